Source: an optimization exercise on an open RTL-to-GDS flow (aim: small area). Production flows keep margins and buffers that such runs may drop. RTL that was checked went through simulation tests only; none was proved equivalent to the original. Order is by start time. A run may have started before the one above it ended, and the first run may already hold edits. Not every run is shown, and edits may drop behaviour that the tests do not exercise. No functional check of the RTL was part of runs 7, 12 and 13. Power and IR drop assume default switching activity.

==> flow/design.v <==
module rst_synch(RST_n, clk, rst_n);
input RST_n, clk;
output reg rst_n;
reg metastab;
always_ff @(negedge clk, negedge RST_n) begin
	if (!RST_n)
		metastab <= 1'b0;
	else
		metastab <= 1'b1;
end
always_ff @(negedge clk, negedge RST_n) begin
	if (!RST_n)
		rst_n <= 1'b0;
	else
		rst_n <= metastab;
end
endmodule
module SPI_mstr16(clk, rst_n, cmd, wrt, done, rd_data, SS_n, SCLK, MOSI, MISO);
    typedef enum reg [1:0] {IDLE, PORCH, ACTIVE, FINAL} state_t;
    state_t state, next_state;
    input clk, rst_n;
    input [15:0] cmd;
    input wrt;
    input MISO;
    output [15:0] rd_data;
    output MOSI, SCLK;
    output reg SS_n;
    output reg done;
    logic rst_cnt, smpl, shft, set_done, clr_done;  
    reg [4:0] rcv_cnt;
    reg [4:0] sclk_div;
    reg [15:0] shft_reg;
    reg MISO_smpl;
    assign SCLK = sclk_div[4];
    always_ff @(posedge clk, negedge rst_n)
        if(!rst_n)
            sclk_div <= 5'b00000;
        else if(rst_cnt)
            sclk_div <= 5'b10111;
        else
            sclk_div <= sclk_div + 1;
    always_ff @(posedge clk, negedge rst_n)
        if(!rst_n)
            MISO_smpl <= 1'b0;
        else if(smpl)
            MISO_smpl <= MISO;
        else
            MISO_smpl <= MISO_smpl;
    assign rd_data = shft_reg;
    assign MOSI = shft_reg[15];
    always_ff @(posedge clk, negedge rst_n)
        if(!rst_n)
            shft_reg <= 16'h0000;
        else if(wrt)
            shft_reg <= cmd;
        else if(shft)
            shft_reg <= {shft_reg[14:0], MISO_smpl};
        else
            shft_reg <= shft_reg;
    always_ff @(posedge clk, negedge rst_n)
        if(!rst_n)
            rcv_cnt <= 5'b00000;
        else if(rst_cnt)
            rcv_cnt <= 5'b00000;
        else if(smpl)
            rcv_cnt <= rcv_cnt + 1;
        else
            rcv_cnt <= rcv_cnt;
    always_ff @(posedge clk, negedge rst_n)
        if(!rst_n)
            SS_n <= 1'b1;
        else if(clr_done)
            SS_n <= 1'b0;
        else if(set_done)
            SS_n <= 1'b1;
    always_ff @(posedge clk, negedge rst_n)
        if(!rst_n)
            done <= 1'b0;
        else if(clr_done)
            done <= 1'b0;
        else if(set_done & SS_n)
            done <= 1'b1;
    always_ff @(posedge clk, negedge rst_n)
        if(!rst_n)
            state <= IDLE;
        else
            state <= next_state;
    always_comb begin
        next_state = ACTIVE;
        rst_cnt = 0;
        smpl = 0;
        shft = 0;
        set_done = 0;
        clr_done = 0;
        case(state)
            IDLE:  
                if(wrt) begin
                    rst_cnt = 1;
                    clr_done = 1;
                    next_state = PORCH;
                end else
                    next_state = IDLE;
            PORCH:  
                if(!(&sclk_div))  
                    next_state = PORCH;
            ACTIVE: 
                if(&sclk_div)  
                    shft = 1;  
                else if(&sclk_div[3:0])  
                    smpl = 1;  
                else if(rcv_cnt[4]) begin  
                    set_done = 1;  
                    next_state = FINAL;
                end
            FINAL:
                if(SS_n) begin  
                    shft = 1;  
                    set_done = 1;  
                    next_state = IDLE;
                end else
                    next_state = FINAL;
        endcase
    end
endmodule
module UART_rcv(clk, rst_n, RX, clr_rdy, rx_data, rdy);
    typedef enum reg [1:0] {IDLE, ACTIVE, SHIFT} state_t;
    state_t state, next_state;
    input clk, rst_n;
    input RX;
    input clr_rdy;
    output [7:0] rx_data;
    output reg rdy;
    reg RX_meta, RX_stab;
    reg [3:0] rx_counter;
    reg [11:0] baud_counter;
    reg [8:0] RX_DATA;
    reg shift, rst_rx_cnt, rst_baud_cnt, set_rdy, unset_rdy;
    always_ff @(posedge clk, negedge rst_n) begin
        if(!rst_n) begin
            RX_meta <= 1'b0;
            RX_stab <= 1'b0;
        end else begin
            RX_meta <= RX;
            RX_stab <= RX_meta;
        end
    end
    always_ff @(posedge clk, negedge rst_n) begin
        if(!rst_n)
            baud_counter <= 12'h000;
        else if(rst_baud_cnt && state == IDLE)
            baud_counter <= 12'd1302;
        else if(rst_baud_cnt && state == ACTIVE)
            baud_counter <= 12'h000;
        else if(state == ACTIVE)
            baud_counter <= baud_counter + 1;
    end
    always_ff @(posedge clk, negedge rst_n) begin
        if(!rst_n)
            rx_counter <= 4'h0;
        else if(rst_rx_cnt)
            rx_counter <= 4'h0;
        else if(shift)
            rx_counter <= rx_counter + 1;
    end
    always_ff @(posedge clk, negedge rst_n)
        if(!rst_n)
            RX_DATA = 9'h000;
        else if(shift)
            RX_DATA = {RX_stab, RX_DATA[8:1]};
    always_ff @(posedge clk, negedge rst_n) begin
        if(!rst_n)
            rdy <= 1'b0;
        else if(clr_rdy || unset_rdy)
            rdy <= 1'b0;
        else if(set_rdy)
            rdy <= 1'b1;
    end
    assign rx_data = RX_DATA[7:0];
    always_ff @(posedge clk, negedge rst_n) begin
        if(!rst_n)
            state <= IDLE;
        else
            state <= next_state;
    end
    always_comb begin
        shift = 0;
        rst_rx_cnt = 0;
        rst_baud_cnt = 0;
        next_state = ACTIVE;
        unset_rdy = 0;
        set_rdy = 0;
        case(state)
            IDLE: if(RX_stab == 1'b0) begin
				unset_rdy = 1;
                rst_rx_cnt = 1;
                rst_baud_cnt = 1;
            end else begin
                next_state = IDLE;
                set_rdy = 1;
            end
            ACTIVE: if(baud_counter == 2604) begin
				rst_baud_cnt = 1;
                shift = 1;
            end else if(rx_counter == 10) begin
				set_rdy = 1;
                next_state = IDLE;
            end
        endcase
    end
endmodule
module Auth_blk(clk, rst_n, RX, rider_off, pwr_up);
    typedef enum reg [1:0] {OFF, PWR1, PWR2} state_t;
    state_t state, next_state;
    input clk, rst_n;
    input RX, rider_off;
    output reg pwr_up;
    reg clr_rdy;
    wire rdy;
    wire [7:0] rx_data;
    UART_rcv rcv(.clk(clk), .rst_n(rst_n), .RX(RX), .clr_rdy(clr_rdy), .rx_data(rx_data), .rdy(rdy));
    always_ff @(posedge clk, negedge rst_n)
        if(!rst_n)
            state <= OFF;
        else
            state <= next_state;
    always_comb begin
        next_state = PWR1;
        pwr_up = 0;
        clr_rdy = 0;
        case(state)
            OFF:  
                if(rx_data == 8'h67 && rdy)
                    pwr_up = 1;
                else
                    next_state = OFF;
            PWR1:  
                if(rx_data == 8'h73 && rdy) begin
                    if(rider_off)  
                        next_state = OFF;
                    else begin  
                        next_state = PWR2;
                        pwr_up = 1;
                    end
                end else
                    pwr_up = 1;
            PWR2:
                if(rider_off)  
                    next_state = OFF;
                else if(rx_data == 8'h67 && rdy)  
                    pwr_up = 1;
                else begin
                    next_state = PWR2;
                    pwr_up = 1;
                end
        endcase
    end
endmodule
module inertial_integrator(clk, rst_n, vld, ptch_rt, AZ, ptch);
	input clk, rst_n;
	input vld;
	input [15:0] ptch_rt, AZ;
	output signed [15:0] ptch;
	reg [26:0] ptch_int;
	wire [15:0] ptch_rt_comp;
	wire signed [15:0] AZ_comp, ptch_acc;
	wire signed [26:0] fusion_ptch_offset;
	wire signed [25:0] ptch_acc_product;
	localparam PTCH_RT_OFFSET 	= 16'h03c2;
	localparam AZ_OFFSET 		= 16'hfe80;
	localparam FUDGE 			= 327;
	assign ptch_rt_comp = ptch_rt - PTCH_RT_OFFSET;
	assign AZ_comp = AZ - AZ_OFFSET;
	assign ptch_acc_product = AZ_comp * $signed(FUDGE);
	assign ptch_acc = {{3{ptch_acc_product[25]}}, ptch_acc_product[25:13]};
	assign fusion_ptch_offset = (ptch_acc > ptch) ? 1024 : -1024;
	always_ff @(posedge clk, negedge rst_n)
		if(!rst_n)
			ptch_int <= 0;
		else if(vld)
			ptch_int <= ptch_int - {{11{ptch_rt_comp[15]}}, ptch_rt_comp} +
						fusion_ptch_offset;
	assign ptch = ptch_int[26:11];
endmodule
module inert_intf(clk, rst_n, vld, ptch, SS_n, SCLK, MOSI, MISO, INT);
    typedef enum reg[3:0]{INIT1, INIT2, INIT3, INIT4, CHECK, READ1, READ2, READ3, READ4, VALID}state_t;
    state_t state, nxt_state;
    input clk, rst_n;
    output reg vld;
    output [15:0] ptch;
    output SS_n, SCLK, MOSI;
    input MISO;
    input INT;  
    reg [15:0] timer;  
    reg C_P_H, C_P_L, C_AZ_H, C_AZ_L;
    reg wrt;
    wire done;  
    wire [15:0] rd_data;
    reg [15:0] cmd;  
    SPI_mstr16 mstr(.clk(clk), .rst_n(rst_n),
                    .cmd(cmd), .wrt(wrt), .done(done), .rd_data(rd_data),
                    .SS_n(SS_n), .SCLK(SCLK), .MOSI(MOSI), .MISO(MISO));
    wire [15:0] ptch_rt, ptch, AZ;
    inertial_integrator integ(.clk(clk), .rst_n(rst_n),
                                .vld(vld), .ptch_rt(ptch_rt), .AZ(AZ), .ptch(ptch));
    reg INT_meta, INT_stab;
    always_ff @(posedge clk, negedge rst_n) begin
        if(!rst_n) begin
            INT_meta <= 1'b0;
            INT_stab <= 1'b0;
        end else begin
            INT_meta <= INT;
            INT_stab <= INT_meta;
        end
    end
    reg [7:0] AZ_h, AZ_l;
    always_ff @(posedge clk, negedge rst_n)
        if(!rst_n)
            AZ_h <= 8'h00;
        else if(C_AZ_H)
            AZ_h <= rd_data[7:0];
    always_ff @(posedge clk, negedge rst_n)
        if(!rst_n)
            AZ_l <= 8'h00;
        else if(C_AZ_L)
            AZ_l <= rd_data[7:0];
    assign AZ = {AZ_h, AZ_l};
    reg [7:0] ptch_h, ptch_l;
    always_ff @(posedge clk, negedge rst_n)
        if(!rst_n)
            ptch_h <= 8'h00;
        else if(C_P_H)
            ptch_h <= rd_data[7:0];
    always_ff @(posedge clk, negedge rst_n)
        if(!rst_n)
            ptch_l <= 8'h00;
        else if(C_P_L)
            ptch_l <= rd_data[7:0];
    assign ptch_rt = {ptch_h, ptch_l};
    always @(posedge clk, negedge rst_n)
        if(!rst_n)
            timer <= 16'h0000;
        else
            timer <= timer + 1'b1;
    always_ff @(posedge clk, negedge rst_n)
        if(!rst_n)
            state <= INIT1;
        else
            state <= nxt_state;
    always_comb begin
        nxt_state = INIT1;
        wrt = 1'b0;
        cmd = 16'h0D02;
        vld = 1'b0;
        C_P_H = 1'b0;
        C_P_L = 1'b0;
        C_AZ_H = 1'b0;
        C_AZ_L = 1'b0;
        case(state)
            INIT1:  
                if(&timer) begin
                    wrt = 1'b1;
                    nxt_state = INIT2;
                end
                else
                    nxt_state = INIT1;
            INIT2:
                begin
                    cmd = 16'h1053;
                    if(done) begin
                        wrt = 1'b1;
                        nxt_state = INIT3;
                    end
                    else begin
                        nxt_state = INIT2;
                    end
                end
            INIT3:
                begin
                    cmd = 16'h1150;
                    if(done) begin
                        wrt = 1'b1;
                        nxt_state = INIT4;
                    end
                    else
                        nxt_state = INIT3;
                end
            INIT4:
                begin
                    cmd = 16'h1460;
                    if(done) begin
                        wrt = 1'b1;
                        nxt_state = CHECK;
                    end
                    else
                        nxt_state = INIT4;
                end
            CHECK:  
                if(INT_stab == 1)
                    nxt_state = READ1;
                else
                    nxt_state = CHECK;
            READ1:  
                begin
                    cmd = 16'hA200;
                    if(done) begin
                        wrt = 1'b1;
                        nxt_state = READ2;
                    end
                    else
                        nxt_state = READ1;
                end
            READ2:  
                begin
                    cmd = 16'hA300;
                    if(done) begin
                        wrt = 1'b1;
                        C_P_L = 1'b1;
                        nxt_state = READ3;
                    end
                    else
                        nxt_state = READ2;
                end
            READ3:  
                begin
                    cmd = 16'hAC00;
                    if(done) begin
                        wrt = 1'b1;
                        C_P_H = 1'b1;
                        nxt_state = READ4;
                    end
                    else
                        nxt_state = READ3;
                end
            READ4:  
                begin
                    cmd = 16'hAD00;
                    if(done) begin
                        wrt = 1'b1;
                        C_AZ_L = 1'b1;
                        nxt_state = VALID;
                    end
                    else
                        nxt_state = READ4;
                end
            VALID:  
                begin
                    if(done) begin
                        C_AZ_H = 1'b1;
                        vld = 1'b1;
                        nxt_state = CHECK;
                    end
                    else
                        nxt_state = VALID;
                end
        endcase
    end
endmodule
module balance_cntrl(clk,rst_n,vld,ptch,ld_cell_diff,lft_spd,lft_rev,
                     rght_spd,rght_rev,rider_off, en_steer, pwr_up, too_fast);
  parameter fast_sim = 0;
  input clk,rst_n;
  input vld;                         
  input signed [15:0] ptch;          
  input signed [11:0] ld_cell_diff;  
  input rider_off;                   
  input en_steer;
  output [10:0] lft_spd;             
  output lft_rev;                    
  output [10:0] rght_spd;            
  output rght_rev;                   
  input pwr_up;						 
  output too_fast;					 
    reg signed [17:0] ptch_I_term;
    reg signed [9:0] ptch_err_tmp, prev_ptch_err;
    wire signed [6:0] ptch_D_sat;
    wire signed [9:0] ptch_err_sat, ptch_D_diff;
    wire signed [12:0] ptch_D_term;
    wire signed [14:0] ptch_P_term;
    wire signed [15:0] PID_cntrl, lft_shaped, rght_shaped;
    reg signed [15:0] lft_torque, rght_torque;
    wire [15:0] lft_torque_abs, rght_torque_abs, lft_shaped_abs, rght_shaped_abs;
    wire signed [17:0] ptch_err_sat_ext;
    wire signed [17:0] integral;
    wire ov;
  localparam P_COEFF = 5'h0E;
  localparam D_COEFF = 6'h14;                
  localparam LOW_TORQUE_BAND = 8'h46;    
  localparam GAIN_MULTIPLIER = 6'h0F;    
  localparam MIN_DUTY = 15'h03D4;        
    assign ptch_err_sat = ptch[15] ? &ptch[14:9] ? ptch[9:0]
                                                 : 10'h200
                                   : |ptch[14:9] ? 10'h1ff
                                                 : {1'b0, ptch[8:0]};
    assign ptch_P_term = ptch_err_sat * $signed(P_COEFF);
    always_ff @(posedge clk, negedge rst_n) begin
        if(!rst_n)
            ptch_I_term <= 18'h00000;
        else if(!pwr_up)  
            ptch_I_term <= 18'h00000;
        else if(rider_off)  
            ptch_I_term <= 18'h00000;
        else if(vld & ~ov)  
            ptch_I_term <= integral;
        else
            ptch_I_term <= ptch_I_term;  
    end
    assign ptch_err_sat_ext = { {8{ptch_err_sat[9]}}, ptch_err_sat };
    assign integral = ptch_err_sat_ext + ptch_I_term;
    assign ov = (ptch_err_sat_ext[17] & ptch_I_term[17] & ~integral[17]) | (~ptch_err_sat_ext[17] & ~ptch_I_term[17] & integral[17]);
    always_ff @(posedge clk, negedge rst_n) begin
        if(!rst_n) begin
            ptch_err_tmp <= 10'h000;
            prev_ptch_err <= 10'h000;
        end else if(vld) begin  
            ptch_err_tmp <= ptch_err_sat;
            prev_ptch_err <= ptch_err_tmp;
        end else begin  
            ptch_err_tmp <= ptch_err_tmp;
            prev_ptch_err <= prev_ptch_err;
        end
    end
    assign ptch_D_diff = ptch_err_sat - prev_ptch_err;
    assign ptch_D_sat = ptch_D_diff[9] ? &ptch_D_diff[8:6] ? ptch_D_diff[6:0]
                                                           : 7'h40
                                       : |ptch_D_diff[8:6] ? 7'h3f
                                                           : {1'b0, ptch_D_diff[5:0]};
    assign ptch_D_term = ptch_D_sat * $signed(D_COEFF);
    reg [15:0] ptch_P_term_16, ptch_I_term_16, ptch_D_term_16;
    always_ff @(posedge clk, negedge rst_n)
        if(!rst_n) begin
            ptch_P_term_16 <= 16'h0000;
            ptch_I_term_16 <= 16'h0000;
            ptch_D_term_16 <= 16'h0000;
        end else begin
            ptch_P_term_16 <= { ptch_P_term[14], ptch_P_term };  
            ptch_I_term_16 <= (fast_sim) ? ptch_I_term[17:2] : { {4{ptch_I_term[17]}}, ptch_I_term[17:6] };  
            ptch_D_term_16 <= { {3{ptch_D_term[12]}}, ptch_D_term };  
        end
    assign PID_cntrl = ptch_P_term_16 + ptch_I_term_16 + ptch_D_term_16;  
    always_ff @(posedge clk, negedge rst_n)
        if(!rst_n)
            lft_torque <= 16'h0000;
        else begin
            lft_torque <= (en_steer) ? PID_cntrl - { {7{ld_cell_diff[11]}}, ld_cell_diff[11:3] }
                                     : PID_cntrl;
        end
    always_ff @(posedge clk, negedge rst_n)
        if(!rst_n)
            rght_torque <= 16'h0000;
        else begin
            rght_torque <= (en_steer) ? PID_cntrl + { {7{ld_cell_diff[11]}}, ld_cell_diff[11:3] }
                                     : PID_cntrl;
        end
    assign lft_torque_abs = lft_torque[15] ? ~lft_torque + 1
                                           : lft_torque;
    assign rght_torque_abs = rght_torque[15] ? ~rght_torque + 1
                                             : rght_torque;
    assign lft_shaped = (lft_torque_abs >= LOW_TORQUE_BAND) ? (lft_torque[15]) ? lft_torque - MIN_DUTY
                                                                               : lft_torque + MIN_DUTY
                                                            : lft_torque * $signed(GAIN_MULTIPLIER);
    assign rght_shaped = (rght_torque_abs >= LOW_TORQUE_BAND) ? (rght_torque[15]) ? rght_torque - MIN_DUTY
                                                                                  : rght_torque + MIN_DUTY
                                                              : rght_torque * $signed(GAIN_MULTIPLIER);
    assign lft_shaped_abs = lft_shaped[15] ? ~lft_shaped + 1
                                           : lft_shaped;
    assign rght_shaped_abs = rght_shaped[15] ? ~rght_shaped + 1
                                             : rght_shaped;
    assign lft_rev = lft_shaped[15];
    assign rght_rev = rght_shaped[15];
    assign lft_spd = (|lft_shaped_abs[15:11] ? 11'h7ff : lft_shaped_abs[10:0]) & {11{pwr_up}};
    assign rght_spd = (|rght_shaped_abs[15:11] ? 11'h7ff : rght_shaped_abs[10:0]) & {11{pwr_up}};
    assign too_fast = (lft_spd > 1536) | (rght_spd > 1536);
endmodule
module steer_en(clk,rst_n, lft_ld, rght_ld, en_steer, rider_off, ld_cell_diff);
  input clk;		     
  input rst_n;		     
  input [11:0] lft_ld, rght_ld;     
  output reg en_steer;		 
  output reg rider_off;      
  output [11:0] ld_cell_diff;	 
  wire diff_gt_eigth;	 
  wire diff_gt_15_16;	 
  wire sum_gt_min;		 
  wire sum_lt_min;		 
  wire [11:0] intr_cell_diff;	 
  wire [12:0] ld_sum;			 
  wire tmr_full;				 
  reg [25:0] timer_cnt;			 
  reg clr_tmr;				 
  localparam MIN_RIDER_WEIGHT = 12'h200;	 
  localparam HYSTERESIS = 6'h20;			 
  parameter fast_sim = 0;					 
  typedef enum reg [1:0] {IDLE, WAIT, STEER_EN} state_t;
  state_t state, nxt_state;
  assign ld_sum = lft_ld + rght_ld;
  assign intr_cell_diff = (lft_ld > rght_ld) ? (lft_ld - rght_ld) : (rght_ld - lft_ld);
  assign ld_cell_diff = lft_ld - rght_ld;
  always_ff @(posedge clk, negedge rst_n)
    if(!rst_n)
	timer_cnt <= 26'h0000000;
    else if(clr_tmr)
	timer_cnt <= 26'h0000000;
    else
	timer_cnt <= timer_cnt + 1'b1;
	assign tmr_full = fast_sim ? &timer_cnt[14:0] : &timer_cnt;
	assign diff_gt_eigth = (intr_cell_diff > ((ld_sum) >> 3));
	assign diff_gt_15_16 = (intr_cell_diff > ((ld_sum)-((ld_sum) >> 4)));
	assign sum_gt_min = ((ld_sum) > (MIN_RIDER_WEIGHT + HYSTERESIS));
	assign sum_lt_min = ((ld_sum) < (MIN_RIDER_WEIGHT - HYSTERESIS));
	always_ff @(posedge clk, negedge rst_n)
	if(!rst_n)
		state <= IDLE;
	else
		state <= nxt_state;
always_comb begin
    en_steer = 1'b0;
    clr_tmr = 1'b0;
    nxt_state = IDLE;
    rider_off = 1'b0;
    case(state)
	IDLE:
	    if(sum_gt_min) begin
		nxt_state = WAIT;
		clr_tmr = 1'b1;
	    end
	    else begin
		nxt_state = IDLE;
		rider_off = 1'b1;
	    end
	WAIT:
	    if(!sum_gt_min) begin
		nxt_state = IDLE;
		rider_off = 1'b1;
	    end
	    else if(diff_gt_eigth) begin
		nxt_state = WAIT;
		clr_tmr = 1'b1;
	    end
	    else if(tmr_full) begin
		nxt_state = STEER_EN;
		en_steer = 1'b1;
	    end
	    else
		nxt_state = WAIT;
	STEER_EN:
	    if(sum_lt_min) begin
		nxt_state = IDLE;
		en_steer = 1'b0;
		rider_off = 1'b1;
	    end
	    else if(diff_gt_15_16) begin
		nxt_state = WAIT;
		clr_tmr = 1'b1;
		en_steer = 1'b0;
	    end
	    else if(!diff_gt_15_16) begin
		en_steer = 1'b1;
		nxt_state = STEER_EN;
	    end
	    else
		nxt_state = STEER_EN;
    endcase
end
endmodule
module PWM11(clk, rst_n, duty, PWM_sig);
input clk, rst_n;
input [10:0] duty;
output reg PWM_sig;
reg [10:0] cnt;
reg S, R;
assign S = cnt == 0;
assign R = cnt >= duty;
always_ff @(posedge clk, negedge rst_n) begin
    if(!rst_n)
        cnt <= 0;
    else
        cnt <= cnt + 1;
end
always_ff @(posedge clk, negedge rst_n) begin
    if(!rst_n)
        PWM_sig <= 0;
    else if(R)
        PWM_sig <= 0;
    else if(S)
        PWM_sig <= 1;
    else
        PWM_sig <= PWM_sig;
end
endmodule
module mtr_drv(clk, rst_n, lft_spd, lft_rev, PWM_rev_lft, PWM_frwrd_lft, rght_spd, rght_rev, PWM_rev_rght, PWM_frwrd_rght);
    input clk, rst_n;
    input [10:0] lft_spd, rght_spd;
    input lft_rev, rght_rev;
    output PWM_rev_lft, PWM_frwrd_lft;
    output PWM_rev_rght, PWM_frwrd_rght;
    reg lft_sig, rght_sig;
    PWM11 lft(.clk(clk), .rst_n(rst_n), .duty(lft_spd), .PWM_sig(lft_sig)),
            rght(.clk(clk), .rst_n(rst_n), .duty(rght_spd), .PWM_sig(rght_sig));
    assign PWM_rev_lft = lft_rev & lft_sig;
    assign PWM_frwrd_lft = ~lft_rev & lft_sig;
    assign PWM_rev_rght = rght_rev & rght_sig;
    assign PWM_frwrd_rght = ~rght_rev & rght_sig;
endmodule
module A2D_intf(clk, rst_n, nxt, lft_ld, rght_ld, batt, SS_n, SCLK, MOSI, MISO);
    localparam LFT_LD = 2'b00;
    localparam RGHT_LD = 2'b01;
    localparam BATT = 2'b10;
    typedef enum reg[1:0]{IDLE, WRITE, UPDATE, READ}state_t;
    state_t state, nxt_state;
    input clk, rst_n;
    input nxt;  
    output reg [11:0] lft_ld, rght_ld, batt;
    wire [2:0] channel; 
    input MISO;
    output MOSI, SCLK;
    output SS_n;
    reg wrt, update;  
    wire done;  
    wire [15:0] cmd, rd_data;
    reg [1:0] count;
    SPI_mstr16 master(.clk(clk), .rst_n(rst_n), .cmd(cmd),
                      .wrt(wrt), .done(done), .rd_data(rd_data),
                      .SS_n(SS_n), .SCLK(SCLK), .MOSI(MOSI), .MISO(MISO));
    always_ff @(posedge clk, negedge rst_n)
        if(!rst_n)
            count <= 2'b00;
        else if(update)
            count <= (count == 2'b10) ? 2'b00 : count + 1;
    assign channel = (count == LFT_LD) ? 3'b000 : (count == RGHT_LD) ? 3'b100 : 3'b101;
    assign cmd = {2'b00,channel,11'h000};
    always_ff @(posedge clk, negedge rst_n)
        if(!rst_n)
            lft_ld <= 12'h000;
        else if(update && count == LFT_LD)
            lft_ld <= rd_data[11:0];
    always_ff @(posedge clk, negedge rst_n)
        if(!rst_n)
            rght_ld <= 12'h000;
        else if(update && count == RGHT_LD)
            rght_ld <= rd_data[11:0];
    always_ff @(posedge clk, negedge rst_n)
        if(!rst_n)
            batt <= 12'h000;
        else if(update && count == BATT)
            batt <= rd_data[11:0];
    always_ff @(posedge clk, negedge rst_n)
        if (!rst_n)
            state <= IDLE;
        else
            state <= nxt_state;
    always_comb begin
        update = 1'b0;
        wrt = 1'b0;
        nxt_state = IDLE;
        case(state)
            IDLE:  
                if(nxt)begin
                    wrt = 1'b1;
                    nxt_state = WRITE;
                end
                else
                    nxt_state = IDLE;
            WRITE:  
                if(done)
                    nxt_state = UPDATE;
                else
                    nxt_state = WRITE;
            UPDATE: begin
                nxt_state = READ;
                wrt = 1'b1;
            end
            READ:  
                if(done) begin
                    nxt_state = IDLE;
                    update = 1'b1;
                end else
                    nxt_state = READ;
        endcase
    end
endmodule
module piezo(clk, rst_n, norm_mode, ovr_spd, batt_low, sound, sound_n);
    input clk, rst_n;  
    input norm_mode, ovr_spd, batt_low;
    output reg sound;
    output sound_n;
    assign sound_n = ~sound;
    wire S, R;
    wire S_norm, S_ovr, S_batt;
    wire R_norm, R_ovr, R_batt;
    reg [26:0] count;
    always_ff @(posedge clk, negedge rst_n)
        if(!rst_n)
            count <= 27'h0000000;
        else if(count == 27'h5f5e100)  
            count <= 27'h0000000;
        else
            count <= count + 1;
    assign S_norm = norm_mode & (count[26:22] == 5'b00001) & !count[16];
    assign R_norm = !norm_mode | (count[26:22] != 5'b00001) | count[16];
    assign S_ovr = ovr_spd & !count[13] & count[19];
    assign R_ovr = !ovr_spd | count[13];
    assign S_batt = batt_low & !count[15] & (count[26:25] == 2'b00) & (count[23:22] == 2'b01);
    assign R_batt = !batt_low | count[15];
    assign S = (S_norm & !ovr_spd & !batt_low) | (S_ovr & !((count[26:25] == 2'b00) & (count[23:22] == 2'b01) & batt_low)) | S_batt;
	assign R = R_norm & R_ovr & R_batt;
    always_ff @(posedge clk, negedge rst_n) begin
        if(!rst_n)
            sound <= 0;
        else if(R)
            sound <= 0;
        else if(S)
            sound <= 1;
        else
            sound <= sound;
    end
endmodule
module Segway(clk,RST_n,LED,INERT_SS_n,INERT_MOSI,
              INERT_SCLK,INERT_MISO,A2D_SS_n,A2D_MOSI,A2D_SCLK,
              A2D_MISO,PWM_rev_rght,PWM_frwrd_rght,PWM_rev_lft,
              PWM_frwrd_lft,piezo_n,piezo,INT,RX);
    input clk,RST_n;
    input INERT_MISO;                      
    input A2D_MISO;                        
    input INT;                             
    input RX;                              
    output [7:0] LED;                      
    output A2D_SS_n, INERT_SS_n;           
    output A2D_MOSI, INERT_MOSI;           
    output A2D_SCLK, INERT_SCLK;           
    output PWM_rev_rght, PWM_frwrd_rght;   
    output PWM_rev_lft, PWM_frwrd_lft;     
    output piezo_n,piezo;                  
    localparam fast_sim = 1;   
    wire rst_n;                            
    wire pwr_up;                           
    wire [11:0] lft_ld, rght_ld, batt;     
    wire [15:0] ptch;                      
    wire vld;                              
    wire en_steer;                         
    wire rider_off;                        
    wire [11:0] ld_cell_diff;              
    wire [10:0] lft_spd, rght_spd;         
    wire lft_rev, rght_rev;                
    assign LED = 8'h00;                    
    wire too_fast;                         
    Auth_blk iAUTH(.clk(clk), .rst_n(rst_n),
                    .RX(RX), .rider_off(rider_off),                                              
                    .pwr_up(pwr_up));                                                            
    inert_intf iININT(.clk(clk), .rst_n(rst_n),
                    .INT(INT),                                                                   
                    .vld(vld), .ptch(ptch),                                                      
                    .SS_n(INERT_SS_n), .SCLK(INERT_SCLK), .MOSI(INERT_MOSI), .MISO(INERT_MISO)); 
    balance_cntrl #(.fast_sim(fast_sim)) iBAL(.clk(clk), .rst_n(rst_n),
                    .vld(vld), .ptch(ptch), .rider_off(rider_off),                               
                    .en_steer(en_steer), .pwr_up(pwr_up), .ld_cell_diff(ld_cell_diff),           
                    .too_fast(too_fast), .lft_spd(lft_spd), .lft_rev(lft_rev),                   
                    .rght_spd(rght_spd), .rght_rev(rght_rev));                                   
    steer_en #(.fast_sim(fast_sim)) iSTEER(.clk(clk), .rst_n(rst_n),
                    .lft_ld(lft_ld), .rght_ld(rght_ld),                                          
                    .en_steer(en_steer), .rider_off(rider_off),                                  
                    .ld_cell_diff(ld_cell_diff));                                                
    mtr_drv iMTR(.clk(clk), .rst_n(rst_n),
                .lft_spd(lft_spd), .lft_rev(lft_rev),                                            
                .rght_spd(rght_spd), .rght_rev(rght_rev),                                        
                .PWM_rev_lft(PWM_rev_lft), .PWM_frwrd_lft(PWM_frwrd_lft),                        
                .PWM_rev_rght(PWM_rev_rght), .PWM_frwrd_rght(PWM_frwrd_rght));                   
    A2D_intf iA2DINT(.clk(clk), .rst_n(rst_n),
                    .nxt(vld),                                                                   
                    .lft_ld(lft_ld), .rght_ld(rght_ld), .batt(batt),                             
                    .SS_n(A2D_SS_n), .SCLK(A2D_SCLK), .MOSI(A2D_MOSI), .MISO(A2D_MISO));         
    piezo iSPKR(.clk(clk), .rst_n(rst_n),
                .norm_mode(pwr_up), .ovr_spd(too_fast), .batt_low(batt <= 15'h800),             
                .sound(piezo), .sound_n(piezo_n));											    
    rst_synch iRST(.clk(clk),.RST_n(RST_n),.rst_n(rst_n));
endmodule
==> flow/run.sh <==
#!/bin/bash
# synth_recipe.tcl (not shown) runs the flow's synth.tcl, then flattens the netlist and writes it again
# the make line also repeats each setting of config.mk as NAME=value (left out here)
make -C /OpenROAD-flow-scripts/flow DESIGN_CONFIG=/design/flow/config.mk WORK_HOME=/design/flow/orfs CLKGATE_MAP_FILE= SYNTH_SCRIPT=/design/flow/synth_recipe.tcl finish
==> flow/config.mk <==
export PLATFORM = sky130hd
export DESIGN_NAME = Segway
export DESIGN_NICKNAME = Segway
export VERILOG_FILES = /design/flow/design.v
export SDC_FILE = /design/flow/constraint.sdc
export NUM_CORES = 4
export LEC_CHECK = 0
export CAP_MARGIN = 20
export CORE_MARGIN = 2
export CORE_UTILIZATION = 40
export SLEW_MARGIN = 20
==> flow/constraint.sdc <==
create_clock -name core_clock -period 12.0 [get_ports {clk}]
set_input_delay 2.4000 -clock core_clock [delete_from_list [all_inputs] [get_ports {clk}]]
set_output_delay 2.4000 -clock core_clock [all_outputs]
set_load 0.01 [all_outputs]
==> results of run 1 <==
final cells by class:
class                      instances  area, sq um  share of cell area (%)
timing repair buffer              42        402.9                   1.081
tap                             1144         1431                   3.841
inverter                         338         1269                   3.404
clock buffer                      71         1439                   3.861
multi-input combinational       2841        22610                   60.65
sequential                       395         9887                   26.53
clock inverter                    16        235.2                  0.6311
final timing paths:
check / start / endpoint / slack (ps) / cells past startpoint
max in group asynchronous: RST_n / iRST.rst_n / 3980 / 1
max: iININT.AZ_l[7] / iININT.integ.ptch_int[26] / 1040 / 44
min reg2reg: iRST.metastab / iRST.rst_n / 310 / 0
min: iRST.metastab / iRST.rst_n / 310 / 0
max reg2reg: iININT.AZ_l[7] / iININT.integ.ptch_int[26] / 1040 / 44
min in group asynchronous: iRST.rst_n / iININT.mstr.shft_reg[11] / 6380 / 1
layer usage:
| metal | vias to the layer above | wire (microns) | track usage, % |
|---|---|---|---|
| li1 | 12740 | - | - |
| met3 | 89 | 1801 | 1.814 |
| met4 | 0 | 1568 | 4.201 |
| met1 | 11830 | 33360 | 21.59 |
| met5 | - | 0 | 0 |
| met2 | 274 | 34530 | 29.38 |
placed cells by master (no fill, tap or decap), drive strengths merged, types with 77 or more instances in the layout:
master and instances:
mux2 83, nand3 105, nand2 282, xor2 107, fa 140, a21oi 223
ha 426, mux2i 78, o21ai 185, nor3 77, nor2 259, dfrtp 391
inv 337, xnor2 218
kinds of logic (layout without fill, tap and decap cells):
| group | after synthesis | after routing | share of synthesized area [%] |
|---|---|---|---|
| AO/OA/AOI/OAI | 755 | 755 | 14.06 |
| adder cells (fa/ha/maj) | 566 | 566 | 23.85 |
| flip-flops | 395 | 395 | 29.00 |
| XOR/XNOR | 325 | 325 | 8.349 |
| buffers and inverters | 438 | 467 | 4.988 |
| other | 2 | 9 | 0.02203 |
| multiplexers | 161 | 161 | 5.032 |
| AND/OR/NAND/NOR | 1025 | 1025 | 14.69 |
where the power goes:
part           switching, W  internal (W)
Clock              0.000591      0.000919
Combinational     0.0000405     0.0000188
Sequential        0.0000154       0.00135
Total              0.000647       0.00228
stage by stage:
step | TNS [ps] | area, sq um | total power, W | instances
2_1_floorplan | -2317680 | 34120 | 0.001430 | 3674
3_3_place_gp | 0 | 35550 | 0.001446 | 4759
3_5_place_dp | 0 | 35550 | 0.001447 | 4759
4_1_cts | 0 | 37220 | 0.002989 | 4846
5_1_grt | 0 | 37270 | 0.003051 | 4847
6_report | 0 | 37270 | 0.002930 | 4847
==> qor.csv, run 1 <==
metric;value;unit
Ys Warns;13;
CP Launch Type;flop;
RSZ-0062 raised after global routing;false;
cell area after synthesis;34090;sq um
DP Worst Slack;1021;ps
Tot GR Track Use;16.61;%
CP endpoint kind;flop;
cell accounting for the most synthesized area;dfrtp_1;
period utilisation layout;91.32;%
post-synthesis sequential area ratio;29.00;%
syn_area_per_cell;9.297;sq um
I/O pins;26;
DRC Markers;0;
largest net degree at the start of global routing;172;
Final Skew;28.72;ps
WL/cell;14.70;microns
family with the most delay on the worst path;compound AO/OA/AOI/OAI gates;
PwrDens;78.63;nW/um^2
first-pass GRT wire length;122100;microns
grt ovf;0;
max-slew violations;0;
clock transition at the registers of the reported paths;50;ps
Final Hold Vio Count;0;
TritonRoute pass-1 iters;5;
crit-path max cell delay;540;ps
Slew @ Worst Pin;1065;ps
most frequent CP cell;ha_1;
CP required;12470;ps
Netlist cell types;94;
leak pwr;18.51;nW
post-DP HPWL;54800;microns
Max Freq;0.09125;GHz
type of the worst setup path;flop to flop;
initial antenna violation count;0;
Crit path arrival time;11430;ps
Inserted Clock Buffers;48;
Post-synth top cells;ha_1 (426), dfrtp_1 (391), inv_1 (335), nand2_1 (282), nor2_1 (258);
die footprint;87580;sq um
fill count;8331;
maxcap violations;0;
clock sinks;395;
die height;295.9;microns
port bufs;17;
vias in the first global route;24970;
Post-synth ARST share;100.0;%
ANT nets after route;0;
CTS tree;done;
core box area;84880;sq um
share of Yosys cell area claimed by the top area cell type;28.70;%
HP Class;flop to flop;
share of cells above drive strength 1;6.265;%
initial DRC count;1097;
Clock Tree Buf Depth;3;
CTS Hold Buffers Added;0;
critical path's slowest cell;fa_1;
Setup WS post-layout;1042;ps
VDD IR-drop max;104.1;uV
ranking of synthesized cells by area;dfrtp_1 (29%), ha_1 (16%), fa_1 (8.2%);
Tmin final;10960;ps
biggest regs;iININT.integ.ptch_int x27, iSPKR.count x27, iBAL.ptch_I_term x18;
final hold slack;310.3;ps
fin util;43.91;%
Resized cells post-CTS;0;
post-CTS setup buffers;0;
relative slew slack;28.74;%
# setup viols final;0;
vias per std cell;5.143;
Std-Cell Rows;107;
Clock Latency Late Sink;600;ps
status;timing/DRC/antenna clean;
Post-synth EDFFs;0;
H-tree depth;2;
Die X;295.9;microns
DR vias;24930;
Clock Tree Root;clkbuf_16;
crit-path max FO;14;
# diodes;0;
nets;4238;
routed wire length;71260;microns
GP Congestion;0.8691;
Mapped Cells;3667;
area added between synthesis and finish;9.318;%
Initial Utilization;40.17;%
dominant synthesized flop cell;dfrtp_1;
#FFs+latches synth;395;
Crit path buffers/inverters;5;
count leader, synth;ha_1;
==> inputs of run 2 (changes only) <==
==> flow/design.v (replaced) <==
module rst_synch(RST_n, clk, rst_n);
input RST_n, clk;
output reg rst_n;
reg metastab;
always_ff @(negedge clk, negedge RST_n) begin
	if (!RST_n)
		metastab <= 1'b0;
	else
		metastab <= 1'b1;
end
always_ff @(negedge clk, negedge RST_n) begin
	if (!RST_n)
		rst_n <= 1'b0;
	else
		rst_n <= metastab;
end
endmodule
module rca #(parameter W = 8) (input [W-1:0] a, input [W-1:0] b, input ci,
                               output [W-1:0] s, output co);
    wire [W:0] c;
    assign c[0] = ci;
    genvar i;
    generate
        for (i = 0; i < W; i = i + 1) begin : g
            wire p = a[i] ^ b[i];
            assign s[i] = p ^ c[i];
            assign c[i+1] = (a[i] & b[i]) | (p & c[i]);
        end
    endgenerate
    assign co = c[W];
endmodule
module inc #(parameter W = 8) (input [W-1:0] a, input ci, output [W-1:0] s, output co);
    wire [W:0] c;
    assign c[0] = ci;
    genvar i;
    generate
        for (i = 0; i < W; i = i + 1) begin : g
            assign s[i] = a[i] ^ c[i];
            assign c[i+1] = a[i] & c[i];
        end
    endgenerate
    assign co = c[W];
endmodule
module ltc #(parameter W = 8) (input [W-1:0] a, input [W-1:0] b, input ci, output lt);
    wire [W:0] c;
    assign c[0] = ci;
    genvar i;
    generate
        for (i = 0; i < W; i = i + 1) begin : g
            assign c[i+1] = (~a[i] & b[i]) | (~a[i] & c[i]) | (b[i] & c[i]);
        end
    endgenerate
    assign lt = c[W];
endmodule
module SPI_mstr16 #(parameter RW = 8) (
    input  clk, rst_n,
    input  wrt,
    input  MISO,
    output SCLK,
    output SS_n,
    output done,
    output busy,
    output reg rx0,             
    output reg [RW-1:0] rd,     
    output reg [3:0] mosi_idx   
);
    reg [4:0] sclk_div;
    reg [4:0] c;
    assign SCLK = sclk_div[4];
    assign done = (c == 5'd0);
    assign busy = ~done;
    wire smpl = (sclk_div == 5'd15) && (c != 5'd0);
    wire [4:0] sclk_inc, c_inc;
    inc #(5) u_s(.a(sclk_div), .ci(1'b1), .s(sclk_inc), .co());
    inc #(5) u_c(.a(c), .ci(1'b1), .s(c_inc), .co());
    wire fin  = (c == 5'd17) && (sclk_div == 5'd17);
    assign SS_n = done | fin;
    always_ff @(posedge clk, negedge rst_n)
        if (!rst_n)
            sclk_div <= 5'd0;
        else if (wrt)
            sclk_div <= 5'b10111;
        else
            sclk_div <= sclk_inc;
    always_ff @(posedge clk, negedge rst_n)
        if (!rst_n)
            c <= 5'd0;
        else if (wrt)
            c <= 5'd1;
        else if (smpl)
            c <= c_inc;
        else if (fin)
            c <= 5'd0;
    always_ff @(posedge clk, negedge rst_n)
        if (!rst_n)
            rx0 <= 1'b0;
        else if (smpl && c == 5'd1)
            rx0 <= MISO;
    always_ff @(posedge clk)
        if (smpl)
            rd <= {rd[RW-2:0], MISO};
    always_comb begin
        if (!sclk_div[4] || c == 5'd1)
            mosi_idx = 4'd15 - (c[3:0] - 4'd1);
        else
            mosi_idx = 4'd15 - (c[3:0] - 4'd2);
    end
endmodule
module UART_rcv(clk, rst_n, RX, is_g, is_s);
    input clk, rst_n;
    input RX;
    output is_g, is_s;
    reg RX_meta, RX_stab;
    reg active;
    reg [3:0] rx_counter;
    reg [11:0] baud_counter;
    reg mg, ms;
    always_ff @(posedge clk, negedge rst_n)
        if (!rst_n) begin
            RX_meta <= 1'b0;
            RX_stab <= 1'b0;
        end else begin
            RX_meta <= RX;
            RX_stab <= RX_meta;
        end
    wire [11:0] baud_inc;
    wire [3:0] rx_inc;
    inc #(12) u_b(.a(baud_counter), .ci(1'b1), .s(baud_inc), .co());
    inc #(4) u_r(.a(rx_counter), .ci(1'b1), .s(rx_inc), .co());
    wire start = ~active & ~RX_stab;
    wire shift = active & (baud_counter == 12'd2604);
    wire fin   = active & ~shift & (rx_counter == 4'd10);
    always_ff @(posedge clk, negedge rst_n)
        if (!rst_n)
            active <= 1'b0;
        else if (start)
            active <= 1'b1;
        else if (fin)
            active <= 1'b0;
    always_ff @(posedge clk, negedge rst_n)
        if (!rst_n)
            baud_counter <= 12'h000;
        else if (start)
            baud_counter <= 12'd1302;
        else if (shift)
            baud_counter <= 12'h000;
        else if (active)
            baud_counter <= baud_inc;
    always_ff @(posedge clk, negedge rst_n)
        if (!rst_n)
            rx_counter <= 4'h0;
        else if (start)
            rx_counter <= 4'h0;
        else if (shift)
            rx_counter <= rx_inc;
    reg pg, ps;
    always_comb begin
        pg = 1'b1; ps = 1'b1;
        case (rx_counter)
            4'd1: begin pg = 1'b1; ps = 1'b1; end
            4'd2: begin pg = 1'b1; ps = 1'b1; end
            4'd3: begin pg = 1'b1; ps = 1'b0; end
            4'd4: begin pg = 1'b0; ps = 1'b0; end
            4'd5: begin pg = 1'b0; ps = 1'b1; end
            4'd6: begin pg = 1'b1; ps = 1'b1; end
            4'd7: begin pg = 1'b1; ps = 1'b1; end
            4'd8: begin pg = 1'b0; ps = 1'b0; end
            default: begin pg = RX_stab; ps = RX_stab; end    
        endcase
    end
    always_ff @(posedge clk, negedge rst_n)
        if (!rst_n) begin
            mg <= 1'b0;
            ms <= 1'b0;
        end else if (start) begin
            mg <= 1'b1;
            ms <= 1'b1;
        end else if (shift) begin
            mg <= mg & (RX_stab == pg);
            ms <= ms & (RX_stab == ps);
        end
    assign is_g = ~active & mg;
    assign is_s = ~active & ms;
endmodule
module Auth_blk(clk, rst_n, RX, rider_off, pwr_up);
    input clk, rst_n;
    input RX, rider_off;
    output reg pwr_up;
    localparam [1:0] OFF = 2'd0, PWR1 = 2'd1, PWR2 = 2'd2;
    reg [1:0] state, next_state;
    wire g, s;
    UART_rcv rcv(.clk(clk), .rst_n(rst_n), .RX(RX), .is_g(g), .is_s(s));
    always_ff @(posedge clk, negedge rst_n)
        if (!rst_n)
            state <= OFF;
        else
            state <= next_state;
    always_comb begin
        next_state = PWR1;
        pwr_up = 1'b0;
        case (state)
            OFF:
                if (g) pwr_up = 1'b1;
                else next_state = OFF;
            PWR1:
                if (s) begin
                    if (rider_off) next_state = OFF;
                    else begin next_state = PWR2; pwr_up = 1'b1; end
                end else
                    pwr_up = 1'b1;
            PWR2:
                if (rider_off) next_state = OFF;
                else if (g) pwr_up = 1'b1;
                else begin next_state = PWR2; pwr_up = 1'b1; end
            default: ;
        endcase
    end
endmodule
module inertial_integrator(clk, rst_n, upd, ld_fus, ptch_rt, AZ, ptch);
    input clk, rst_n;
    input upd, ld_fus;
    input [15:0] ptch_rt, AZ;
    output [15:0] ptch;
    reg [26:0] ptch_int;
    reg fus;
    wire lt;
    wire [26:0] nxt;
    integ_comb u_c(.ptch_int(ptch_int), .ptch_rt(ptch_rt), .AZ(AZ), .fus(fus), .lt(lt), .nxt(nxt));
    always_ff @(posedge clk)
        if (ld_fus)
            fus <= lt;
    always_ff @(posedge clk, negedge rst_n)
        if (!rst_n)
            ptch_int <= 27'd0;
        else if (upd)
            ptch_int <= nxt;
    assign ptch = ptch_int[26:11];
endmodule
module integ_comb(input [26:0] ptch_int, input [15:0] ptch_rt, input [15:0] AZ, input fus,
                  output lt, output [26:0] nxt);
    wire [15:0] ptch = ptch_int[26:11];
    wire [8:0] azc_hi;
    wire [15:0] X;
    rca #(9) u_az3(.a(AZ[15:7]), .b(9'd3), .ci(1'b0), .s(azc_hi), .co());
    assign X = {azc_hi, AZ[6:0]};
    wire [18:0] Xe = {{3{X[15]}}, X};
    wire [18:0] X5, X7;
    rca #(19) u_x5b(.a({Xe[16:0], 2'b00}), .b(Xe), .ci(1'b0), .s(X5), .co());
    rca #(19) u_x7(.a({Xe[15:0], 3'b000}), .b(~Xe), .ci(1'b1), .s(X7), .co());
    wire [25:0] prod;
    rca #(26) u_pr(.a({X5[18], X5, 6'b0}), .b({{7{X7[18]}}, X7}), .ci(1'b0), .s(prod), .co());
    wire [15:0] acc = {{3{prod[25]}}, prod[25:13]};
    ltc #(16) u_cmp(.a({~ptch[15], ptch[14:0]}), .b({~acc[15], acc[14:0]}), .ci(1'b0), .lt(lt));
    wire [15:0] R;
    rca #(16) u_r(.a(ptch_rt), .b(16'hFC3E), .ci(1'b0), .s(R), .co());
    wire [26:0] B = ~{{11{R[15]}}, R};
    wire [16:0] T_hi;
    rca #(17) u_t(.a(B[26:10]), .b({17{~fus}}), .ci(fus), .s(T_hi), .co());
    rca #(27) u_n(.a(ptch_int), .b({T_hi, B[9:0]}), .ci(1'b1), .s(nxt), .co());
endmodule
module inert_intf(clk, rst_n, tmr_full, vld, vld_d, ptch, SS_n, SCLK, MOSI, MISO, INT);
    input clk, rst_n;
    input tmr_full;           
    output vld;               
    output reg vld_d;         
    output [15:0] ptch;       
    output SS_n, SCLK, MOSI;
    input MISO;
    input INT;
    localparam [3:0] INIT1 = 4'd0, INIT2 = 4'd1, INIT3 = 4'd2, INIT4 = 4'd3,
                     CHECK = 4'd4, READ1 = 4'd5, READ2 = 4'd6, READ3 = 4'd7,
                     READ4 = 4'd8, VALID = 4'd9;
    reg [3:0] state, nxt_state;
    wire done, busy, rx0;
    wire [7:0] rd;
    wire [3:0] idx;
    reg wrt;
    SPI_mstr16 #(.RW(8)) mstr(.clk(clk), .rst_n(rst_n), .wrt(wrt), .MISO(MISO),
                    .SCLK(SCLK), .SS_n(SS_n), .done(done), .busy(busy),
                    .rx0(rx0), .rd(rd), .mosi_idx(idx));
    reg [15:0] cmd;
    always_comb
        case (state)
            INIT2:   cmd = 16'h0D02;
            INIT3:   cmd = 16'h1053;
            INIT4:   cmd = 16'h1150;
            READ2:   cmd = 16'hA200;
            READ3:   cmd = 16'hA300;
            READ4:   cmd = 16'hAC00;
            VALID:   cmd = 16'hAD00;
            default: cmd = 16'h1460;    
        endcase
    assign MOSI = busy ? cmd[idx] : rx0;
    reg INT_meta, INT_stab;
    always_ff @(posedge clk, negedge rst_n)
        if (!rst_n) begin
            INT_meta <= 1'b0;
            INT_stab <= 1'b0;
        end else begin
            INT_meta <= INT;
            INT_stab <= INT_meta;
        end
    always_ff @(posedge clk, negedge rst_n)
        if (!rst_n)
            vld_d <= 1'b0;
        else
            vld_d <= vld;
    always_ff @(posedge clk, negedge rst_n)
        if (!rst_n)
            state <= INIT1;
        else
            state <= nxt_state;
    always_comb begin
        nxt_state = state;
        wrt = 1'b0;
        case (state)
            INIT1: if (tmr_full) begin wrt = 1'b1; nxt_state = INIT2; end
            INIT2: if (done) begin wrt = 1'b1; nxt_state = INIT3; end
            INIT3: if (done) begin wrt = 1'b1; nxt_state = INIT4; end
            INIT4: if (done) begin wrt = 1'b1; nxt_state = CHECK; end
            CHECK: if (INT_stab) nxt_state = READ1;
            READ1: if (done) begin wrt = 1'b1; nxt_state = READ2; end
            READ2: if (done) begin wrt = 1'b1; nxt_state = READ3; end
            READ3: if (done) begin wrt = 1'b1; nxt_state = READ4; end
            READ4: if (done) begin wrt = 1'b1; nxt_state = VALID; end
            VALID: if (done) nxt_state = CHECK;
            default: nxt_state = INIT1;
        endcase
    end
    assign vld = (state == VALID) && done;
    reg [7:0] ptch_h, ptch_l, AZ_h;
    always_ff @(posedge clk) begin
        if (state == READ2 && done) ptch_l <= rd;
        if (state == READ3 && done) ptch_h <= rd;
    end
    always_ff @(posedge clk, negedge rst_n)
        if (!rst_n)
            AZ_h <= 8'h00;
        else if (vld_d)
            AZ_h <= rd;
    inertial_integrator integ(.clk(clk), .rst_n(rst_n), .upd(vld_d),
                              .ld_fus(state == READ4 && done),
                              .ptch_rt({ptch_h, ptch_l}), .AZ({AZ_h, rd}), .ptch(ptch));
endmodule
module balance_cntrl(clk, rst_n, vld, ptch, ld_cell_diff, lft_spd, lft_rev,
                     rght_spd, rght_rev, rider_off, en_steer, pwr_up, too_fast);
    input clk, rst_n;
    input vld;                         
    input [15:0] ptch;                 
    input [8:0] ld_cell_diff;          
    input rider_off;
    input en_steer;
    input pwr_up;
    output [10:0] lft_spd, rght_spd;
    output lft_rev, rght_rev;
    output too_fast;
    reg [17:0] ptch_I_term;
    reg [9:0] ptch_err_tmp, prev_ptch_err;
    reg clr_d;
    reg [10:0] lspd, rspd;
    reg lrev, rrev;
    wire [9:0] e;
    wire [17:0] integral;
    wire ov;
    wire [10:0] lspd_n, rspd_n;
    wire lrev_n, rrev_n;
    bal_comb u_c(.ptch(ptch), .ptch_I_term(ptch_I_term), .prev_ptch_err(prev_ptch_err),
                 .steer_d(en_steer), .diff_d(ld_cell_diff), .pwr_up(1'b1),
                 .e(e), .integral(integral), .ov(ov),
                 .lft_spd(lspd_n), .lft_rev(lrev_n), .rght_spd(rspd_n), .rght_rev(rrev_n),
                 .too_fast());
    always_ff @(posedge clk, negedge rst_n)
        if (!rst_n) begin
            lspd <= 11'd0;
            rspd <= 11'd0;
            lrev <= 1'b0;
            rrev <= 1'b0;
        end else begin
            lspd <= lspd_n;
            rspd <= rspd_n;
            lrev <= lrev_n;
            rrev <= rrev_n;
        end
    assign lft_spd = lspd & {11{pwr_up}};
    assign rght_spd = rspd & {11{pwr_up}};
    assign lft_rev = lrev;
    assign rght_rev = rrev;
    assign too_fast = pwr_up & ((lspd > 11'd1536) | (rspd > 11'd1536));
    always_ff @(posedge clk, negedge rst_n)
        if (!rst_n)
            clr_d <= 1'b0;
        else
            clr_d <= ~pwr_up | rider_off;
    always_ff @(posedge clk, negedge rst_n)
        if (!rst_n)
            ptch_I_term <= 18'h00000;
        else if (clr_d)
            ptch_I_term <= 18'h00000;
        else if (vld & ~ov)
            ptch_I_term <= integral;
    always_ff @(posedge clk, negedge rst_n)
        if (!rst_n) begin
            ptch_err_tmp <= 10'h000;
            prev_ptch_err <= 10'h000;
        end else if (vld) begin
            ptch_err_tmp <= e;
            prev_ptch_err <= ptch_err_tmp;
        end
endmodule
module bal_comb(input [15:0] ptch, input [17:0] ptch_I_term, input [9:0] prev_ptch_err,
                input steer_d, input [8:0] diff_d, input pwr_up,
                output [9:0] e, output [17:0] integral, output ov,
                output [10:0] lft_spd, output lft_rev, output [10:0] rght_spd, output rght_rev,
                output too_fast);
    assign e = ptch[15] ? (&ptch[14:9] ? ptch[9:0] : 10'h200)
                        : (|ptch[14:9] ? 10'h1ff : {1'b0, ptch[8:0]});
    rca #(18) u_i(.a({{8{e[9]}}, e}), .b(ptch_I_term), .ci(1'b0), .s(integral), .co());
    assign ov = (e[9] & ptch_I_term[17] & ~integral[17]) |
                (~e[9] & ~ptch_I_term[17] & integral[17]);
    wire [9:0] dd;
    rca #(10) u_d(.a(e), .b(~prev_ptch_err), .ci(1'b1), .s(dd), .co());
    wire [6:0] ds = dd[9] ? (&dd[8:6] ? dd[6:0] : 7'h40)
                          : (|dd[8:6] ? 7'h3f : {1'b0, dd[5:0]});
    wire [12:0] ee = {{3{e[9]}}, e};
    wire [12:0] e7;
    rca #(13) u_e7(.a({ee[9:0], 3'b000}), .b(~ee), .ci(1'b1), .s(e7), .co());
    wire [9:0] dse = {{3{ds[6]}}, ds};
    wire [9:0] d5;
    rca #(10) u_d5(.a({dse[7:0], 2'b00}), .b(dse), .ci(1'b0), .s(d5), .co());
    wire [14:0] pd;
    rca #(15) u_pd(.a({{2{e7[12]}}, e7}), .b({{4{d5[9]}}, d5, 1'b0}), .ci(1'b0), .s(pd), .co());
    wire [15:0] pid;
    rca #(16) u_pid(.a({pd, 1'b0}), .b(ptch_I_term[17:2]), .ci(1'b0), .s(pid), .co());
    wire [15:0] steer = steer_d ? {{7{diff_d[8]}}, diff_d} : 16'h0000;
    wire [15:0] lft_torque, rght_torque;
    rca #(16) u_l(.a(pid), .b(~steer), .ci(1'b1), .s(lft_torque), .co());
    rca #(16) u_r(.a(pid), .b(steer), .ci(1'b0), .s(rght_torque), .co());
    shape sl(.t(lft_torque), .pwr_up(pwr_up), .spd(lft_spd), .rev(lft_rev));
    shape sr(.t(rght_torque), .pwr_up(pwr_up), .spd(rght_spd), .rev(rght_rev));
    assign too_fast = (lft_spd > 11'd1536) | (rght_spd > 11'd1536);
endmodule
module shape(input [15:0] t, input pwr_up, output [10:0] spd, output rev);
    wire neg = t[15];
    wire [15:0] x = t ^ {16{neg}};            
    wire lowt = ~|x[15:7] & ((x[6:0] < 7'd69) | ((x[6:0] == 7'd69) & ~neg));
    wire hit  = |x[15:11] | (x[10:0] > 11'd1067) | ((x[10:0] == 11'd1067) & neg);
    wire [10:0] big;
    rca #(11) u_b(.a(x[10:0]), .b(11'd980), .ci(neg), .s(big), .co());
    wire [6:0] a7;
    inc #(7) u_a(.a(x[6:0]), .ci(neg), .s(a7), .co());
    wire [10:0] m15;
    rca #(11) u_m(.a({a7, 4'b0000}), .b(~{4'b0000, a7}), .ci(1'b1), .s(m15), .co());
    assign spd = (hit ? 11'h7ff : (lowt ? m15 : big)) & {11{pwr_up}};
    assign rev = neg ? (t >= 16'd33748) : (t >= 16'd31788);
endmodule
module steer_en(clk, rst_n, lft_ld, rght_ld, en_steer, rider_off, ld_cell_diff);
    input clk, rst_n;
    input [11:0] lft_ld, rght_ld;
    output reg en_steer;
    output reg rider_off;
    output [8:0] ld_cell_diff;       
    localparam [1:0] IDLE = 2'd0, WAIT = 2'd1, STEER_EN = 2'd2;
    reg [1:0] state, nxt_state;
    reg [14:0] timer_cnt;
    reg clr_tmr;
    wire diff_gt_eigth, diff_gt_15_16, sum_gt_min, sum_lt_min;
    steer_comb u_c(.lft_ld(lft_ld), .rght_ld(rght_ld), .ld_cell_diff(ld_cell_diff),
                   .diff_gt_eigth(diff_gt_eigth), .diff_gt_15_16(diff_gt_15_16),
                   .sum_gt_min(sum_gt_min), .sum_lt_min(sum_lt_min));
    wire tmr_full = &timer_cnt;
    wire [14:0] tmr_inc;
    inc #(15) u_t(.a(timer_cnt), .ci(1'b1), .s(tmr_inc), .co());
    always_ff @(posedge clk)
        timer_cnt <= clr_tmr ? 15'd0 : tmr_inc;
    always_ff @(posedge clk, negedge rst_n)
        if (!rst_n)
            state <= IDLE;
        else
            state <= nxt_state;
    always_comb begin
        en_steer = 1'b0;
        clr_tmr = 1'b0;
        rider_off = 1'b0;
        nxt_state = IDLE;
        case (state)
            IDLE:
                if (sum_gt_min) begin
                    nxt_state = WAIT;
                    clr_tmr = 1'b1;
                end else
                    rider_off = 1'b1;
            WAIT:
                if (!sum_gt_min)
                    rider_off = 1'b1;
                else if (diff_gt_eigth) begin
                    nxt_state = WAIT;
                    clr_tmr = 1'b1;
                end else if (tmr_full) begin
                    nxt_state = STEER_EN;
                    en_steer = 1'b1;
                end else
                    nxt_state = WAIT;
            STEER_EN:
                if (sum_lt_min)
                    rider_off = 1'b1;
                else if (diff_gt_15_16) begin
                    nxt_state = WAIT;
                    clr_tmr = 1'b1;
                end else begin
                    en_steer = 1'b1;
                    nxt_state = STEER_EN;
                end
            default: ;
        endcase
    end
endmodule
module steer_comb(input [11:0] lft_ld, input [11:0] rght_ld, output [8:0] ld_cell_diff,
                  output diff_gt_eigth, output diff_gt_15_16, output sum_gt_min, output sum_lt_min);
    wire [12:0] ld_sum;
    rca #(12) u_s(.a(lft_ld), .b(rght_ld), .ci(1'b0), .s(ld_sum[11:0]), .co(ld_sum[12]));
    wire [11:0] d;
    wire ge;                                    
    rca #(12) u_d(.a(lft_ld), .b(~rght_ld), .ci(1'b1), .s(d), .co(ge));
    assign ld_cell_diff = d[11:3];
    wire neg = ~ge;
    wire [11:0] x = d ^ {12{neg}};
    wire gt8;
    ltc #(12) u_c8(.a({2'b00, ld_sum[12:3]}), .b(x), .ci(neg), .lt(gt8));
    assign diff_gt_eigth = gt8;
    wire [11:0] mn = neg ? lft_ld : rght_ld;
    wire le16;
    ltc #(9) u_c16(.a({mn[7:0], 1'b1}), .b(ld_sum[12:4]), .ci(1'b1), .lt(le16));
    assign diff_gt_15_16 = ~|mn[11:8] & le16;
    assign sum_gt_min = ld_sum > 13'h220;
    assign sum_lt_min = ld_sum < 13'h1e0;
endmodule
module PWM11(clk, rst_n, cnt, duty, PWM_sig);
    input clk, rst_n;
    input [10:0] cnt;
    input [10:0] duty;
    output reg PWM_sig;
    wire R;    
    wire lt;
    ltc #(11) u_c(.a(cnt), .b(duty), .ci(1'b0), .lt(lt));
    assign R = ~lt;
    always_ff @(posedge clk, negedge rst_n)
        if (!rst_n)
            PWM_sig <= 1'b0;
        else if (R)
            PWM_sig <= 1'b0;
        else if (cnt == 11'd0)
            PWM_sig <= 1'b1;
endmodule
module mtr_drv(clk, rst_n, lft_spd, lft_rev, PWM_rev_lft, PWM_frwrd_lft, rght_spd, rght_rev, PWM_rev_rght, PWM_frwrd_rght);
    input clk, rst_n;
    input [10:0] lft_spd, rght_spd;
    input lft_rev, rght_rev;
    output PWM_rev_lft, PWM_frwrd_lft;
    output PWM_rev_rght, PWM_frwrd_rght;
    reg [10:0] cnt;
    wire lft_sig, rght_sig;
    wire [10:0] cnt_inc;
    inc #(11) u_i(.a(cnt), .ci(1'b1), .s(cnt_inc), .co());
    always_ff @(posedge clk, negedge rst_n)
        if (!rst_n)
            cnt <= 11'd0;
        else
            cnt <= cnt_inc;
    PWM11 lft(.clk(clk), .rst_n(rst_n), .cnt(cnt), .duty(lft_spd), .PWM_sig(lft_sig));
    PWM11 rght(.clk(clk), .rst_n(rst_n), .cnt(cnt), .duty(rght_spd), .PWM_sig(rght_sig));
    assign PWM_rev_lft = lft_rev & lft_sig;
    assign PWM_frwrd_lft = ~lft_rev & lft_sig;
    assign PWM_rev_rght = rght_rev & rght_sig;
    assign PWM_frwrd_rght = ~rght_rev & rght_sig;
endmodule
module A2D_intf(clk, rst_n, nxt, lft_ld, rght_ld, batt_low, SS_n, SCLK, MOSI, MISO);
    input clk, rst_n;
    input nxt;
    output reg [11:0] lft_ld, rght_ld;
    output reg batt_low;
    input MISO;
    output MOSI, SCLK, SS_n;
    localparam [1:0] IDLE = 2'd0, WRITE = 2'd1, UPDATE = 2'd2, READ = 2'd3;
    reg [1:0] state, nxt_state;
    reg [1:0] count;
    reg wrt, update;
    wire done, busy, rx0;
    wire [11:0] rd;
    wire [3:0] idx;
    SPI_mstr16 #(.RW(12)) master(.clk(clk), .rst_n(rst_n), .wrt(wrt), .MISO(MISO),
                    .SCLK(SCLK), .SS_n(SS_n), .done(done), .busy(busy),
                    .rx0(rx0), .rd(rd), .mosi_idx(idx));
    assign MOSI = busy ? ((idx == 4'd13) & (count != 2'd0)) | ((idx == 4'd11) & (count == 2'd2))
                       : rx0;
    always_ff @(posedge clk, negedge rst_n)
        if (!rst_n)
            count <= 2'b00;
        else if (update)
            count <= (count == 2'b10) ? 2'b00 : count + 2'd1;
    always_ff @(posedge clk, negedge rst_n)
        if (!rst_n)
            lft_ld <= 12'h000;
        else if (update && count == 2'd0)
            lft_ld <= rd;
    always_ff @(posedge clk, negedge rst_n)
        if (!rst_n)
            rght_ld <= 12'h000;
        else if (update && count == 2'd1)
            rght_ld <= rd;
    always_ff @(posedge clk, negedge rst_n)
        if (!rst_n)
            batt_low <= 1'b1;
        else if (update && count[1])
            batt_low <= (rd <= 12'h800);
    always_ff @(posedge clk, negedge rst_n)
        if (!rst_n)
            state <= IDLE;
        else
            state <= nxt_state;
    always_comb begin
        update = 1'b0;
        wrt = 1'b0;
        nxt_state = state;
        case (state)
            IDLE:   if (nxt) begin wrt = 1'b1; nxt_state = WRITE; end
            WRITE:  if (done) nxt_state = UPDATE;
            UPDATE: begin wrt = 1'b1; nxt_state = READ; end
            READ:   if (done) begin update = 1'b1; nxt_state = IDLE; end
        endcase
    end
endmodule
module piezo(clk, rst_n, norm_mode, ovr_spd, batt_low, sound, sound_n, tmr_full);
    input clk, rst_n;
    input norm_mode, ovr_spd, batt_low;
    output reg sound;
    output sound_n;
    output tmr_full;
    reg [26:0] count;
    assign sound_n = ~sound;
    assign tmr_full = &count[15:0];
    wire [26:0] count_inc;
    inc #(27) u_i(.a(count), .ci(1'b1), .s(count_inc), .co());
    always_ff @(posedge clk, negedge rst_n)
        if (!rst_n)
            count <= 27'h0000000;
        else if (count == 27'h5f5e100)
            count <= 27'h0000000;
        else
            count <= count_inc;
    wire S_norm = norm_mode & (count[26:22] == 5'b00001) & !count[16];
    wire R_norm = !norm_mode | (count[26:22] != 5'b00001) | count[16];
    wire S_ovr  = ovr_spd & !count[13] & count[19];
    wire R_ovr  = !ovr_spd | count[13];
    wire batt_win = (count[26:25] == 2'b00) & (count[23:22] == 2'b01);
    wire S_batt = batt_low & !count[15] & batt_win;
    wire R_batt = !batt_low | count[15];
    wire S = (S_norm & !ovr_spd & !batt_low) | (S_ovr & !(batt_win & batt_low)) | S_batt;
    wire R = R_norm & R_ovr & R_batt;
    always_ff @(posedge clk, negedge rst_n)
        if (!rst_n)
            sound <= 1'b0;
        else if (R)
            sound <= 1'b0;
        else if (S)
            sound <= 1'b1;
endmodule
module Segway(clk,RST_n,LED,INERT_SS_n,INERT_MOSI,
              INERT_SCLK,INERT_MISO,A2D_SS_n,A2D_MOSI,A2D_SCLK,
              A2D_MISO,PWM_rev_rght,PWM_frwrd_rght,PWM_rev_lft,
              PWM_frwrd_lft,piezo_n,piezo,INT,RX);
    input clk,RST_n;
    input INERT_MISO;
    input A2D_MISO;
    input INT;
    input RX;
    output [7:0] LED;
    output A2D_SS_n, INERT_SS_n;
    output A2D_MOSI, INERT_MOSI;
    output A2D_SCLK, INERT_SCLK;
    output PWM_rev_rght, PWM_frwrd_rght;
    output PWM_rev_lft, PWM_frwrd_lft;
    output piezo_n,piezo;
    wire rst_n;
    wire pwr_up;
    wire [11:0] lft_ld, rght_ld;
    wire batt_low;
    wire [15:0] ptch;                      
    wire vld, vld_d;
    wire tmr_full;
    wire en_steer, rider_off;
    wire [8:0] ld_cell_diff;
    wire [10:0] lft_spd, rght_spd;
    wire lft_rev, rght_rev;
    wire too_fast;
    assign LED = 8'h00;
    Auth_blk iAUTH(.clk(clk), .rst_n(rst_n), .RX(RX), .rider_off(rider_off), .pwr_up(pwr_up));
    inert_intf iININT(.clk(clk), .rst_n(rst_n), .tmr_full(tmr_full), .INT(INT),
                      .vld(vld), .vld_d(vld_d), .ptch(ptch),
                      .SS_n(INERT_SS_n), .SCLK(INERT_SCLK), .MOSI(INERT_MOSI), .MISO(INERT_MISO));
    balance_cntrl iBAL(.clk(clk), .rst_n(rst_n), .vld(vld_d), .ptch(ptch), .rider_off(rider_off),
                       .en_steer(en_steer), .pwr_up(pwr_up), .ld_cell_diff(ld_cell_diff),
                       .too_fast(too_fast), .lft_spd(lft_spd), .lft_rev(lft_rev),
                       .rght_spd(rght_spd), .rght_rev(rght_rev));
    steer_en iSTEER(.clk(clk), .rst_n(rst_n), .lft_ld(lft_ld), .rght_ld(rght_ld),
                    .en_steer(en_steer), .rider_off(rider_off), .ld_cell_diff(ld_cell_diff));
    mtr_drv iMTR(.clk(clk), .rst_n(rst_n), .lft_spd(lft_spd), .lft_rev(lft_rev),
                 .rght_spd(rght_spd), .rght_rev(rght_rev),
                 .PWM_rev_lft(PWM_rev_lft), .PWM_frwrd_lft(PWM_frwrd_lft),
                 .PWM_rev_rght(PWM_rev_rght), .PWM_frwrd_rght(PWM_frwrd_rght));
    A2D_intf iA2DINT(.clk(clk), .rst_n(rst_n), .nxt(vld),
                     .lft_ld(lft_ld), .rght_ld(rght_ld), .batt_low(batt_low),
                     .SS_n(A2D_SS_n), .SCLK(A2D_SCLK), .MOSI(A2D_MOSI), .MISO(A2D_MISO));
    piezo iSPKR(.clk(clk), .rst_n(rst_n), .norm_mode(pwr_up), .ovr_spd(too_fast), .batt_low(batt_low),
                .sound(piezo), .sound_n(piezo_n), .tmr_full(tmr_full));
    rst_synch iRST(.clk(clk), .RST_n(RST_n), .rst_n(rst_n));
endmodule
==> qor.csv, run 2 <==
metric;value;unit;change
post-DP HPWL;29980;microns;was 54800 microns
Die X;228.4;microns;was 295.9 microns
clock sinks;276;;was 395
count leader, synth;inv_1;;was ha_1
grt ovf;0;;unchanged
Inserted Clock Buffers;34;;was 48
VDD IR-drop max;80.27;uV;was 104.1 uV
leak pwr;11.14;nW;was 18.51 nW
grt met1 use;20.95;%;was 21.59%
biggest regs;iININT.integ.ptch_int x27, iSPKR.count x27, iBAL.ptch_I_term x18;;unchanged
area added between synthesis and finish;20.01;%;was 9.318%
dominant synthesized flop cell;dfrtp_1;;unchanged
share of cells above drive strength 1;22.77;%;was 6.265%
crit-path max FO;6;;was 14
most frequent CP cell;fa_2;;was ha_1
core box area;49970;sq um;was 84880 sq um
most common cell after layout, fill and taps aside;inv_1;;was ha_1
max-slew violations;0;;unchanged
CP required;12420;ps;was 12470 ps
Setup WS post-layout;-2851;ps;was 1042 ps
initial DRC count;630;;was 1097
CTS tree;done;;unchanged
post-synthesis sequential area ratio;34.83;%;was 29.00%
Tot GR Track Use;15.83;%;was 16.61%
Post-synth ARST share;81.16;%;was 100.0%
DRC Markers;0;;unchanged
Final Skew;18.26;ps;was 28.72 ps
routed wire length;39440;microns;was 71260 microns
initial antenna violation count;0;;unchanged
HP Class;flop to flop;;unchanged
DR vias;13300;;was 24930
ANT nets after route;0;;unchanged
vias per std cell;4.931;;was 5.143
TritonRoute pass-1 iters;5;;unchanged
critical path's slowest cell;fa_2;;was fa_1
Crit path arrival time;15270;ps;was 11430 ps
vias in the first global route;14100;;was 24970
relative slew slack;32.59;%;was 28.74%
GP Congestion;0.8282;;was 0.8691
WL/cell;14.62;microns;was 14.70 microns
die footprint;52180;sq um;was 87580 sq um
Fail Reasons;negative setup slack;;
period utilisation layout;123.8;%;was 91.32%
die height;228.4;microns;was 295.9 microns
GR peak layer;met2;;unchanged
maxcap violations;0;;unchanged
type of the worst setup path;flop to flop;;unchanged
CP Launch Type;flop;;unchanged
Slew @ Worst Pin;1003;ps;was 1065 ps
port bufs;17;;unchanged
Netlist cell types;84;;was 94
first-pass GRT wire length;69370;microns;was 122100 microns
grt met2 use;27.00;%;was 29.38%
nets;2384;;was 4238
I/O pins;26;;unchanged
Clock Tree Root;clkbuf_16;;unchanged
Final Hold Vio Count;0;;unchanged
largest net degree at the start of global routing;160;;was 172
PwrDens;83.86;nW/um^2;was 78.63 nW/um^2
ranking of synthesized cells by area;dfrtp_1 (27%), fa_1 (19%), ha_1 (11%);;was dfrtp_1 (29%), ha_1 (16%), fa_1 (8.2%)
DP Worst Slack;-3198;ps;was 1021 ps
RSZ-0062 raised after global routing;true;;was false
most frequent cells in the layout;inv_1 (267), dfrtp_1 (220), ha_1 (161);;was ha_1 (426), dfrtp_1 (391), inv_1 (335)
# setup viols final;24;;was 0
CP endpoint kind;flop;;unchanged
clock transition at the registers of the reported paths;50;ps;about the same
syn_area_per_cell;10.94;sq um;was 9.297 sq um
# diodes;0;;unchanged
status;finished with violations;;was timing/DRC/antenna clean
cell accounting for the most synthesized area;dfrtp_1;;unchanged
#FFs+latches synth;276;;was 395
Ys Warns;13;;unchanged
Clock Latency Late Sink;550;ps;was 600 ps
Max Freq;0.06734;GHz;was 0.09125 GHz
M3 GR Usage;2.058;%;was 1.814%
Initial Utilization;40.32;%;was 40.17%
cell area after synthesis;20150;sq um;was 34090 sq um
Clock Tree Buf Depth;3;;unchanged
H-tree depth;2;;unchanged
Tmin final;14850;ps;was 10960 ps
Mapped Cells;1842;;was 3667
Post-synth EDFFs;37;;was 0
Std-Cell Rows;82;;was 107
Post-synth top cells;inv_1 (284), dfrtp_1 (221), fa_1 (193), ha_1 (185), nand2_1 (102);;was ha_1 (426), dfrtp_1 (391), inv_1 (335), nand2_1 (282), nor2_1 (258)
Setup TNS Final;-42250;ps;was 0 ps
crit-path max cell delay;410;ps;was 540 ps
share of Yosys cell area claimed by the top area cell type;27.45;%;was 28.70%
## run 2: changes by cell type in the layout (fill, tap and decap cells not counted), sizes merged, moves of 52 or more
cell	change
buf	+129
fa	+53
xnor2	-186
ha	-241
nand2	-180
o21ai	-129
nand3	-88
xor2	-85
a21oi	-137
a21o	-52
nor2	-166
dfrtp	-170
## run 2: cell type report
type / count / area [sq um]
Clock buffer: 44 / 918.4
Timing Repair Buffer: 172 / 1450
Fill cell: 4506 / 25790
Tap cell: 672 / 840.8
Inverter: 286 / 1082
Clock inverter: 17 / 175.2
Multi-Input combinational cell: 1230 / 12690
Sequential cell: 276 / 7019
## run 2: final timing paths
path	start	endpoint	slack, ps	depth (start not counted)
max	iA2DINT.lft_ld[0]	iBAL.lspd[10]	-2850	62
min	iRST.metastab	iRST.rst_n	300	0
max reg2reg	iA2DINT.lft_ld[0]	iBAL.lspd[10]	-2850	62
min reg2reg	iRST.metastab	iRST.rst_n	300	0
max in group asynchronous	RST_n	iRST.rst_n	3940	1
min in group asynchronous	iRST.rst_n	iININT.INT_meta	6320	0
## run 2: stage by stage
step	cell area (sq um)	instances	total power, W	utilization, %	hold WS (ps)
after detailed placement	22510	2617	0.001042	45.05	301.6
final	24180	2697	0.002028	48.39	300.3
after floorplan	20740	1849	0.001026	-	291.7
after CTS	23990	2690	0.002067	48.02	300.8
after global routing	24180	2697	0.002114	48.39	323.0
after global placement	22510	2617	0.001038	45.05	297.3
## run 2: power by group
part	leakage (nW)	switching [W]	internal (W)	total, W
Sequential	3.49	0.0000118	0.000960	0.000972
Combinational	7.10	0.0000310	0.0000202	0.0000512
Clock	0.540	0.000413	0.000591	0.00100
Total	11.1	0.000456	0.00157	0.00203
## run 2: layer usage
metal	vias up	wire (microns)
met2	120	19400
met5	-	0
met1	6655	18170
li1	6456	-
met3	68	878
met4	0	991
## run 2: kinds of logic (layout without fill, tap and decap cells)
| group | after synthesis | in the layout | synth area share, % |
|---|---|---|---|
| flops | 276 | 276 | 34.83 |
| xor+xnor | 54 | 54 | 2.441 |
| other cells | 2 | 9 | 0.03728 |
| simple gates | 399 | 399 | 9.980 |
| fa+ha+maj | 400 | 400 | 31.86 |
| compound gates | 258 | 258 | 8.285 |
| buf+inv | 343 | 519 | 6.577 |
| mux | 110 | 110 | 5.987 |
## run 2: worst max-delay path: cells and delay by family (launching register included)
kind            cells  cell delay (ps)
mux                 1              320
simple gates        6              640
buf+inv             9              700
xor+xnor            4              760
flops               1              400
fa+ha+maj          35            11070
compound gates      7              860
## run 2: what timing repair did
action | CTS | global route
gates cloned | 0 | 1
setup buffers | 12 | 5
pin swaps | 33 | 23
setup endpoints to repair | 24 | 24
hold buffers | 0 | 0
resized for setup | 60 | 23
endpoints found under the hold margin | 0 | 0
==> inputs of run 3 (changes only) <==
--- a/flow/design.v
+++ b/flow/design.v
@@ -62,2 +62,3 @@
     output busy,
+    output fin,                 
     output reg rx0,             
@@ -75,3 +76,3 @@
     inc #(5) u_c(.a(c), .ci(1'b1), .s(c_inc), .co());
-    wire fin  = (c == 5'd17) && (sclk_div == 5'd17);
+    assign fin = (c == 5'd17) && (sclk_div == 5'd17);
     assign SS_n = done | fin;
@@ -115,3 +116,3 @@
     reg [3:0] rx_counter;
-    reg [11:0] baud_counter;
+    reg [11:0] baud_counter;      
     reg mg, ms;
@@ -125,8 +126,9 @@
         end
-    wire [11:0] baud_inc;
+    localparam [11:0] LFSR_1302 = 12'h72d, LFSR_2604 = 12'h7ee;
+    wire [11:0] baud_inc = {baud_counter[10:0],
+                            ~(baud_counter[11] ^ baud_counter[10] ^ baud_counter[9] ^ baud_counter[3])};
     wire [3:0] rx_inc;
-    inc #(12) u_b(.a(baud_counter), .ci(1'b1), .s(baud_inc), .co());
     inc #(4) u_r(.a(rx_counter), .ci(1'b1), .s(rx_inc), .co());
     wire start = ~active & ~RX_stab;
-    wire shift = active & (baud_counter == 12'd2604);
+    wire shift = active & (baud_counter == LFSR_2604);
     wire fin   = active & ~shift & (rx_counter == 4'd10);
@@ -139,7 +141,5 @@
             active <= 1'b0;
-    always_ff @(posedge clk, negedge rst_n)
-        if (!rst_n)
-            baud_counter <= 12'h000;
-        else if (start)
-            baud_counter <= 12'd1302;
+    always_ff @(posedge clk)
+        if (start)
+            baud_counter <= LFSR_1302;
         else if (shift)
@@ -148,6 +148,4 @@
             baud_counter <= baud_inc;
-    always_ff @(posedge clk, negedge rst_n)
-        if (!rst_n)
-            rx_counter <= 4'h0;
-        else if (start)
+    always_ff @(posedge clk)
+        if (start)
             rx_counter <= 4'h0;
@@ -260,3 +258,3 @@
 endmodule
-module inert_intf(clk, rst_n, tmr_full, vld, vld_d, ptch, SS_n, SCLK, MOSI, MISO, INT);
+module inert_intf(clk, rst_n, tmr_full, vld, ptch, SS_n, SCLK, MOSI, MISO, INT);
     input clk, rst_n;
@@ -264,4 +262,3 @@
     output vld;               
-    output reg vld_d;         
-    output [15:0] ptch;       
+    output [15:0] ptch;
     output SS_n, SCLK, MOSI;
@@ -278,3 +275,3 @@
     SPI_mstr16 #(.RW(8)) mstr(.clk(clk), .rst_n(rst_n), .wrt(wrt), .MISO(MISO),
-                    .SCLK(SCLK), .SS_n(SS_n), .done(done), .busy(busy),
+                    .SCLK(SCLK), .SS_n(SS_n), .done(done), .busy(busy), .fin(),
                     .rx0(rx0), .rd(rd), .mosi_idx(idx));
@@ -304,7 +301,2 @@
         if (!rst_n)
-            vld_d <= 1'b0;
-        else
-            vld_d <= vld;
-    always_ff @(posedge clk, negedge rst_n)
-        if (!rst_n)
             state <= INIT1;
@@ -338,5 +330,5 @@
             AZ_h <= 8'h00;
-        else if (vld_d)
+        else if (vld)
             AZ_h <= rd;
-    inertial_integrator integ(.clk(clk), .rst_n(rst_n), .upd(vld_d),
+    inertial_integrator integ(.clk(clk), .rst_n(rst_n), .upd(vld),
                               .ld_fus(state == READ4 && done),
@@ -347,4 +339,4 @@
     input clk, rst_n;
-    input vld;                         
-    input [15:0] ptch;                 
+    input vld;
+    input [15:0] ptch;
     input [8:0] ld_cell_diff;          
@@ -358,3 +350,3 @@
     reg [9:0] ptch_err_tmp, prev_ptch_err;
-    reg clr_d;
+    reg [15:0] pid_q;
     reg [10:0] lspd, rspd;
@@ -364,21 +356,16 @@
     wire ov;
+    wire [15:0] pid;
+    pid_comb u_p(.ptch(ptch), .ptch_I_term(ptch_I_term), .prev_ptch_err(prev_ptch_err),
+                 .e(e), .integral(integral), .ov(ov), .pid(pid));
     wire [10:0] lspd_n, rspd_n;
     wire lrev_n, rrev_n;
-    bal_comb u_c(.ptch(ptch), .ptch_I_term(ptch_I_term), .prev_ptch_err(prev_ptch_err),
-                 .steer_d(en_steer), .diff_d(ld_cell_diff), .pwr_up(1'b1),
-                 .e(e), .integral(integral), .ov(ov),
-                 .lft_spd(lspd_n), .lft_rev(lrev_n), .rght_spd(rspd_n), .rght_rev(rrev_n),
-                 .too_fast());
-    always_ff @(posedge clk, negedge rst_n)
-        if (!rst_n) begin
-            lspd <= 11'd0;
-            rspd <= 11'd0;
-            lrev <= 1'b0;
-            rrev <= 1'b0;
-        end else begin
-            lspd <= lspd_n;
-            rspd <= rspd_n;
-            lrev <= lrev_n;
-            rrev <= rrev_n;
-        end
+    trq_comb u_t(.pid(pid_q), .steer(en_steer), .diff(ld_cell_diff),
+                 .lft_spd(lspd_n), .lft_rev(lrev_n), .rght_spd(rspd_n), .rght_rev(rrev_n));
+    always_ff @(posedge clk) begin
+        pid_q <= pid;
+        lspd <= lspd_n;
+        rspd <= rspd_n;
+        lrev <= lrev_n;
+        rrev <= rrev_n;
+    end
     assign lft_spd = lspd & {11{pwr_up}};
@@ -388,11 +375,4 @@
     assign too_fast = pwr_up & ((lspd > 11'd1536) | (rspd > 11'd1536));
-    always_ff @(posedge clk, negedge rst_n)
-        if (!rst_n)
-            clr_d <= 1'b0;
-        else
-            clr_d <= ~pwr_up | rider_off;
-    always_ff @(posedge clk, negedge rst_n)
-        if (!rst_n)
-            ptch_I_term <= 18'h00000;
-        else if (clr_d)
+    always_ff @(posedge clk)
+        if (~pwr_up | rider_off)
             ptch_I_term <= 18'h00000;
@@ -409,7 +389,4 @@
 endmodule
-module bal_comb(input [15:0] ptch, input [17:0] ptch_I_term, input [9:0] prev_ptch_err,
-                input steer_d, input [8:0] diff_d, input pwr_up,
-                output [9:0] e, output [17:0] integral, output ov,
-                output [10:0] lft_spd, output lft_rev, output [10:0] rght_spd, output rght_rev,
-                output too_fast);
+module pid_comb(input [15:0] ptch, input [17:0] ptch_I_term, input [9:0] prev_ptch_err,
+                output [9:0] e, output [17:0] integral, output ov, output [15:0] pid);
     assign e = ptch[15] ? (&ptch[14:9] ? ptch[9:0] : 10'h200)
@@ -431,13 +408,14 @@
     rca #(15) u_pd(.a({{2{e7[12]}}, e7}), .b({{4{d5[9]}}, d5, 1'b0}), .ci(1'b0), .s(pd), .co());
-    wire [15:0] pid;
     rca #(16) u_pid(.a({pd, 1'b0}), .b(ptch_I_term[17:2]), .ci(1'b0), .s(pid), .co());
-    wire [15:0] steer = steer_d ? {{7{diff_d[8]}}, diff_d} : 16'h0000;
+endmodule
+module trq_comb(input [15:0] pid, input steer, input [8:0] diff,
+                output [10:0] lft_spd, output lft_rev, output [10:0] rght_spd, output rght_rev);
+    wire [15:0] s = steer ? {{7{diff[8]}}, diff} : 16'h0000;
     wire [15:0] lft_torque, rght_torque;
-    rca #(16) u_l(.a(pid), .b(~steer), .ci(1'b1), .s(lft_torque), .co());
-    rca #(16) u_r(.a(pid), .b(steer), .ci(1'b0), .s(rght_torque), .co());
-    shape sl(.t(lft_torque), .pwr_up(pwr_up), .spd(lft_spd), .rev(lft_rev));
-    shape sr(.t(rght_torque), .pwr_up(pwr_up), .spd(rght_spd), .rev(rght_rev));
-    assign too_fast = (lft_spd > 11'd1536) | (rght_spd > 11'd1536);
+    rca #(16) u_l(.a(pid), .b(~s), .ci(1'b1), .s(lft_torque), .co());
+    rca #(16) u_r(.a(pid), .b(s), .ci(1'b0), .s(rght_torque), .co());
+    shape sl(.t(lft_torque), .spd(lft_spd), .rev(lft_rev));
+    shape sr(.t(rght_torque), .spd(rght_spd), .rev(rght_rev));
 endmodule
-module shape(input [15:0] t, input pwr_up, output [10:0] spd, output rev);
+module shape(input [15:0] t, output [10:0] spd, output rev);
     wire neg = t[15];
@@ -452,24 +430,40 @@
     rca #(11) u_m(.a({a7, 4'b0000}), .b(~{4'b0000, a7}), .ci(1'b1), .s(m15), .co());
-    assign spd = (hit ? 11'h7ff : (lowt ? m15 : big)) & {11{pwr_up}};
+    assign spd = hit ? 11'h7ff : (lowt ? m15 : big);
     assign rev = neg ? (t >= 16'd33748) : (t >= 16'd31788);
 endmodule
-module steer_en(clk, rst_n, lft_ld, rght_ld, en_steer, rider_off, ld_cell_diff);
+module steer_en(clk, rst_n, lft_e, rght_e, en_steer, rider_off, ld_cell_diff);
     input clk, rst_n;
-    input [11:0] lft_ld, rght_ld;
+    input [11:0] lft_e, rght_e;
     output reg en_steer;
     output reg rider_off;
-    output [8:0] ld_cell_diff;       
+    output reg [8:0] ld_cell_diff;   
     localparam [1:0] IDLE = 2'd0, WAIT = 2'd1, STEER_EN = 2'd2;
     reg [1:0] state, nxt_state;
-    reg [14:0] timer_cnt;
+    reg [15:0] timer_cnt;         
     reg clr_tmr;
-    wire diff_gt_eigth, diff_gt_15_16, sum_gt_min, sum_lt_min;
-    steer_comb u_c(.lft_ld(lft_ld), .rght_ld(rght_ld), .ld_cell_diff(ld_cell_diff),
-                   .diff_gt_eigth(diff_gt_eigth), .diff_gt_15_16(diff_gt_15_16),
-                   .sum_gt_min(sum_gt_min), .sum_lt_min(sum_lt_min));
-    wire tmr_full = &timer_cnt;
-    wire [14:0] tmr_inc;
-    inc #(15) u_t(.a(timer_cnt), .ci(1'b1), .s(tmr_inc), .co());
+    wire gt8_n, gt16_n, sgt_n, slt_n;
+    wire [8:0] diff_n;
+    steer_comb u_c(.lft_ld(lft_e), .rght_ld(rght_e), .ld_cell_diff(diff_n),
+                   .diff_gt_eigth(gt8_n), .diff_gt_15_16(gt16_n),
+                   .sum_gt_min(sgt_n), .sum_lt_min(slt_n));
+    reg diff_gt_eigth, diff_gt_15_16, sum_gt_min, sum_lt_min;
+    always_ff @(posedge clk, negedge rst_n)
+        if (!rst_n) begin
+            diff_gt_eigth <= 1'b0;    
+            diff_gt_15_16 <= 1'b0;
+            sum_gt_min <= 1'b0;
+            sum_lt_min <= 1'b1;
+        end else begin
+            diff_gt_eigth <= gt8_n;
+            diff_gt_15_16 <= gt16_n;
+            sum_gt_min <= sgt_n;
+            sum_lt_min <= slt_n;
+        end
     always_ff @(posedge clk)
-        timer_cnt <= clr_tmr ? 15'd0 : tmr_inc;
+        ld_cell_diff <= diff_n;
+    wire tmr_full = (timer_cnt == 16'hd577);
+    wire [15:0] tmr_inc = {timer_cnt[14:0],
+                           ~(timer_cnt[15] ^ timer_cnt[14] ^ timer_cnt[12] ^ timer_cnt[3])};
+    always_ff @(posedge clk)
+        timer_cnt <= clr_tmr ? 16'd0 : tmr_inc;
     always_ff @(posedge clk, negedge rst_n)
@@ -575,6 +569,6 @@
 endmodule
-module A2D_intf(clk, rst_n, nxt, lft_ld, rght_ld, batt_low, SS_n, SCLK, MOSI, MISO);
+module A2D_intf(clk, rst_n, nxt, lft_e, rght_e, batt_low, SS_n, SCLK, MOSI, MISO);
     input clk, rst_n;
     input nxt;
-    output reg [11:0] lft_ld, rght_ld;
+    output reg [11:0] lft_e, rght_e;
     output reg batt_low;
@@ -586,3 +580,3 @@
     reg wrt, update;
-    wire done, busy, rx0;
+    wire done, busy, fin, rx0;
     wire [11:0] rd;
@@ -590,3 +584,3 @@
     SPI_mstr16 #(.RW(12)) master(.clk(clk), .rst_n(rst_n), .wrt(wrt), .MISO(MISO),
-                    .SCLK(SCLK), .SS_n(SS_n), .done(done), .busy(busy),
+                    .SCLK(SCLK), .SS_n(SS_n), .done(done), .busy(busy), .fin(fin),
                     .rx0(rx0), .rd(rd), .mosi_idx(idx));
@@ -601,10 +595,10 @@
         if (!rst_n)
-            lft_ld <= 12'h000;
-        else if (update && count == 2'd0)
-            lft_ld <= rd;
+            lft_e <= 12'h000;
+        else if (state == READ && fin && count == 2'd0)
+            lft_e <= rd;
     always_ff @(posedge clk, negedge rst_n)
         if (!rst_n)
-            rght_ld <= 12'h000;
-        else if (update && count == 2'd1)
-            rght_ld <= rd;
+            rght_e <= 12'h000;
+        else if (state == READ && fin && count == 2'd1)
+            rght_e <= rd;
     always_ff @(posedge clk, negedge rst_n)
@@ -684,6 +678,6 @@
     wire pwr_up;
-    wire [11:0] lft_ld, rght_ld;
+    wire [11:0] lft_e, rght_e;            
     wire batt_low;
-    wire [15:0] ptch;                      
-    wire vld, vld_d;
+    wire [15:0] ptch;
+    wire vld;
     wire tmr_full;
@@ -697,5 +691,5 @@
     inert_intf iININT(.clk(clk), .rst_n(rst_n), .tmr_full(tmr_full), .INT(INT),
-                      .vld(vld), .vld_d(vld_d), .ptch(ptch),
+                      .vld(vld), .ptch(ptch),
                       .SS_n(INERT_SS_n), .SCLK(INERT_SCLK), .MOSI(INERT_MOSI), .MISO(INERT_MISO));
-    balance_cntrl iBAL(.clk(clk), .rst_n(rst_n), .vld(vld_d), .ptch(ptch), .rider_off(rider_off),
+    balance_cntrl iBAL(.clk(clk), .rst_n(rst_n), .vld(vld), .ptch(ptch), .rider_off(rider_off),
                        .en_steer(en_steer), .pwr_up(pwr_up), .ld_cell_diff(ld_cell_diff),
@@ -703,3 +697,3 @@
                        .rght_spd(rght_spd), .rght_rev(rght_rev));
-    steer_en iSTEER(.clk(clk), .rst_n(rst_n), .lft_ld(lft_ld), .rght_ld(rght_ld),
+    steer_en iSTEER(.clk(clk), .rst_n(rst_n), .lft_e(lft_e), .rght_e(rght_e),
                     .en_steer(en_steer), .rider_off(rider_off), .ld_cell_diff(ld_cell_diff));
@@ -710,3 +704,3 @@
     A2D_intf iA2DINT(.clk(clk), .rst_n(rst_n), .nxt(vld),
-                     .lft_ld(lft_ld), .rght_ld(rght_ld), .batt_low(batt_low),
+                     .lft_e(lft_e), .rght_e(rght_e), .batt_low(batt_low),
                      .SS_n(A2D_SS_n), .SCLK(A2D_SCLK), .MOSI(A2D_MOSI), .MISO(A2D_MISO));
==> qor.csv, run 3 <==
metric;value;unit;change
CP endpoint kind;flop;;unchanged
Slew @ Worst Pin;1039;ps;was 1003 ps
DR vias;13600;;was 13300
biggest regs;iININT.integ.ptch_int x27, iSPKR.count x27, iBAL.ptch_I_term x18;;unchanged
# setup viols final;0;;was 24
Crit path arrival time;11850;ps;was 15270 ps
CP Capture Point;iBAL.pid_q[15];;was iBAL.lspd[10]
Inserted Clock Buffers;37;;was 34
fill count;4669;;was 4506
Sequential cell area;7300;sq um;was 7019 sq um
share of Yosys cell area claimed by the top area cell type;20.05;%;was 27.45%
flop2flop setup slack;580;ps;was -2850 ps
Max Freq;0.08756;GHz;was 0.06734 GHz
dominant synthesized flop cell;dfrtp_1;;unchanged
clock transition at the registers of the reported paths;60;ps;was 50 ps
CTS tree;done;;unchanged
die height;230.2;microns;was 228.4 microns
most common cell after layout, fill and taps aside;inv_1;;unchanged
Final Skew;22.35;ps;was 18.26 ps
most frequent CP cell;fa_1;;was fa_2
Clock Tree Buf Depth;3;;unchanged
most frequent cells in the layout;inv_1 (284), nand2_1 (214), fa_1 (188);;was inv_1 (267), dfrtp_1 (220), ha_1 (161)
crit-path max cell delay;490;ps;was 410 ps
non-filler instance count after layout;2727;;was 2697
Final Hold Vio Count;0;;unchanged
RSZ-0062 raised after global routing;false;;was true
Std-Cell Rows;82;;unchanged
critical path's slowest cell;fa_1;;was fa_2
relative slew slack;30.19;%;was 32.59%
H-tree depth;2;;unchanged
r2r startpoint;iININT.integ.ptch_int[23];;was iA2DINT.lft_ld[0]
WL/cell;14.44;microns;was 14.62 microns
TritonRoute pass-1 iters;5;;unchanged
PwrDens;98.55;nW/um^2;was 83.86 nW/um^2
placed insts;2654;;was 2617
CP Launch Point;iININT.integ.ptch_int[23];;was iA2DINT.lft_ld[0]
final instance area;22710;sq um;was 24180 sq um
largest net degree at the start of global routing;167;;was 160
cell accounting for the most synthesized area;dfrtp_1;;unchanged
routed wire length;39380;microns;was 39440 microns
vias in the first global route;14050;;was 14100
status;timing/DRC/antenna clean;;was finished with violations
reg2reg end;iBAL.pid_q[15];;was iBAL.lspd[10]
Ys Warns;13;;unchanged
grt ovf;0;;unchanged
Clock Latency Late Sink;560;ps;was 550 ps
Post-synth EDFFs;37;;unchanged
I/O pins;26;;unchanged
leak pwr;10.06;nW;was 11.14 nW
Multi-input gate area;11930;sq um;was 12690 sq um
core box area;50380;sq um;was 49970 sq um
ANT nets after route;0;;unchanged
type of the worst setup path;flop to flop;;unchanged
area added between synthesis and finish;10.94;%;was 20.01%
Tot GR Track Use;15.54;%;was 15.83%
CP Launch Type;flop;;unchanged
vias per std cell;4.986;;was 4.931
CTS Hold Buffers Added;0;;unchanged
placed inst area;21430;sq um;was 22510 sq um
Netlist cell types;93;;was 84
crit-path max FO;6;;unchanged
VDD IR-drop max;103.6;uV;was 80.27 uV
Post-synth top cells;inv_1 (286), nand2_1 (214), fa_1 (191), ha_1 (165), dfrtp_1 (164);;was inv_1 (284), dfrtp_1 (221), fa_1 (193), ha_1 (185), nand2_1 (102)
cell area after synthesis;20470;sq um;was 20150 sq um
# diodes;0;;unchanged
Mapped Cells;1996;;was 1842
post-synthesis sequential area ratio;35.66;%;was 34.83%
syn_area_per_cell;10.25;sq um;was 10.94 sq um
count leader, synth;inv_1;;unchanged
DRC Markers;0;;unchanged
period utilisation layout;95.17;%;was 123.8%
Post-synth ARST share;55.26;%;was 81.16%
max-slew violations;0;;unchanged
share of cells above drive strength 1;7.105;%;was 22.77%
post-DP HPWL;29950;microns;was 29980 microns
nets;2389;;was 2384
port bufs;17;;unchanged
die footprint;52990;sq um;was 52180 sq um
Clock Tree Root;clkbuf_16;;unchanged
Tmin final;11420;ps;was 14850 ps
maxcap violations;0;;unchanged
GP Congestion;0.8396;;was 0.8282
Initial Utilization;40.63;%;was 40.32%
length in cells of the worst reg-to-reg path;34;;was 62
initial DRC count;843;;was 630
CP required;12430;ps;was 12420 ps
Setup TNS Final;0;ps;was -42250 ps
HP Class;flop to flop;;unchanged
#FFs+latches synth;304;;was 276
ranking of synthesized cells by area;dfrtp_1 (20%), fa_1 (19%), ha_1 (10%);;was dfrtp_1 (27%), fa_1 (19%), ha_1 (11%)
Die X;230.2;microns;was 228.4 microns
clock sinks;304;;was 276
initial antenna violation count;0;;unchanged
first-pass GRT wire length;68600;microns;was 69370 microns
## run 3: cell types whose count changed in the layout (fill, tap and decap cells not counted), moves of 22 or more
cell     before  now
dfrtp_1     220  164
dfxtp_1      15   99
nor2b_1      31   75
buf_4       139   25
fa_2         65    3
mux2_2       60   18
nand2_1      96  214
and2_1       41    7
o21ai_0      50  113
a21oi_1      82   56
ha_4         22    0
fa_1        128  188
## run 3: power breakdown
group          switching [W]  internal, W
Sequential         0.0000206      0.00106
Clock               0.000438     0.000642
Combinational      0.0000405    0.0000351
## run 3: cells by family after synthesis
logic type | count (synthesis) | synth area share [%]
and+or+nand+nor | 555 | 13.47
adders and majority gates | 368 | 29.36
buffers and inverters | 346 | 6.584
AOI/OAI and AO/OA | 313 | 9.726
DFF | 304 | 35.66
xor gates and xnor gates | 60 | 2.659
muxes | 48 | 2.500
other | 2 | 0.03669
## run 3: area by class of cell
type | count | area share (%)
Clock buffer | 53 | 4.524
Inverter | 287 | 4.755
Clock inverter | 14 | 0.6116
Tap cell | 672 | 3.703
Sequential cell | 304 | 32.15
Timing Repair Buffer | 44 | 1.714
Multi-Input combinational cell | 1353 | 52.55
## run 3: worst max-delay path: cells and delay by family, from the launching register on
family                     cells  cell delay, ps
AOI/OAI and AO/OA              4             870
xor gates and xnor gates       4             570
adders and majority gates     23            9190
buffers and inverters          2             140
DFF                            1             400
and+or+nand+nor                1             120
## run 3: routing by layer
metal | global-route usage, % | routed length, microns | vias up
met5 | 0 | 0 | -
met4 | 4.899 | 880 | 0
met3 | 2.158 | 1102 | 59
met2 | 26.76 | 19320 | 146
met1 | 20.22 | 18080 | 6715
li1 | - | - | 6677
## run 3: timing repair
action / 4_1_cts / 5_1_grt
endpoints found under the setup margin: 0 / 8
setup buffers: 0 / 6
endpoints found under the hold margin: 0 / 0
gates resized for setup: 0 / 19
## run 3: how the worst min path moves through the flow
stage	end	depth (start not counted)	startpoint	slack [ps]
6_report	iRST.rst_n	0	iRST.metastab	300
5_1_grt	iRST.rst_n	0	iRST.metastab	310
4_1_cts	iRST.rst_n	0	iRST.metastab	300
3_5_place_dp	iRST.rst_n	0	iRST.metastab	300
3_3_place_gp	iRST.rst_n	0	iRST.metastab	300
2_1_floorplan	iRST.rst_n	0	iRST.metastab	290
## run 3: stage by stage
step           util (%)  worst slack, ps  hold slack [ps]  total power, W
6_report          45.07            579.6            301.1        0.002238
5_1_grt           45.07            14.85            313.6        0.002333
4_1_cts           44.86            215.6            302.9        0.002280
3_5_place_dp      42.54            248.4            303.0        0.001180
3_3_place_gp      42.54            459.6            299.1        0.001177
2_1_floorplan         -            330.8            291.7        0.001159
==> inputs of run 4 (changes only) <==
--- a/flow/config.mk
+++ b/flow/config.mk
@@ -9,3 +9,3 @@
 export CORE_MARGIN = 2
-export CORE_UTILIZATION = 40
+export CORE_UTILIZATION = 60
 export SLEW_MARGIN = 20
==> qor.csv, run 4 <==
metric;value;unit;change
Max Freq;0.08726;GHz;was 0.08756 GHz
initial DRC count;845;;was 843
period utilisation layout;95.50;%;was 95.17%
clock transition at the registers of the reported paths;60;ps;about the same
area added between synthesis and finish;9.414;%;was 10.94%
routed wire length;39510;microns;was 39380 microns
Tot GR Track Use;23.37;%;was 15.54%
CTS tree;done;;unchanged
core box area;33530;sq um;was 50380 sq um
HP Class;flop to flop;;unchanged
cell area after synthesis;20470;sq um;unchanged
CP endpoint kind;flop;;unchanged
Post-synth EDFFs;37;;unchanged
die footprint;35610;sq um;was 52990 sq um
crit-path max FO;6;;unchanged
Clock Latency Late Sink;550;ps;was 560 ps
critical path's slowest cell;fa_1;;unchanged
post-DP HPWL;29540;microns;was 29950 microns
H-tree depth;2;;unchanged
# setup viols final;0;;unchanged
first-pass GRT wire length;67890;microns;was 68600 microns
CP required;12430;ps;about the same
port bufs;17;;unchanged
most common cell after layout, fill and taps aside;inv_1;;unchanged
dominant synthesized flop cell;dfrtp_1;;unchanged
Tmin final;11460;ps;was 11420 ps
CP Launch Type;flop;;unchanged
PwrDens;101.0;nW/um^2;was 98.55 nW/um^2
grt ovf;0;;unchanged
I/O pins;26;;unchanged
share of cells above drive strength 1;6.895;%;was 7.105%
die height;188.7;microns;was 230.2 microns
Post-synth top cells;inv_1 (286), nand2_1 (214), fa_1 (191), ha_1 (165), dfrtp_1 (164);;unchanged
DP Worst Slack;354.3;ps;was 248.4 ps
final hold slack;305.8;ps;was 301.1 ps
vias per std cell;5.455;;was 4.986
Final Skew;27.41;ps;was 22.35 ps
WL/cell;15.85;microns;was 14.44 microns
largest net degree at the start of global routing;167;;unchanged
nets;2381;;was 2389
status;timing/DRC/antenna clean;;unchanged
clock sinks;304;;unchanged
Setup WS post-layout;539.8;ps;was 579.6 ps
Clock Tree Buf Depth;3;;unchanged
Setup TNS Final;0;ps;unchanged
# diodes;0;;unchanged
fin util;66.78;%;was 45.07%
initial antenna violation count;0;;unchanged
GP Congestion;0.8655;;was 0.8396
relative slew slack;32.43;%;was 30.19%
DRC Markers;0;;unchanged
most frequent CP cell;fa_1;;unchanged
vias in the first global route;14270;;was 14050
total power;0.002262;W;was 0.002238 W
leak pwr;10.05;nW;was 10.06 nW
Clock Tree Root;clkbuf_16;;unchanged
Die X;188.7;microns;was 230.2 microns
type of the worst setup path;flop to flop;;unchanged
Final Hold Vio Count;0;;unchanged
ranking of synthesized cells by area;dfrtp_1 (20%), fa_1 (19%), ha_1 (10%);;unchanged
CTS Hold Buffers Added;0;;unchanged
Crit path buffers/inverters;4;;was 2
post-synthesis sequential area ratio;35.66;%;unchanged
cell accounting for the most synthesized area;dfrtp_1;;unchanged
Mapped Cells;1996;;unchanged
maxcap violations;0;;unchanged
count leader, synth;inv_1;;unchanged
Post-synth ARST share;55.26;%;unchanged
Slew @ Worst Pin;1005;ps;was 1039 ps
Crit path arrival time;11890;ps;was 11850 ps
most frequent cells in the layout;inv_1 (284), nand2_1 (214), fa_1 (189);;was inv_1 (284), nand2_1 (214), fa_1 (188)
Initial Utilization;61.04;%;was 40.63%
family with the most delay on the worst path;adder cells;;unchanged
Netlist cell types;93;;unchanged
#FFs+latches synth;304;;unchanged
crit-path max cell delay;480;ps;was 490 ps
max-slew violations;0;;unchanged
biggest regs;iININT.integ.ptch_int x27, iSPKR.count x27, iBAL.ptch_I_term x18;;unchanged
Ys Warns;13;;unchanged
VDD IR-drop max;114.7;uV;was 103.6 uV
DR vias;13600;;about the same
syn_area_per_cell;10.25;sq um;unchanged
Inserted Clock Buffers;35;;was 37
Std-Cell Rows;67;;was 82
share of Yosys cell area claimed by the top area cell type;20.05;%;unchanged
TritonRoute pass-1 iters;6;;was 5
ANT nets after route;0;;unchanged
==> run 4: cell types whose count changed in the layout (fill, tap and decap cells not counted), moves of 2 or more <==
cell       previous run  this run
buf_4                25        19
bufinv_16             2         4
clkbuf_1             13         6
clkinv_2              5         8
o21ai_0             113       115
o21ai_1               6         4
==> run 4: routing by layer <==
metal | vias to the layer above | GRT usage, % | wire, microns
met4 | 0 | 7.422 | 872
met1 | 6693 | 29.80 | 17340
met3 | 60 | 3.110 | 1179
met5 | - | 0 | 0
met2 | 196 | 41.42 | 20120
li1 | 6651 | - | -
==> run 4: worst paths after layout <==
| kind | from | end | slack, ps | cells past startpoint |
|---|---|---|---|---|
| worst max-delay path | iININT.integ.ptch_int[22] | iBAL.pid_q[15] | 540 | 33 |
| worst min-delay path | iRST.metastab | iRST.rst_n | 310 | 0 |
| worst max register to register | iININT.integ.ptch_int[22] | iBAL.pid_q[15] | 540 | 33 |
| worst min register to register | iRST.metastab | iRST.rst_n | 310 | 0 |
| max in group asynchronous | RST_n | iRST.rst_n | 3950 | 1 |
| min in group asynchronous | iRST.rst_n | iSPKR.count[4] | 6450 | 1 |
==> run 4: metrics by stage <==
step           std cells  area (sq um)
2_1_floorplan       2003         20500
3_3_place_gp        2428         21130
3_5_place_dp        2428         21140
4_1_cts             2491         22330
5_1_grt             2493         22390
6_report            2493         22390
==> run 4: cell families (layout without fill, tap and decap cells) <==
family	after synthesis	in the layout	share of synthesized area, %
and+or+nand+nor	555	555	13.47
other	2	9	0.03669
AOI/OAI and AO/OA	313	313	9.726
DFF	304	304	35.66
muxes	48	48	2.500
buffers and inverters	346	388	6.584
adders and majority gates	368	368	29.36
xor gates and xnor gates	60	60	2.659
==> run 4: what timing repair did <==
item / 4_1_cts / 5_1_grt
resized for setup: 0 / 14
endpoints found under the hold margin: 0 / 0
buffers inserted: 0 / 2
endpoints found under the setup margin: 0 / 7
==> run 4: area by class of cell <==
class	count	area, sq um
Timing Repair Buffer	38	344.1
Fill cell	2616	11140
Sequential cell	304	7301
Inverter	287	1080
Multi-Input combinational cell	1353	11920
Clock buffer	44	962.2
Clock inverter	19	229.0
Tap cell	448	560.5
==> run 4: worst reg2reg max path: cells and delay by family (launching register included) <==
kind / cells / cell delay (ps)
adders and majority gates: 23 / 9440
buffers and inverters: 4 / 390
xor gates and xnor gates: 2 / 260
AOI/OAI and AO/OA: 4 / 860
DFF: 1 / 370
==> run 4: where the power goes <==
group          leakage [nW]  switching (W)  internal (W)   total, W
combinational          6.06      0.0000391     0.0000348  0.0000739
sequential             3.41      0.0000247       0.00106    0.00109
clock                 0.584       0.000440      0.000662    0.00110
total                  10.1       0.000504       0.00176    0.00226
==> inputs of run 5 (changes only) <==
--- a/flow/config.mk
+++ b/flow/config.mk
@@ -10,2 +10,3 @@
 export CORE_UTILIZATION = 60
+export CTS_BUF_LIST = sky130_fd_sc_hd__clkbuf_4
 export SLEW_MARGIN = 20
==> qor.csv, run 5 <==
metric;value;unit;change
status;timing/DRC/antenna clean;;unchanged
leak pwr;10.15;nW;was 10.05 nW
non-filler instance count after layout;2587;;was 2493
H-tree depth;3;;was 2
clock transition at the registers of the reported paths;70;ps;was 60 ps
M1 wire length;17260;microns;was 17340 microns
Clock Tree Buf Depth;3;;unchanged
cell area after synthesis;20470;sq um;unchanged
port bufs;17;;unchanged
#FFs+latches synth;304;;unchanged
Final Skew;115.5;ps;was 27.41 ps
ANT nets after route;0;;unchanged
crit-path max cell delay;480;ps;about the same
syn_area_per_cell;10.25;sq um;unchanged
crit-path max FO;6;;unchanged
fill count;2700;;was 2616
CP endpoint kind;flop;;unchanged
maxcap violations;0;;unchanged
WL met2;20250;microns;was 20120 microns
Post-synth EDFFs;37;;unchanged
WL/cell;15.42;microns;was 15.85 microns
die footprint;35610;sq um;unchanged
Post-synth top cells;inv_1 (286), nand2_1 (214), fa_1 (191), ha_1 (165), dfrtp_1 (164);;unchanged
Max Freq;0.08755;GHz;was 0.08726 GHz
core box area;33530;sq um;unchanged
DP Worst Slack;354.3;ps;unchanged
Crit path arrival time;12060;ps;was 11890 ps
Slew @ Worst Pin;1014;ps;was 1005 ps
most common cell after layout, fill and taps aside;inv_1;;unchanged
CP required;12630;ps;was 12430 ps
vias per std cell;5.383;;was 5.455
GP Congestion;0.8655;;unchanged
family with the most delay on the worst path;adder cells;;unchanged
share of cells above drive strength 1;10.10;%;was 6.895%
largest net degree at the start of global routing;167;;unchanged
TritonRoute pass-1 iters;5;;was 6
Clock Latency Late Sink;760;ps;was 550 ps
initial antenna violation count;1;;was 0
post-DP HPWL;29540;microns;unchanged
Crit path buffers/inverters;4;;unchanged
nets;2430;;was 2381
Post-synth ARST share;55.26;%;unchanged
type of the worst setup path;flop to flop;;unchanged
max-slew violations;0;;unchanged
WL met3;1424;microns;was 1179 microns
Final Hold Vio Count;0;;unchanged
Clock Tree Root;clkbuf_4;;was clkbuf_16
CTS tree;done;;unchanged
ranking of synthesized cells by area;dfrtp_1 (20%), fa_1 (19%), ha_1 (10%);;unchanged
vias in the first global route;14670;;was 14270
cell accounting for the most synthesized area;dfrtp_1;;unchanged
die height;188.7;microns;unchanged
# setup viols final;0;;unchanged
CTS Hold Buffers Added;0;;unchanged
grt ovf;0;;unchanged
I/O pins;26;;unchanged
DR vias;13930;;was 13600
RSZ-0062 raised after global routing;false;;
share of Yosys cell area claimed by the top area cell type;20.05;%;unchanged
Initial Utilization;61.04;%;unchanged
VDD IR-drop max;107.1;uV;was 114.7 uV
biggest regs;iININT.integ.ptch_int x27, iSPKR.count x27, iBAL.ptch_I_term x18;;unchanged
Std-Cell Rows;67;;unchanged
area added between synthesis and finish;9.182;%;was 9.414%
Netlist cell types;93;;unchanged
routed wire length;39900;microns;was 39510 microns
dominant synthesized flop cell;dfrtp_1;;unchanged
Setup WS post-layout;577.4;ps;was 539.8 ps
Tmin final;11420;ps;was 11460 ps
placed insts;2428;;unchanged
clock sinks;304;;unchanged
count leader, synth;inv_1;;unchanged
Top Metal Used;met4;;unchanged
Die X;188.7;microns;unchanged
Mapped Cells;1996;;unchanged
most frequent CP cell;fa_1;;unchanged
initial DRC count;806;;was 845
relative slew slack;31.85;%;was 32.43%
Ys Warns;13;;unchanged
DRC Markers;0;;unchanged
Tot GR Track Use;23.76;%;was 23.37%
first-pass GRT wire length;68900;microns;was 67890 microns
PwrDens;96.17;nW/um^2;was 101.0 nW/um^2
Inserted Clock Buffers;83;;was 35
post-synthesis sequential area ratio;35.66;%;unchanged
critical path's slowest cell;fa_1;;unchanged
period utilisation layout;95.19;%;was 95.50%
HP Class;flop to flop;;unchanged
Setup TNS Final;0;ps;unchanged
most frequent cells in the layout;inv_1 (285), nand2_1 (214), fa_1 (189);;was inv_1 (284), nand2_1 (214), fa_1 (189)
CP Launch Type;flop;;unchanged
==> run 5: changes by cell type in the layout (fill, tap and decap cells not counted), moves of 2 or more <==
cell,delta
buf_4,+2
clkbuf_1,-6
clkbuf_16,-37
clkbuf_4,+118
clkinv_1,+22
clkinv_4,-2
clkinvlp_4,-2
inv_2,+2
==> run 5: what timing repair did <==
action | in CTS | in global routing
endpoints found under the hold margin | 0 | 0
setup buffers | 0 | 3
endpoints found under the setup margin | 0 | 7
resized for setup | 0 | 11
==> run 5: logic make-up (layout without fill, tap and decap cells) <==
kind of cell,Yosys count,after routing,synth area share (%)
AOI/OAI and AO/OA,313,313,9.726
xor gates and xnor gates,60,60,2.659
adders and majority gates,368,368,29.36
buffers and inverters,346,481,6.584
DFF,304,304,35.66
muxes,48,48,2.500
other,2,10,0.03669
and+or+nand+nor,555,555,13.47
==> run 5: through the flow <==
stage / total power (W) / hold WS (ps) / instance area [sq um] / utilization (%)
final: 0.002149 / 304.0 / 22350 / 66.64
after global routing: 0.002259 / 319.8 / 22350 / 66.64
after CTS: 0.002193 / 308.3 / 22280 / 66.44
after detailed placement: 0.001181 / 310.4 / 21140 / 63.04
after global placement: 0.001176 / 296.6 / 21130 / 63.03
after floorplan: 0.001159 / 291.7 / 20500 / -
==> run 5: worst paths after layout <==
kind	from	endpoint	slack, ps	cells past startpoint
hold reg to reg	iRST.metastab	iRST.rst_n	300	0
min in group asynchronous	iRST.rst_n	iSPKR.count[4]	6360	1
hold / removal	iRST.metastab	iRST.rst_n	300	0
setup / recovery	iININT.integ.ptch_int[22]	iBAL.pid_q[15]	580	33
max in group asynchronous	RST_n	iRST.metastab	4050	1
setup reg to reg	iININT.integ.ptch_int[22]	iBAL.pid_q[15]	580	33
==> run 5: layout make-up <==
cell class                      instances  area, sq um  area share (%)
Clock inverter                         37        254.0           1.137
Multi-Input combinational cell       1353        11920           53.32
Antenna cell                            1        2.502         0.01120
Timing Repair Buffer                   39        347.8           1.557
Clock buffer                          118        885.9           3.964
Sequential cell                       304         7301           32.67
Inverter                              287         1080           4.832
Tap cell                              448        560.5           2.508
==> run 5: power breakdown <==
part           internal, W  total [W]  switching, W
combinational    0.0000348  0.0000739     0.0000390
clock             0.000544   0.000990      0.000446
sequential         0.00106    0.00109     0.0000245
total              0.00164    0.00215      0.000509
==> run 5: per-layer routing <==
| metal | global-route usage, % | vias to the layer above |
|---|---|---|
| li1 | - | 6811 |
| met1 | 29.77 | 6776 |
| met2 | 41.43 | 260 |
| met3 | 4.302 | 80 |
| met4 | 8.444 | 0 |
| met5 | 0 | - |
==> inputs of run 6 (changes only) <==
--- a/flow/design.v
+++ b/flow/design.v
@@ -65,15 +65,19 @@
     output reg [RW-1:0] rd,     
-    output reg [3:0] mosi_idx   
+    output [3:0] mosi_idx       
 );
     reg [4:0] sclk_div;
-    reg [4:0] c;
+    reg [3:0] q;
+    reg bsy;
     assign SCLK = sclk_div[4];
-    assign done = (c == 5'd0);
-    assign busy = ~done;
-    wire smpl = (sclk_div == 5'd15) && (c != 5'd0);
-    wire [4:0] sclk_inc, c_inc;
+    assign busy = bsy;
+    assign done = ~bsy;
+    wire smpl = bsy && (sclk_div == 5'd15);
+    wire shft = bsy && (sclk_div == 5'd31);
+    assign fin = bsy && (q == 4'd15) && (sclk_div == 5'd17);
+    wire porch = (q == 4'd15) && sclk_div[4] && (sclk_div[3] || (&sclk_div[2:0]));
+    assign SS_n = ~bsy | fin;
+    wire [4:0] sclk_inc;
+    wire [3:0] q_inc;
     inc #(5) u_s(.a(sclk_div), .ci(1'b1), .s(sclk_inc), .co());
-    inc #(5) u_c(.a(c), .ci(1'b1), .s(c_inc), .co());
-    assign fin = (c == 5'd17) && (sclk_div == 5'd17);
-    assign SS_n = done | fin;
+    inc #(4) u_q(.a(q), .ci(1'b1), .s(q_inc), .co());
     always_ff @(posedge clk, negedge rst_n)
@@ -87,9 +91,12 @@
         if (!rst_n)
-            c <= 5'd0;
+            bsy <= 1'b0;
         else if (wrt)
-            c <= 5'd1;
-        else if (smpl)
-            c <= c_inc;
+            bsy <= 1'b1;
         else if (fin)
-            c <= 5'd0;
+            bsy <= 1'b0;
+    always_ff @(posedge clk)
+        if (wrt)
+            q <= 4'd15;
+        else if (shft)
+            q <= q_inc;
     always_ff @(posedge clk, negedge rst_n)
@@ -97,3 +104,3 @@
             rx0 <= 1'b0;
-        else if (smpl && c == 5'd1)
+        else if (smpl && q == 4'd0)
             rx0 <= MISO;
@@ -102,8 +109,3 @@
             rd <= {rd[RW-2:0], MISO};
-    always_comb begin
-        if (!sclk_div[4] || c == 5'd1)
-            mosi_idx = 4'd15 - (c[3:0] - 4'd1);
-        else
-            mosi_idx = 4'd15 - (c[3:0] - 4'd2);
-    end
+    assign mosi_idx = porch ? 4'd15 : ~q;
 endmodule
@@ -424,9 +426,9 @@
     wire hit  = |x[15:11] | (x[10:0] > 11'd1067) | ((x[10:0] == 11'd1067) & neg);
-    wire [10:0] big;
-    rca #(11) u_b(.a(x[10:0]), .b(11'd980), .ci(neg), .s(big), .co());
     wire [6:0] a7;
     inc #(7) u_a(.a(x[6:0]), .ci(neg), .s(a7), .co());
-    wire [10:0] m15;
-    rca #(11) u_m(.a({a7, 4'b0000}), .b(~{4'b0000, a7}), .ci(1'b1), .s(m15), .co());
-    assign spd = hit ? 11'h7ff : (lowt ? m15 : big);
+    wire [10:0] A = lowt ? {a7, 4'b0000} : x[10:0];
+    wire [10:0] B = lowt ? ~{4'b0000, a7} : 11'd980;
+    wire [10:0] m;
+    rca #(11) u_m(.a(A), .b(B), .ci(lowt | neg), .s(m), .co());
+    assign spd = hit ? 11'h7ff : m;
     assign rev = neg ? (t >= 16'd33748) : (t >= 16'd31788);
--- a/flow/config.mk
+++ b/flow/config.mk
@@ -10,3 +10,5 @@
 export CORE_UTILIZATION = 60
-export CTS_BUF_LIST = sky130_fd_sc_hd__clkbuf_4
+export CTS_BUF_LIST = sky130_fd_sc_hd__clkbuf_16
+export CTS_CLUSTER_DIAMETER = 100
+export CTS_CLUSTER_SIZE = 24
 export SLEW_MARGIN = 20
==> qor.csv, run 6 <==
metric;value;unit;change
status;timing/DRC/antenna clean;;unchanged
Clock Tree Buf Depth;3;;unchanged
net switching power;0.0004125;W;was 0.0005094 W
Die X;185.4;microns;was 188.7 microns
syn_area_per_cell;10.42;sq um;was 10.25 sq um
DRC Markers;0;;unchanged
reg2reg end;iBAL.lspd[10];;was iBAL.pid_q[15]
die height;185.4;microns;was 188.7 microns
max-slew violations;0;;unchanged
core box area;32450;sq um;was 33530 sq um
TritonRoute pass-1 iters;7;;was 5
nets;2264;;was 2430
WL met2;19010;microns;was 20250 microns
Slew @ Worst Pin;1045;ps;was 1014 ps
Setup TNS Final;0;ps;unchanged
initial antenna violation count;0;;was 1
clock transition at the registers of the reported paths;90;ps;was 70 ps
Inserted Clock Buffers;17;;was 83
die footprint;34370;sq um;was 35610 sq um
critical path's slowest cell;or4b_4;;was fa_1
Top Metal Used;met4;;unchanged
Final Hold Vio Count;0;;unchanged
largest net degree at the start of global routing;159;;was 167
Ys Warns;13;;unchanged
CP Capture Point;iBAL.lspd[10];;was iBAL.pid_q[15]
Comb pwr share;4.6;%;was 3.4%
CTS tree;done;;unchanged
biggest regs;iININT.integ.ptch_int x27, iSPKR.count x27, iBAL.ptch_I_term x18;;unchanged
CP required;12400;ps;was 12630 ps
routed wire length;37120;microns;was 39900 microns
# diodes;0;;was 1
CP Launch Type;flop;;unchanged
crit-path max FO;4;;was 6
clock sinks;304;;unchanged
Post-synth EDFFs;37;;unchanged
area added between synthesis and finish;8.773;%;was 9.182%
dominant synthesized flop cell;dfrtp_1;;unchanged
stages on the worst setup path;43;;was 33
PwrDens;82.81;nW/um^2;was 96.17 nW/um^2
RSZ-0062 raised after global routing;true;;was false
non-filler instance count after layout;2373;;was 2587
most frequent cells in the layout;inv_1 (276), nand2_1 (195), fa_1 (163);;was inv_1 (285), nand2_1 (214), fa_1 (189)
DR vias;12790;;was 13930
Switching Share;23.20;%;was 23.71%
WL/cell;15.64;microns;was 15.42 microns
period utilisation layout;98.25;%;was 95.19%
length in cells of the worst reg-to-reg path;43;;was 33
Final Skew;17.10;ps;was 115.5 ps
Int Pwr;0.001365;W;was 0.001640 W
flop2flop setup slack;210;ps;was 580 ps
total power;0.001778;W;was 0.002149 W
fill count;2597;;was 2700
Max Freq;0.08482;GHz;was 0.08755 GHz
I/O pins;26;;unchanged
GP Congestion;0.8930;;was 0.8655
Tmin final;11790;ps;was 11420 ps
cell area after synthesis;19740;sq um;was 20470 sq um
family with the most delay on the worst path;adder cells;;unchanged
initial DRC count;627;;was 806
post-DP HPWL;28120;microns;was 29540 microns
VDD IR-drop max;83.31;uV;was 107.1 uV
Multi-input gate area;11560;sq um;was 11920 sq um
share of Yosys cell area claimed by the top area cell type;19.78;%;was 20.05%
crit-path max cell delay;550;ps;was 480 ps
Clock Tree Root;clkbuf_16;;was clkbuf_4
Sequential cell area;7262;sq um;was 7301 sq um
Crit path buffers/inverters;6;;was 4
cell accounting for the most synthesized area;dfrtp_1;;unchanged
r2r startpoint;iSTEER.diff_gt_eigth;;was iININT.integ.ptch_int[22]
count leader, synth;inv_1;;unchanged
grt ovf;0;;unchanged
vias in the first global route;13080;;was 14670
Std-Cell Rows;66;;was 67
type of the worst setup path;flop to flop;;unchanged
Flop pwr share;61.2;%;was 50.5%
#FFs+latches synth;304;;unchanged
CP endpoint kind;flop;;unchanged
maxcap violations;0;;unchanged
placed insts;2335;;was 2428
Crit path arrival time;12190;ps;was 12060 ps
Post-synth top cells;inv_1 (273), nand2_1 (196), fa_1 (193), dfrtp_1 (156), ha_1 (144);;was inv_1 (286), nand2_1 (214), fa_1 (191), ha_1 (165), dfrtp_1 (164)
Initial Utilization;60.82;%;was 61.04%
Netlist cell types;82;;was 93
H-tree depth;1;;was 3
# setup viols final;0;;unchanged
leak pwr;9.664;nW;was 10.15 nW
first-pass GRT wire length;63860;microns;was 68900 microns
Mapped Cells;1894;;was 1996
most common cell after layout, fill and taps aside;inv_1;;unchanged
WL met3;925;microns;was 1424 microns
Tot GR Track Use;22.97;%;was 23.76%
share of cells above drive strength 1;9.891;%;was 10.10%
most frequent CP cell;fa_2;;was fa_1
CP Launch Point;iSTEER.diff_gt_eigth;;was iININT.integ.ptch_int[22]
port bufs;17;;unchanged
HP Class;flop to flop;;unchanged
post-synthesis sequential area ratio;36.78;%;was 35.66%
Clock Latency Late Sink;510;ps;was 760 ps
final hold slack;307.3;ps;was 304.0 ps
Clk pwr share;34.3;%;was 46.1%
M1 wire length;16650;microns;was 17260 microns
ANT nets after route;0;;unchanged
relative slew slack;30.31;%;was 31.85%
Post-synth ARST share;52.63;%;was 55.26%
ranking of synthesized cells by area;dfrtp_1 (20%), fa_1 (20%), dfxtp_1 (11%);;was dfrtp_1 (20%), fa_1 (19%), ha_1 (10%)
vias per std cell;5.389;;was 5.383
run 6: cell types whose count changed after synthesis, sizes merged, moves of 7 or more:
cell / previous run / this run
o21ai: 122 / 91
ha: 165 / 144
nand2: 215 / 196
inv: 287 / 274
nor2b: 75 / 62
clkbuf: 42 / 50
dfrtp: 164 / 156
dfxtp: 99 / 107
a21o: 6 / 13
a311oi: 7 / 0
and3: 11 / 4
nor4: 21 / 14
run 6: power by group through the flow:
stage               Sequential [W]  Combinational (W)  Clock (W)
CTS                        0.00109          0.0000849   0.000632
floorplan                  0.00111          0.0000624          0
detailed placement         0.00111          0.0000845          0
finish                     0.00109          0.0000817   0.000609
global placement           0.00111          0.0000816          0
global route               0.00109          0.0000962   0.000672
run 6: cell families (layout without fill, tap and decap cells):
kind of cell,after synthesis,in the layout,synth area share (%)
AOI/OAI and AO/OA,284,284,9.115
xor gates and xnor gates,50,50,2.219
adders and majority gates,355,355,29.61
buffers and inverters,341,371,6.713
DFF,304,304,36.78
muxes,60,60,3.239
other,2,9,0.03805
and+or+nand+nor,498,498,12.28
run 6: how the worst min path moves through the flow:
stage               slack [ps]           from  cells after the start    endpoint
CTS                        310  iRST.metastab                      0  iRST.rst_n
global route               320  iRST.metastab                      0  iRST.rst_n
floorplan                  290  iRST.metastab                      0  iRST.rst_n
finish                     310  iRST.metastab                      0  iRST.rst_n
detailed placement         310  iRST.metastab                      0  iRST.rst_n
global placement           300  iRST.metastab                      0  iRST.rst_n
run 6: what timing repair did:
action / in CTS / in global routing
resized for setup: 13 / 48
pin swaps: 10 / 8
hold endpoints to repair: 0 / 0
setup endpoints to repair: 2 / 7
cloned: 0 / 0
setup buffers: 0 / 8
hold buffers: 0 / 0
run 6: per-stage QoR:
| step | worst slack, ps | area [sq um] | utilization [%] |
|---|---|---|---|
| CTS | 8.415 | 21180 | 65.26 |
| floorplan | -3.202 | 19870 | - |
| global placement | -81.58 | 20640 | 63.59 |
| global route | -123.9 | 21470 | 66.16 |
| detailed placement | -296.6 | 20640 | 63.59 |
| finish | 209.8 | 21470 | 66.16 |
run 6: routing by layer:
layer	track usage (%)	vias to the layer above
met2	41.84	169
li1	-	6266
met3	2.143	45
met1	30.20	6307
met5	0	-
met4	4.032	0
run 6: layout make-up:
cell class                 instances  area share (%)
multi-input combinational       1256           53.83
timing repair buffer              68           2.657
sequential                       304           33.82
clock inverter                    12          0.3380
clock buffer                      17           1.981
tap                              442           2.576
inverter                         274           4.790
==> inputs of run 7 (changes only) <==
--- a/flow/design.v
+++ b/flow/design.v
@@ -260,3 +260,3 @@
 endmodule
-module inert_intf(clk, rst_n, tmr_full, vld, ptch, SS_n, SCLK, MOSI, MISO, INT);
+module inert_intf(clk, rst_n, tmr_full, vld, vld_d, ptch, SS_n, SCLK, MOSI, MISO, INT);
     input clk, rst_n;
@@ -264,3 +264,4 @@
     output vld;               
-    output [15:0] ptch;
+    output reg vld_d;         
+    output [15:0] ptch;       
     output SS_n, SCLK, MOSI;
@@ -303,2 +304,7 @@
         if (!rst_n)
+            vld_d <= 1'b0;
+        else
+            vld_d <= vld;
+    always_ff @(posedge clk, negedge rst_n)
+        if (!rst_n)
             state <= INIT1;
@@ -332,5 +338,5 @@
             AZ_h <= 8'h00;
-        else if (vld)
+        else if (vld_d)
             AZ_h <= rd;
-    inertial_integrator integ(.clk(clk), .rst_n(rst_n), .upd(vld),
+    inertial_integrator integ(.clk(clk), .rst_n(rst_n), .upd(vld_d),
                               .ld_fus(state == READ4 && done),
@@ -341,4 +347,4 @@
     input clk, rst_n;
-    input vld;
-    input [15:0] ptch;
+    input vld;                         
+    input [15:0] ptch;                 
     input [8:0] ld_cell_diff;          
@@ -352,5 +358,4 @@
     reg [9:0] ptch_err_tmp, prev_ptch_err;
-    reg [15:0] pid_q;
-    reg [10:0] lspd, rspd;
-    reg lrev, rrev;
+    reg clr_d;
+    reg [15:0] lft_torque, rght_torque;
     wire [9:0] e;
@@ -361,20 +366,21 @@
                  .e(e), .integral(integral), .ov(ov), .pid(pid));
-    wire [10:0] lspd_n, rspd_n;
-    wire lrev_n, rrev_n;
-    trq_comb u_t(.pid(pid_q), .steer(en_steer), .diff(ld_cell_diff),
-                 .lft_spd(lspd_n), .lft_rev(lrev_n), .rght_spd(rspd_n), .rght_rev(rrev_n));
+    wire [15:0] lt_n, rt_n;
+    trq_comb u_t(.pid(pid), .steer(en_steer), .diff(ld_cell_diff), .lft(lt_n), .rght(rt_n));
     always_ff @(posedge clk) begin
-        pid_q <= pid;
-        lspd <= lspd_n;
-        rspd <= rspd_n;
-        lrev <= lrev_n;
-        rrev <= rrev_n;
+        lft_torque <= lt_n;
+        rght_torque <= rt_n;
     end
+    wire [10:0] lspd, rspd;
+    shape sl(.t(lft_torque), .spd(lspd), .rev(lft_rev));
+    shape sr(.t(rght_torque), .spd(rspd), .rev(rght_rev));
     assign lft_spd = lspd & {11{pwr_up}};
     assign rght_spd = rspd & {11{pwr_up}};
-    assign lft_rev = lrev;
-    assign rght_rev = rrev;
     assign too_fast = pwr_up & ((lspd > 11'd1536) | (rspd > 11'd1536));
+    always_ff @(posedge clk, negedge rst_n)
+        if (!rst_n)
+            clr_d <= 1'b1;
+        else
+            clr_d <= ~pwr_up | rider_off;
     always_ff @(posedge clk)
-        if (~pwr_up | rider_off)
+        if (clr_d)
             ptch_I_term <= 18'h00000;
@@ -413,9 +419,6 @@
 module trq_comb(input [15:0] pid, input steer, input [8:0] diff,
-                output [10:0] lft_spd, output lft_rev, output [10:0] rght_spd, output rght_rev);
+                output [15:0] lft, output [15:0] rght);
     wire [15:0] s = steer ? {{7{diff[8]}}, diff} : 16'h0000;
-    wire [15:0] lft_torque, rght_torque;
-    rca #(16) u_l(.a(pid), .b(~s), .ci(1'b1), .s(lft_torque), .co());
-    rca #(16) u_r(.a(pid), .b(s), .ci(1'b0), .s(rght_torque), .co());
-    shape sl(.t(lft_torque), .spd(lft_spd), .rev(lft_rev));
-    shape sr(.t(rght_torque), .spd(rght_spd), .rev(rght_rev));
+    rca #(16) u_l(.a(pid), .b(~s), .ci(1'b1), .s(lft), .co());
+    rca #(16) u_r(.a(pid), .b(s), .ci(1'b0), .s(rght), .co());
 endmodule
@@ -683,3 +686,3 @@
     wire [15:0] ptch;
-    wire vld;
+    wire vld, vld_d;                       
     wire tmr_full;
@@ -693,5 +696,5 @@
     inert_intf iININT(.clk(clk), .rst_n(rst_n), .tmr_full(tmr_full), .INT(INT),
-                      .vld(vld), .ptch(ptch),
+                      .vld(vld), .vld_d(vld_d), .ptch(ptch),
                       .SS_n(INERT_SS_n), .SCLK(INERT_SCLK), .MOSI(INERT_MOSI), .MISO(INERT_MISO));
-    balance_cntrl iBAL(.clk(clk), .rst_n(rst_n), .vld(vld), .ptch(ptch), .rider_off(rider_off),
+    balance_cntrl iBAL(.clk(clk), .rst_n(rst_n), .vld(vld_d), .ptch(ptch), .rider_off(rider_off),
                        .en_steer(en_steer), .pwr_up(pwr_up), .ld_cell_diff(ld_cell_diff),
--- a/flow/config.mk
+++ b/flow/config.mk
@@ -10,5 +10,5 @@
 export CORE_UTILIZATION = 60
-export CTS_BUF_LIST = sky130_fd_sc_hd__clkbuf_16
-export CTS_CLUSTER_DIAMETER = 100
-export CTS_CLUSTER_SIZE = 24
+export CTS_BUF_LIST = sky130_fd_sc_hd__clkbuf_8
+export CTS_CLUSTER_DIAMETER = 60
+export CTS_CLUSTER_SIZE = 16
 export SLEW_MARGIN = 20
==> qor.csv, run 7 <==
metric;value;unit;change
status;timing/DRC/antenna clean;;unchanged
die height;185.6;microns;was 185.4 microns
nets;2229;;was 2264
CP required;12510;ps;was 12400 ps
biggest regs;iININT.integ.ptch_int x27, iSPKR.count x27, iBAL.ptch_I_term x18;;unchanged
largest net degree at the start of global routing;161;;was 159
type of the worst setup path;flop to flop;;unchanged
hold endpoint;iRST.rst_n;;unchanged
HP Class;flop to flop;;unchanged
Clock Latency Late Sink;630;ps;was 510 ps
critical path's slowest cell;fa_1;;was or4b_4
DRC Markers;0;;unchanged
reg2reg end;iBAL.rght_torque[15];;was iBAL.lspd[10]
clock sinks;297;;was 304
Setup TNS Final;0;ps;unchanged
Crit path arrival time;12000;ps;was 12190 ps
WL/cell;15.39;microns;was 15.64 microns
Post-synth EDFFs;37;;unchanged
Crit path buffers/inverters;3;;was 6
Post-synth top cells;inv_1 (272), fa_1 (193), dfrtp_1 (157), ha_1 (143), nand2_1 (118);;was inv_1 (273), nand2_1 (196), fa_1 (193), dfrtp_1 (156), ha_1 (144)
GP Congestion;0.8204;;was 0.8930
# setup viols final;0;;unchanged
initial antenna violation count;0;;unchanged
vias per std cell;5.367;;was 5.389
Std-Cell Rows;66;;unchanged
CTS Hold Buffers Added;0;;unchanged
# diodes;0;;unchanged
dominant synthesized flop cell;dfrtp_1;;unchanged
area added between synthesis and finish;7.400;%;was 8.773%
clock transition at the registers of the reported paths;90;ps;about the same
DR vias;12640;;was 12790
port bufs;17;;unchanged
H-tree depth;1;;unchanged
Netlist cell types;81;;was 82
total power;0.001877;W;was 0.001778 W
count leader, synth;inv_1;;unchanged
most frequent cells in the layout;inv_1 (278), fa_1 (185), dfrtp_1 (156);;was inv_1 (276), nand2_1 (195), fa_1 (163)
post-DP HPWL;27540;microns;was 28120 microns
Initial Utilization;60.81;%;was 60.82%
CTS tree;done;;unchanged
most common cell after layout, fill and taps aside;inv_1;;unchanged
CP Launch Type;flop;;unchanged
length in cells of the worst reg-to-reg path;34;;was 43
Die X;185.6;microns;was 185.4 microns
cell area after synthesis;19780;sq um;was 19740 sq um
die footprint;34440;sq um;was 34370 sq um
Mapped Cells;1873;;was 1894
VDD IR-drop max;112.9;uV;was 83.31 uV
vias in the first global route;13000;;was 13080
Tot GR Track Use;22.22;%;was 22.97%
hold depth;0;;unchanged
crit-path max cell delay;610;ps;was 550 ps
TritonRoute pass-1 iters;5;;was 7
relative slew slack;29.30;%;was 30.31%
routed wire length;36230;microns;was 37120 microns
r2r startpoint;iININT.integ.ptch_int[25];;was iSTEER.diff_gt_eigth
max-slew violations;0;;unchanged
ANT nets after route;0;;unchanged
maxcap violations;0;;unchanged
placed insts;2293;;was 2335
leak pwr;10.05;nW;was 9.664 nW
post-synthesis sequential area ratio;36.04;%;was 36.78%
most frequent CP cell;fa_1;;was fa_2
Max Freq;0.08697;GHz;was 0.08482 GHz
syn_area_per_cell;10.56;sq um;was 10.42 sq um
share of cells above drive strength 1;8.473;%;was 9.891%
Tmin final;11500;ps;was 11790 ps
I/O pins;26;;unchanged
PwrDens;88.33;nW/um^2;was 82.81 nW/um^2
cell accounting for the most synthesized area;dfrtp_1;;unchanged
ranking of synthesized cells by area;dfrtp_1 (20%), fa_1 (20%), dfxtp_1 (9.9%);;was dfrtp_1 (20%), fa_1 (20%), dfxtp_1 (11%)
initial DRC count;490;;was 627
non-filler instance count after layout;2354;;was 2373
grt ovf;0;;unchanged
first-pass GRT wire length;62210;microns;was 63860 microns
min-delay src;iRST.metastab;;unchanged
Inserted Clock Buffers;31;;was 17
Post-synth ARST share;54.55;%;was 52.63%
#FFs+latches synth;297;;was 304
period utilisation layout;95.82;%;was 98.25%
Setup WS post-layout;501.5;ps;was 209.8 ps
core box area;32540;sq um;was 32450 sq um
Final Skew;67.46;ps;was 17.10 ps
RSZ-0062 raised after global routing;false;;was true
flop2flop setup slack;500;ps;was 210 ps
Clock Tree Buf Depth;3;;unchanged
DP Worst Slack;-65.79;ps;was -296.6 ps
Slew @ Worst Pin;1054;ps;was 1045 ps
family with the most delay on the worst path;adder cells;;unchanged
Ys Warns;13;;unchanged
Clock Tree Root;clkbuf_8;;was clkbuf_16
Final Hold Vio Count;0;;unchanged
CP endpoint kind;flop;;unchanged
crit-path max FO;8;;was 4
share of Yosys cell area claimed by the top area cell type;19.86;%;was 19.78%
-- run 7: cell types whose count changed after synthesis, sizes merged, moves of 7 or more --
cell   before  now
nand3      31   24
dfxtp     107   98
nor2b      62   38
mux2i      32   43
a21o       13    6
and2        9   38
xor2       13   32
maj3       18    7
nor2       86  106
nand2     196  118
o21ai      91   68
a21oi      65   95
mux2       28   46
-- run 7: kinds of logic (layout without fill, tap and decap cells) --
kind of cell | after synthesis | count (layout) | synth area share (%)
fa+ha+maj | 343 | 343 | 28.97
simple gates | 439 | 439 | 11.11
other cells | 2 | 9 | 0.03796
buf+inv | 342 | 374 | 6.666
xor+xnor | 65 | 65 | 2.878
flops | 297 | 297 | 36.04
mux | 89 | 89 | 4.813
compound gates | 296 | 296 | 9.487
-- run 7: layout make-up --
cell class | instances | area [sq um]
Multi-Input combinational cell | 1241 | 11450
Fill cell | 2667 | 11290
Sequential cell | 297 | 7132
Inverter | 275 | 1032
Tap cell | 442 | 553.0
Clock buffer | 32 | 440.4
Timing Repair Buffer | 41 | 362.8
Clock inverter | 26 | 276.5
-- run 7: timing repair --
action	4_1_cts	5_1_grt
endpoints found under the hold margin	0	0
resized for setup	3	13
setup endpoints to repair	2	4
buffers inserted	0	2
pin swaps	0	4
-- run 7: metrics by stage --
| stage | util (%) | hold slack [ps] | cell area (sq um) |
|---|---|---|---|
| floorplan | - | 291.7 | 19830 |
| global placement | 62.83 | 303.4 | 20440 |
| detailed placement | 62.83 | 301.7 | 20440 |
| CTS | 65.07 | 300.9 | 21170 |
| global route | 65.31 | 295.4 | 21250 |
| finish | 65.31 | 298.6 | 21250 |
-- run 7: metal layers --
| layer | GRT usage (%) | vias up | wire [microns] |
|---|---|---|---|
| met5 | 0 | - | 0 |
| met2 | 39.45 | 141 | 18080 |
| li1 | - | 6242 | - |
| met1 | 29.30 | 6201 | 16510 |
| met4 | 4.945 | 0 | 739 |
| met3 | 2.798 | 51 | 902 |
-- run 7: worst max-delay path by stage --
stage	start	end	slack, ps	cells after the start
floorplan	iININT.integ.ptch_int[22]	iBAL.rght_torque[15]	60	34
global placement	iININT.integ.ptch_int[22]	iBAL.rght_torque[15]	140	32
detailed placement	iININT.integ.ptch_int[25]	iBAL.rght_torque[15]	-70	34
CTS	iININT.integ.ptch_int[25]	iBAL.rght_torque[15]	6	34
global route	iININT.integ.ptch_int[25]	iBAL.rght_torque[15]	20	34
finish	iININT.integ.ptch_int[25]	iBAL.rght_torque[15]	500	34
-- run 7: report_power, final --
group / internal [W] / switching, W / leakage, nW / total, W
registers: 0.00104 / 0.0000252 / 3.32 / 0.00106
logic: 0.0000390 / 0.0000452 / 6.36 / 0.0000842
clock network: 0.000335 / 0.000395 / 0.381 / 0.000731
==> inputs of run 8 (changes only) <==
--- a/flow/design.v
+++ b/flow/design.v
@@ -148,3 +148,3 @@
             baud_counter <= 12'h000;
-        else if (active)
+        else
             baud_counter <= baud_inc;
@@ -636,14 +636,23 @@
     output tmr_full;
-    reg [26:0] count;
+    reg [12:0] lo;                   
+    reg [13:0] hi;                   
     assign sound_n = ~sound;
-    assign tmr_full = &count[15:0];
-    wire [26:0] count_inc;
-    inc #(27) u_i(.a(count), .ci(1'b1), .s(count_inc), .co());
+    wire lo_top = (lo == 13'h1000);
+    wire wrap = (hi == 14'h2faf) && (lo == 13'h0ca3);      
+    assign tmr_full = lo_top & (&hi[2:0]);                   
+    wire lo_fb = lo[12] ^ lo[3] ^ lo[2] ^ lo[0] ^ ~|lo[11:0];
+    wire [13:0] hi_inc;
+    inc #(14) u_i(.a(hi), .ci(lo_top), .s(hi_inc), .co());
     always_ff @(posedge clk, negedge rst_n)
-        if (!rst_n)
-            count <= 27'h0000000;
-        else if (count == 27'h5f5e100)
-            count <= 27'h0000000;
-        else
-            count <= count_inc;
+        if (!rst_n) begin
+            lo <= 13'd0;
+            hi <= 14'd0;
+        end else if (wrap) begin
+            lo <= 13'd0;
+            hi <= 14'd0;
+        end else begin
+            lo <= {lo[11:0], lo_fb};
+            hi <= hi_inc;
+        end
+    wire [26:13] count = hi;
     wire S_norm = norm_mode & (count[26:22] == 5'b00001) & !count[16];
--- a/flow/config.mk
+++ b/flow/config.mk
@@ -9,3 +9,3 @@
 export CORE_MARGIN = 2
-export CORE_UTILIZATION = 60
+export CORE_UTILIZATION = 75
 export CTS_BUF_LIST = sky130_fd_sc_hd__clkbuf_8
==> qor.csv, run 8 <==
metric;value;unit;change
Slew @ Worst Pin;1125;ps;was 1054 ps
clock transition at the registers of the reported paths;100;ps;was 90 ps
crit-path max FO;8;;unchanged
Post-synth top cells;inv_1 (262), fa_1 (193), dfrtp_1 (157), ha_1 (130), nor2_1 (109);;was inv_1 (272), fa_1 (193), dfrtp_1 (157), ha_1 (143), nand2_1 (118)
ANT nets after route;0;;unchanged
Tmin final;11610;ps;was 11500 ps
status;timing/DRC/antenna clean;;unchanged
ranking of synthesized cells by area;dfrtp_1 (20%), fa_1 (20%), dfxtp_1 (10%);;was dfrtp_1 (20%), fa_1 (20%), dfxtp_1 (9.9%)
first-pass GRT wire length;62980;microns;was 62210 microns
Std-Cell Rows;58;;was 66
core box area;25330;sq um;was 32540 sq um
Clock Tree Root;clkbuf_8;;unchanged
share of Yosys cell area claimed by the top area cell type;20.16;%;was 19.86%
Sequential cell area;7133;sq um;was 7132 sq um
DR vias;12860;;was 12640
CP required;12480;ps;was 12510 ps
dominant synthesized flop cell;dfrtp_1;;unchanged
Max Freq;0.08611;GHz;was 0.08697 GHz
#FFs+latches synth;297;;unchanged
fill count;1507;;was 2667
clock sinks;297;;unchanged
most frequent CP cell;fa_1;;unchanged
share of cells above drive strength 1;7.817;%;was 8.473%
most common cell after layout, fill and taps aside;inv_1;;unchanged
CP Launch Type;flop;;unchanged
flop2flop setup slack;390;ps;was 500 ps
CTS Hold Buffers Added;0;;unchanged
Mapped Cells;1824;;was 1873
Clock Latency Late Sink;590;ps;was 630 ps
Ys Warns;13;;unchanged
Post-synth EDFFs;37;;unchanged
# setup viols final;0;;unchanged
largest family of logic cells by synthesized area;adder cells;;unchanged
relative slew slack;24.40;%;was 29.30%
area added between synthesis and finish;5.997;%;was 7.400%
VDD IR-drop max;90.39;uV;was 112.9 uV
critical path's slowest cell;fa_1;;unchanged
placed insts;2129;;was 2293
grt ovf;0;;unchanged
Netlist cell types;83;;was 81
mux share of post-synthesis cell area;4.732;%;was 4.813%
fin util;81.55;%;was 65.31%
Final Hold Vio Count;0;;unchanged
GP Congestion;0.8623;;was 0.8204
initial DRC count;865;;was 490
H-tree depth;1;;unchanged
cell accounting for the most synthesized area;dfrtp_1;;unchanged
nets;2162;;was 2229
CTS tree;done;;unchanged
xor/xnor share of the synthesized area;2.922;%;was 2.878%
die footprint;27290;sq um;was 34440 sq um
Die X;165.2;microns;was 185.6 microns
Tot GR Track Use;28.99;%;was 22.22%
Inserted Clock Buffers;28;;was 31
HP Class;flop to flop;;unchanged
initial antenna violation count;0;;unchanged
DRC Markers;0;;unchanged
crit-path max cell delay;600;ps;was 610 ps
PwrDens;86.94;nW/um^2;was 88.33 nW/um^2
period utilisation layout;96.77;%;was 95.82%
most frequent cells in the layout;inv_1 (271), fa_1 (186), dfrtp_1 (155);;was inv_1 (278), fa_1 (185), dfrtp_1 (156)
post-DP HPWL;28310;microns;was 27540 microns
simple-gate area share of the yosys netlist;10.93;%;was 11.11%
DP Worst Slack;-216.7;ps;was -65.79 ps
final instance area;20650;sq um;was 21250 sq um
maxcap violations;0;;unchanged
post-synthesis sequential area ratio;36.59;%;was 36.04%
CP endpoint kind;flop;;unchanged
Setup TNS Final;0;ps;unchanged
Clock Tree Buf Depth;3;;unchanged
Final Skew;52.48;ps;was 67.46 ps
syn_area_per_cell;10.68;sq um;was 10.56 sq um
complex-gate fraction of the synthesized area;9.381;%;was 9.486%
count leader, synth;inv_1;;unchanged
# diodes;0;;unchanged
biggest regs;iININT.integ.ptch_int x27, iBAL.ptch_I_term x18;;was iININT.integ.ptch_int x27, iSPKR.count x27, iBAL.ptch_I_term x18
placed inst area;19940;sq um;was 20440 sq um
die height;165.2;microns;was 185.6 microns
max reg flops;27;;
TritonRoute pass-1 iters;6;;was 5
WL/cell;17.30;microns;was 15.39 microns
routed wire length;37800;microns;was 36230 microns
largest net degree at the start of global routing;161;;unchanged
vias in the first global route;13260;;was 13000
Initial Utilization;76.94;%;was 60.81%
non-filler instance count after layout;2185;;was 2354
I/O pins;26;;unchanged
Multi-input gate area;11170;sq um;was 11450 sq um
cell area after synthesis;19490;sq um;was 19780 sq um
Setup WS post-layout;387.5;ps;was 501.5 ps
max-slew violations;0;;unchanged
type of the worst setup path;flop to flop;;unchanged
leak pwr;9.509;nW;was 10.05 nW
Crit path arrival time;12090;ps;was 12000 ps
Post-synth ARST share;54.55;%;unchanged
post-synthesis adder-cell area fraction;28.88;%;was 28.97%
vias per std cell;5.884;;was 5.367
most flop-heavy register;iININT.integ.ptch_int;;
port bufs;17;;unchanged
==> run 8: changes by cell type in the layout (fill, tap and decap cells not counted), sizes merged, moves of 6 or more <==
cell,change
ha,-13
nand2,-13
o21a,+9
inv,-8
nor3,+7
a31oi,-6
and2,-6
buf,-6
maj3,+6
==> run 8: timing repair <==
item / 4_1_cts / 5_1_grt
setup endpoints to repair: 4 / 5
resized for setup: 5 / 12
setup buffers: 1 / 3
pin swaps: 1 / 4
==> run 8: cells by family (layout without fill, tap and decap cells) <==
group                    after synthesis  count (layout)
buffers and inverters                328             352
flip-flops                           297             297
multiplexers                          86              86
other                                  2               9
XOR/XNOR                              65              65
AND/OR/NAND/NOR                      423             423
AO/OA/AOI/OAI                        287             287
adder cells (fa/ha/maj)              336             336
==> run 8: metal layers <==
layer	vias up	GRT usage [%]	routed length, microns
met5	-	0	0
met4	0	7.115	762
met3	69	4.396	1957
met2	305	50.08	18930
met1	6421	39.02	16140
li1	6062	-	-
==> run 8: critical path: cells and delay by family, from the launching register on <==
| kind | cells | cell delay [ps] |
|---|---|---|
| buf+inv | 4 | 410 |
| xor+xnor | 3 | 450 |
| simple gates | 1 | 180 |
| fa+ha+maj | 23 | 9250 |
| compound gates | 4 | 780 |
| flops | 1 | 400 |
==> run 8: worst paths after layout <==
kind,startpoint,cells past startpoint,endpoint
max,iININT.integ.ptch_int[25],35,iBAL.lft_torque[15]
min,iRST.metastab,0,iRST.rst_n
min reg2reg,iRST.metastab,0,iRST.rst_n
max reg2reg,iININT.integ.ptch_int[25],35,iBAL.lft_torque[15]
min in group asynchronous,iRST.rst_n,1,iA2DINT.rght_e[4]
max in group asynchronous,RST_n,1,iRST.metastab
==> run 8: cell type report <==
type                       instances  area share, %
multi-input combinational       1206          54.08
sequential                       297          34.53
inverter                         265          4.816
clock buffer                      31          2.066
tap                              330          1.999
timing repair buffer              35          1.539
clock inverter                    21         0.9692
==> run 8: where the power goes <==
group / switching [W] / leakage (nW) / total [W] / internal (W)
logic: 0.0000421 / 5.87 / 0.0000752 / 0.0000331
registers: 0.0000155 / 3.28 / 0.00105 / 0.00103
clock network: 0.000373 / 0.353 / 0.000670 / 0.000297
total: 0.000430 / 9.51 / 0.00180 / 0.00137
==> run 8: metrics by stage <==
stage / total power [W] / hold WS [ps]
after detailed placement: 0.001147 / 312.4
after CTS: 0.001809 / 312.8
after global placement: 0.001145 / 304.0
after floorplan: 0.001126 / 291.7
after global routing: 0.001862 / 313.8
final: 0.001796 / 309.6
==> inputs of run 9 (changes only) <==
--- a/flow/config.mk
+++ b/flow/config.mk
@@ -9,3 +9,3 @@
 export CORE_MARGIN = 2
-export CORE_UTILIZATION = 75
+export CORE_UTILIZATION = 60
 export CTS_BUF_LIST = sky130_fd_sc_hd__clkbuf_8
==> qor.csv, run 9 <==
metric;value;unit;change
max reg flops;27;;unchanged
ANT nets after route;0;;unchanged
Ys Warns;13;;unchanged
Crit path arrival time;11960;ps;was 12090 ps
most frequent cells in the layout;inv_1 (267), fa_1 (186), dfrtp_1 (156);;was inv_1 (271), fa_1 (186), dfrtp_1 (155)
area added between synthesis and finish;6.935;%;was 5.997%
PwrDens;86.95;nW/um^2;was 86.94 nW/um^2
Tot GR Track Use;22.76;%;was 28.99%
nets;2168;;was 2162
CP required;12500;ps;was 12480 ps
Clock Tree Buf Depth;3;;unchanged
Clock Latency Late Sink;620;ps;was 590 ps
count leader, synth;inv_1;;unchanged
hold endpoint;iRST.rst_n;;unchanged
RSZ-0062 raised after global routing;false;;
CTS tree;done;;unchanged
post-synthesis sequential area ratio;36.59;%;unchanged
length in cells of the worst reg-to-reg path;32;;was 35
total power;0.001812;W;was 0.001796 W
initial DRC count;499;;was 865
CTS Hold Buffers Added;0;;unchanged
CP Launch Point;iININT.integ.ptch_int[21];;was iININT.integ.ptch_int[25]
ranking of synthesized cells by area;dfrtp_1 (20%), fa_1 (20%), dfxtp_1 (10%);;unchanged
CP Launch Type;flop;;unchanged
Setup TNS Final;0;ps;unchanged
#FFs+latches synth;297;;unchanged
share of Yosys cell area claimed by the top area cell type;20.16;%;unchanged
r2r startpoint;iININT.integ.ptch_int[21];;was iININT.integ.ptch_int[25]
reg2reg end;iBAL.rght_torque[15];;was iBAL.lft_torque[15]
relative slew slack;29.48;%;was 24.40%
leak pwr;9.522;nW;was 9.509 nW
Final Hold Vio Count;0;;unchanged
routed wire length;35940;microns;was 37800 microns
critical path's slowest cell;fa_2;;was fa_1
CP endpoint kind;flop;;unchanged
initial antenna violation count;0;;unchanged
VDD IR-drop max;82.65;uV;was 90.39 uV
vias in the first global route;12890;;was 13260
HP Class;flop to flop;;unchanged
clock sinks;297;;unchanged
crit-path max FO;6;;was 8
hold depth;0;;unchanged
port bufs;17;;unchanged
period utilisation layout;95.52;%;was 96.77%
most flop-heavy register;iININT.integ.ptch_int;;unchanged
WL met2;17000;microns;was 18930 microns
M1 wire length;17120;microns;was 16140 microns
Inserted Clock Buffers;30;;was 28
syn_area_per_cell;10.68;sq um;unchanged
H-tree depth;1;;unchanged
TritonRoute pass-1 iters;6;;unchanged
most frequent CP cell;fa_1;;unchanged
type of the worst setup path;flop to flop;;unchanged
Post-synth top cells;inv_1 (262), fa_1 (193), dfrtp_1 (157), ha_1 (130), nor2_1 (109);;unchanged
fin util;65.53;%;was 81.55%
Top Metal Used;met4;;unchanged
cell accounting for the most synthesized area;dfrtp_1;;unchanged
Initial Utilization;61.28;%;was 76.94%
die height;184.2;microns;was 165.2 microns
share of cells above drive strength 1;8.266;%;was 7.817%
Slew @ Worst Pin;1050;ps;was 1125 ps
post-DP HPWL;27580;microns;was 28310 microns
cell area after synthesis;19490;sq um;unchanged
Std-Cell Rows;65;;was 58
die footprint;33940;sq um;was 27290 sq um
vias per std cell;5.450;;was 5.884
Final Skew;57.25;ps;was 52.48 ps
I/O pins;26;;unchanged
WL met3;1092;microns;was 1957 microns
DRC Markers;0;;unchanged
crit-path max cell delay;580;ps;was 600 ps
WL/cell;15.63;microns;was 17.30 microns
largest net degree at the start of global routing;72;;was 161
DP Worst Slack;-37.10;ps;was -216.7 ps
first-pass GRT wire length;62450;microns;was 62980 microns
max-slew violations;0;;unchanged
Post-synth EDFFs;37;;unchanged
Mapped Cells;1824;;unchanged
dominant synthesized flop cell;dfrtp_1;;unchanged
GP Congestion;0.8613;;was 0.8623
DR vias;12530;;was 12860
grt ovf;0;;unchanged
Clock Tree Root;clkbuf_8;;unchanged
flop2flop setup slack;540;ps;was 390 ps
Die X;184.2;microns;was 165.2 microns
Setup WS post-layout;537.5;ps;was 387.5 ps
Netlist cell types;83;;unchanged
Tmin final;11460;ps;was 11610 ps
biggest regs;iININT.integ.ptch_int x27, iBAL.ptch_I_term x18;;unchanged
Max Freq;0.08724;GHz;was 0.08611 GHz
# setup viols final;0;;unchanged
min-delay src;iRST.metastab;;unchanged
clock transition at the registers of the reported paths;90;ps;was 100 ps
Post-synth ARST share;54.55;%;unchanged
core box area;31800;sq um;was 25330 sq um
status;timing/DRC/antenna clean;;unchanged
most common cell after layout, fill and taps aside;inv_1;;unchanged
maxcap violations;0;;unchanged
-- run 9: cell counts after synthesis --
No cell type changed its count.
-- run 9: metrics by stage --
step	hold WS (ps)	std cells	instance area [sq um]
2_1_floorplan	291.7	1831	19520
3_3_place_gp	297.0	2239	20100
3_5_place_dp	301.5	2239	20100
4_1_cts	302.0	2295	20760
5_1_grt	312.2	2298	20840
6_report	301.9	2299	20840
-- run 9: timing repair --
action / in CTS / in global routing
cloned: 0 / 0
resized for setup: 1 / 15
buffers inserted: 0 / 3
setup endpoints to repair: 2 / 5
pin swaps: 0 / 5
-- run 9: worst max-delay path by stage --
stage	cells after the start	endpoint	slack, ps
finish	32	iBAL.rght_torque[15]	540
global route	34	iBAL.rght_torque[15]	7
CTS	32	iBAL.rght_torque[15]	80
global placement	32	iBAL.rght_torque[15]	110
floorplan	32	iBAL.rght_torque[15]	80
detailed placement	32	iBAL.rght_torque[15]	-40
-- run 9: layer usage --
metal  up-vias  global-route usage [%]
met1      6236                   32.23
met5         -                       0
met4         0                   4.864
li1       6071                       -
met3        43                   2.470
met2       180                   38.32
-- run 9: final cells by class --
cell class                 instances  area [sq um]
fill                            2543         10960
inverter                         265         994.7
clock inverter                    24         219.0
sequential                       297          7132
multi-input combinational       1206         11170
antenna                            1         2.502
tap                              435         544.3
timing repair buffer              39         339.1
clock buffer                      32         440.4
-- run 9: critical path, delay by kind of cell (launching register included) --
family | cells | cell delay [ps]
buffers and inverters | 2 | 150
AND/OR/NAND/NOR | 1 | 200
AO/OA/AOI/OAI | 4 | 830
flip-flops | 1 | 410
adder cells (fa/ha/maj) | 24 | 9630
XOR/XNOR | 1 | 130
-- run 9: kinds of logic after synthesis --
logic type,after synthesis,synth area share (%)
other cells,2,0.03854
xor+xnor,65,2.922
simple gates,423,10.93
fa+ha+maj,336,28.88
buf+inv,328,6.517
flops,297,36.59
compound gates,287,9.381
mux,86,4.732
-- run 9: report_power, final --
group | switching (W) | internal [W]
registers | 0.0000144 | 0.00103
logic | 0.0000414 | 0.0000331
clock network | 0.000395 | 0.000293
total | 0.000451 | 0.00136
==> inputs of run 10 (changes only) <==
--- a/flow/config.mk
+++ b/flow/config.mk
@@ -9,6 +9,6 @@
 export CORE_MARGIN = 2
-export CORE_UTILIZATION = 60
-export CTS_BUF_LIST = sky130_fd_sc_hd__clkbuf_8
-export CTS_CLUSTER_DIAMETER = 60
-export CTS_CLUSTER_SIZE = 16
+export CORE_UTILIZATION = 70
+export CTS_BUF_LIST = sky130_fd_sc_hd__clkbuf_4
+export CTS_CLUSTER_DIAMETER = 50
+export CTS_CLUSTER_SIZE = 10
 export SLEW_MARGIN = 20
==> qor.csv, run 10 <==
metric;value;unit;change
CP required;12590;ps;was 12500 ps
biggest regs;iININT.integ.ptch_int x27, iBAL.ptch_I_term x18;;unchanged
largest family of logic cells by synthesized area;adder cells;;unchanged
#FFs+latches synth;297;;unchanged
max reg flops;27;;unchanged
Int Pwr;0.001348;W;was 0.001361 W
ranking of synthesized cells by area;dfrtp_1 (20%), fa_1 (20%), dfxtp_1 (10%);;unchanged
I/O pins;26;;unchanged
simple-gate area share of the yosys netlist;10.93;%;unchanged
flop2flop setup slack;500;ps;was 540 ps
crit-path max cell delay;590;ps;was 580 ps
routed wire length;36340;microns;was 35940 microns
Slew @ Worst Pin;1071;ps;was 1050 ps
CP Capture Point;iBAL.rght_torque[14];;was iBAL.rght_torque[15]
Clock Tree Root;clkbuf_4;;was clkbuf_8
r2r startpoint;iININT.integ.ptch_int[20];;was iININT.integ.ptch_int[21]
xor/xnor share of the synthesized area;2.922;%;unchanged
critical path's slowest cell;fa_1;;was fa_2
Flop pwr share;59.6;%;was 57.9%
cell area after synthesis;19490;sq um;unchanged
M1 wire length;16520;microns;was 17120 microns
most frequent CP cell;fa_1;;unchanged
Max Freq;0.08696;GHz;was 0.08724 GHz
mux share of post-synthesis cell area;4.732;%;unchanged
H-tree depth;2;;was 1
share of Yosys cell area claimed by the top area cell type;20.16;%;unchanged
leak pwr;9.512;nW;was 9.522 nW
nets;2177;;was 2168
Top Metal Used;met4;;unchanged
most frequent cells in the layout;inv_1 (262), fa_1 (187), dfrtp_1 (155);;was inv_1 (267), fa_1 (186), dfrtp_1 (156)
Tot GR Track Use;26.49;%;was 22.76%
post-synthesis sequential area ratio;36.59;%;unchanged
most flop-heavy register;iININT.integ.ptch_int;;unchanged
TritonRoute pass-1 iters;6;;unchanged
CP endpoint kind;flop;;unchanged
RSZ-0062 raised after global routing;false;;unchanged
final hold slack;299.6;ps;was 301.9 ps
Post-synth ARST share;54.55;%;unchanged
DR vias;12640;;was 12530
Crit path arrival time;12090;ps;was 11960 ps
die footprint;29190;sq um;was 33940 sq um
WL met3;1279;microns;was 1092 microns
Ys Warns;13;;unchanged
dominant synthesized flop cell;dfrtp_1;;unchanged
port bufs;17;;unchanged
length in cells of the worst reg-to-reg path;34;;was 32
ANT nets after route;0;;unchanged
cell accounting for the most synthesized area;dfrtp_1;;unchanged
net switching power;0.0004136;W;was 0.0004507 W
vias per std cell;5.596;;was 5.450
Initial Utilization;70.53;%;was 61.28%
Mapped Cells;1824;;unchanged
Final Skew;72.55;ps;was 57.25 ps
post-DP HPWL;27670;microns;was 27580 microns
CP Launch Point;iININT.integ.ptch_int[20];;was iININT.integ.ptch_int[21]
VDD IR-drop max;90.97;uV;was 82.65 uV
CTS Hold Buffers Added;0;;unchanged
first-pass GRT wire length;61900;microns;was 62450 microns
largest net degree at the start of global routing;161;;was 72
fin util;74.85;%;was 65.53%
Post-synth top cells;inv_1 (262), fa_1 (193), dfrtp_1 (157), ha_1 (130), nor2_1 (109);;unchanged
core box area;27630;sq um;was 31800 sq um
HP Class;flop to flop;;unchanged
Post-synth EDFFs;37;;unchanged
PwrDens;85.18;nW/um^2;was 86.95 nW/um^2
Inserted Clock Buffers;39;;was 30
type of the worst setup path;flop to flop;;unchanged
WL/cell;16.09;microns;was 15.63 microns
crit-path max FO;4;;was 6
count leader, synth;inv_1;;unchanged
die height;170.8;microns;was 184.2 microns
GP Congestion;0.8552;;was 0.8613
WL met2;17680;microns;was 17000 microns
CTS tree;done;;unchanged
Tmin final;11500;ps;was 11460 ps
DRC Markers;0;;unchanged
maxcap violations;0;;unchanged
Std-Cell Rows;61;;was 65
clock sinks;297;;unchanged
post-synthesis adder-cell area fraction;28.88;%;unchanged
initial DRC count;681;;was 499
reg2reg end;iBAL.rght_torque[14];;was iBAL.rght_torque[15]
Die X;170.8;microns;was 184.2 microns
Comb pwr share;4.2;%;was 4.1%
Switching Share;23.48;%;was 24.88%
Final Hold Vio Count;0;;unchanged
most common cell after layout, fill and taps aside;inv_1;;unchanged
Clock Tree Buf Depth;3;;unchanged
Clock Latency Late Sink;690;ps;was 620 ps
clock transition at the registers of the reported paths;100;ps;was 90 ps
Clk pwr share;36.2;%;was 38.0%
CP Launch Type;flop;;unchanged
period utilisation layout;95.83;%;was 95.52%
max-slew violations;0;;unchanged
# setup viols final;0;;unchanged
Netlist cell types;83;;unchanged
complex-gate fraction of the synthesized area;9.381;%;unchanged
status;timing/DRC/antenna clean;;unchanged
relative slew slack;28.07;%;was 29.48%
share of cells above drive strength 1;9.101;%;was 8.266%
grt ovf;0;;unchanged
vias in the first global route;12930;;was 12890
syn_area_per_cell;10.68;sq um;unchanged
initial antenna violation count;1;;was 0
area added between synthesis and finish;6.132;%;was 6.935%
## run 10: cell families after synthesis
kind of cell,after synthesis
AOI/OAI and AO/OA,287
xor gates and xnor gates,65
adders and majority gates,336
buffers and inverters,328
DFF,297
muxes,86
other,2
and+or+nand+nor,423
## run 10: area by class of cell
type	count	area, sq um
fillers	1971	6948
inverters	265	994.7
clock buffers	61	457.9
multi-input cells	1206	11160
flip-flops and latches	297	7133
clock inverters	11	112.6
repair buffers	39	347.8
diodes	1	2.502
well taps	378	473.0
## run 10: stage by stage
stage	power (W)	cells	TNS (ps)	cell area, sq um	setup WS, ps
6_report	0.001762	2258	0	20680	500.3
5_1_grt	0.001831	2258	0	20680	53.26
4_1_cts	0.001786	2251	0	20600	42.72
3_5_place_dp	0.001147	2179	-307.6	20020	-152.6
3_3_place_gp	0.001144	2179	0	20020	146.2
2_1_floorplan	0.001126	1831	0	19520	80.40
## run 10: how the worst min path moves through the flow
stage	start	to	slack [ps]	cells past startpoint
6_report	iRST.metastab	iRST.rst_n	300	0
5_1_grt	iRST.metastab	iRST.rst_n	310	0
4_1_cts	iRST.metastab	iRST.rst_n	300	0
3_5_place_dp	iRST.metastab	iRST.rst_n	300	0
3_3_place_gp	iRST.metastab	iRST.rst_n	290	0
2_1_floorplan	iRST.metastab	iRST.rst_n	290	0
## run 10: critical path, delay by kind of cell, from the launching register on
kind	cells	cell delay [ps]
adders and majority gates	24	9630
AOI/OAI and AO/OA	4	690
DFF	1	410
xor gates and xnor gates	2	300
buffers and inverters	3	210
and+or+nand+nor	1	190
## run 10: layer usage
metal  vias to the layer above  global-route usage, %
met1                      6260                  36.80
met5                         -                      0
li1                       6105                      -
met4                         0                  7.259
met3                        67                  3.470
met2                       203                  44.50
## run 10: power groups by stage
stage	combinational, W	clock (W)	sequential (W)
floorplan	0.0000524	0	0.00107
global placement	0.0000737	0	0.00107
detailed placement	0.0000755	0	0.00107
CTS	0.0000764	0.000659	0.00105
global route	0.0000853	0.000693	0.00105
finish	0.0000744	0.000637	0.00105
## run 10: what timing repair did
item / 4_1_cts / 5_1_grt
pin swaps: 0 / 3
gates resized for setup: 5 / 9
setup buffers: 0 / 6
setup endpoints to repair: 3 / 5
==> inputs of run 11 (changes only) <==
--- a/flow/config.mk
+++ b/flow/config.mk
@@ -10,5 +10,5 @@
 export CORE_UTILIZATION = 70
-export CTS_BUF_LIST = sky130_fd_sc_hd__clkbuf_4
-export CTS_CLUSTER_DIAMETER = 50
-export CTS_CLUSTER_SIZE = 10
+export CTS_BUF_LIST = sky130_fd_sc_hd__clkbuf_8
+export CTS_CLUSTER_DIAMETER = 60
+export CTS_CLUSTER_SIZE = 20
 export SLEW_MARGIN = 20
==> qor.csv, run 11 <==
metric;value;unit;change
total power;0.001796;W;was 0.001762 W
flop2flop setup slack;470;ps;was 500 ps
Ys Warns;13;;unchanged
Sequential cell area;7133;sq um;unchanged
status;timing/DRC/antenna clean;;unchanged
fin util;75.19;%;was 74.85%
Mapped Cells;1824;;unchanged
most common cell after layout, fill and taps aside;inv_1;;unchanged
Top Metal Used;met4;;unchanged
routed wire length;36030;microns;was 36340 microns
first-pass GRT wire length;61350;microns;was 61900 microns
critical path's slowest cell;fa_1;;unchanged
vias per std cell;5.628;;was 5.596
Multi-input gate area;11190;sq um;was 11160 sq um
post-DP HPWL;27670;microns;unchanged
Die X;170.8;microns;unchanged
type of the worst setup path;flop to flop;;unchanged
clock transition at the registers of the reported paths;110;ps;was 100 ps
leak pwr;9.515;nW;was 9.512 nW
Crit path buffers/inverters;6;;was 3
M1 wire length;16380;microns;was 16520 microns
#FFs+latches synth;297;;unchanged
cell accounting for the most synthesized area;dfrtp_1;;unchanged
port bufs;17;;unchanged
CP Launch Type;flop;;unchanged
initial DRC count;711;;was 681
DR vias;12580;;was 12640
Netlist cell types;83;;unchanged
WL/cell;16.11;microns;was 16.09 microns
placed insts;2179;;unchanged
relative slew slack;28.13;%;was 28.07%
Final Skew;70.32;ps;was 72.55 ps
initial antenna violation count;0;;was 1
ranking of synthesized cells by area;dfrtp_1 (20%), fa_1 (20%), dfxtp_1 (10%);;unchanged
Post-synth ARST share;54.55;%;unchanged
post-synthesis sequential area ratio;36.59;%;unchanged
max-slew violations;0;;unchanged
Post-synth top cells;inv_1 (262), fa_1 (193), dfrtp_1 (157), ha_1 (130), nor2_1 (109);;unchanged
nets;2167;;was 2177
# diodes;0;;was 1
crit-path max cell delay;590;ps;about the same
cell area after synthesis;19490;sq um;unchanged
largest net degree at the start of global routing;161;;unchanged
Initial Utilization;70.53;%;unchanged
share of cells above drive strength 1;8.342;%;was 9.101%
clock sinks;297;;unchanged
Slew @ Worst Pin;1070;ps;was 1071 ps
share of Yosys cell area claimed by the top area cell type;20.16;%;unchanged
Std-Cell Rows;61;;unchanged
CP required;12490;ps;was 12590 ps
most frequent cells in the layout;inv_1 (263), fa_1 (185), dfrtp_1 (155);;was inv_1 (262), fa_1 (187), dfrtp_1 (155)
Tot GR Track Use;26.04;%;was 26.49%
ANT nets after route;0;;unchanged
DP Worst Slack;-152.6;ps;unchanged
vias in the first global route;12780;;was 12930
Post-synth EDFFs;37;;unchanged
period utilisation layout;96.05;%;was 95.83%
most flop-heavy register;iININT.integ.ptch_int;;unchanged
CTS Hold Buffers Added;0;;unchanged
HP Class;flop to flop;;unchanged
die height;170.8;microns;unchanged
I/O pins;26;;unchanged
dominant synthesized flop cell;dfrtp_1;;unchanged
count leader, synth;inv_1;;unchanged
grt ovf;0;;unchanged
fill count;1937;;was 1971
DRC Markers;0;;unchanged
Max Freq;0.08676;GHz;was 0.08696 GHz
core box area;27630;sq um;unchanged
CTS tree;done;;unchanged
crit-path max FO;4;;unchanged
Inserted Clock Buffers;27;;was 39
# setup viols final;0;;unchanged
Crit path arrival time;12010;ps;was 12090 ps
die footprint;29190;sq um;unchanged
PwrDens;86.47;nW/um^2;was 85.18 nW/um^2
WL met3;1254;microns;was 1279 microns
biggest regs;iININT.integ.ptch_int x27, iBAL.ptch_I_term x18;;unchanged
maxcap violations;0;;unchanged
TritonRoute pass-1 iters;5;;was 6
area added between synthesis and finish;6.607;%;was 6.132%
non-filler instance count after layout;2236;;was 2258
Setup WS post-layout;473.6;ps;was 500.3 ps
Clock Tree Buf Depth;3;;unchanged
H-tree depth;1;;was 2
VDD IR-drop max;97.20;uV;was 90.97 uV
final hold slack;299.6;ps;about the same
syn_area_per_cell;10.68;sq um;unchanged
Final Hold Vio Count;0;;unchanged
Clock Tree Root;clkbuf_8;;was clkbuf_4
Tmin final;11530;ps;was 11500 ps
GP Congestion;0.8552;;unchanged
WL met2;17810;microns;was 17680 microns
family with the most delay on the worst path;adder cells;;unchanged
Clock Latency Late Sink;600;ps;was 690 ps
max reg flops;27;;unchanged
CP endpoint kind;flop;;unchanged
most frequent CP cell;fa_1;;unchanged
run 11: metal layers:
metal  vias to the layer above  global-route usage [%]
met5                         -                       0
met4                         0                   5.232
met3                        45                   2.706
met2                       218                   44.68
met1                      6243                   36.64
li1                       6078                       -
run 11: layout make-up:
class,instances,area share [%]
well taps,378,2.277
clock inverters,22,1.174
flip-flops and latches,297,34.34
clock buffers,27,1.789
inverters,265,4.788
repair buffers,41,1.765
multi-input cells,1206,53.87
run 11: logic make-up after synthesis:
group                      share of synthesized area (%)
muxes                                              4.732
and+or+nand+nor                                    10.93
adders and majority gates                          28.88
AOI/OAI and AO/OA                                  9.381
other                                            0.03854
buffers and inverters                              6.517
DFF                                                36.59
xor gates and xnor gates                           2.922
run 11: what timing repair did:
action	CTS	global route
setup buffers	0	8
gates resized for setup	5	17
setup endpoints to repair	3	5
pin swaps	0	5
run 11: stage by stage:
stage | instance area [sq um] | TNS [ps]
3_3_place_gp | 20020 | 0
3_5_place_dp | 20020 | -307.6
5_1_grt | 20770 | -10.07
2_1_floorplan | 19520 | 0
4_1_cts | 20650 | 0
6_report | 20770 | 0
run 11: worst paths after layout:
kind	cells past startpoint	startpoint	endpoint
max	36	iININT.integ.ptch_int[20]	iBAL.rght_torque[14]
max reg2reg	36	iININT.integ.ptch_int[20]	iBAL.rght_torque[14]
min in group asynchronous	1	iRST.rst_n	iA2DINT.master.rx0
min	0	iRST.metastab	iRST.rst_n
min reg2reg	0	iRST.metastab	iRST.rst_n
max in group asynchronous	1	RST_n	iRST.metastab
run 11: where the power goes:
| part | internal [W] | total (W) | switching, W |
|---|---|---|---|
| Clock | 0.000280 | 0.000671 | 0.000391 |
| Combinational | 0.0000331 | 0.0000746 | 0.0000415 |
| Sequential | 0.00104 | 0.00105 | 0.0000152 |
| Total | 0.00135 | 0.00180 | 0.000448 |
==> inputs of run 12 (changes only) <==
--- a/flow/design.v
+++ b/flow/design.v
@@ -255,6 +255,6 @@
     rca #(16) u_r(.a(ptch_rt), .b(16'hFC3E), .ci(1'b0), .s(R), .co());
-    wire [26:0] B = ~{{11{R[15]}}, R};
-    wire [16:0] T_hi;
-    rca #(17) u_t(.a(B[26:10]), .b({17{~fus}}), .ci(fus), .s(T_hi), .co());
-    rca #(27) u_n(.a(ptch_int), .b({T_hi, B[9:0]}), .ci(1'b1), .s(nxt), .co());
+    wire [15:0] nR = ~R;                      
+    wire [6:0] t7;
+    rca #(7) u_t(.a({nR[15], nR[15:10]}), .b({7{~fus}}), .ci(fus), .s(t7), .co());
+    rca #(27) u_n(.a(ptch_int), .b({{10{t7[6]}}, t7, nR[9:0]}), .ci(1'b1), .s(nxt), .co());
 endmodule
@@ -414,5 +414,5 @@
     rca #(10) u_d5(.a({dse[7:0], 2'b00}), .b(dse), .ci(1'b0), .s(d5), .co());
-    wire [14:0] pd;
-    rca #(15) u_pd(.a({{2{e7[12]}}, e7}), .b({{4{d5[9]}}, d5, 1'b0}), .ci(1'b0), .s(pd), .co());
-    rca #(16) u_pid(.a({pd, 1'b0}), .b(ptch_I_term[17:2]), .ci(1'b0), .s(pid), .co());
+    wire [13:0] pd;
+    rca #(14) u_pd(.a({e7[12], e7}), .b({{3{d5[9]}}, d5, 1'b0}), .ci(1'b0), .s(pd), .co());
+    rca #(16) u_pid(.a({pd[13], pd, 1'b0}), .b(ptch_I_term[17:2]), .ci(1'b0), .s(pid), .co());
 endmodule
--- a/flow/config.mk
+++ b/flow/config.mk
@@ -9,6 +9,6 @@
 export CORE_MARGIN = 2
-export CORE_UTILIZATION = 70
+export CORE_UTILIZATION = 60
 export CTS_BUF_LIST = sky130_fd_sc_hd__clkbuf_8
 export CTS_CLUSTER_DIAMETER = 60
-export CTS_CLUSTER_SIZE = 20
+export CTS_CLUSTER_SIZE = 16
 export SLEW_MARGIN = 20
==> qor.csv, run 12 <==
metric;value;unit;change
initial DRC count;522;;was 711
crit-path max FO;6;;was 4
most common cell after layout, fill and taps aside;inv_1;;unchanged
DRC Markers;0;;unchanged
cell accounting for the most synthesized area;dfrtp_1;;unchanged
count leader, synth;inv_1;;unchanged
Std-Cell Rows;65;;was 61
placed insts;2223;;was 2179
nets;2179;;was 2167
Post-synth EDFFs;37;;unchanged
syn_area_per_cell;10.63;sq um;was 10.68 sq um
# setup viols final;0;;unchanged
#FFs+latches synth;297;;unchanged
Setup TNS Final;0;ps;unchanged
dominant synthesized flop cell;dfrtp_1;;unchanged
vias in the first global route;12800;;was 12780
Clock Tree Buf Depth;3;;unchanged
ANT nets after route;0;;unchanged
Final Hold Vio Count;0;;unchanged
maxcap violations;0;;unchanged
core box area;31720;sq um;was 27630 sq um
PwrDens;87.83;nW/um^2;was 86.47 nW/um^2
type of the worst setup path;flop to flop;;unchanged
leak pwr;9.605;nW;was 9.515 nW
Tmin final;11570;ps;was 11530 ps
initial antenna violation count;0;;unchanged
Final Skew;66.08;ps;was 70.32 ps
most frequent cells in the layout;inv_1 (278), fa_1 (179), dfrtp_1 (156);;was inv_1 (263), fa_1 (185), dfrtp_1 (155)
share of Yosys cell area claimed by the top area cell type;20.25;%;was 20.16%
r2r startpoint;iININT.integ.ptch_int[24];;was iININT.integ.ptch_int[20]
Die X;183.8;microns;was 170.8 microns
Ys Warns;13;;unchanged
most frequent CP cell;fa_1;;unchanged
H-tree depth;1;;unchanged
clock transition at the registers of the reported paths;100;ps;was 110 ps
non-filler instance count after layout;2281;;was 2236
Inserted Clock Buffers;30;;was 27
flop2flop setup slack;430;ps;was 470 ps
WL/cell;15.76;microns;was 16.11 microns
max reg flops;27;;unchanged
CP Launch Point;iININT.integ.ptch_int[24];;was iININT.integ.ptch_int[20]
DR vias;12490;;was 12580
critical path's slowest cell;fa_2;;was fa_1
crit-path max cell delay;580;ps;was 590 ps
Netlist cell types;83;;unchanged
Post-synth top cells;inv_1 (272), fa_1 (188), dfrtp_1 (157), ha_1 (130), nor2_1 (108);;was inv_1 (262), fa_1 (193), dfrtp_1 (157), ha_1 (130), nor2_1 (109)
TritonRoute pass-1 iters;5;;unchanged
GP Congestion;0.8776;;was 0.8552
# diodes;0;;unchanged
most flop-heavy register;iININT.integ.ptch_int;;unchanged
share of cells above drive strength 1;8.994;%;was 8.342%
HP Class;flop to flop;;unchanged
final instance area;20840;sq um;was 20770 sq um
Initial Utilization;61.17;%;was 70.53%
Post-synth ARST share;54.55;%;unchanged
biggest regs;iININT.integ.ptch_int x27, iBAL.ptch_I_term x18;;unchanged
Clock Latency Late Sink;640;ps;was 600 ps
Max Freq;0.08641;GHz;was 0.08676 GHz
Slew @ Worst Pin;1050;ps;was 1070 ps
Clock Tree Root;clkbuf_8;;unchanged
post-DP HPWL;27300;microns;was 27670 microns
relative slew slack;29.07;%;was 28.13%
CTS Hold Buffers Added;0;;unchanged
reg2reg end;iBAL.rght_torque[15];;was iBAL.rght_torque[14]
Multi-input gate area;11070;sq um;was 11190 sq um
Mapped Cells;1825;;was 1824
largest net degree at the start of global routing;161;;unchanged
first-pass GRT wire length;62040;microns;was 61350 microns
status;timing/DRC/antenna clean;;unchanged
vias per std cell;5.474;;was 5.628
CP Launch Type;flop;;unchanged
fill count;2490;;was 1937
Crit path arrival time;12110;ps;was 12010 ps
area added between synthesis and finish;7.417;%;was 6.607%
clock sinks;297;;unchanged
port bufs;17;;unchanged
length in cells of the worst reg-to-reg path;35;;was 36
Setup WS post-layout;427.4;ps;was 473.6 ps
routed wire length;35960;microns;was 36030 microns
CP required;12540;ps;was 12490 ps
cell area after synthesis;19400;sq um;was 19490 sq um
hold depth;0;;unchanged
die height;183.8;microns;was 170.8 microns
period utilisation layout;96.44;%;was 96.05%
grt ovf;0;;unchanged
CTS tree;done;;unchanged
ranking of synthesized cells by area;dfrtp_1 (20%), fa_1 (19%), dfxtp_1 (10%);;was dfrtp_1 (20%), fa_1 (20%), dfxtp_1 (10%)
I/O pins;26;;unchanged
post-synthesis sequential area ratio;36.75;%;was 36.59%
CP Capture Point;iBAL.rght_torque[15];;was iBAL.rght_torque[14]
max-slew violations;0;;unchanged
DP Worst Slack;15.26;ps;was -152.6 ps
VDD IR-drop max;90.15;uV;was 97.20 uV
Tot GR Track Use;22.53;%;was 26.04%
placed inst area;20110;sq um;was 20020 sq um
final hold slack;298.8;ps;was 299.6 ps
die footprint;33790;sq um;was 29190 sq um
CP endpoint kind;flop;;unchanged
Sequential cell area;7132;sq um;was 7133 sq um
==> run 12: changes by cell type in the layout (fill, tap and decap cells not counted), sizes merged, moves of 6 or more <==
cell	delta
buf	+10
inv	+14
mux2i	-6
nand3	+8
nor3	-6
==> run 12: worst max-delay path, delay by kind of cell (launching register included) <==
| kind | cells | cell delay [ps] |
|---|---|---|
| adders and majority gates | 24 | 9310 |
| and+or+nand+nor | 1 | 130 |
| AOI/OAI and AO/OA | 4 | 850 |
| buffers and inverters | 3 | 320 |
| xor gates and xnor gates | 3 | 510 |
| DFF | 1 | 360 |
==> run 12: routing by layer <==
layer  GRT usage, %  up-vias  part of all wire (%)
li1               -     6110                     -
met1          29.94     6172                    45
met2          39.11      144                    49
met3          3.407       60                   2.9
met4          5.440        0                   2.8
met5              0        -                     0
==> run 12: worst min-delay path by stage <==
stage,startpoint,end,slack [ps]
after detailed placement,iRST.metastab,iRST.rst_n,300
after CTS,iRST.metastab,iRST.rst_n,300
after global placement,iRST.metastab,iRST.rst_n,300
after floorplan,iRST.metastab,iRST.rst_n,290
after global routing,iRST.metastab,iRST.rst_n,300
final,iRST.metastab,iRST.rst_n,300
==> run 12: cells by family (layout without fill, tap and decap cells) <==
| group | count (synthesis) | in the layout | share of synthesized area (%) |
|---|---|---|---|
| other | 2 | 9 | 0.03871 |
| adder cells (fa/ha/maj) | 334 | 334 | 28.65 |
| XOR/XNOR | 66 | 66 | 2.979 |
| AO/OA/AOI/OAI | 283 | 283 | 9.255 |
| buffers and inverters | 334 | 381 | 6.649 |
| flip-flops | 297 | 297 | 36.75 |
| AND/OR/NAND/NOR | 428 | 428 | 11.18 |
| multiplexers | 81 | 81 | 4.501 |
==> run 12: stage by stage <==
stage                     total power (W)  utilization [%]
after floorplan                  0.001127                -
after global placement           0.001153            63.38
after detailed placement         0.001154            63.41
after CTS                        0.001858            65.52
after global routing             0.001907            65.70
final                            0.001830            65.70
==> run 12: cell type report <==
type	count	area share [%]
clock buffer	30	1.981
clock inverter	26	1.213
inverter	274	4.935
multi-input combinational	1201	53.13
sequential	297	34.22
tap	402	2.414
timing repair buffer	51	2.101
==> run 12: power by group <==
group	leakage (nW)	switching, W	internal [W]
Combinational	5.97	0.0000468	0.0000366
Sequential	3.28	0.0000140	0.00103
Clock	0.357	0.000398	0.000300
==> run 12: what timing repair did <==
item,CTS,global route
endpoints found under the setup margin,1,4
resized for setup,2,13
pin swaps,0,3
endpoints found under the hold margin,0,0
buffers inserted,0,2
==> inputs of run 13 (changes only) <==
--- a/flow/config.mk
+++ b/flow/config.mk
@@ -9,3 +9,3 @@
 export CORE_MARGIN = 2
-export CORE_UTILIZATION = 60
+export CORE_UTILIZATION = 75
 export CTS_BUF_LIST = sky130_fd_sc_hd__clkbuf_8
==> qor.csv, run 13 <==
metric;value;unit;change
status;timing/DRC/antenna clean;;unchanged
WL/cell;16.63;microns;was 15.76 microns
dominant synthesized flop cell;dfrtp_1;;unchanged
maxcap violations;0;;unchanged
Inserted Clock Buffers;30;;unchanged
most flop-heavy register;iININT.integ.ptch_int;;unchanged
type of the worst setup path;flop to flop;;unchanged
most common cell after layout, fill and taps aside;inv_1;;unchanged
share of Yosys cell area claimed by the top area cell type;20.25;%;unchanged
TritonRoute pass-1 iters;5;;unchanged
Setup WS post-layout;374.9;ps;was 427.4 ps
GP Congestion;0.8579;;was 0.8776
first-pass GRT wire length;61490;microns;was 62040 microns
cell accounting for the most synthesized area;dfrtp_1;;unchanged
fin util;82.03;%;was 65.70%
Initial Utilization;76.82;%;was 61.17%
vias in the first global route;13230;;was 12800
CP Launch Type;flop;;unchanged
max reg flops;27;;unchanged
routed wire length;36630;microns;was 35960 microns
grt ovf;0;;unchanged
Std-Cell Rows;58;;was 65
DRC Markers;0;;unchanged
Max Freq;0.08602;GHz;was 0.08641 GHz
H-tree depth;1;;unchanged
largest net degree at the start of global routing;161;;unchanged
Setup TNS Final;0;ps;unchanged
post-DP HPWL;27860;microns;was 27300 microns
fill count;1458;;was 2490
port bufs;17;;unchanged
# diodes;0;;unchanged
syn_area_per_cell;10.63;sq um;unchanged
DR vias;12880;;was 12490
Ys Warns;13;;unchanged
leak pwr;9.580;nW;was 9.605 nW
period utilisation layout;96.88;%;was 96.44%
CP endpoint kind;flop;;unchanged
hold endpoint;iRST.rst_n;;unchanged
Clock Latency Late Sink;610;ps;was 640 ps
Die X;164.8;microns;was 183.8 microns
cell area after synthesis;19400;sq um;unchanged
share of cells above drive strength 1;8.654;%;was 8.994%
vias per std cell;5.847;;was 5.474
Multi-input gate area;11090;sq um;was 11070 sq um
Final Hold Vio Count;0;;unchanged
post-synthesis sequential area ratio;36.75;%;unchanged
Netlist cell types;83;;unchanged
count leader, synth;inv_1;;unchanged
Sequential cell area;7132;sq um;unchanged
Clock Tree Buf Depth;3;;unchanged
flop2flop setup slack;370;ps;was 430 ps
Crit path arrival time;12120;ps;was 12110 ps
min-delay src;iRST.metastab;;unchanged
Tmin final;11630;ps;was 11570 ps
Clock Tree Root;clkbuf_8;;unchanged
CTS tree;done;;unchanged
placed inst area;19920;sq um;was 20110 sq um
I/O pins;26;;unchanged
clock transition at the registers of the reported paths;90;ps;was 100 ps
initial DRC count;778;;was 522
most frequent cells in the layout;inv_1 (279), fa_1 (181), dfrtp_1 (156);;was inv_1 (278), fa_1 (179), dfrtp_1 (156)
CP required;12490;ps;was 12540 ps
r2r startpoint;iININT.integ.ptch_int[22];;was iININT.integ.ptch_int[24]
nets;2172;;was 2179
ANT nets after route;0;;unchanged
#FFs+latches synth;297;;unchanged
Tot GR Track Use;28.04;%;was 22.53%
VDD IR-drop max;102.6;uV;was 90.15 uV
reg2reg end;iBAL.lft_torque[15];;was iBAL.rght_torque[15]
DP Worst Slack;-143.8;ps;was 15.26 ps
Slew @ Worst Pin;1049;ps;was 1050 ps
die footprint;27170;sq um;was 33790 sq um
initial antenna violation count;1;;was 0
clock sinks;297;;unchanged
Mapped Cells;1825;;unchanged
length in cells of the worst reg-to-reg path;33;;was 35
ranking of synthesized cells by area;dfrtp_1 (20%), fa_1 (19%), dfxtp_1 (10%);;unchanged
final instance area;20710;sq um;was 20840 sq um
core box area;25250;sq um;was 31720 sq um
critical path's slowest cell;fa_1;;was fa_2
relative slew slack;29.99;%;was 29.07%
total power;0.001814;W;was 0.001830 W
PwrDens;87.55;nW/um^2;was 87.83 nW/um^2
# setup viols final;0;;unchanged
die height;164.8;microns;was 183.8 microns
max-slew violations;0;;unchanged
Post-synth EDFFs;37;;unchanged
biggest regs;iININT.integ.ptch_int x27, iBAL.ptch_I_term x18;;unchanged
crit-path max FO;3;;was 6
HP Class;flop to flop;;unchanged
Post-synth top cells;inv_1 (272), fa_1 (188), dfrtp_1 (157), ha_1 (130), nor2_1 (108);;unchanged
Post-synth ARST share;54.55;%;unchanged
area added between synthesis and finish;6.772;%;was 7.417%
Final Skew;47.82;ps;was 66.08 ps
crit-path max cell delay;600;ps;was 580 ps
most frequent CP cell;fa_1;;unchanged
hold depth;0;;unchanged
[run 13: cell counts after synthesis]
No cell type changed its count.
[run 13: worst max-delay path, delay by kind of cell, from the launching register on]
kind / cells / cell delay (ps)
compound gates: 4 / 910
buf+inv: 4 / 330
xor+xnor: 1 / 130
flops: 1 / 380
fa+ha+maj: 24 / 9770
[run 13: worst max-delay path by stage]
stage / start / end / slack (ps) / cells after the start
final: iININT.integ.ptch_int[22] / iBAL.lft_torque[15] / 370 / 33
after detailed placement: iININT.integ.ptch_int[22] / iBAL.rght_torque[15] / -140 / 32
after floorplan: iININT.integ.ptch_int[26] / iBAL.rght_torque[15] / 7 / 34
after global placement: iININT.integ.ptch_int[22] / iBAL.rght_torque[15] / 120 / 33
after global routing: iININT.integ.ptch_int[22] / iBAL.lft_torque[15] / -30 / 34
after CTS: iININT.integ.ptch_int[24] / iBAL.rght_torque[14] / 7 / 34
[run 13: cell families after synthesis]
kind of cell,after synthesis,synth area share (%)
mux,81,4.501
compound gates,283,9.255
other cells,2,0.03871
simple gates,428,11.18
buf+inv,334,6.649
flops,297,36.75
fa+ha+maj,334,28.65
xor+xnor,66,2.979
[run 13: through the flow]
stage	instances	hold WS (ps)
final	2202	306.8
after global routing	2202	314.5
after CTS	2197	314.4
after detailed placement	2137	305.2
after global placement	2137	301.0
after floorplan	1832	291.7
[run 13: cell type report]
| cell class | instances | share of cell area [%] |
|---|---|---|
| Multi-Input combinational cell | 1201 | 53.52 |
| Sequential cell | 297 | 34.43 |
| Inverter | 274 | 4.965 |
| Clock buffer | 32 | 2.126 |
| Tap cell | 330 | 1.993 |
| Timing Repair Buffer | 44 | 1.878 |
| Clock inverter | 24 | 1.093 |
[run 13: timing repair]
| action | 4_1_cts | 5_1_grt |
|---|---|---|
| hold buffers | 0 | 0 |
| endpoints found under the setup margin | 3 | 5 |
| gates resized for setup | 6 | 11 |
| endpoints found under the hold margin | 0 | 0 |
| cloned | 0 | 0 |
| buffers inserted | 4 | 4 |
| pin swaps | 2 | 4 |
[run 13: report_power, final]
| part | switching, W | total, W | internal (W) |
|---|---|---|---|
| Combinational | 0.0000419 | 0.0000764 | 0.0000345 |
| Clock | 0.000393 | 0.000687 | 0.000294 |
| Sequential | 0.0000150 | 0.00105 | 0.00104 |
| Total | 0.000450 | 0.00181 | 0.00136 |
[run 13: routing by layer]
| metal | up-vias | GRT usage, % | share of wire [%] |
|---|---|---|---|
| li1 | 6099 | - | - |
| met1 | 6421 | 35.59 | 42 |
| met2 | 269 | 50.86 | 52 |
| met3 | 86 | 3.139 | 3.2 |
| met4 | 0 | 8.538 | 3.0 |
| met5 | - | 0 | 0 |
==> inputs of run 14 (changes only) <==
--- a/flow/design.v
+++ b/flow/design.v
@@ -255,6 +255,6 @@
     rca #(16) u_r(.a(ptch_rt), .b(16'hFC3E), .ci(1'b0), .s(R), .co());
-    wire [15:0] nR = ~R;                      
-    wire [6:0] t7;
-    rca #(7) u_t(.a({nR[15], nR[15:10]}), .b({7{~fus}}), .ci(fus), .s(t7), .co());
-    rca #(27) u_n(.a(ptch_int), .b({{10{t7[6]}}, t7, nR[9:0]}), .ci(1'b1), .s(nxt), .co());
+    wire [26:0] B = ~{{11{R[15]}}, R};
+    wire [16:0] T_hi;
+    rca #(17) u_t(.a(B[26:10]), .b({17{~fus}}), .ci(fus), .s(T_hi), .co());
+    rca #(27) u_n(.a(ptch_int), .b({T_hi, B[9:0]}), .ci(1'b1), .s(nxt), .co());
 endmodule
@@ -414,5 +414,5 @@
     rca #(10) u_d5(.a({dse[7:0], 2'b00}), .b(dse), .ci(1'b0), .s(d5), .co());
-    wire [13:0] pd;
-    rca #(14) u_pd(.a({e7[12], e7}), .b({{3{d5[9]}}, d5, 1'b0}), .ci(1'b0), .s(pd), .co());
-    rca #(16) u_pid(.a({pd[13], pd, 1'b0}), .b(ptch_I_term[17:2]), .ci(1'b0), .s(pid), .co());
+    wire [14:0] pd;
+    rca #(15) u_pd(.a({{2{e7[12]}}, e7}), .b({{4{d5[9]}}, d5, 1'b0}), .ci(1'b0), .s(pd), .co());
+    rca #(16) u_pid(.a({pd, 1'b0}), .b(ptch_I_term[17:2]), .ci(1'b0), .s(pid), .co());
 endmodule
--- a/flow/config.mk
+++ b/flow/config.mk
@@ -9,3 +9,3 @@
 export CORE_MARGIN = 2
-export CORE_UTILIZATION = 75
+export CORE_UTILIZATION = 70
 export CTS_BUF_LIST = sky130_fd_sc_hd__clkbuf_8
@@ -13,2 +13,4 @@
 export CTS_CLUSTER_SIZE = 16
+export GPL_ROUTABILITY_DRIVEN = 0
+export GPL_TIMING_DRIVEN = 0
 export SLEW_MARGIN = 20
==> qor.csv, run 14 <==
metric;value;unit;change
status;timing/DRC/antenna clean;;unchanged
Final Skew;51.54;ps;was 47.82 ps
port bufs;17;;unchanged
most frequent cells in the layout;inv_1 (263), fa_1 (182), dfrtp_1 (157);;was inv_1 (279), fa_1 (181), dfrtp_1 (156)
post-synthesis sequential area ratio;36.59;%;was 36.75%
Clock Tree Buf Depth;3;;unchanged
CP endpoint kind;flop;;unchanged
clock transition at the registers of the reported paths;90;ps;about the same
initial DRC count;742;;was 778
ranking of synthesized cells by area;dfrtp_1 (20%), fa_1 (20%), dfxtp_1 (10%);;was dfrtp_1 (20%), fa_1 (19%), dfxtp_1 (10%)
syn_area_per_cell;10.68;sq um;was 10.63 sq um
RSZ-0062 raised after global routing;false;;
Die X;170.8;microns;was 164.8 microns
crit-path max cell delay;620;ps;was 600 ps
biggest regs;iININT.integ.ptch_int x27, iBAL.ptch_I_term x18;;unchanged
CP Launch Type;flop;;unchanged
CTS tree;done;;unchanged
DRC Markers;0;;unchanged
Crit path arrival time;11970;ps;was 12120 ps
VDD IR-drop max;94.08;uV;was 102.6 uV
# diodes;0;;unchanged
fill count;1935;;was 1458
maxcap violations;0;;unchanged
leak pwr;9.707;nW;was 9.580 nW
CP Launch Point;iININT.integ.ptch_int[20];;was iININT.integ.ptch_int[22]
Netlist cell types;83;;unchanged
most frequent CP cell;fa_1;;unchanged
die footprint;29190;sq um;was 27170 sq um
Slew @ Worst Pin;1052;ps;was 1049 ps
Clock Tree Root;clkbuf_8;;unchanged
grt ovf;0;;unchanged
PwrDens;86.86;nW/um^2;was 87.55 nW/um^2
die height;170.8;microns;was 164.8 microns
post-DP HPWL;28960;microns;was 27860 microns
most common cell after layout, fill and taps aside;inv_1;;unchanged
vias per std cell;5.639;;was 5.847
cell accounting for the most synthesized area;dfrtp_1;;unchanged
relative slew slack;29.30;%;was 29.99%
HP Class;flop to flop;;unchanged
Post-synth ARST share;54.55;%;unchanged
Inserted Clock Buffers;31;;was 30
Ys Warns;13;;unchanged
initial antenna violation count;0;;was 1
share of Yosys cell area claimed by the top area cell type;20.16;%;was 20.25%
Mapped Cells;1824;;was 1825
first-pass GRT wire length;64570;microns;was 61490 microns
vias in the first global route;13570;;was 13230
Std-Cell Rows;61;;was 58
Max Freq;0.08711;GHz;was 0.08602 GHz
core box area;27630;sq um;was 25250 sq um
Tot GR Track Use;27.42;%;was 28.04%
most flop-heavy register;iININT.integ.ptch_int;;unchanged
Setup TNS Final;0;ps;unchanged
dominant synthesized flop cell;dfrtp_1;;unchanged
nets;2229;;was 2172
max reg flops;27;;unchanged
Tmin final;11480;ps;was 11630 ps
Clock Latency Late Sink;620;ps;was 610 ps
critical path's slowest cell;fa_2;;was fa_1
r2r startpoint;iININT.integ.ptch_int[20];;was iININT.integ.ptch_int[22]
share of cells above drive strength 1;9.195;%;was 8.654%
type of the worst setup path;flop to flop;;unchanged
area added between synthesis and finish;9.060;%;was 6.772%
Final Hold Vio Count;0;;unchanged
clock sinks;297;;unchanged
H-tree depth;1;;unchanged
# setup viols final;0;;unchanged
DR vias;12990;;was 12880
min-delay src;iRST.metastab;;unchanged
TritonRoute pass-1 iters;5;;unchanged
ANT nets after route;0;;unchanged
routed wire length;37400;microns;was 36630 microns
CP required;12490;ps;about the same
crit-path max FO;6;;was 3
count leader, synth;inv_1;;unchanged
family with the most delay on the worst path;adder cells;;unchanged
#FFs+latches synth;297;;unchanged
total power;0.001846;W;was 0.001814 W
WL/cell;16.24;microns;was 16.63 microns
I/O pins;26;;unchanged
max-slew violations;0;;unchanged
period utilisation layout;95.67;%;was 96.88%
Post-synth EDFFs;37;;unchanged
Initial Utilization;70.53;%;was 76.82%
largest net degree at the start of global routing;18;;was 161
Post-synth top cells;inv_1 (262), fa_1 (193), dfrtp_1 (157), ha_1 (130), nor2_1 (109);;was inv_1 (272), fa_1 (188), dfrtp_1 (157), ha_1 (130), nor2_1 (108)
Crit path buffers/inverters;4;;unchanged
cell area after synthesis;19490;sq um;was 19400 sq um
run 14: cell count changes after synthesis, moves of 5 or more:
cell	change
inv_1	-10
clkbuf_1	+8
nand3_1	-8
nor3_1	+7
mux2i_1	+6
a22o_1	+5
and2_1	-5
and3_1	-5
fa_1	+5
o21ai_0	+5
run 14: what timing repair did:
item	4_1_cts	5_1_grt
endpoints found under the setup margin	8	4
buffers inserted	9	0
resized for setup	15	16
pin swaps	4	2
hold buffers	0	0
run 14: area by class of cell:
class                   instances  area, sq um  area share, %
clock buffers                  31        426.7          2.008
plain buffers                  62        271.5          1.278
multi-input cells            1206        11250          52.92
repair buffers                 37        456.7          2.149
inverters                     265        994.7          4.681
clock inverters                27        252.7          1.189
flip-flops and latches        297         7131          33.55
well taps                     378        473.0          2.225
run 14: path summary, 6_finish.rpt:
| kind | to | slack (ps) | cells after the start |
|---|---|---|---|
| min reg2reg | iRST.rst_n | 300 | 0 |
| min | iRST.rst_n | 300 | 0 |
| max | iBAL.lft_torque[15] | 520 | 34 |
| max reg2reg | iBAL.lft_torque[15] | 520 | 34 |
| max in group asynchronous | iRST.rst_n | 3960 | 1 |
| min in group asynchronous | iA2DINT.rght_e[0] | 6160 | 0 |
run 14: report_power, final:
part | switching (W) | leakage [nW] | internal [W]
sequential | 0.0000144 | 3.29 | 0.00103
clock | 0.000401 | 0.350 | 0.000308
combinational | 0.0000455 | 6.07 | 0.0000420
total | 0.000461 | 9.71 | 0.00138
run 14: cells by family (layout without fill, tap and decap cells):
| family | count (synthesis) | in the layout | share of synthesized area [%] |
|---|---|---|---|
| AO/OA/AOI/OAI | 287 | 287 | 9.381 |
| XOR/XNOR | 65 | 65 | 2.922 |
| adder cells (fa/ha/maj) | 336 | 336 | 28.88 |
| buffers and inverters | 328 | 422 | 6.517 |
| flip-flops | 297 | 297 | 36.59 |
| multiplexers | 86 | 86 | 4.732 |
| other | 2 | 9 | 0.03854 |
| AND/OR/NAND/NOR | 423 | 423 | 10.93 |
run 14: stage by stage:
stage / std cells / hold WS, ps / util [%] / setup slack [ps] / cell area (sq um)
finish: 2303 / 300.7 / 76.92 / 519.8 / 21250
global route: 2303 / 313.7 / 76.92 / 31.97 / 21250
CTS: 2303 / 300.7 / 76.68 / 35.19 / 21190
detailed placement: 2237 / 299.8 / 73.77 / -1011 / 20380
global placement: 2226 / 293.3 / 72.97 / -929.9 / 20160
floorplan: 1831 / 291.7 / - / 80.40 / 19520
run 14: layer usage:
layer  global-route usage [%]  share of wire (%)  vias up
met5                        0                  0        -
met3                    3.077                3.4       69
met2                    48.37                 51      243
met4                    6.264                2.1        0
met1                    36.93                 44     6455
li1                         -                  -     6219
==> inputs of run 15 (changes only) <==
--- a/flow/design.v
+++ b/flow/design.v
@@ -255,6 +255,6 @@
     rca #(16) u_r(.a(ptch_rt), .b(16'hFC3E), .ci(1'b0), .s(R), .co());
-    wire [26:0] B = ~{{11{R[15]}}, R};
-    wire [16:0] T_hi;
-    rca #(17) u_t(.a(B[26:10]), .b({17{~fus}}), .ci(fus), .s(T_hi), .co());
-    rca #(27) u_n(.a(ptch_int), .b({T_hi, B[9:0]}), .ci(1'b1), .s(nxt), .co());
+    wire [15:0] nR = ~R;                      
+    wire [6:0] t7;
+    rca #(7) u_t(.a({nR[15], nR[15:10]}), .b({7{~fus}}), .ci(fus), .s(t7), .co());
+    rca #(27) u_n(.a(ptch_int), .b({{10{t7[6]}}, t7, nR[9:0]}), .ci(1'b1), .s(nxt), .co());
 endmodule
@@ -414,5 +414,5 @@
     rca #(10) u_d5(.a({dse[7:0], 2'b00}), .b(dse), .ci(1'b0), .s(d5), .co());
-    wire [14:0] pd;
-    rca #(15) u_pd(.a({{2{e7[12]}}, e7}), .b({{4{d5[9]}}, d5, 1'b0}), .ci(1'b0), .s(pd), .co());
-    rca #(16) u_pid(.a({pd, 1'b0}), .b(ptch_I_term[17:2]), .ci(1'b0), .s(pid), .co());
+    wire [13:0] pd;
+    rca #(14) u_pd(.a({e7[12], e7}), .b({{3{d5[9]}}, d5, 1'b0}), .ci(1'b0), .s(pd), .co());
+    rca #(16) u_pid(.a({pd[13], pd, 1'b0}), .b(ptch_I_term[17:2]), .ci(1'b0), .s(pid), .co());
 endmodule
@@ -429,6 +429,4 @@
     wire hit  = |x[15:11] | (x[10:0] > 11'd1067) | ((x[10:0] == 11'd1067) & neg);
-    wire [6:0] a7;
-    inc #(7) u_a(.a(x[6:0]), .ci(neg), .s(a7), .co());
-    wire [10:0] A = lowt ? {a7, 4'b0000} : x[10:0];
-    wire [10:0] B = lowt ? ~{4'b0000, a7} : 11'd980;
+    wire [10:0] A = lowt ? {x[6:0], {4{neg}}} : x[10:0];
+    wire [10:0] B = lowt ? ~{4'b0000, x[6:0]} : 11'd980;
     wire [10:0] m;
--- a/flow/config.mk
+++ b/flow/config.mk
@@ -9,3 +9,3 @@
 export CORE_MARGIN = 2
-export CORE_UTILIZATION = 70
+export CORE_UTILIZATION = 75
 export CTS_BUF_LIST = sky130_fd_sc_hd__clkbuf_8
@@ -13,4 +13,2 @@
 export CTS_CLUSTER_SIZE = 16
-export GPL_ROUTABILITY_DRIVEN = 0
-export GPL_TIMING_DRIVEN = 0
 export SLEW_MARGIN = 20
==> qor.csv, run 15 <==
metric;value;unit;change
CTS tree;done;;unchanged
die footprint;27360;sq um;was 29190 sq um
Switching Share;24.26;%;was 24.99%
xor/xnor share of the synthesized area;3.183;%;was 2.922%
Clock Tree Root;clkbuf_8;;unchanged
VDD IR-drop max;139.5;uV;was 94.08 uV
DR vias;12860;;was 12990
critical path's slowest cell;fa_2;;unchanged
area added between synthesis and finish;5.981;%;was 9.060%
Int Pwr;0.001329;W;was 0.001385 W
relative slew slack;30.03;%;was 29.30%
post-synthesis sequential area ratio;36.50;%;was 36.59%
DRC Markers;0;;unchanged
core box area;25840;sq um;was 27630 sq um
most common cell after layout, fill and taps aside;inv_1;;unchanged
Die X;165.4;microns;was 170.8 microns
largest net degree at the start of global routing;161;;was 18
die height;165.4;microns;was 170.8 microns
Multi-input gate area;11150;sq um;was 11250 sq um
share of Yosys cell area claimed by the top area cell type;20.11;%;was 20.16%
CP required;12470;ps;was 12490 ps
clock sinks;297;;unchanged
mux share of post-synthesis cell area;4.515;%;was 4.732%
total power;0.001755;W;was 0.001846 W
Tmin final;11600;ps;was 11480 ps
Post-synth top cells;inv_1 (269), fa_1 (192), dfrtp_1 (157), nand2_1 (121);;was inv_1 (262), fa_1 (193), dfrtp_1 (157), ha_1 (130), nor2_1 (109)
Setup WS post-layout;396.7;ps;was 519.8 ps
type of the worst setup path;flop to flop;;unchanged
Flop pwr share;59.8;%;was 56.8%
Ys Warns;13;;unchanged
vias in the first global route;13100;;was 13570
I/O pins;26;;unchanged
#FFs+latches synth;297;;unchanged
crit-path max cell delay;580;ps;was 620 ps
HP Class;flop to flop;;unchanged
most frequent CP cell;fa_1;;unchanged
maxcap violations;0;;unchanged
ANT nets after route;0;;unchanged
initial DRC count;757;;was 742
GP Congestion;0.8709;;
Post-synth EDFFs;37;;unchanged
Netlist cell types;84;;was 83
complex-gate fraction of the synthesized area;9.510;%;was 9.381%
PwrDens;84.74;nW/um^2;was 86.86 nW/um^2
Clock Latency Late Sink;590;ps;was 620 ps
Std-Cell Rows;59;;was 61
Sequential cell area;7132;sq um;was 7131 sq um
status;timing/DRC/antenna clean;;unchanged
max-slew violations;0;;unchanged
RSZ-0062 raised after global routing;false;;unchanged
vias per std cell;5.763;;was 5.639
final instance area;20710;sq um;was 21250 sq um
most flop-heavy register;iININT.integ.ptch_int;;unchanged
CP endpoint kind;flop;;unchanged
H-tree depth;1;;unchanged
fill count;1698;;was 1935
post-DP HPWL;28040;microns;was 28960 microns
Final Hold Vio Count;0;;unchanged
Final Skew;46.85;ps;was 51.54 ps
CP Launch Type;flop;;unchanged
dominant synthesized flop cell;dfrtp_1;;unchanged
Clk pwr share;35.7;%;was 38.4%
# diodes;0;;unchanged
Max Freq;0.08618;GHz;was 0.08711 GHz
biggest regs;iININT.integ.ptch_int x27, iBAL.ptch_I_term x18;;unchanged
most frequent cells in the layout;inv_1 (277), fa_1 (182), dfrtp_1 (156);;was inv_1 (263), fa_1 (182), dfrtp_1 (157)
max reg flops;27;;unchanged
clock transition at the registers of the reported paths;90;ps;about the same
Post-synth ARST share;54.55;%;unchanged
WL/cell;16.65;microns;was 16.24 microns
count leader, synth;inv_1;;unchanged
Comb pwr share;4.5;%;was 4.7%
crit-path max FO;6;;unchanged
initial antenna violation count;0;;unchanged
placed inst area;20060;sq um;was 20380 sq um
family with the most delay on the worst path;adder cells;;unchanged
Clock Tree Buf Depth;3;;unchanged
first-pass GRT wire length;61940;microns;was 64570 microns
nets;2188;;was 2229
net switching power;0.0004256;W;was 0.0004613 W
port bufs;17;;unchanged
ranking of synthesized cells by area;dfrtp_1 (20%), fa_1 (20%), dfxtp_1 (10%);;unchanged
DP Worst Slack;-396.0;ps;was -1011 ps
cell accounting for the most synthesized area;dfrtp_1;;unchanged
cell area after synthesis;19540;sq um;was 19490 sq um
period utilisation layout;96.69;%;was 95.67%
Crit path buffers/inverters;3;;was 4
Tot GR Track Use;28.32;%;was 27.42%
Mapped Cells;1870;;was 1824
TritonRoute pass-1 iters;5;;unchanged
Crit path arrival time;12080;ps;was 11970 ps
share of cells above drive strength 1;8.224;%;was 9.195%
routed wire length;37170;microns;was 37400 microns
Setup TNS Final;0;ps;unchanged
largest family of logic cells by synthesized area;adder cells;;unchanged
leak pwr;9.472;nW;was 9.707 nW
syn_area_per_cell;10.45;sq um;was 10.68 sq um
# setup viols final;0;;unchanged
grt ovf;0;;unchanged
simple-gate area share of the yosys netlist;11.64;%;was 10.93%
Initial Utilization;75.62;%;was 70.53%
Slew @ Worst Pin;1042;ps;was 1052 ps
Inserted Clock Buffers;27;;was 31
post-synthesis adder-cell area fraction;27.66;%;was 28.88%
run 15: changes by cell type after synthesis, sizes merged, moves of 6 or more:
cell,delta
a21oi,+12
buf,+9
clkbuf,+6
ha,-16
inv,+8
nand2,+16
nand2b,+10
o21ai,-6
o21bai,-7
xnor2,+15
xor2,-9
run 15: worst paths after layout:
check                                  endpoint  cells past startpoint  slack, ps                 startpoint
hold / removal                       iRST.rst_n                      0        300              iRST.metastab
setup reg to reg           iBAL.rght_torque[15]                     35        400  iININT.integ.ptch_int[23]
hold reg to reg                      iRST.rst_n                      0        300              iRST.metastab
min in group asynchronous       iININT.mstr.rx0                      1       6510                 iRST.rst_n
setup / recovery           iBAL.rght_torque[15]                     35        400  iININT.integ.ptch_int[23]
max in group asynchronous         iRST.metastab                      1       3960                      RST_n
run 15: cell families (layout without fill, tap and decap cells):
kind of cell / after synthesis / count (layout)
compound gates: 288 / 288
xor+xnor: 71 / 71
fa+ha+maj: 319 / 319
buf+inv: 350 / 370
flops: 297 / 297
mux: 82 / 82
other cells: 2 / 9
simple gates: 461 / 461
run 15: power by group through the flow:
stage / clock, W / combinational [W] / sequential, W
2_1_floorplan: 0 / 0.0000552 / 0.00107
3_3_place_gp: 0 / 0.0000763 / 0.00107
3_5_place_dp: 0 / 0.0000786 / 0.00107
4_1_cts: 0.000640 / 0.0000794 / 0.00105
5_1_grt: 0.000679 / 0.0000871 / 0.00105
6_report: 0.000627 / 0.0000783 / 0.00105
run 15: worst register-to-register path: cells and delay by family (launching register included):
| family | cells | cell delay, ps |
|---|---|---|
| AOI/OAI and AO/OA | 4 | 840 |
| adders and majority gates | 24 | 9370 |
| buffers and inverters | 3 | 320 |
| DFF | 1 | 390 |
| and+or+nand+nor | 1 | 110 |
| xor gates and xnor gates | 3 | 460 |
run 15: layout make-up:
class | instances | share of cell area (%)
multi-input cells | 1230 | 53.87
flip-flops and latches | 297 | 34.44
inverters | 272 | 4.937
well taps | 335 | 2.024
repair buffers | 48 | 2.006
clock buffers | 29 | 1.928
clock inverters | 21 | 0.7916
run 15: metal layers:
layer	part of all wire (%)	track usage, %	wire length, microns
met1	43	37.45	16030
met4	2.6	7.602	954
met5	0	0	0
met3	3.7	3.347	1358
met2	51	50.09	18830
run 15: timing repair:
item | in CTS | in global routing
setup endpoints to repair | 4 | 4
gates resized for setup | 4 | 11
setup buffers | 2 | 1
hold buffers | 0 | 0
pin swaps | 1 | 3
run 15: metrics by stage:
step	cells	utilization (%)	hold WS (ps)
after CTS	2230	79.94	307.7
after floorplan	1877	-	291.7
after global routing	2232	80.14	309.1
after global placement	2178	77.63	298.4
final	2232	80.14	304.4
after detailed placement	2178	77.63	307.2
==> inputs of run 16 (changes only) <==
--- a/flow/design.v
+++ b/flow/design.v
@@ -270,4 +270,4 @@
     localparam [3:0] INIT1 = 4'd0, INIT2 = 4'd1, INIT3 = 4'd2, INIT4 = 4'd3,
-                     CHECK = 4'd4, READ1 = 4'd5, READ2 = 4'd6, READ3 = 4'd7,
-                     READ4 = 4'd8, VALID = 4'd9;
+                     CHECK = 4'd4, READ1 = 4'd5, READ2 = 4'd8, READ3 = 4'd9,
+                     READ4 = 4'd10, VALID = 4'd11;
     reg [3:0] state, nxt_state;
--- a/flow/config.mk
+++ b/flow/config.mk
@@ -9,3 +9,3 @@
 export CORE_MARGIN = 2
-export CORE_UTILIZATION = 75
+export CORE_UTILIZATION = 60
 export CTS_BUF_LIST = sky130_fd_sc_hd__clkbuf_8
==> qor.csv, run 16 <==
metric;value;unit;change
status;timing/DRC/antenna clean;;unchanged
I/O pins;26;;unchanged
CP Launch Type;flop;;unchanged
Post-synth top cells;inv_1 (268), fa_1 (192), dfrtp_1 (157), nor2_1 (122), ha_1 (114);;was inv_1 (269), fa_1 (192), dfrtp_1 (157), nand2_1 (121)
vias per std cell;5.403;;was 5.763
CTS tree;done;;unchanged
CP required;12510;ps;was 12470 ps
syn_area_per_cell;10.60;sq um;was 10.45 sq um
# diodes;0;;unchanged
WL/cell;15.19;microns;was 16.65 microns
Clk pwr share;38.2;%;was 35.7%
DP Worst Slack;-307.7;ps;was -396.0 ps
max reg flops;27;;unchanged
Setup WS post-layout;472.2;ps;was 396.7 ps
CP Launch Point;iININT.integ.ptch_int[23];;unchanged
length in cells of the worst reg-to-reg path;36;;was 35
area added between synthesis and finish;7.695;%;was 5.981%
RSZ-0062 raised after global routing;false;;unchanged
Final Skew;56.24;ps;was 46.85 ps
Flop pwr share;57.7;%;was 59.8%
DRC Markers;0;;unchanged
share of Yosys cell area claimed by the top area cell type;20.46;%;was 20.11%
CP endpoint kind;flop;;unchanged
share of cells above drive strength 1;9.281;%;was 8.224%
VDD IR-drop max;108.9;uV;was 139.5 uV
Comb pwr share;4.1;%;was 4.5%
count leader, synth;inv_1;;unchanged
flop2flop setup slack;470;ps;was 400 ps
Post-synth EDFFs;37;;unchanged
type of the worst setup path;flop to flop;;unchanged
nets;2151;;was 2188
hold endpoint;iRST.rst_n;;unchanged
Crit path arrival time;12040;ps;was 12080 ps
min-delay src;iRST.metastab;;unchanged
CTS Hold Buffers Added;0;;unchanged
net switching power;0.0004511;W;was 0.0004256 W
initial antenna violation count;0;;unchanged
largest net degree at the start of global routing;161;;unchanged
#FFs+latches synth;297;;unchanged
# setup viols final;0;;unchanged
relative slew slack;34.33;%;was 30.03%
Mapped Cells;1812;;was 1870
Clock Latency Late Sink;620;ps;was 590 ps
most frequent cells in the layout;inv_1 (275), fa_1 (183), dfrtp_1 (156);;was inv_1 (277), fa_1 (182), dfrtp_1 (156)
ranking of synthesized cells by area;dfrtp_1 (20%), fa_1 (20%), dfxtp_1 (10%);;unchanged
most flop-heavy register;iININT.integ.ptch_int;;unchanged
fill count;2553;;was 1698
dominant synthesized flop cell;dfrtp_1;;unchanged
most common cell after layout, fill and taps aside;inv_1;;unchanged
TritonRoute pass-1 iters;4;;was 5
Slew @ Worst Pin;977.6;ps;was 1042 ps
Tmin final;11530;ps;was 11600 ps
period utilisation layout;96.06;%;was 96.69%
most frequent CP cell;fa_1;;unchanged
Inserted Clock Buffers;31;;was 27
ANT nets after route;0;;unchanged
Int Pwr;0.001367;W;was 0.001329 W
crit-path max cell delay;570;ps;was 580 ps
HP Class;flop to flop;;unchanged
H-tree depth;1;;unchanged
post-DP HPWL;25980;microns;was 28040 microns
Clock Tree Buf Depth;3;;unchanged
hold depth;0;;unchanged
clock sinks;297;;unchanged
max-slew violations;0;;unchanged
Clock Tree Root;clkbuf_8;;unchanged
clock transition at the registers of the reported paths;90;ps;about the same
Tot GR Track Use;21.77;%;was 28.32%
Switching Share;24.81;%;was 24.26%
cell area after synthesis;19200;sq um;was 19540 sq um
die height;182.9;microns;was 165.4 microns
crit-path max FO;6;;unchanged
r2r startpoint;iININT.integ.ptch_int[23];;unchanged
Sequential cell area;7132;sq um;unchanged
first-pass GRT wire length;59820;microns;was 61940 microns
port bufs;17;;unchanged
DR vias;12240;;was 12860
Final Hold Vio Count;0;;unchanged
Multi-input gate area;10890;sq um;was 11150 sq um
total power;0.001818;W;was 0.001755 W
Max Freq;0.08675;GHz;was 0.08618 GHz
PwrDens;87.92;nW/um^2;was 84.74 nW/um^2
Die X;182.9;microns;was 165.4 microns
core box area;31560;sq um;was 25840 sq um
initial DRC count;563;;was 757
Std-Cell Rows;65;;was 59
maxcap violations;0;;unchanged
biggest regs;iININT.integ.ptch_int x27, iBAL.ptch_I_term x18;;unchanged
cell accounting for the most synthesized area;dfrtp_1;;unchanged
GP Congestion;0.8668;;was 0.8709
reg2reg end;iBAL.rght_torque[14];;was iBAL.rght_torque[15]
Initial Utilization;60.85;%;was 75.62%
Netlist cell types;72;;was 84
vias in the first global route;12510;;was 13100
grt ovf;0;;unchanged
die footprint;33450;sq um;was 27360 sq um
Ys Warns;13;;unchanged
post-synthesis sequential area ratio;37.13;%;was 36.50%
leak pwr;9.477;nW;was 9.472 nW
critical path's slowest cell;fa_2;;unchanged
routed wire length;34420;microns;was 37170 microns
Post-synth ARST share;54.55;%;unchanged
[run 16: cell types whose count changed after synthesis, sizes merged, moves of 5 or more]
cell	before	now
nor2	114	122
a21oi	104	99
nand3	30	20
nand2b	26	15
a21o	5	10
maj3	13	20
nor4	13	18
nor3	31	18
nand2	121	109
a22oi	1	6
clkbuf	54	45
[run 16: worst max-delay path, delay by kind of cell, from the launching register on]
kind | cells | cell delay (ps)
AO/OA/AOI/OAI | 4 | 700
adder cells (fa/ha/maj) | 24 | 9360
XOR/XNOR | 2 | 330
flip-flops | 1 | 370
AND/OR/NAND/NOR | 1 | 120
buffers and inverters | 5 | 550
[run 16: cells by family after synthesis]
group / synth area share (%)
and+or+nand+nor: 10.99
buffers and inverters: 6.790
adders and majority gates: 28.55
DFF: 37.13
AOI/OAI and AO/OA: 8.972
muxes: 4.242
xor gates and xnor gates: 3.284
other: 0.03911
[run 16: cell type report]
type                    count  area share (%)
repair buffers             53           2.190
well taps                 402           2.432
clock inverters            26           1.204
inverters                 271           4.919
multi-input cells        1185           52.64
clock buffers              32           2.130
flip-flops and latches    297           34.49
[run 16: power by group through the flow]
| stage | Sequential (W) | Clock, W | Combinational (W) |
|---|---|---|---|
| 3_5_place_dp | 0.00107 | 0 | 0.0000763 |
| 2_1_floorplan | 0.00107 | 0 | 0.0000519 |
| 5_1_grt | 0.00105 | 0.000769 | 0.0000834 |
| 4_1_cts | 0.00105 | 0.000725 | 0.0000769 |
| 6_report | 0.00105 | 0.000695 | 0.0000745 |
| 3_3_place_gp | 0.00107 | 0 | 0.0000730 |
[run 16: per-layer routing]
| metal | track usage (%) | wire length, microns |
|---|---|---|
| met3 | 2.859 | 983 |
| met5 | 0 | 0 |
| met1 | 29.45 | 15720 |
| met4 | 5.344 | 812 |
| met2 | 37.60 | 16910 |
[run 16: worst max path at each step]
stage | end | slack (ps) | cells past startpoint
global route | iBAL.rght_torque[15] | 3 | 36
global placement | iBAL.rght_torque[15] | -120 | 35
floorplan | iBAL.rght_torque[15] | 30 | 34
CTS | iBAL.rght_torque[14] | 30 | 36
detailed placement | iBAL.rght_torque[15] | -310 | 35
finish | iBAL.rght_torque[14] | 470 | 36
[run 16: through the flow]
stage          utilization, %  setup TNS, ps  hold slack [ps]  instance area [sq um]  instances
2_1_floorplan               -              0            291.7                  19250       1819
3_3_place_gp            63.00         -251.0            296.9                  19880       2202
3_5_place_dp            63.00         -908.4            302.2                  19880       2202
4_1_cts                 65.36              0            300.7                  20620       2264
5_1_grt                 65.54              0            308.1                  20680       2266
6_report                65.54              0            294.1                  20680       2266
[run 16: repair_timing]
action / in CTS / in global routing
setup buffers: 4 / 2
resized for setup: 7 / 9
setup endpoints to repair: 4 / 5
pin swaps: 4 / 2
==> inputs of run 17 (changes only) <==
--- a/flow/config.mk
+++ b/flow/config.mk
@@ -9,3 +9,3 @@
 export CORE_MARGIN = 2
-export CORE_UTILIZATION = 60
+export CORE_UTILIZATION = 75
 export CTS_BUF_LIST = sky130_fd_sc_hd__clkbuf_8
==> qor.csv, run 17 <==
metric;value;unit;change
period utilisation layout;96.48;%;was 96.06%
RSZ-0062 raised after global routing;false;;unchanged
die height;164.0;microns;was 182.9 microns
maxcap violations;0;;unchanged
routed wire length;35620;microns;was 34420 microns
ANT nets after route;0;;unchanged
Initial Utilization;76.25;%;was 60.85%
TritonRoute pass-1 iters;5;;was 4
CTS Hold Buffers Added;0;;unchanged
Clock Tree Root;clkbuf_8;;unchanged
type of the worst setup path;flop to flop;;unchanged
# setup viols final;0;;unchanged
Top Metal Used;met4;;unchanged
WL met3;1055;microns;was 983 microns
CP required;12470;ps;was 12510 ps
Tot GR Track Use;27.72;%;was 21.77%
flop2flop setup slack;420;ps;was 470 ps
I/O pins;26;;unchanged
Mapped Cells;1812;;unchanged
most frequent cells in the layout;inv_1 (276), fa_1 (184), dfrtp_1 (156);;was inv_1 (275), fa_1 (183), dfrtp_1 (156)
initial DRC count;802;;was 563
most common cell after layout, fill and taps aside;inv_1;;unchanged
placed insts;2129;;was 2202
Inserted Clock Buffers;26;;was 31
clock sinks;297;;unchanged
cell area after synthesis;19200;sq um;unchanged
Die X;164.0;microns;was 182.9 microns
ranking of synthesized cells by area;dfrtp_1 (20%), fa_1 (20%), dfxtp_1 (10%);;unchanged
max reg flops;27;;unchanged
HP Class;flop to flop;;unchanged
max-slew violations;0;;unchanged
syn_area_per_cell;10.60;sq um;unchanged
clock transition at the registers of the reported paths;90;ps;about the same
length in cells of the worst reg-to-reg path;35;;was 36
DR vias;12530;;was 12240
most frequent CP cell;fa_1;;unchanged
hold endpoint;iRST.rst_n;;unchanged
share of cells above drive strength 1;8.369;%;was 9.281%
Post-synth ARST share;54.55;%;unchanged
Slew @ Worst Pin;1081;ps;was 977.6 ps
Final Hold Vio Count;0;;unchanged
Ys Warns;13;;unchanged
min-delay src;iRST.metastab;;unchanged
status;timing/DRC/antenna clean;;unchanged
Netlist cell types;72;;unchanged
DRC Markers;0;;unchanged
critical path's slowest cell;fa_2;;unchanged
Post-synth EDFFs;37;;unchanged
Tmin final;11580;ps;was 11530 ps
CP endpoint kind;flop;;unchanged
H-tree depth;1;;unchanged
CP Launch Type;flop;;unchanged
grt ovf;0;;unchanged
Post-synth top cells;inv_1 (268), fa_1 (192), dfrtp_1 (157), nor2_1 (122), ha_1 (114);;unchanged
non-filler instance count after layout;2182;;was 2266
Std-Cell Rows;58;;was 65
first-pass GRT wire length;60240;microns;was 59820 microns
hold depth;0;;unchanged
nets;2144;;was 2151
count leader, synth;inv_1;;unchanged
port bufs;17;;unchanged
VDD IR-drop max;112.4;uV;was 108.9 uV
r2r startpoint;iININT.integ.ptch_int[21];;was iININT.integ.ptch_int[23]
initial antenna violation count;0;;unchanged
M1 wire length;15150;microns;was 15720 microns
GP Congestion;0.8578;;was 0.8668
total power;0.001791;W;was 0.001818 W
dominant synthesized flop cell;dfrtp_1;;unchanged
CP Launch Point;iININT.integ.ptch_int[21];;was iININT.integ.ptch_int[23]
#FFs+latches synth;297;;unchanged
biggest regs;iININT.integ.ptch_int x27, iBAL.ptch_I_term x18;;unchanged
core box area;25180;sq um;was 31560 sq um
Crit path arrival time;12050;ps;was 12040 ps
WL/cell;16.33;microns;was 15.19 microns
cell accounting for the most synthesized area;dfrtp_1;;unchanged
crit-path max FO;6;;unchanged
share of Yosys cell area claimed by the top area cell type;20.46;%;unchanged
largest net degree at the start of global routing;76;;was 161
crit-path max cell delay;580;ps;was 570 ps
WL met2;18510;microns;was 16910 microns
Setup TNS Final;0;ps;unchanged
area added between synthesis and finish;6.529;%;was 7.695%
reg2reg end;iBAL.rght_torque[14];;unchanged
PwrDens;87.57;nW/um^2;was 87.92 nW/um^2
relative slew slack;27.66;%;was 34.33%
Clock Latency Late Sink;590;ps;was 620 ps
post-DP HPWL;27010;microns;was 25980 microns
vias in the first global route;12820;;was 12510
Max Freq;0.08637;GHz;was 0.08675 GHz
Clock Tree Buf Depth;3;;unchanged
# diodes;0;;unchanged
most flop-heavy register;iININT.integ.ptch_int;;unchanged
vias per std cell;5.740;;was 5.403
post-synthesis sequential area ratio;37.13;%;unchanged
leak pwr;9.434;nW;was 9.477 nW
die footprint;26900;sq um;was 33450 sq um
Final Skew;44.00;ps;was 56.24 ps
CTS tree;done;;unchanged
## run 17: changes by cell type in the layout (fill, tap and decap cells not counted), sizes merged
cell / before / now
inv: 285 / 283
clkinvlp: 2 / 0
bufinv: 1 / 4
clkbuf: 32 / 28
buf: 36 / 34
clkinv: 9 / 4
## run 17: area by class of cell
type	instances	area (sq um)
clock buffers	28	385.4
flip-flops and latches	297	7132
well taps	330	412.9
inverters	271	1017
fillers	1542	4726
multi-input cells	1185	10860
clock inverters	20	225.2
repair buffers	51	422.9
## run 17: power breakdown
| part | total (W) | switching, W | internal [W] |
|---|---|---|---|
| clock network | 0.000667 | 0.000354 | 0.000313 |
| logic | 0.0000742 | 0.0000386 | 0.0000356 |
| registers | 0.00105 | 0.0000153 | 0.00103 |
## run 17: repair_timing
item,CTS,global route
pin swaps,3,2
resized for setup,6,7
buffers inserted,4,0
endpoints found under the setup margin,4,4
## run 17: through the flow
stage / util (%) / area (sq um) / hold slack (ps) / setup WS, ps
floorplan: - / 19250 / 291.7 / 26.14
global placement: 78.51 / 19770 / 295.6 / 96.94
detailed placement: 78.51 / 19770 / 307.1 / -143.3
CTS: 81.12 / 20430 / 305.7 / 2.570
global route: 81.23 / 20460 / 308.6 / 1.045
finish: 81.23 / 20460 / 298.1 / 422.3
## run 17: cell families after synthesis
| kind of cell | share of synthesized area [%] |
|---|---|
| compound gates | 8.972 |
| mux | 4.242 |
| other cells | 0.03911 |
| flops | 37.13 |
| simple gates | 10.99 |
| buf+inv | 6.790 |
| xor+xnor | 3.284 |
| fa+ha+maj | 28.55 |
## run 17: how the worst max path moves through the flow
stage	endpoint	slack, ps	depth (start not counted)
finish	iBAL.rght_torque[14]	420	35
detailed placement	iBAL.rght_torque[14]	-140	35
global placement	iBAL.rght_torque[15]	100	35
global route	iBAL.lft_torque[15]	1	37
CTS	iBAL.rght_torque[14]	3	36
floorplan	iBAL.rght_torque[15]	30	34
## run 17: worst max-delay path: cells and delay by family (launching register included)
| kind | cells | cell delay [ps] |
|---|---|---|
| adders and majority gates | 24 | 9430 |
| AOI/OAI and AO/OA | 4 | 880 |
| xor gates and xnor gates | 2 | 320 |
| DFF | 1 | 370 |
| buffers and inverters | 5 | 480 |
## run 17: routing by layer
metal / global-route usage, % / up-vias
met1: 35.96 / 6244
met4: 7.257 / 0
met5: 0 / -
met2: 49.89 / 220
li1: - / 5983
met3: 3.258 / 78
==> inputs of run 18 (changes only) <==
--- a/flow/design.v
+++ b/flow/design.v
@@ -218,15 +218,29 @@
 endmodule
-module inertial_integrator(clk, rst_n, upd, ld_fus, ptch_rt, AZ, ptch);
+module inertial_integrator(clk, rst_n, upd, ld_lo, ld_hi, ld_fus, rd, AZ, ptch);
     input clk, rst_n;
-    input upd, ld_fus;
-    input [15:0] ptch_rt, AZ;
+    input upd, ld_lo, ld_hi, ld_fus;
+    input [7:0] rd;
+    input [15:0] AZ;
     output [15:0] ptch;
     reg [26:0] ptch_int;
-    reg fus;
+    reg fus, b0, cr;
+    reg [5:0] hi6;
     wire lt;
-    wire [26:0] nxt;
-    integ_comb u_c(.ptch_int(ptch_int), .ptch_rt(ptch_rt), .AZ(AZ), .fus(fus), .lt(lt), .nxt(nxt));
-    always_ff @(posedge clk)
-        if (ld_fus)
-            fus <= lt;
+    integ_fus u_f(.ptch(ptch_int[26:11]), .AZ(AZ), .lt(lt));
+    wire [7:0] lo8;
+    wire c8, b0_n;
+    integ_lo u_l(.p(ptch_int[7:0]), .rl(rd), .s(lo8), .c8(c8), .b0(b0_n));
+    wire [1:0] mid2;
+    wire c10;
+    wire [5:0] hi6_n;
+    integ_mid u_m(.p(ptch_int[9:8]), .rh(rd), .b0(b0), .c8(cr), .s(mid2), .c10(c10), .hi6(hi6_n));
+    wire [16:0] top;
+    integ_top u_t(.p(ptch_int[26:10]), .hi6(hi6), .c10(cr), .fus(fus), .s(top));
+    always_ff @(posedge clk) begin
+        if (ld_fus) fus <= lt;
+        if (ld_lo) b0 <= b0_n;
+        if (ld_lo) cr <= c8;
+        else if (ld_hi) cr <= c10;
+        if (ld_hi) hi6 <= hi6_n;
+    end
     always_ff @(posedge clk, negedge rst_n)
@@ -234,9 +248,29 @@
             ptch_int <= 27'd0;
-        else if (upd)
-            ptch_int <= nxt;
+        else begin
+            if (ld_lo) ptch_int[7:0] <= lo8;
+            if (ld_hi) ptch_int[9:8] <= mid2;
+            if (upd) ptch_int[26:10] <= top;
+        end
     assign ptch = ptch_int[26:11];
 endmodule
-module integ_comb(input [26:0] ptch_int, input [15:0] ptch_rt, input [15:0] AZ, input fus,
-                  output lt, output [26:0] nxt);
-    wire [15:0] ptch = ptch_int[26:11];
+module integ_lo(input [7:0] p, input [7:0] rl, output [7:0] s, output c8, output b0);
+    wire [7:0] r;
+    wire co;
+    rca #(8) u_r(.a(rl), .b(8'h3e), .ci(1'b0), .s(r), .co(co));
+    assign b0 = ~co;
+    rca #(8) u_s(.a(p), .b(~r), .ci(1'b1), .s(s), .co(c8));
+endmodule
+module integ_mid(input [1:0] p, input [7:0] rh, input b0, input c8,
+                 output [1:0] s, output c10, output [5:0] hi6);
+    wire [7:0] r;
+    rca #(8) u_r(.a(rh), .b(8'hfc), .ci(~b0), .s(r), .co());
+    rca #(2) u_s(.a(p), .b(~r[1:0]), .ci(c8), .s(s), .co(c10));
+    assign hi6 = ~r[7:2];
+endmodule
+module integ_top(input [16:0] p, input [5:0] hi6, input c10, input fus, output [16:0] s);
+    wire [6:0] t7;
+    rca #(7) u_t(.a({hi6[5], hi6}), .b({7{~fus}}), .ci(fus), .s(t7), .co());
+    rca #(17) u_s(.a(p), .b({{10{t7[6]}}, t7}), .ci(c10), .s(s), .co());
+endmodule
+module integ_fus(input [15:0] ptch, input [15:0] AZ, output lt);
     wire [8:0] azc_hi;
@@ -253,8 +287,2 @@
     ltc #(16) u_cmp(.a({~ptch[15], ptch[14:0]}), .b({~acc[15], acc[14:0]}), .ci(1'b0), .lt(lt));
-    wire [15:0] R;
-    rca #(16) u_r(.a(ptch_rt), .b(16'hFC3E), .ci(1'b0), .s(R), .co());
-    wire [15:0] nR = ~R;                      
-    wire [6:0] t7;
-    rca #(7) u_t(.a({nR[15], nR[15:10]}), .b({7{~fus}}), .ci(fus), .s(t7), .co());
-    rca #(27) u_n(.a(ptch_int), .b({{10{t7[6]}}, t7, nR[9:0]}), .ci(1'b1), .s(nxt), .co());
 endmodule
@@ -330,7 +358,3 @@
     assign vld = (state == VALID) && done;
-    reg [7:0] ptch_h, ptch_l, AZ_h;
-    always_ff @(posedge clk) begin
-        if (state == READ2 && done) ptch_l <= rd;
-        if (state == READ3 && done) ptch_h <= rd;
-    end
+    reg [7:0] AZ_h;
     always_ff @(posedge clk, negedge rst_n)
@@ -341,4 +365,5 @@
     inertial_integrator integ(.clk(clk), .rst_n(rst_n), .upd(vld_d),
+                              .ld_lo(state == READ2 && done), .ld_hi(state == READ3 && done),
                               .ld_fus(state == READ4 && done),
-                              .ptch_rt({ptch_h, ptch_l}), .AZ({AZ_h, rd}), .ptch(ptch));
+                              .rd(rd), .AZ({AZ_h, rd}), .ptch(ptch));
 endmodule
==> qor.csv, run 18 <==
metric;value;unit;change
Tmin final;11720;ps;was 11580 ps
non-filler instance count after layout;2187;;was 2182
Sequential cell area;6892;sq um;was 7132 sq um
H-tree depth;1;;unchanged
Tot GR Track Use;28.95;%;was 27.72%
Std-Cell Rows;58;;unchanged
status;timing/DRC/antenna clean;;unchanged
cell area after synthesis;19020;sq um;was 19200 sq um
Die X;163.3;microns;was 164.0 microns
Clock Latency Late Sink;590;ps;about the same
clock sinks;289;;was 297
CP Launch Type;flop;;unchanged
first-pass GRT wire length;62340;microns;was 60240 microns
share of Yosys cell area claimed by the top area cell type;20.65;%;was 20.46%
cell accounting for the most synthesized area;dfrtp_1;;unchanged
min-delay src;iRST.metastab;;unchanged
GP Congestion;0.8664;;was 0.8578
WL/cell;16.76;microns;was 16.33 microns
leak pwr;9.413;nW;was 9.434 nW
crit-path max cell delay;520;ps;was 580 ps
TritonRoute pass-1 iters;5;;unchanged
most common cell after layout, fill and taps aside;inv_1;;unchanged
length in cells of the worst reg-to-reg path;34;;was 35
Final Hold Vio Count;0;;unchanged
fill count;1550;;was 1542
DR vias;12680;;was 12530
DRC Markers;0;;unchanged
initial DRC count;999;;was 802
flop2flop setup slack;280;ps;was 420 ps
ANT nets after route;0;;unchanged
max reg flops;27;;unchanged
count leader, synth;inv_1;;unchanged
Crit path arrival time;12230;ps;was 12050 ps
hold depth;0;;unchanged
post-synthesis sequential area ratio;36.22;%;was 37.13%
nets;2149;;was 2144
period utilisation layout;97.66;%;was 96.48%
Int Pwr;0.001317;W;was 0.001384 W
biggest regs;iININT.integ.ptch_int x27, iBAL.ptch_I_term x18;;unchanged
Setup TNS Final;0;ps;unchanged
most frequent CP cell;fa_1;;unchanged
syn_area_per_cell;10.41;sq um;was 10.60 sq um
HP Class;flop to flop;;unchanged
CP endpoint kind;flop;;unchanged
ranking of synthesized cells by area;dfrtp_1 (21%), fa_1 (20%), dfxtp_1 (10%);;was dfrtp_1 (20%), fa_1 (20%), dfxtp_1 (10%)
core box area;25040;sq um;was 25180 sq um
CP required;12510;ps;was 12470 ps
die footprint;26650;sq um;was 26900 sq um
largest net degree at the start of global routing;161;;was 76
fin util;80.89;%;was 81.23%
CTS tree;done;;unchanged
Max Freq;0.08533;GHz;was 0.08637 GHz
reg2reg end;iBAL.lft_torque[15];;was iBAL.rght_torque[14]
Ys Warns;13;;unchanged
maxcap violations;0;;unchanged
port bufs;17;;unchanged
max-slew violations;0;;unchanged
dominant synthesized flop cell;dfrtp_1;;unchanged
Initial Utilization;75.98;%;was 76.25%
Post-synth top cells;inv_1 (262), fa_1 (192), dfrtp_1 (157), nand2_1 (128), ha_1 (114);;was inv_1 (268), fa_1 (192), dfrtp_1 (157), nor2_1 (122), ha_1 (114)
relative slew slack;30.52;%;was 27.66%
Final Skew;49.58;ps;was 44.00 ps
most flop-heavy register;iININT.integ.ptch_int;;unchanged
crit-path max FO;5;;was 6
type of the worst setup path;flop to flop;;unchanged
I/O pins;26;;unchanged
r2r startpoint;iININT.integ.ptch_int[20];;was iININT.integ.ptch_int[21]
# diodes;0;;unchanged
Post-synth ARST share;56.06;%;was 54.55%
# setup viols final;0;;unchanged
Switching Share;24.18;%;was 22.74%
Setup WS post-layout;280.3;ps;was 422.3 ps
final hold slack;308.9;ps;was 298.1 ps
Comb pwr share;4.4;%;was 4.1%
Mapped Cells;1828;;was 1812
placed insts;2133;;was 2129
net switching power;0.0004200;W;was 0.0004074 W
Flop pwr share;58.7;%;was 58.6%
post-DP HPWL;27280;microns;was 27010 microns
#FFs+latches synth;289;;was 297
Netlist cell types;79;;was 72
grt ovf;0;;unchanged
vias in the first global route;13100;;was 12820
initial antenna violation count;0;;unchanged
PwrDens;85.79;nW/um^2;was 87.57 nW/um^2
die height;163.3;microns;was 164.0 microns
Multi-input gate area;10940;sq um;was 10860 sq um
Slew @ Worst Pin;1042;ps;was 1081 ps
routed wire length;36650;microns;was 35620 microns
clock transition at the registers of the reported paths;100;ps;was 90 ps
hold endpoint;iRST.rst_n;;unchanged
Clock Tree Buf Depth;3;;unchanged
Post-synth EDFFs;29;;was 37
critical path's slowest cell;fa_1;;was fa_2
Inserted Clock Buffers;27;;was 26
Clock Tree Root;clkbuf_8;;unchanged
vias per std cell;5.797;;was 5.740
VDD IR-drop max;117.1;uV;was 112.4 uV
share of cells above drive strength 1;7.701;%;was 8.369%
DP Worst Slack;-352.3;ps;was -143.3 ps
most frequent cells in the layout;inv_1 (271), fa_1 (187), dfrtp_1 (156);;was inv_1 (276), fa_1 (184), dfrtp_1 (156)
Clk pwr share;36.9;%;was 37.2%
area added between synthesis and finish;6.459;%;was 6.529%
[run 18: cell types whose count changed after synthesis, moves of 7 or more]
cell,delta
nand2_1,+19
clkbuf_1,+17
a21oi_1,-11
o21ai_0,+10
nor2_1,-9
edfxtp_1,-8
nor4_1,-8
buf_2,-7
mux2_2,-7
nand3_1,+7
[run 18: through the flow]
| stage | instance area, sq um | total power, W |
|---|---|---|
| global route | 20250 | 0.001803 |
| detailed placement | 19530 | 0.001117 |
| floorplan | 19050 | 0.001100 |
| CTS | 20150 | 0.001754 |
| global placement | 19530 | 0.001115 |
| finish | 20250 | 0.001737 |
[run 18: logic make-up (layout without fill, tap and decap cells)]
group	after synthesis	count (layout)	synth area share (%)
and+or+nand+nor	446	446	11.46
buffers and inverters	340	362	6.906
adders and majority gates	316	316	28.27
DFF	289	289	36.22
AOI/OAI and AO/OA	286	286	9.478
muxes	76	76	4.262
xor gates and xnor gates	73	73	3.361
other	2	9	0.03948
[run 18: per-layer routing]
| metal | GRT usage, % | part of all wire, % |
|---|---|---|
| met4 | 8.206 | 2.7 |
| met2 | 48.56 | 49 |
| met1 | 40.40 | 44 |
| met5 | 0 | 0 |
| met3 | 3.504 | 4.2 |
[run 18: timing repair]
| action | 4_1_cts | 5_1_grt |
|---|---|---|
| gates resized for setup | 5 | 15 |
| hold buffers | 0 | 0 |
| setup buffers | 2 | 2 |
| pin swaps | 2 | 4 |
| endpoints found under the setup margin | 4 | 4 |
[run 18: cell type report]
type	count	share of cell area [%]
Multi-Input combinational cell	1206	54.01
Sequential cell	289	34.03
Inverter	265	4.912
Timing Repair Buffer	48	2.107
Tap cell	330	2.039
Clock buffer	28	1.903
Clock inverter	21	1.001
[run 18: power groups by stage]
stage          logic [W]  clock network, W  registers [W]
2_1_floorplan  0.0000566                 0        0.00104
3_3_place_gp   0.0000752                 0        0.00104
3_5_place_dp   0.0000771                 0        0.00104
4_1_cts        0.0000779          0.000656        0.00102
5_1_grt        0.0000875          0.000692        0.00102
6_report       0.0000767          0.000641        0.00102
[run 18: worst max path at each step]
| stage | slack, ps | startpoint | to | cells after the start |
|---|---|---|---|---|
| 2_1_floorplan | 70 | iININT.integ.ptch_int[26] | iBAL.rght_torque[15] | 32 |
| 4_1_cts | 10 | iININT.integ.ptch_int[23] | iBAL.rght_torque[15] | 33 |
| 3_5_place_dp | -350 | iININT.integ.ptch_int[23] | iBAL.rght_torque[15] | 33 |
| 6_report | 280 | iININT.integ.ptch_int[20] | iBAL.lft_torque[15] | 34 |
| 3_3_place_gp | 90 | iININT.integ.ptch_int[20] | iBAL.rght_torque[15] | 32 |
| 5_1_grt | -70 | iININT.integ.ptch_int[25] | iBAL.rght_torque[15] | 35 |
[run 18: critical path: cells and delay by family, from the launching register on]
| kind | cells | cell delay (ps) |
|---|---|---|
| xor+xnor | 3 | 530 |
| simple gates | 1 | 190 |
| buf+inv | 2 | 260 |
| fa+ha+maj | 24 | 9550 |
| compound gates | 4 | 770 |
| flops | 1 | 350 |
==> inputs of run 19 (changes only) <==
--- a/flow/config.mk
+++ b/flow/config.mk
@@ -9,3 +9,3 @@
 export CORE_MARGIN = 2
-export CORE_UTILIZATION = 75
+export CORE_UTILIZATION = 82
 export CTS_BUF_LIST = sky130_fd_sc_hd__clkbuf_8
==> qor.csv, run 19 <==
metric;value;unit;change
DP Worst Slack;-34.64;ps;was -352.3 ps
H-tree depth;1;;unchanged
Ys Warns;13;;unchanged
VDD IR-drop max;83.12;uV;was 117.1 uV
CP Launch Type;flop;;unchanged
most frequent cells in the layout;inv_1 (270), fa_1 (185), dfrtp_1 (156);;was inv_1 (271), fa_1 (187), dfrtp_1 (156)
cell area after synthesis;19020;sq um;unchanged
largest net degree at the start of global routing;161;;unchanged
most frequent CP cell;fa_1;;unchanged
Netlist cell types;79;;unchanged
max-slew violations;0;;unchanged
clock sinks;289;;unchanged
most flop-heavy register;iININT.integ.ptch_int;;unchanged
die footprint;24430;sq um;was 26650 sq um
leak pwr;9.313;nW;was 9.413 nW
most common cell after layout, fill and taps aside;inv_1;;unchanged
share of cells above drive strength 1;7.359;%;was 7.701%
total power;0.001696;W;was 0.001737 W
WL/cell;18.57;microns;was 16.76 microns
status;timing/DRC/antenna clean;;unchanged
ranking of synthesized cells by area;dfrtp_1 (21%), fa_1 (20%), dfxtp_1 (10%);;unchanged
HP Class;flop to flop;;unchanged
Max Freq;0.08531;GHz;was 0.08533 GHz
grt ovf;0;;unchanged
crit-path max cell delay;590;ps;was 520 ps
Inserted Clock Buffers;26;;was 27
count leader, synth;inv_1;;unchanged
Multi-input gate area;10930;sq um;was 10940 sq um
TritonRoute pass-1 iters;5;;unchanged
DRC Markers;0;;unchanged
relative slew slack;28.72;%;was 30.52%
CP endpoint kind;flop;;unchanged
core box area;22710;sq um;was 25040 sq um
nets;2140;;was 2149
fill count;1064;;was 1550
DR vias;13100;;was 12680
Post-synth top cells;inv_1 (262), fa_1 (192), dfrtp_1 (157), nand2_1 (128), ha_1 (114);;unchanged
syn_area_per_cell;10.41;sq um;unchanged
Clock Tree Root;clkbuf_8;;unchanged
Std-Cell Rows;55;;was 58
post-DP HPWL;28070;microns;was 27280 microns
max reg flops;27;;unchanged
#FFs+latches synth;289;;unchanged
# diodes;0;;unchanged
Slew @ Worst Pin;1069;ps;was 1042 ps
Clock Tree Buf Depth;3;;unchanged
dominant synthesized flop cell;dfrtp_1;;unchanged
I/O pins;26;;unchanged
final hold slack;310.2;ps;was 308.9 ps
Tmin final;11720;ps;about the same
Tot GR Track Use;33.03;%;was 28.95%
clock transition at the registers of the reported paths;100;ps;about the same
cell accounting for the most synthesized area;dfrtp_1;;unchanged
first-pass GRT wire length;64420;microns;was 62340 microns
CTS tree;done;;unchanged
CP required;12460;ps;was 12510 ps
initial antenna violation count;0;;unchanged
Final Skew;56.04;ps;was 49.58 ps
Setup WS post-layout;277.4;ps;was 280.3 ps
CTS Hold Buffers Added;0;;unchanged
critical path's slowest cell;fa_1;;unchanged
post-synthesis sequential area ratio;36.22;%;unchanged
routed wire length;39610;microns;was 36650 microns
biggest regs;iININT.integ.ptch_int x27, iBAL.ptch_I_term x18;;unchanged
port bufs;17;;unchanged
initial DRC count;1092;;was 999
period utilisation layout;97.69;%;was 97.66%
area added between synthesis and finish;5.459;%;was 6.459%
vias per std cell;6.140;;was 5.797
GP Congestion;0.8674;;was 0.8664
vias in the first global route;13620;;was 13100
Post-synth EDFFs;29;;unchanged
Sequential cell area;6892;sq um;unchanged
crit-path max FO;3;;was 5
Final Hold Vio Count;0;;unchanged
PwrDens;84.55;nW/um^2;was 85.79 nW/um^2
maxcap violations;0;;unchanged
Die X;156.3;microns;was 163.3 microns
type of the worst setup path;flop to flop;;unchanged
die height;156.3;microns;was 163.3 microns
Mapped Cells;1828;;unchanged
share of Yosys cell area claimed by the top area cell type;20.65;%;unchanged
Post-synth ARST share;56.06;%;unchanged
Initial Utilization;83.77;%;was 75.98%
# setup viols final;0;;unchanged
Crit path arrival time;12180;ps;was 12230 ps
ANT nets after route;0;;unchanged
Clock Latency Late Sink;600;ps;was 590 ps
## run 19: cell counts after synthesis
No cell type changed its count.
## run 19: power breakdown
group | leakage (nW) | switching (W) | total, W | internal, W
clock network | 0.298 | 0.000361 | 0.000597 | 0.000236
registers | 3.16 | 0.0000160 | 0.00102 | 0.00101
logic | 5.85 | 0.0000417 | 0.0000781 | 0.0000364
total | 9.31 | 0.000419 | 0.00170 | 0.00128
## run 19: metal layers
metal | vias up | global-route usage, % | part of all wire [%]
met5 | - | 0 | 0
met2 | 453 | 57.25 | 51
met3 | 94 | 3.960 | 5.2
met1 | 6558 | 44.47 | 41
met4 | 0 | 9.917 | 3.0
li1 | 5992 | - | -
## run 19: critical path, delay by kind of cell (launching register included)
kind,cells,cell delay (ps)
AOI/OAI and AO/OA,4,700
adders and majority gates,24,9590
buffers and inverters,3,230
xor gates and xnor gates,3,450
DFF,1,400
and+or+nand+nor,1,180
## run 19: kinds of logic after synthesis
family / share of synthesized area [%]
flip-flops: 36.22
buffers and inverters: 6.906
XOR/XNOR: 3.361
adder cells (fa/ha/maj): 28.27
other: 0.03948
multiplexers: 4.262
AND/OR/NAND/NOR: 11.46
AO/OA/AOI/OAI: 9.478
## run 19: timing repair
action,CTS,global route
gates cloned,0,0
buffers inserted,0,7
gates resized for setup,3,19
setup endpoints to repair,2,5
pin swaps,0,6
## run 19: path summary, 6_finish.rpt
kind                                      startpoint                   to  slack, ps  cells after the start
max                        iININT.integ.ptch_int[25]  iBAL.lft_torque[15]        280                     35
min                                    iRST.metastab           iRST.rst_n        310                      0
max reg2reg                iININT.integ.ptch_int[25]  iBAL.lft_torque[15]        280                     35
min reg2reg                            iRST.metastab           iRST.rst_n        310                      0
max in group asynchronous                      RST_n        iRST.metastab       3960                      1
min in group asynchronous                 iRST.rst_n   iA2DINT.master.rx0       6430                      1
## run 19: area by class of cell
class                           instances  area share, %
Clock buffer                           29          1.990
Clock inverter                         19         0.6486
Inverter                              265          4.958
Multi-Input combinational cell       1206          54.48
Sequential cell                       289          34.35
Tap cell                              285          1.777
Timing Repair Buffer                   40          1.790
## run 19: through the flow
stage	std cells	util [%]	instance area, sq um	setup TNS (ps)
6_report	2133	88.34	20060	0
5_1_grt	2133	88.34	20060	-139.1
4_1_cts	2126	87.77	19930	0
3_5_place_dp	2078	85.41	19400	-67.97
3_3_place_gp	2078	85.41	19400	0
2_1_floorplan	1835	-	19050	0
==> inputs of run 20 (changes only) <==
--- a/flow/design.v
+++ b/flow/design.v
@@ -604,3 +604,3 @@
     output MOSI, SCLK, SS_n;
-    localparam [1:0] IDLE = 2'd0, WRITE = 2'd1, UPDATE = 2'd2, READ = 2'd3;
+    localparam [1:0] IDLE = 2'd0, WRITE = 2'd2, UPDATE = 2'd3, READ = 2'd1;
     reg [1:0] state, nxt_state;
--- a/flow/config.mk
+++ b/flow/config.mk
@@ -9,3 +9,3 @@
 export CORE_MARGIN = 2
-export CORE_UTILIZATION = 82
+export CORE_UTILIZATION = 78
 export CTS_BUF_LIST = sky130_fd_sc_hd__clkbuf_8
==> qor.csv, run 20 <==
metric;value;unit;change
Inserted Clock Buffers;27;;was 26
HP Class;flop to flop;;unchanged
crit-path max cell delay;520;ps;was 590 ps
Slew @ Worst Pin;877.9;ps;was 1069 ps
count leader, synth;inv_1;;unchanged
reg2reg end;iBAL.lft_torque[15];;unchanged
biggest regs;iININT.integ.ptch_int x27, iBAL.ptch_I_term x18;;unchanged
DR vias;12600;;was 13100
core box area;23610;sq um;was 22710 sq um
Post-synth top cells;inv_1 (258), fa_1 (192), dfrtp_1 (157), nand2_1 (119), ha_1 (109);;was inv_1 (262), fa_1 (192), dfrtp_1 (157), nand2_1 (128), ha_1 (114)
family with the most delay on the worst path;adder cells;;unchanged
complex-gate fraction of the synthesized area;8.756;%;was 9.478%
CP endpoint kind;flop;;unchanged
hold depth;0;;unchanged
Tmin final;11780;ps;was 11720 ps
DRC Markers;0;;unchanged
Crit path arrival time;12260;ps;was 12180 ps
ANT nets after route;0;;unchanged
hold endpoint;iRST.rst_n;;unchanged
syn_area_per_cell;10.59;sq um;was 10.41 sq um
max reg flops;27;;unchanged
most flop-heavy register;iININT.integ.ptch_int;;unchanged
CTS Hold Buffers Added;0;;unchanged
WL/cell;17.46;microns;was 18.57 microns
VDD IR-drop max;112.9;uV;was 83.12 uV
largest family of logic cells by synthesized area;adder cells;;unchanged
# diodes;0;;unchanged
nets;2100;;was 2140
r2r startpoint;iININT.integ.ptch_int[25];;unchanged
largest net degree at the start of global routing;161;;unchanged
crit-path max FO;4;;was 3
Max Freq;0.08488;GHz;was 0.08531 GHz
relative slew slack;41.47;%;was 28.72%
Die X;159.6;microns;was 156.3 microns
PwrDens;88.26;nW/um^2;was 84.55 nW/um^2
post-synthesis sequential area ratio;36.50;%;was 36.22%
area added between synthesis and finish;6.284;%;was 5.459%
GP Congestion;0.8769;;was 0.8674
die height;159.6;microns;was 156.3 microns
grt ovf;0;;unchanged
post-DP HPWL;27520;microns;was 28070 microns
routed wire length;37240;microns;was 39610 microns
Crit path buffers/inverters;2;;was 3
critical path's slowest cell;fa_1;;unchanged
Clock Latency Late Sink;600;ps;about the same
leak pwr;9.331;nW;was 9.313 nW
# setup viols final;0;;unchanged
DP Worst Slack;22.26;ps;was -34.64 ps
clock sinks;289;;unchanged
cell area after synthesis;18880;sq um;was 19020 sq um
Post-synth ARST share;56.06;%;unchanged
CP Launch Type;flop;;unchanged
type of the worst setup path;flop to flop;;unchanged
cell accounting for the most synthesized area;dfrtp_1;;unchanged
placed insts;2075;;was 2078
Clock Tree Buf Depth;3;;unchanged
port bufs;17;;unchanged
ranking of synthesized cells by area;dfrtp_1 (21%), fa_1 (20%), dfxtp_1 (10%);;unchanged
#FFs+latches synth;289;;unchanged
CTS tree;done;;unchanged
period utilisation layout;98.18;%;was 97.69%
Post-synth EDFFs;29;;unchanged
die footprint;25460;sq um;was 24430 sq um
min-delay src;iRST.metastab;;unchanged
non-filler instance count after layout;2133;;unchanged
Clock Tree Root;clkbuf_8;;unchanged
TritonRoute pass-1 iters;5;;unchanged
Std-Cell Rows;56;;was 55
status;timing/DRC/antenna clean;;unchanged
Setup WS post-layout;218.3;ps;was 277.4 ps
post-synthesis adder-cell area fraction;28.43;%;was 28.27%
flop2flop setup slack;220;ps;was 280 ps
Final Hold Vio Count;0;;unchanged
most frequent CP cell;fa_1;;unchanged
H-tree depth;1;;unchanged
Final Skew;51.19;ps;was 56.04 ps
max-slew violations;0;;unchanged
Tot GR Track Use;29.88;%;was 33.03%
most frequent cells in the layout;inv_1 (264), fa_1 (183), dfrtp_1 (156);;was inv_1 (270), fa_1 (185), dfrtp_1 (156)
vias per std cell;5.907;;was 6.140
Netlist cell types;82;;was 79
most common cell after layout, fill and taps aside;inv_1;;unchanged
I/O pins;26;;unchanged
first-pass GRT wire length;62290;microns;was 64420 microns
Ys Warns;13;;unchanged
share of Yosys cell area claimed by the top area cell type;20.81;%;was 20.65%
length in cells of the worst reg-to-reg path;34;;was 35
xor/xnor share of the synthesized area;3.387;%;was 3.361%
dominant synthesized flop cell;dfrtp_1;;unchanged
Initial Utilization;79.94;%;was 83.77%
vias in the first global route;13190;;was 13620
fin util;84.97;%;was 88.34%
Mapped Cells;1782;;was 1828
maxcap violations;0;;unchanged
initial antenna violation count;0;;unchanged
clock transition at the registers of the reported paths;100;ps;about the same
share of cells above drive strength 1;7.497;%;was 7.359%
initial DRC count;848;;was 1092
simple-gate area share of the yosys netlist;11.08;%;was 11.46%
CP required;12480;ps;was 12460 ps
mux share of post-synthesis cell area;4.878;%;was 4.262%
run 20: changes by cell type after synthesis, moves of 11 or more:
cell / delta
o21ai_0: -38
clkbuf_1: -18
mux2_2: -13
o21ai_1: +23
nor2_1: -11
mux2_1: +25
run 20: per-layer routing:
layer  GRT usage [%]  wire length (microns)  vias up
met3           3.751                   1445      114
met1           36.94                  14560     6236
met5               0                      0        -
met2           53.48                  19520      376
li1                -                      -     5874
met4           12.40                   1711        0
run 20: per-stage QoR:
stage               instance area (sq um)  setup TNS, ps  hold slack, ps  total power (W)
floorplan                           18910              0           291.7         0.001099
global placement                    19300              0           294.4         0.001119
detailed placement                  19300              0           300.7         0.001123
CTS                                 19940              0           301.2         0.001783
global route                        20060         -457.2           311.4         0.001831
finish                              20060              0           300.2         0.001771
run 20: worst max-delay path by stage:
stage / startpoint / to / slack, ps / cells after the start
after floorplan: iININT.integ.ptch_int[26] / iBAL.rght_torque[15] / 150 / 33
after global placement: iININT.integ.ptch_int[20] / iBAL.rght_torque[15] / 270 / 32
after detailed placement: iININT.integ.ptch_int[20] / iBAL.rght_torque[14] / 20 / 32
after CTS: iININT.integ.ptch_int[20] / iBAL.rght_torque[14] / 0.5 / 32
after global routing: iININT.integ.ptch_int[25] / iBAL.lft_torque[15] / -160 / 34
final: iININT.integ.ptch_int[25] / iBAL.lft_torque[15] / 220 / 34
run 20: cell type report:
type	count	area, sq um
well taps	319	399.1
fillers	1272	3550
inverters	268	1006
flip-flops and latches	289	6892
clock buffers	32	440.4
clock inverters	18	191.4
repair buffers	40	362.8
multi-input cells	1167	10770
run 20: cells by family after synthesis:
| logic type | count (synthesis) |
|---|---|
| compound gates | 264 |
| xor+xnor | 73 |
| fa+ha+maj | 316 |
| buf+inv | 333 |
| flops | 289 |
| mux | 86 |
| other cells | 2 |
| simple gates | 419 |
run 20: repair_timing:
item / 4_1_cts / 5_1_grt
pin swaps: 0 / 7
resized for setup: 2 / 15
cloned: 0 / 0
setup buffers: 0 / 5
endpoints found under the setup margin: 2 / 4
run 20: report_power, final:
group	internal [W]	total (W)	leakage [nW]	switching, W
Sequential	0.00100	0.00102	3.16	0.0000173
Combinational	0.0000363	0.0000802	5.83	0.0000439
Clock	0.000301	0.000668	0.339	0.000368
Total	0.00134	0.00177	9.33	0.000429
==> inputs of run 21 (changes only) <==
--- a/flow/config.mk
+++ b/flow/config.mk
@@ -9,3 +9,3 @@
 export CORE_MARGIN = 2
-export CORE_UTILIZATION = 78
+export CORE_UTILIZATION = 82
 export CTS_BUF_LIST = sky130_fd_sc_hd__clkbuf_8
==> qor.csv, run 21 <==
metric;value;unit;change
leak pwr;9.282;nW;was 9.331 nW
count leader, synth;inv_1;;unchanged
Tot GR Track Use;32.67;%;was 29.88%
Ys Warns;13;;unchanged
length in cells of the worst reg-to-reg path;34;;unchanged
Clock Tree Root;clkbuf_8;;unchanged
status;timing/DRC/antenna clean;;unchanged
clock sinks;289;;unchanged
ANT nets after route;0;;unchanged
Switching Share;24.28;%;was 24.22%
maxcap violations;0;;unchanged
Setup WS post-layout;261.7;ps;was 218.3 ps
# setup viols final;0;;unchanged
Post-synth ARST share;56.06;%;unchanged
dominant synthesized flop cell;dfrtp_1;;unchanged
core box area;22640;sq um;was 23610 sq um
I/O pins;26;;unchanged
H-tree depth;1;;unchanged
post-synthesis sequential area ratio;36.50;%;unchanged
most frequent CP cell;fa_1;;unchanged
clock transition at the registers of the reported paths;100;ps;about the same
Setup TNS Final;0;ps;unchanged
most flop-heavy register;iININT.integ.ptch_int;;unchanged
share of cells above drive strength 1;6.803;%;was 7.497%
vias per std cell;6.075;;was 5.907
HP Class;flop to flop;;unchanged
initial antenna violation count;0;;unchanged
WL/cell;18.27;microns;was 17.46 microns
# diodes;0;;unchanged
largest net degree at the start of global routing;161;;unchanged
biggest regs;iININT.integ.ptch_int x27, iBAL.ptch_I_term x18;;unchanged
initial DRC count;1039;;was 848
Std-Cell Rows;55;;was 56
syn_area_per_cell;10.59;sq um;unchanged
TritonRoute pass-1 iters;6;;was 5
Comb pwr share;4.8;%;was 4.5%
Int Pwr;0.001274;W;was 0.001342 W
post-DP HPWL;28550;microns;was 27520 microns
Post-synth EDFFs;29;;unchanged
Crit path arrival time;12190;ps;was 12260 ps
Inserted Clock Buffers;25;;was 27
Clock Latency Late Sink;600;ps;about the same
DRC Markers;0;;unchanged
Flop pwr share;60.7;%;was 57.7%
grt met1 use;39.32;%;was 36.94%
relative slew slack;29.87;%;was 41.47%
port bufs;17;;unchanged
CP required;12450;ps;was 12480 ps
area added between synthesis and finish;5.243;%;was 6.284%
Slew @ Worst Pin;1052;ps;was 877.9 ps
net switching power;0.0004087;W;was 0.0004288 W
CTS Hold Buffers Added;0;;unchanged
M3 GR Usage;3.444;%;was 3.751%
placed inst area;19260;sq um;was 19300 sq um
crit-path max FO;4;;unchanged
die height;155.7;microns;was 159.6 microns
die footprint;24250;sq um;was 25460 sq um
Initial Utilization;83.38;%;was 79.94%
Final Skew;44.92;ps;was 51.19 ps
GP Congestion;0.9115;;was 0.8769
Die X;155.7;microns;was 159.6 microns
CTS tree;done;;unchanged
CP endpoint kind;flop;;unchanged
first-pass GRT wire length;63340;microns;was 62290 microns
ranking of synthesized cells by area;dfrtp_1 (21%), fa_1 (20%), dfxtp_1 (10%);;unchanged
grt met2 use;59.65;%;was 53.48%
cell accounting for the most synthesized area;dfrtp_1;;unchanged
Max Freq;0.08519;GHz;was 0.08488 GHz
hold depth;0;;unchanged
routed wire length;38240;microns;was 37240 microns
Post-synth top cells;inv_1 (258), fa_1 (192), dfrtp_1 (157), nand2_1 (119), ha_1 (109);;unchanged
VDD IR-drop max;114.2;uV;was 112.9 uV
final hold slack;300.7;ps;was 300.2 ps
final instance area;19870;sq um;was 20060 sq um
CP Launch Type;flop;;unchanged
Clock Tree Buf Depth;3;;unchanged
max reg flops;27;;unchanged
most frequent cells in the layout;inv_1 (267), fa_1 (186), dfrtp_1 (156);;was inv_1 (264), fa_1 (183), dfrtp_1 (156)
most common cell after layout, fill and taps aside;inv_1;;unchanged
Netlist cell types;82;;unchanged
grt ovf;0;;unchanged
vias in the first global route;13470;;was 13190
share of Yosys cell area claimed by the top area cell type;20.81;%;unchanged
Mapped Cells;1782;;unchanged
type of the worst setup path;flop to flop;;unchanged
Clk pwr share;34.5;%;was 37.8%
DP Worst Slack;-12.45;ps;was 22.26 ps
total power;0.001683;W;was 0.001771 W
cell area after synthesis;18880;sq um;unchanged
Final Hold Vio Count;0;;unchanged
DR vias;12720;;was 12600
PwrDens;84.72;nW/um^2;was 88.26 nW/um^2
#FFs+latches synth;289;;unchanged
max-slew violations;0;;unchanged
period utilisation layout;97.82;%;was 98.18%
GR peak layer;met2;;unchanged
nets;2096;;was 2100
Tmin final;11740;ps;was 11780 ps
critical path's slowest cell;fa_1;;unchanged
crit-path max cell delay;600;ps;was 520 ps
run 21: what timing repair did:
| action | 4_1_cts | 5_1_grt |
|---|---|---|
| gates resized for setup | 2 | 12 |
| buffers inserted | 0 | 6 |
| pin swaps | 0 | 4 |
| endpoints found under the setup margin | 3 | 5 |
| endpoints found under the hold margin | 0 | 0 |
run 21: final timing paths:
path | from | end | slack [ps]
max | iININT.integ.ptch_int[20] | iBAL.rght_torque[15] | 260
min | iRST.metastab | iRST.rst_n | 300
max reg2reg | iININT.integ.ptch_int[20] | iBAL.rght_torque[15] | 260
min reg2reg | iRST.metastab | iRST.rst_n | 300
max in group asynchronous | RST_n | iRST.metastab | 3940
min in group asynchronous | iRST.rst_n | iA2DINT.master.sclk_div[0] | 6480
run 21: per-stage QoR:
stage | utilization, % | std cells
floorplan | - | 1789
global placement | 85.06 | 2041
detailed placement | 85.06 | 2041
CTS | 87.30 | 2087
global route | 87.75 | 2093
finish | 87.75 | 2093
run 21: cells by family (layout without fill, tap and decap cells):
group           Yosys count  after routing  synth area share [%]
compound gates          264            264                 8.756
xor+xnor                 73             73                 3.387
fa+ha+maj               316            316                 28.43
buf+inv                 333            352                 6.933
flops                   289            289                 36.50
mux                      86             86                 4.878
other cells               2              9               0.03978
simple gates            419            419                 11.08
run 21: critical path: cells and delay by family (launching register included):
kind                       cells  cell delay, ps
adders and majority gates     24            9610
AOI/OAI and AO/OA              4             730
and+or+nand+nor                1             140
xor gates and xnor gates       3             550
buffers and inverters          2             160
DFF                            1             420
run 21: power by group through the flow:
| stage | clock network [W] | logic (W) | registers, W |
|---|---|---|---|
| after CTS | 0.000583 | 0.0000812 | 0.00102 |
| after global routing | 0.000617 | 0.0000911 | 0.00102 |
| after floorplan | 0 | 0.0000565 | 0.00104 |
| after detailed placement | 0 | 0.0000811 | 0.00104 |
| after global placement | 0 | 0.0000772 | 0.00104 |
| final | 0.000580 | 0.0000809 | 0.00102 |
run 21: layer usage:
metal / vias up / wire [microns]
met5: - / 0
met4: 0 / 1846
met3: 135 / 1292
met2: 359 / 20300
met1: 6364 / 14800
li1: 5857 / -
run 21: layout make-up:
class                   instances  area (sq um)
multi-input cells            1167         10770
flip-flops and latches        289          6892
fillers                      1091          2774
inverters                     268          1006
clock buffers                  26         357.8
well taps                     285         356.6
repair buffers                 38         340.3
clock inverters                20         141.4
